Background: an optimization exercise with open tools, aiming at small area, a short achievable clock period and few clock cycles per item. Do not read the settings as production practice. RTL that was checked went through simulation tests only; none was proved equivalent to the original. Runs are listed by start time; runs that overlapped did not see each other's results, and the first one shown may already differ from the original design. Some runs may be left out. An edit can pass the tests and still lose a function that they never use. Only the layout flow was run in runs 1 to 12, 14, 17 to 19 and 24; the RTL was not checked for function there.

--- flow/constraint.sdc ---
create_clock -name core_clock -period 12.0 [get_ports {clk}]
set_input_delay 2.4000 -clock core_clock [delete_from_list [all_inputs] [get_ports {clk}]]
set_output_delay 2.4000 -clock core_clock [all_outputs]
set_load 0.01 [all_outputs]
--- flow/config.mk ---
export PLATFORM = sky130hd
export DESIGN_NAME = div
export DESIGN_NICKNAME = div
export VERILOG_FILES = /design/flow/design.v
export SDC_FILE = /design/flow/constraint.sdc
export NUM_CORES = 4
export LEC_CHECK = 0
export CAP_MARGIN = 20
export CORE_MARGIN = 2
export CORE_UTILIZATION = 40
export SLEW_MARGIN = 20
--- flow/run.sh ---
#!/bin/bash
# synth_recipe.tcl (not shown) runs the flow's synth.tcl, then flattens the netlist and writes it again
# the make line also repeats each setting of config.mk as NAME=value (left out here)
make -C /OpenROAD-flow-scripts/flow DESIGN_CONFIG=/design/flow/config.mk WORK_HOME=/design/flow/orfs CLKGATE_MAP_FILE= SYNTH_SCRIPT=/design/flow/synth_recipe.tcl finish
--- flow/design.v ---
module div_find_ones (
    input wire [32-1 : 0]  data_in,
    output wire [4:0]               lz,
    output wire                     zero
);
wire [15:0] data_1;
wire [7:0]  data_2;
wire [3:0]  data_3;
wire [1:0]  data_4;
assign zero  = ~|data_in;
assign lz[4] = ~|data_in[31:16];
assign data_1 = (lz[4])? data_in[15:0] : data_in[31:16];
assign lz[3] = ~|data_1[15:8];
assign data_2 = (lz[3])? data_1[7:0] : data_1[15:8];
assign lz[2] = ~|data_2[7:4];
assign data_3 = (lz[2])? data_2[3:0] : data_2[7:4];
assign lz[1] = ~|data_3[3:2];
assign data_4 = (lz[1])? data_3[1:0] : data_3[3:2];
assign lz[0] = ~data_4[1];
endmodule
module div (
    input wire                      clk,
    input wire                      rst_n,
    input wire                      div_start,
    input wire [2:0]                div_opcode,
    input wire [32-1 : 0]  div_divident,
    input wire [32-1 : 0]  div_divisor,
    output wire [32-1 : 0] div_quotient,
    output wire [32-1 : 0] div_remainder,
    output wire                     div_finish
);
localparam S_IDLE  = 3'd0;
localparam S_ABS   = 3'd1;
localparam S_ALIGN = 3'd2;
localparam S_ITER  = 3'd3;
localparam S_FIX   = 3'd4;
localparam S_DONE  = 3'd5;
reg [2:0]  state;
reg [31:0] rem_r;     
reg [31:0] dsr_r;     
reg [31:0] quo_r;
reg [4:0]  cnt_r;
reg        sgn_r;     
reg        neg_q;     
reg        neg_r;     
wire sa = sgn_r & rem_r[31];
wire sb = sgn_r & dsr_r[31];
wire [4:0] lz_a, lz_b;
wire       zero_a, zero_b;
div_find_ones u_lz_a (.data_in(rem_r), .lz(lz_a), .zero(zero_a));
div_find_ones u_lz_b (.data_in(dsr_r), .lz(lz_b), .zero(zero_b));
wire [5:0]  k     = {1'b0, lz_b} - {1'b0, lz_a};
wire [32:0] diff  = {1'b0, rem_r} - {1'b0, dsr_r};
wire start_signed = (div_opcode == 3'd1);
wire start_neg    = start_signed & (div_divident[31] | div_divisor[31]);
always @(posedge clk or negedge rst_n) begin
    if (!rst_n) begin
        state <= S_IDLE;
    end else if (div_start) begin
        state <= start_neg ? S_ABS : S_ALIGN;
    end else begin
        case (state)
        S_ABS:   state <= S_ALIGN;
        S_ALIGN: state <= (zero_b | k[5]) ? ((neg_q | neg_r) ? S_FIX : S_DONE) : S_ITER;
        S_ITER:  state <= (cnt_r == 5'd0) ? ((neg_q | neg_r) ? S_FIX : S_DONE) : S_ITER;
        S_FIX:   state <= S_DONE;
        default: state <= S_IDLE;
        endcase
    end
end
always @(posedge clk) begin
    if (div_start) begin
        rem_r <= div_divident;
        dsr_r <= div_divisor;
        sgn_r <= start_signed;
        neg_q <= 1'b0;
        neg_r <= 1'b0;
    end else begin
        case (state)
        S_ABS: begin
            rem_r <= sa ? (~rem_r + 32'd1) : rem_r;
            dsr_r <= sb ? (~dsr_r + 32'd1) : dsr_r;
            neg_q <= sa ^ sb;
            neg_r <= sa;
        end
        S_ALIGN: begin
            cnt_r <= k[4:0];
            dsr_r <= dsr_r << k[4:0];
            quo_r <= zero_b ? 32'hFFFF_FFFF : 32'd0;
            if (zero_b) neg_q <= 1'b0;
        end
        S_ITER: begin
            if (!diff[32]) rem_r <= diff[31:0];
            quo_r <= {quo_r[30:0], ~diff[32]};
            dsr_r <= {1'b0, dsr_r[31:1]};
            cnt_r <= cnt_r - 5'd1;
        end
        S_FIX: begin
            rem_r <= neg_r ? (~rem_r + 32'd1) : rem_r;
            quo_r <= neg_q ? (~quo_r + 32'd1) : quo_r;
        end
        default: ;
        endcase
    end
end
assign div_quotient  = quo_r;
assign div_remainder = rem_r;
assign div_finish    = (state == S_DONE);
endmodule
==> key figures, run 1 <==
Outcome
  – Outcome: complete, no violations

Critical path
  – Max stage delay on crit path: 0.68 ns
  – WS Path Type: flip-flop to flip-flop
  – Max FO, Critical Path: 33
  – Cell Chain, Critical Path: or4_1 -> nor2_1 -> and3_1 -> inv_6 -> nor4_4 -> nor2_2 -> nor4b_2 -> a211o_1 -> a21oi_1 -> o21a_1 -> ha_2 -> fa_1 -> buf_4 -> inv_1 -> nand3_1 -> o21ai_0 -> mux2i_1 -> mux4_2 -> nor2_1 -> a211oi_1 -> a21oi_1 -> mux2_2
  – Startpoint types: flip-flop
  – CP Data Arrival Time: 6.55 ns
  – CP required: 12.13 ns
  – Slowest-stage cell, CP: or4_1
  – WP buf/inv: 3
  – CP top delay family: simple AND/OR/NAND/NOR gates
  – CP endpoint kind: flip-flop

Die
  – I/O pin count: 135
  – Initial Util: 40.8%
  – Row count: 60
  – Die area: 0.0289 mm^2
  – Die Ht: 170 um
  – Core ar.: 0.0270 mm^2
  – Die Wd: 170 um

Detailed routing
  – Post-Route M1 WL: 17.2 mm
  – Vias: 10.8k
  – WL/cell: 22.5 um
  – Met3 WL: 2.95 mm
  – Antenna-violating nets left: 0
  – 1st-pass router iterations: 7
  – DR top layer: met4
  – DRC Markers: 0
  – Met2 WL: 17.3 mm
  – DRT iter0 DRCs: 1356
  – Via/cell ratio: 6.30
  – WL final: 38.6 mm

STA
  – RSZ-0062 raised after global routing: false
  – Fin crit share: 53.5%
  – Worst-Margin Slew: 1.02 ns
  – Final slew viol count: 0
  – Endpoints failing setup: 0
  – Final Skew: 0.0196 ns
  – Achievable Freq: 156 MHz
  – Final Hold Fails: 0
  – Min Clock Period, post-route: 6.42 ns
  – Max_slew headroom: 31.6%
  – Setup ws final: 5.58 ns
  – Fin Setup TNS: 0 ns

Clock network
  – H-tree levels: 3
  – Cts bufs inserted: 9
  – Post-cts sizing count: 0
  – Worst skew pair latency: 0.37 ns
  – Postcts setup bufs: 0
  – Bufs on Longest Clock Path: 2
  – CTS clk-pin slew, worst paths: 0.09 ns
  – Post-CTS Hold Buffers: 0
  – CTS sink count: 107
  – CTS root buffer: clkbuf_16
  – CTS tree: yes

Finish
  – Number of diodes: 0
  – Layout cells sized above 1: 8.50%
  – Area Overhead vs Synth: 16.8%
  – Final nets: 1484
  – FILL cells: 2662

Global route
  – First-pass GRT wire length: 58.4 mm
  – Largest net degree at the start of global routing: 87
  – Total GRT Usage: 26.2%
  – Initial antenna violation count: 0
  – Vias in the first global route: 9832
  – Total grt overflow: 0

Synth
  – Number of synthesized register bits: 107
  – Top_reg_cell synth: edfxtp_1
  – Seq/Total Area, Yosys: 28.8%
  – Ys async rst share: 2.80%
  – Number of synthesized flops with an enable pin: 102
  – Syn Area/Cell: 8.51 um^2
  – Cells after Synth: 1297
  – Yosys warns: 1
  – Syn_nets: 1410
  – Synthesized area: 0.0110 mm^2
  – Yosys cell types: 81

Flow run
  – Max cap viols: 0

Hold path
  – Worst hold path class: flip-flop to flip-flop

Placement
  – Pre-CTS setup slack: 5.70 ns
  – Final Wtd Congestion: 0.952
  – DP HPWL: 28.5 mm
  – IO Port Bufs: 134
[layer usage]
layer	up-vias	GRT usage (%)
li1	5013	-
met3	77	3.74
met1	5178	36.8
met4	0	8.77
met2	542	41.3
met5	-	0
[cell usage in the layout (no fill, tap or decap), types with 14 or more instances in the layout]
cell	n
mux2_2	32
a221oi_1	15
nor2b_1	16
nand3_1	22
nand2b_1	14
clkdlybuf4s50_1	133
o21ai_0	94
mux2i_1	57
a211oi_1	14
mux4_2	18
o211ai_1	16
edfxtp_1	102
buf_4	15
xor2_1	36
nand2_1	120
nor2_1	95
nor4_1	18
nor3_1	29
ha_1	40
xnor2_1	60
inv_1	64
a21oi_1	107
[cell type report]
cell class                      count  area [um^2]  share of cell area, %
Clock buffer                        9          225                   1.75
Tap cell                          341          427                   3.31
Sequential cell                   107         3180                   24.6
Multi-Input combinational cell   1038         7280                   56.5
Clock inverter                      7         80.1                  0.621
Inverter                           67          256                   1.99
Timing Repair Buffer              148         1440                   11.2
[path summary, 6_finish.rpt]
| kind | slack, ns | end | startpoint | cells past startpoint |
|---|---|---|---|---|
| worst max-delay path | 5.58 | dsr_r[30]$_DFFE_PP_ | rem_r[16]$_DFFE_PP_ | 22 |
| worst min-delay path | 0.49 | neg_r$_SDFFE_PP0P_ | neg_r$_SDFFE_PP0P_ | 2 |
| worst max register to register | 5.58 | dsr_r[30]$_DFFE_PP_ | rem_r[16]$_DFFE_PP_ | 22 |
| worst min register to register | 0.49 | neg_r$_SDFFE_PP0P_ | neg_r$_SDFFE_PP0P_ | 2 |
| max in group asynchronous | 9.65 | state[1]$_DFF_PN0_ | rst_n | 1 |
| min in group asynchronous | 2.21 | state[2]$_DFF_PN0_ | rst_n | 1 |
[worst min-delay path, stage by stage, from the launching register on]
cell and delay (ns):
dfxtp_1 0.33, nand2_1 0.06, a21oi_1 0.05
[flip-flops by register name, summed over array words and instances (netlist names)]
| name | count |
|---|---|
| rem_r | 32 |
| cnt_r | 5 |
| neg_q | 1 |
| neg_r | 1 |
| dsr_r | 32 |
| state | 3 |
| quo_r | 32 |
| sgn_r | 1 |
[cells by family after synthesis]
group | share of synthesized area, %
AND/OR/NAND/NOR | 17.8
AO/OA/AOI/OAI | 23.1
buffers and inverters | 5.45
multiplexers | 12.1
flip-flops | 28.8
XOR/XNOR | 7.70
adder cells (fa/ha/maj) | 5.01
[cells in the mapped netlist (all sizes together), types with 31 or more instances]
master,count,area (um^2)
xnor2,60,526
nor2,98,373
xor2,37,324
o21ai,106,534
ha,41,513
mux2i,57,571
mux2,32,360
a21oi,108,541
nand2,121,454
inv,67,257
clkbuf,63,236
nor3,31,165
edfxtp,102,3060
[stage by stage]
stage / utilization, % / instances / area [um^2] / hold WS (ns)
detailed placement: 46.6 / 1701 / 12600 / 0.475
floorplan: - / 1297 / 11000 / 0.449
global placement: 46.6 / 1701 / 12600 / 0.477
finish: 47.7 / 1717 / 12900 / 0.489
CTS: 47.7 / 1717 / 12900 / 0.487
global route: 47.7 / 1717 / 12900 / 0.503
Power of run 1 is not shown: the default activity estimate is doubtful for this run.
==> run 2, diff against run 1 <==
--- a/flow/design.v
+++ b/flow/design.v
@@ -37,9 +37,9 @@
 localparam S_DONE  = 3'd5;
 reg [2:0]  state;
 reg [31:0] rem_r;     
-reg [31:0] dsr_r;     
+reg [32:0] dsr_r;     
 reg [31:0] quo_r;
-reg [4:0]  cnt_r;
+reg [3:0]  cnt_r;
 reg        sgn_r;     
 reg        neg_q;     
 reg        neg_r;     
@@ -48,9 +48,13 @@
 wire [4:0] lz_a, lz_b;
 wire       zero_a, zero_b;
 div_find_ones u_lz_a (.data_in(rem_r), .lz(lz_a), .zero(zero_a));
-div_find_ones u_lz_b (.data_in(dsr_r), .lz(lz_b), .zero(zero_b));
+div_find_ones u_lz_b (.data_in(dsr_r[31:0]), .lz(lz_b), .zero(zero_b));
 wire [5:0]  k     = {1'b0, lz_b} - {1'b0, lz_a};
-wire [32:0] diff  = {1'b0, rem_r} - {1'b0, dsr_r};
+wire [4:0]  sh    = k[4:0] | 5'd1;
+wire [33:0] diff1 = {2'b0, rem_r} - {1'b0, dsr_r};
+wire [31:0] rem1  = diff1[33] ? rem_r : diff1[31:0];
+wire [32:0] diff2 = {1'b0, rem1} - {1'b0, dsr_r[32:1]};
+wire [31:0] rem2  = diff2[32] ? rem1 : diff2[31:0];
 wire start_signed = (div_opcode == 3'd1);
 wire start_neg    = start_signed & (div_divident[31] | div_divisor[31]);
 always @(posedge clk or negedge rst_n) begin
@@ -62,7 +66,7 @@
         case (state)
         S_ABS:   state <= S_ALIGN;
         S_ALIGN: state <= (zero_b | k[5]) ? ((neg_q | neg_r) ? S_FIX : S_DONE) : S_ITER;
-        S_ITER:  state <= (cnt_r == 5'd0) ? ((neg_q | neg_r) ? S_FIX : S_DONE) : S_ITER;
+        S_ITER:  state <= (cnt_r == 4'd0) ? ((neg_q | neg_r) ? S_FIX : S_DONE) : S_ITER;
         S_FIX:   state <= S_DONE;
         default: state <= S_IDLE;
         endcase
@@ -71,7 +75,7 @@
 always @(posedge clk) begin
     if (div_start) begin
         rem_r <= div_divident;
-        dsr_r <= div_divisor;
+        dsr_r <= {1'b0, div_divisor};
         sgn_r <= start_signed;
         neg_q <= 1'b0;
         neg_r <= 1'b0;
@@ -79,21 +83,21 @@
         case (state)
         S_ABS: begin
             rem_r <= sa ? (~rem_r + 32'd1) : rem_r;
-            dsr_r <= sb ? (~dsr_r + 32'd1) : dsr_r;
+            dsr_r <= {1'b0, sb ? (~dsr_r[31:0] + 32'd1) : dsr_r[31:0]};
             neg_q <= sa ^ sb;
             neg_r <= sa;
         end
         S_ALIGN: begin
-            cnt_r <= k[4:0];
-            dsr_r <= dsr_r << k[4:0];
+            cnt_r <= sh[4:1];
+            dsr_r <= {1'b0, dsr_r[31:0]} << sh;
             quo_r <= zero_b ? 32'hFFFF_FFFF : 32'd0;
             if (zero_b) neg_q <= 1'b0;
         end
         S_ITER: begin
-            if (!diff[32]) rem_r <= diff[31:0];
-            quo_r <= {quo_r[30:0], ~diff[32]};
-            dsr_r <= {1'b0, dsr_r[31:1]};
-            cnt_r <= cnt_r - 5'd1;
+            rem_r <= rem2;
+            quo_r <= {quo_r[29:0], ~diff1[33], ~diff2[32]};
+            dsr_r <= {2'b0, dsr_r[32:2]};
+            cnt_r <= cnt_r - 4'd1;
         end
         S_FIX: begin
             rem_r <= neg_r ? (~rem_r + 32'd1) : rem_r;
==> run 2 against run 1 <==
Compared with the run above:
- worst setup slack lost 1.4 ns
- clock skew shrank 0.0016 ns
- non-clock buffer count grew 10
- worst hold slack gained 0.042 ns
- synthesized cell count grew 16%
- area after synthesis grew 13%
- routed wire length grew 17%
- cell area grew 13%
- via count grew 16%
- die area grew 13%
- sequential share of layout area shrank 2.8 points
- critical path type unchanged
- critical endpoint is now rem_r[31]$_DFFE_PP_
==> key figures, run 2 <==
Clock network
  – H-tree levels: 3 (unchanged)
  – Post-cts sizing count: 0 (unchanged)
  – CTS sink count: 107 (unchanged)
  – Cts bufs inserted: 9 (unchanged)
  – CTS root buffer: clkbuf_16 (unchanged)
  – Bufs on Longest Clock Path: 2 (unchanged)
  – Postcts setup bufs: 0 (unchanged)
  – CTS tree: yes (unchanged)
  – Post-CTS Hold Buffers: 0 (unchanged)
  – CTS clk-pin slew, worst paths: 0.09 ns (about the same)
  – Worst skew pair latency: 0.39 ns (was 0.37 ns)

Detailed routing
  – WL/cell: 22.6 um (was 22.5 um)
  – DRC Markers: 0 (unchanged)
  – Vias: 12.6k (was 10.8k)
  – 1st-pass router iterations: 5 (was 7)
  – WL final: 45.2 mm (was 38.6 mm)
  – Via/cell ratio: 6.28 (was 6.30)
  – Antenna-violating nets left: 0 (unchanged)
  – DRT iter0 DRCs: 1168 (was 1356)

Hold path
  – Worst hold path class: flip-flop to flip-flop (unchanged)

Placement
  – IO Port Bufs: 134 (unchanged)
  – DP HPWL: 33.9 mm (was 28.5 mm)
  – DP Cell Count: 1985 (was 1701)
  – Final Wtd Congestion: 0.990 (was 0.952)

Synth
  – Seq/Total Area, Yosys: 25.3% (was 28.8%)
  – Yosys cell types: 90 (was 81)
  – Yosys warns: 1 (unchanged)
  – Number of synthesized register bits: 107 (unchanged)
  – Syn_nets: 1656 (was 1410)
  – Synthesized area: 0.0125 mm^2 (was 0.0110 mm^2)
  – Top_reg_cell synth: edfxtp_1 (unchanged)
  – Top-area cell type share of the netlist area: 24.2% (was 27.8%)
  – Yosys top cell by area: edfxtp_1 (unchanged)
  – Top-count cell post-synth: nor2_1 (was nand2_1)
  – Number of synthesized flops with an enable pin: 101 (was 102)
  – Cells after Synth: 1511 (was 1297)
  – Syn Area/Cell: 8.28 um^2 (was 8.51 um^2)
  – Synth cell count leaders: nor2_1, a21oi_1, nand2_1, edfxtp_1, o21ai_0 (was nand2_1, a21oi_1, edfxtp_1, nor2_1, o21ai_0)
  – Synth top area cells: edfxtp_1, ha_1, xnor2_1, a21oi_1, nor2_1 (was edfxtp_1, mux2i_1, a21oi_1, xnor2_1, ha_1)
  – Ys async rst share: 2.80% (unchanged)

Global route
  – Total grt overflow: 0 (unchanged)
  – Initial antenna violation count: 0 (unchanged)
  – First-pass GRT wire length: 69.4 mm (was 58.4 mm)
  – Vias in the first global route: 12.0k (was 9832)
  – Largest net degree at the start of global routing: 52 (was 87)
  – Total GRT Usage: 27.0% (was 26.2%)

Critical path
  – Crit path depth: 27 (was 22)
  – Crit path top cell by count: a21o_1
  – CP Data Arrival Time: 8.04 ns (was 6.55 ns)
  – CP endpoint: rem_r[31]$_DFFE_PP_ (was dsr_r[30]$_DFFE_PP_)
  – Max FO, Critical Path: 33 (unchanged)
  – CP endpoint kind: flip-flop (unchanged)
  – WP buf/inv: 3 (unchanged)
  – R2R Path Start: dsr_r[1]$_DFFE_PP_ (was rem_r[16]$_DFFE_PP_)
  – Max stage delay on crit path: 0.81 ns (was 0.68 ns)
  – CP startpoint: dsr_r[1]$_DFFE_PP_ (was rem_r[16]$_DFFE_PP_)
  – WS Path Type: flip-flop to flip-flop (unchanged)
  – Slowest-stage cell, CP: nor2_2 (was or4_1)
  – RR Endpoint: rem_r[31]$_DFFE_PP_ (was dsr_r[30]$_DFFE_PP_)
  – R2R depth: 27 (was 22)
  – CP required: 12.23 ns (was 12.13 ns)
  – Startpoint types: flip-flop (unchanged)
  – CP top delay family: compound AO/OA/AOI/OAI gates (was simple AND/OR/NAND/NOR gates)
  – R2R setup slack: 4.19 ns (was 5.58 ns)

Die
  – I/O pin count: 135 (unchanged)
  – Die Wd: 181 um (was 170 um)
  – Initial Util: 40.8% (about the same)
  – Core ar.: 0.0307 mm^2 (was 0.0270 mm^2)
  – Die area: 0.0327 mm^2 (was 0.0289 mm^2)
  – Die Ht: 181 um (was 170 um)
  – Row count: 64 (was 60)

Finish
  – Commonest non-fill, non-tap cell in the layout: nor2_1 (was clkdlybuf4s50_1)
  – Number of diodes: 0 (unchanged)
  – Area Overhead vs Synth: 16.0% (was 16.8%)
  – Final nets: 1745 (was 1484)
  – Largest registers: dsr_r x33, quo_r x32, rem_r x32 (was dsr_r x32, quo_r x32, rem_r x32)
  – Largest register FFs: 33
  – Top reg by flops: dsr_r
  – Layout Cells excl Fill: 2001 (was 1717)
  – FILL cells: 3046 (was 2662)
  – Highest-count cells in the layout ignoring fill and taps: nor2_1, a21oi_1, clkdlybuf4s50_1 (was clkdlybuf4s50_1, nand2_1, a21oi_1)
  – Layout cells sized above 1: 7.98% (was 8.50%)

Outcome
  – Outcome: complete, no violations (unchanged)

STA
  – Fin Setup TNS: 0 ns (unchanged)
  – Achievable Freq: 128 MHz (was 156 MHz)
  – Min Clock Period, post-route: 7.81 ns (was 6.42 ns)
  – Final Skew: 0.0180 ns (was 0.0196 ns)
  – Final slew viol count: 0 (unchanged)
  – Final Hold Fails: 0 (unchanged)
  – Endpoints failing setup: 0 (unchanged)
  – Fin crit share: 65.1% (was 53.5%)
  – Max_slew headroom: 31.1% (was 31.6%)
  – Worst-Margin Slew: 1.03 ns (was 1.02 ns)
  – RSZ-0062 raised after global routing: false (unchanged)

Flow run
  – Max cap viols: 0 (unchanged)
-- run 2: metrics by stage --
stage / setup slack, ns / area (um^2) / utilization, % / hold WS, ns
after floorplan: 5.79 / 12500 / - / 0.462
after global placement: 4.56 / 14200 / 46.4 / 0.481
after detailed placement: 4.38 / 14200 / 46.4 / 0.504
after CTS: 4.33 / 14500 / 47.3 / 0.522
after global routing: 3.64 / 14500 / 47.3 / 0.589
final: 4.19 / 14500 / 47.3 / 0.531
-- run 2: cells by family after synthesis --
| logic type | count (synthesis) | synth area share [%] |
|---|---|---|
| AND/OR/NAND/NOR | 462 | 18.1 |
| AO/OA/AOI/OAI | 510 | 27.4 |
| buffers and inverters | 151 | 4.99 |
| flip-flops | 107 | 25.3 |
| multiplexers | 78 | 7.44 |
| XOR/XNOR | 128 | 9.11 |
| adder cells (fa/ha/maj) | 75 | 7.68 |
-- run 2: final cells by class --
type	count	area, um^2	area share, %
Clock inverter	7	63.8	0.440
Tap cell	396	495	3.41
Sequential cell	107	3170	21.8
Inverter	71	267	1.84
Multi-Input combinational cell	1253	8780	60.5
Timing Repair Buffer	158	1520	10.5
Clock buffer	9	225	1.55
-- run 2: per-layer routing --
layer  track usage, %  wire length [um]  vias up
met4             10.9              1670        0
met1             36.8             20000     6019
li1                 -                 -     5891
met2             42.0             20000      559
met3             5.14              3510       93
met5                0                 0        -
-- run 2: how the worst min path moves through the flow --
stage | startpoint | endpoint | slack, ns | cells after the start
4_1_cts | neg_r$_SDFFE_PP0P_ | neg_r$_SDFFE_PP0P_ | 0.52 | 2
6_report | neg_r$_SDFFE_PP0P_ | neg_r$_SDFFE_PP0P_ | 0.53 | 2
2_1_floorplan | neg_r$_SDFFE_PP0P_ | neg_r$_SDFFE_PP0P_ | 0.46 | 2
5_1_grt | neg_r$_SDFFE_PP0P_ | neg_r$_SDFFE_PP0P_ | 0.59 | 2
3_5_place_dp | neg_r$_SDFFE_PP0P_ | neg_r$_SDFFE_PP0P_ | 0.50 | 2
3_3_place_gp | neg_r$_SDFFE_PP0P_ | neg_r$_SDFFE_PP0P_ | 0.48 | 2
-- run 2: worst reg2reg max path, delay by kind of cell (launching register included) --
kind                     cells  cell delay [ns]
AO/OA/AOI/OAI               19             4.60
buffers and inverters        3             0.78
adder cells (fa/ha/maj)      2             0.64
flip-flops                   1             0.49
AND/OR/NAND/NOR              3             1.14
Power of run 2 is left out: the tool's default activity adds up to more than one toggle a clock period on the data nets, which glitch-free logic cannot reach.
==> run 3, diff against run 2 <==
==> flow/flow/run.sh (new file) <==
#!/bin/bash
set -euo pipefail
MARGIN=7.0
bash standard.sh synth > synth.log 2>&1
bash standard.sh SETUP_SLACK_MARGIN=$MARGIN finish > layout.log 2>&1
==> flow/standard.sh (new file) <==
#!/bin/bash
# synth_recipe.tcl (not shown) runs the flow's synth.tcl, then flattens the netlist and writes it again
# the make line also repeats each setting of config.mk as NAME=value (left out here)
make -C /OpenROAD-flow-scripts/flow DESIGN_CONFIG=/design/flow/config.mk WORK_HOME=/design/flow/orfs CLKGATE_MAP_FILE= SYNTH_SCRIPT=/design/flow/synth_recipe.tcl "${@:-finish}"
removed: flow/run.sh
==> run 3 against run 2 <==
Compared with the run above:
- still clean on timing, DRC and antenna
- first-iteration DRC count grew 12%
- sequential cell count unchanged
- worst setup slack improved by 2.2 ns
- core utilization increased by 7.7 points
- die area unchanged
- worst hold slack lost 0.035 ns
- via count is 10% higher
- clock skew grew 0.0016 ns
- non-clock buffer count is 157 higher
==> key figures, run 3 <==
Finish
  – Area Overhead vs Synth: 34.8% (was 16.0%)
  – Largest registers: dsr_r x33, quo_r x32, rem_r x32 (unchanged)
  – Commonest non-fill, non-tap cell in the layout: buf_4 (was nor2_1)
  – Layout cells sized above 1: 24.6% (was 7.98%)
  – Largest register FFs: 33 (unchanged)
  – Highest-count cells in the layout ignoring fill and taps: buf_4, clkdlybuf4s50_1, nor2_1 (was nor2_1, a21oi_1, clkdlybuf4s50_1)
  – Top reg by flops: dsr_r (unchanged)
  – Final nets: 1903 (was 1745)

Critical path
  – Startpoint types: flip-flop (unchanged)
  – R2R Path Start: dsr_r[10]$_DFFE_PP_ (was dsr_r[1]$_DFFE_PP_)
  – R2R setup slack: 6.37 ns (was 4.19 ns)
  – CP required: 12.12 ns (was 12.23 ns)
  – CP endpoint kind: flip-flop (unchanged)
  – Max FO, Critical Path: 7 (was 33)
  – WS Path Type: flip-flop to flip-flop (unchanged)
  – R2R depth: 27 (unchanged)
  – CP Data Arrival Time: 5.75 ns (was 8.04 ns)
  – RR Endpoint: rem_r[31]$_DFFE_PP_ (unchanged)

Clock network
  – H-tree levels: 3 (unchanged)
  – CTS root buffer: clkbuf_16 (unchanged)
  – Bufs on Longest Clock Path: 2 (unchanged)
  – Cts bufs inserted: 9 (unchanged)
  – CTS tree: yes (unchanged)
  – CTS sink count: 107 (unchanged)
  – CTS clk-pin slew, worst paths: 0.09 ns (about the same)
  – Post-CTS Hold Buffers: 0 (unchanged)
  – Worst skew pair latency: 0.39 ns (about the same)

Global route
  – Initial antenna violation count: 0 (unchanged)
  – Vias in the first global route: 12.7k (was 12.0k)
  – Total GRT Usage: 29.6% (was 27.0%)
  – First-pass GRT wire length: 75.6 mm (was 69.4 mm)
  – Total grt overflow: 0 (unchanged)
  – Largest net degree at the start of global routing: 51 (was 52)

Synth
  – Number of synthesized flops with an enable pin: 101 (unchanged)
  – Yosys cell types: 90 (unchanged)
  – Yosys warns: 1 (unchanged)
  – Yosys top cell by area: edfxtp_1 (unchanged)
  – Syn Area/Cell: 8.28 um^2 (unchanged)
  – Top-area cell type share of the netlist area: 24.2% (unchanged)
  – Top-count cell post-synth: nor2_1 (unchanged)
  – Seq/Total Area, Yosys: 25.3% (unchanged)
  – Cells after Synth: 1511 (unchanged)
  – Synth cell count leaders: nor2_1, a21oi_1, nand2_1, edfxtp_1, o21ai_0 (unchanged)
  – Syn_nets: 1656 (unchanged)
  – Ys async rst share: 2.80% (unchanged)
  – Number of synthesized register bits: 107 (unchanged)
  – Synth top area cells: edfxtp_1, ha_1, xnor2_1, a21oi_1, nor2_1 (unchanged)
  – Top_reg_cell synth: edfxtp_1 (unchanged)
  – Synthesized area: 0.0125 mm^2 (unchanged)

Detailed routing
  – Antenna-violating nets left: 0 (unchanged)
  – Via/cell ratio: 6.41 (was 6.28)
  – Vias: 13.8k (was 12.6k)
  – DRC Markers: 0 (unchanged)
  – 1st-pass router iterations: 6 (was 5)
  – WL final: 51.6 mm (was 45.2 mm)
  – WL/cell: 23.9 um (was 22.6 um)
  – DRT iter0 DRCs: 1311 (was 1168)

STA
  – Max_slew headroom: 29.5% (was 31.1%)
  – Worst-Margin Slew: 1.05 ns (was 1.03 ns)
  – Endpoints failing setup: 0 (unchanged)
  – Final Hold Fails: 0 (unchanged)
  – Min Clock Period, post-route: 5.63 ns (was 7.81 ns)
  – RSZ-0062 raised after global routing: true (was false)
  – Final slew viol count: 0 (unchanged)
  – Fin crit share: 46.9% (was 65.1%)
  – Final Skew: 0.0196 ns (was 0.0180 ns)
  – Achievable Freq: 178 MHz (was 128 MHz)
  – Fin Setup TNS: 0 ns (unchanged)

Die
  – Die area: 0.0327 mm^2 (unchanged)
  – Row count: 64 (unchanged)
  – Die Ht: 181 um (unchanged)
  – I/O pin count: 135 (unchanged)
  – Die Wd: 181 um (unchanged)
  – Initial Util: 40.8% (unchanged)
  – Core ar.: 0.0307 mm^2 (unchanged)

Flow run
  – Max cap viols: 0 (unchanged)

Placement
  – DP HPWL: 34.9 mm (was 33.9 mm)
  – IO Port Bufs: 134 (unchanged)
  – Final Wtd Congestion: 0.973 (was 0.990)

Hold path
  – Hold EP: neg_r$_SDFFE_PP0P_ (unchanged)
  – Worst hold start: neg_r$_SDFFE_PP0P_ (unchanged)
  – Worst hold path class: flip-flop to flip-flop (unchanged)
  – Hold Path Cell Cnt: 2 (unchanged)

Outcome
  – Outcome: complete, no violations (unchanged)
[run 3: changes by cell type in the layout (fill, tap and decap cells not counted), sizes merged]
cell	before	now
buf	25	178
clkbuf	9	13
clkinv	1	3
clkinvlp	0	4
diode	0	1
inv	77	71
nor2	140	141
[run 3: worst max-delay path by stage]
stage	slack [ns]	to	startpoint
after global placement	5.48	rem_r[31]$_DFFE_PP_	dsr_r[11]$_DFFE_PP_
after CTS	6.46	rem_r[31]$_DFFE_PP_	rem_r[5]$_DFFE_PP_
after floorplan	6.65	rem_r[19]$_DFFE_PP_	rem_r[1]$_DFFE_PP_
after detailed placement	5.35	rem_r[31]$_DFFE_PP_	dsr_r[11]$_DFFE_PP_
final	6.37	rem_r[31]$_DFFE_PP_	dsr_r[10]$_DFFE_PP_
after global routing	6.25	rem_r[21]$_DFFE_PP_	dsr_r[10]$_DFFE_PP_
[run 3: metal layers]
layer,share of wire (%),wire [um],GRT usage [%]
met1,42,21900,40.7
met2,45,23000,46.3
met3,8.8,4560,4.76
met4,4.1,2130,11.7
met5,0,0,0
[run 3: worst max-delay path, cell delays in order (launching register included)]
cell,delay [ns]
edfxtp_1,0.44
inv_4,0.13
ha_4,0.22
a21o_1,0.19
a21o_1,0.16
a221o_1,0.38
o31ai_4,0.31
a21boi_2,0.11
o21ai_2,0.22
a311oi_4,0.16
buf_6,0.17
mux2_4,0.32
ha_4,0.17
inv_2,0.06
fa_2,0.20
a21o_1,0.13
a21oi_2,0.06
o21ai_2,0.23
a21oi_4,0.10
o31ai_4,0.20
a32o_2,0.32
a21oi_4,0.10
a21oi_4,0.20
buf_12,0.17
nor2_4,0.05
buf_12,0.17
a221oi_2,0.24
a32oi_1,0.12
[run 3: cell type report]
class                           instances  area [um^2]
Fill cell                            2826        13800
Tap cell                              396          495
Multi-Input combinational cell       1254         9660
Antenna cell                            1         2.50
Sequential cell                       107         3170
Inverter                               71          288
Clock inverter                          7         60.1
Clock buffer                            9          225
Timing Repair Buffer                  315         2970
[run 3: logic make-up after synthesis]
logic type | synth area share (%)
AOI/OAI and AO/OA | 27.4
and+or+nand+nor | 18.1
buffers and inverters | 4.99
xor gates and xnor gates | 9.11
DFF | 25.3
muxes | 7.44
adders and majority gates | 7.68
[run 3: timing repair]
action,4_1_cts,5_1_grt
setup endpoints to repair,63,64
gates cloned,2,4
setup buffers,98,55
gates resized for setup,81,127
hold endpoints to repair,0,0
pin swaps,46,54
[run 3: metrics by stage]
stage	std cells	cell area (um^2)	hold slack (ns)	utilization [%]	setup WS (ns)
finish	2160	16900	0.496	55.0	6.37
global placement	1983	14400	0.483	46.9	5.48
CTS	2100	15800	0.493	51.6	6.46
floorplan	1511	12800	0.462	-	6.65
detailed placement	1984	14400	0.481	47.0	5.35
global route	2159	16900	0.532	55.0	6.25
Power of run 3 is left out for the same reason.
==> run 4, diff against run 3 <==
==> flow/design.v: back to that of run 1 <==
==> flow/flow/run.sh (replaced) <==
#!/bin/bash
set -euo pipefail
MARGIN=8.5
bash standard.sh synth > synth.log 2>&1
bash standard.sh SETUP_SLACK_MARGIN=$MARGIN finish > layout.log 2>&1
==> run 4 against run 3 <==
Compared with the run above:
- core utilization up 4.7 points
- sequential share of layout area up 0.95 points
- non-clock buffer count up 70
- maximum frequency up 4.2%
- cell area down 4.4%
- synthesized cell count down 14%
- cell count down 9.4%
==> key figures, run 4 <==
Outcome
  – Outcome: complete, no violations (unchanged)

Synth
  – Top-area cell type share of the netlist area: 27.8% (was 24.2%)
  – Top-count cell post-synth: nand2_1 (was nor2_1)
  – Yosys cell types: 81 (was 90)
  – Largest family of logic cells by synthesized area: compound AO/OA/AOI/OAI gates (unchanged)
  – Synth cell count leaders: nand2_1, a21oi_1, edfxtp_1, nor2_1, o21ai_0 (was nor2_1, a21oi_1, nand2_1, edfxtp_1, o21ai_0)
  – Yosys warns: 1 (unchanged)
  – Post-synthesis mux area share: 12.1% (was 7.44%)
  – Post-Synth XOR/XNOR Area: 7.70% (was 9.11%)
  – Yosys top cell by area: edfxtp_1 (unchanged)
  – Synth top area cells: edfxtp_1, mux2i_1, a21oi_1, xnor2_1, ha_1 (was edfxtp_1, ha_1, xnor2_1, a21oi_1, nor2_1)
  – Syn Area/Cell: 8.51 um^2 (was 8.28 um^2)
  – Syn_nets: 1410 (was 1656)
  – Simple-Gate Fraction of Synth Area: 17.8% (was 18.1%)
  – Cells after Synth: 1297 (was 1511)
  – Synthesized area: 0.0110 mm^2 (was 0.0125 mm^2)
  – Seq/Total Area, Yosys: 28.8% (was 25.3%)
  – Top_reg_cell synth: edfxtp_1 (unchanged)
  – Number of synthesized flops with an enable pin: 102 (was 101)
  – Number of synthesized register bits: 107 (unchanged)
  – Post-synthesis adder-cell area fraction: 5.01% (was 7.68%)
  – Post-synthesis compound-gate area fraction: 23.1% (was 27.4%)
  – Ys async rst share: 2.80% (unchanged)

STA
  – Max_slew headroom: 45.1% (was 29.5%)
  – Fin Setup TNS: 0 ns (unchanged)
  – Achievable Freq: 185 MHz (was 178 MHz)
  – Endpoints failing setup: 0 (unchanged)
  – RSZ-0062 raised after global routing: true (unchanged)
  – Worst-Margin Slew: 0.812 ns (was 1.05 ns)
  – Final Skew: 0.0148 ns (was 0.0196 ns)
  – Fin crit share: 45.0% (was 46.9%)
  – Final Hold Fails: 0 (unchanged)
  – Final slew viol count: 0 (unchanged)
  – Min Clock Period, post-route: 5.40 ns (was 5.63 ns)

Critical path
  – CP required: 12.13 ns (was 12.12 ns)
  – Startpoint types: flip-flop (unchanged)
  – CP Data Arrival Time: 5.53 ns (was 5.75 ns)
  – Max FO, Critical Path: 7 (unchanged)
  – R2R setup slack: 6.60 ns (was 6.37 ns)
  – CP endpoint kind: flip-flop (unchanged)
  – R2R depth: 21 (was 27)
  – WS Path Type: flip-flop to flip-flop (unchanged)
  – R2R Path Start: rem_r[18]$_DFFE_PP_ (was dsr_r[10]$_DFFE_PP_)
  – RR Endpoint: dsr_r[24]$_DFFE_PP_ (was rem_r[31]$_DFFE_PP_)

Global route
  – Largest net degree at the start of global routing: 52 (was 51)
  – Total grt overflow: 0 (unchanged)
  – Total GRT Usage: 30.3% (was 29.6%)
  – Initial antenna violation count: 0 (unchanged)
  – First-pass GRT wire length: 67.3 mm (was 75.6 mm)
  – Vias in the first global route: 11.6k (was 12.7k)

Detailed routing
  – 1st-pass router iterations: 6 (unchanged)
  – Met2 WL: 20.4 mm (was 23.0 mm)
  – Met3 WL: 4.07 mm (was 4.56 mm)
  – DR top layer: met4 (unchanged)
  – Via/cell ratio: 6.29 (was 6.41)
  – Vias: 12.3k (was 13.8k)
  – Post-Route M1 WL: 18.9 mm (was 21.9 mm)
  – Antenna-violating nets left: 0 (unchanged)
  – WL final: 45.7 mm (was 51.6 mm)
  – DRC Markers: 0 (unchanged)
  – WL/cell: 23.3 um (was 23.9 um)
  – DRT iter0 DRCs: 1385 (was 1311)

Hold path
  – Worst hold path class: flip-flop to flip-flop (unchanged)
  – Hold EP: neg_r$_SDFFE_PP0P_ (unchanged)
  – Worst hold start: neg_r$_SDFFE_PP0P_ (unchanged)
  – Hold Path Cell Cnt: 2 (unchanged)

Clock network
  – Post-CTS Hold Buffers: 0 (unchanged)
  – CTS clk-pin slew, worst paths: 0.09 ns (about the same)
  – Worst skew pair latency: 0.38 ns (was 0.39 ns)
  – CTS tree: yes (unchanged)
  – CTS sink count: 107 (unchanged)
  – Bufs on Longest Clock Path: 2 (unchanged)
  – Cts bufs inserted: 9 (unchanged)
  – CTS root buffer: clkbuf_16 (unchanged)
  – H-tree levels: 3 (unchanged)

Finish
  – Largest registers: dsr_r x32, quo_r x32, rem_r x32 (was dsr_r x33, quo_r x32, rem_r x32)
  – Area Overhead vs Synth: 46.1% (was 34.8%)
  – Layout Cells excl Fill: 1956 (was 2160)
  – Final nets: 1723 (was 1903)
  – Highest-count cells in the layout ignoring fill and taps: buf_4, nand2_1, edfxtp_1 (was buf_4, clkdlybuf4s50_1, nor2_1)
  – Post-layout util: 59.7% (was 55.0%)
  – FILL cells: 2385 (was 2826)
  – Number of diodes: 0 (was 1)
  – Layout cells sized above 1: 31.6% (was 24.6%)
  – Commonest non-fill, non-tap cell in the layout: buf_4 (unchanged)

Placement
  – Final Wtd Congestion: 0.957 (was 0.973)
  – IO Port Bufs: 134 (unchanged)
  – DP HPWL: 28.1 mm (was 34.9 mm)
  – DP Cell Count: 1697 (was 1984)

Die
  – I/O pin count: 135 (unchanged)
  – Initial Util: 40.8% (about the same)
  – Core ar.: 0.0270 mm^2 (was 0.0307 mm^2)
  – Die Ht: 170 um (was 181 um)
  – Row count: 60 (was 64)
  – Die area: 0.0289 mm^2 (was 0.0327 mm^2)
  – Die Wd: 170 um (was 181 um)

Flow run
  – Max cap viols: 0 (unchanged)
## run 4: cell families after synthesis
family,Yosys count
AO/OA/AOI/OAI,395
buffers and inverters,152
flip-flops,107
multiplexers,107
adder cells (fa/ha/maj),43
AND/OR/NAND/NOR,396
XOR/XNOR,97
## run 4: worst max-delay path by stage
stage	start	to	slack, ns	cells past startpoint
floorplan	rem_r[23]$_DFFE_PP_	dsr_r[24]$_DFFE_PP_	6.92	22
global placement	rem_r[23]$_DFFE_PP_	dsr_r[2]$_DFFE_PP_	5.67	20
detailed placement	rem_r[26]$_DFFE_PP_	dsr_r[3]$_DFFE_PP_	5.70	19
CTS	rem_r[20]$_DFFE_PP_	dsr_r[26]$_DFFE_PP_	6.73	19
global route	rem_r[18]$_DFFE_PP_	dsr_r[24]$_DFFE_PP_	6.47	21
finish	rem_r[18]$_DFFE_PP_	dsr_r[24]$_DFFE_PP_	6.60	21
## run 4: cell type report
cell class / count / area [um^2] / area share [%]
inverters: 67 / 272 / 1.68
clock inverters: 7 / 70.1 / 0.434
flip-flops and latches: 107 / 3180 / 19.7
clock buffers: 9 / 225 / 1.40
multi-input cells: 1040 / 8160 / 50.6
repair buffers: 385 / 3790 / 23.5
well taps: 341 / 427 / 2.65
## run 4: through the flow
stage	hold WS, ns	worst slack (ns)	cell area, um^2
after global routing	0.510	6.47	16100
after floorplan	0.448	6.92	11200
final	0.500	6.60	16100
after CTS	0.491	6.73	15000
after global placement	0.474	5.67	12600
after detailed placement	0.479	5.70	12600
## run 4: critical path, stage by stage, from the launching register on
cell,delay [ns]
edfxtp_1,0.44
or4_4,0.59
nor2_4,0.14
and3_4,0.25
inv_8,0.05
o211a_4,0.26
nand4b_1,0.09
o211ai_1,0.15
or3_1,0.37
o21a_1,0.24
ha_4,0.17
fa_2,0.56
buf_12,0.14
buf_4,0.12
buf_4,0.10
mux4_2,0.33
mux2i_1,0.26
mux2i_1,0.12
mux2_4,0.30
a22oi_2,0.11
o21ai_1,0.08
mux2_2,0.26
## run 4: repair_timing
item                                    CTS  global route
pin swaps                                25            37
gates resized for setup                 343           147
endpoints found under the setup margin  249           142
buffers inserted                        174            61
cloned                                    6             2
## run 4: layer usage
metal	vias up	track usage (%)
met5	-	0
met4	0	13.0
met3	171	5.77
met2	738	48.3
met1	5903	40.2
li1	5500	-
Power of run 4 is left out for the same reason.
==> run 5, diff against run 4 <==
==> flow/design.v (replaced) <==
module div_find_ones (
    input wire [32-1 : 0]  data_in,
    output wire [4:0]               lz,
    output wire                     zero
);
wire [15:0] data_1;
wire [7:0]  data_2;
wire [3:0]  data_3;
wire [1:0]  data_4;
assign zero  = ~|data_in;
assign lz[4] = ~|data_in[31:16];
assign data_1 = (lz[4])? data_in[15:0] : data_in[31:16];
assign lz[3] = ~|data_1[15:8];
assign data_2 = (lz[3])? data_1[7:0] : data_1[15:8];
assign lz[2] = ~|data_2[7:4];
assign data_3 = (lz[2])? data_2[3:0] : data_2[7:4];
assign lz[1] = ~|data_3[3:2];
assign data_4 = (lz[1])? data_3[1:0] : data_3[3:2];
assign lz[0] = ~data_4[1];
endmodule
module div (
    input wire                      clk,
    input wire                      rst_n,
    input wire                      div_start,
    input wire [2:0]                div_opcode,
    input wire [32-1 : 0]  div_divident,
    input wire [32-1 : 0]  div_divisor,
    output wire [32-1 : 0] div_quotient,
    output wire [32-1 : 0] div_remainder,
    output wire                     div_finish
);
reg st_idle, st_abs, st_lz, st_shift, st_iter, st_fix, st_done;
reg [31:0] rem_r;     
reg [33:0] dsr_r;     
reg [31:0] quo_r;
reg [4:0]  lza_r;     
reg [4:0]  lzb_r;     
reg [4:0]  k_r;       
reg        sa_r;      
reg        sb_r;      
reg        neg_q;     
reg        neg_r;     
wire load = st_idle | st_done;
wire start_signed = (div_opcode == 3'd1);
wire [31:0] rem_neg = ~rem_r + 32'd1;
wire [31:0] b_mag = dsr_r[31:0] ^ {32{sb_r}};
wire [4:0] lz_a, lz_b;
wire       zero_a, zero_b;
div_find_ones u_lz_a (.data_in(rem_r), .lz(lz_a), .zero(zero_a));
div_find_ones u_lz_b (.data_in(b_mag), .lz(lz_b), .zero(zero_b));
wire       b_is_0 = zero_b & ~sb_r;
wire       k_neg  = (lz_b < lz_a);
wire [4:0] k      = lzb_r - lza_r;
wire       fix_lz = sa_r | ((sa_r ^ sb_r) & ~b_is_0);
wire       lz_end = st_lz & (b_is_0 | k_neg);
wire       it_end = st_iter & (k_r == 5'd0);
wire        fill = ~sb_r;
wire [33:0] s0 = k[0] ? {dsr_r[32:0], fill}     : dsr_r;
wire [33:0] s1 = k[1] ? {s0[31:0], {2{fill}}}   : s0;
wire [33:0] s2 = k[2] ? {s1[29:0], {4{fill}}}   : s1;
wire [33:0] s3 = k[3] ? {s2[25:0], {8{fill}}}   : s2;
wire [33:0] s4 = k[4] ? {s3[17:0], {16{fill}}}  : s3;
wire [33:0] sum = {2'b00, rem_r} + dsr_r + {33'd0, ~sb_r};
wire        qbit = ~sum[33];
always @(posedge clk or negedge rst_n) begin
    if (!rst_n) begin
        st_idle  <= 1'b1;
        st_abs   <= 1'b0;
        st_lz    <= 1'b0;
        st_shift <= 1'b0;
        st_iter  <= 1'b0;
        st_fix   <= 1'b0;
        st_done  <= 1'b0;
    end else begin
        st_idle  <= (st_idle | st_done) & ~div_start;
        st_abs   <= div_start & start_signed & div_divident[31];
        st_lz    <= (div_start & ~(start_signed & div_divident[31])) | st_abs;
        st_shift <= st_lz & ~(b_is_0 | k_neg);
        st_iter  <= st_shift | (st_iter & (k_r != 5'd0));
        st_fix   <= (lz_end & fix_lz) | (it_end & (neg_r | neg_q));
        st_done  <= st_fix | (lz_end & ~fix_lz) | (it_end & ~(neg_r | neg_q));
    end
end
always @(posedge clk) begin
    if (load) begin
        rem_r <= div_divident;
        dsr_r <= {{2{start_signed & div_divisor[31]}}, div_divisor};
        sa_r  <= start_signed & div_divident[31];
        sb_r  <= start_signed & div_divisor[31];
    end
    if (st_abs) begin
        rem_r <= rem_neg;
    end
    if (st_lz) begin
        dsr_r <= sb_r ? dsr_r : ~dsr_r;
        lza_r <= lz_a;
        lzb_r <= lz_b;
        quo_r <= {32{b_is_0}};
        neg_q <= (sa_r ^ sb_r) & ~b_is_0;
        neg_r <= sa_r;
    end
    if (st_shift) begin
        dsr_r <= s4;
        k_r   <= k;
    end
    if (st_iter) begin
        if (qbit) rem_r <= sum[31:0];
        quo_r <= {quo_r[30:0], qbit};
        dsr_r <= {dsr_r[33], dsr_r[33:1]};
        k_r   <= k_r - 5'd1;
    end
    if (st_fix) begin
        if (neg_r) rem_r <= rem_neg;
        if (neg_q) quo_r <= ~quo_r + 32'd1;
    end
end
assign div_quotient  = quo_r;
assign div_remainder = rem_r;
assign div_finish    = st_done;
endmodule
==> flow/flow/run.sh (replaced) <==
#!/bin/bash
set -euo pipefail
MARGIN=7.5
bash standard.sh synth > synth.log 2>&1
bash standard.sh SETUP_SLACK_MARGIN=$MARGIN finish > layout.log 2>&1
==> run 5 against run 4 <==
Compared with the run above:
- non-clock buffer count shrank 217
- clock skew grew 0.0059 ns
- worst setup slack better by 1.2 ns
- still clean on timing, DRC and antenna
- core utilization fell by 11 points
- first-iteration DRC count grew 19%
- largest cell class unchanged
- cell count rose by 8.3%
- synthesized cell count up 27%
- critical path depth down 20
- routed wire length fell by 2.5%
- count of clock-buffer cells in the layout increased by 11
- sequential cell count is 17 higher
- global-route usage down 2.7 points
==> key figures, run 5 <==
Synth
  – Ys async rst share: 5.65% (was 2.80%)
  – Seq/Total Area, Yosys: 25.4% (was 28.8%)
  – Yosys top cell by area: edfxtp_1 (unchanged)
  – Top-area cell type share of the netlist area: 13.7% (was 27.8%)
  – Synth cell count leaders: nand2_1, a21oi_1, o21ai_0, nor2_1, clkbuf_1 (was nand2_1, a21oi_1, edfxtp_1, nor2_1, o21ai_0)
  – Top_reg_cell synth: dfxtp_1 (was edfxtp_1)
  – Number of synthesized flops with an enable pin: 55 (was 102)
  – Cells after Synth: 1650 (was 1297)
  – Syn Area/Cell: 7.33 um^2 (was 8.51 um^2)
  – Yosys warns: 1 (unchanged)
  – Synth top area cells: edfxtp_1, dfxtp_1, a21oi_1, nand2_1, o21ai_0 (was edfxtp_1, mux2i_1, a21oi_1, xnor2_1, ha_1)
  – Yosys cell types: 78 (was 81)
  – Number of synthesized register bits: 124 (was 107)
  – Synthesized area: 0.0121 mm^2 (was 0.0110 mm^2)
  – Syn_nets: 1767 (was 1410)
  – Top-count cell post-synth: nand2_1 (unchanged)

Clock network
  – CTS tree: yes (unchanged)
  – Post-CTS Hold Buffers: 0 (unchanged)
  – H-tree levels: 4 (was 3)
  – Worst skew pair latency: 0.44 ns (was 0.38 ns)
  – Cts bufs inserted: 17 (was 9)
  – CTS root buffer: clkbuf_16 (unchanged)
  – CTS clk-pin slew, worst paths: 0.07 ns (was 0.09 ns)
  – Bufs on Longest Clock Path: 2 (unchanged)
  – CTS sink count: 124 (was 107)

Detailed routing
  – Via/cell ratio: 6.17 (was 6.29)
  – Antenna-violating nets left: 0 (unchanged)
  – 1st-pass router iterations: 6 (unchanged)
  – Vias: 13.1k (was 12.3k)
  – WL/cell: 21.0 um (was 23.3 um)
  – DRT iter0 DRCs: 1649 (was 1385)
  – WL final: 44.5 mm (was 45.7 mm)
  – DRC Markers: 0 (unchanged)

Critical path
  – Slowest-stage cell, CP: dfxtp_1 (was or4_4)
  – CP endpoint kind: output port (was flip-flop)
  – Cell Chain, Critical Path: clkdlybuf4s50_1 (was or4_4 -> nor2_4 -> and3_4 -> inv_8 -> o211a_4 -> nand4b_1 -> o211ai_1 -> or3_1 -> o21a_1 -> ha_4 -> fa_2 -> buf_12 -> buf_4 -> buf_4 -> mux4_2 -> mux2i_1 -> mux2i_1 -> mux2_4 -> a22oi_2 -> o21ai_1 -> mux2_2)
  – WP buf/inv: 1 (was 4)
  – CP top delay family: flip-flops (was simple AND/OR/NAND/NOR gates)
  – Startpoint types: flip-flop (unchanged)
  – WS Path Type: flip-flop to output port (was flip-flop to flip-flop)
  – CP Data Arrival Time: 1.80 ns (was 5.53 ns)
  – Max FO, Critical Path: 10 (was 7)
  – Max stage delay on crit path: 0.70 ns (was 0.59 ns)
  – CP required: 9.60 ns (was 12.13 ns)
  – R2R setup slack: 7.83 ns (was 6.60 ns)

Die
  – Die Ht: 178 um (was 170 um)
  – Die area: 0.0316 mm^2 (was 0.0289 mm^2)
  – Die Wd: 178 um (was 170 um)
  – Row count: 63 (was 60)
  – Initial Util: 40.7% (was 40.8%)
  – Core ar.: 0.0297 mm^2 (was 0.0270 mm^2)
  – I/O pin count: 135 (unchanged)

Global route
  – First-pass GRT wire length: 67.9 mm (was 67.3 mm)
  – Initial antenna violation count: 0 (unchanged)
  – Largest net degree at the start of global routing: 71 (was 52)
  – Vias in the first global route: 11.8k (was 11.6k)
  – Total grt overflow: 0 (unchanged)
  – Total GRT Usage: 27.7% (was 30.3%)

Finish
  – Commonest non-fill, non-tap cell in the layout: nand2_1 (was buf_4)
  – Number of diodes: 0 (unchanged)
  – Layout cells sized above 1: 7.06% (was 31.6%)
  – Top reg by flops: dsr_r
  – Largest registers: dsr_r x34, quo_r x32, rem_r x32 (was dsr_r x32, quo_r x32, rem_r x32)
  – FILL cells: 2963 (was 2385)
  – Highest-count cells in the layout ignoring fill and taps: nand2_1, a21oi_1, o21ai_0 (was buf_4, nand2_1, edfxtp_1)
  – Register area: 0.00307 mm^2 (was 0.00318 mm^2)
  – Multi-input logic area: 0.00843 mm^2 (was 0.00816 mm^2)
  – Largest register FFs: 34
  – Final nets: 1832 (was 1723)
  – Area Overhead vs Synth: 18.7% (was 46.1%)

Placement
  – IO Port Bufs: 134 (unchanged)
  – Pre-CTS setup slack: 7.36 ns (was 5.70 ns)
  – Final Wtd Congestion: 0.956 (was 0.957)
  – DP HPWL: 31.5 mm (was 28.1 mm)

STA
  – Final Hold Fails: 0 (unchanged)
  – Max_slew headroom: 37.8% (was 45.1%)
  – Min Clock Period, post-route: 4.20 ns (was 5.40 ns)
  – Final slew viol count: 0 (unchanged)
  – Achievable Freq: 238 MHz (was 185 MHz)
  – Worst-Margin Slew: 0.920 ns (was 0.812 ns)
  – Endpoints failing setup: 0 (unchanged)
  – RSZ-0062 raised after global routing: false (was true)
  – Fin crit share: 35.0% (was 45.0%)
  – Setup ws final: 7.80 ns (was 6.60 ns)
  – Fin Setup TNS: 0 ns (unchanged)
  – Final Skew: 0.0207 ns (was 0.0148 ns)

Flow run
  – Max cap viols: 0 (unchanged)

Outcome
  – Outcome: complete, no violations (unchanged)

Hold path
  – Worst hold path class: flip-flop to flip-flop (unchanged)
run 5: layer usage:
| metal | track usage, % | part of all wire, % |
|---|---|---|
| met1 | 39.4 | 45 |
| met4 | 10.6 | 3.4 |
| met2 | 42.4 | 44 |
| met5 | 0 | 0 |
| met3 | 3.56 | 7.6 |
run 5: kinds of logic (layout without fill, tap and decap cells):
logic type,after synthesis,count (layout),synth area share [%]
AO/OA/AOI/OAI,565,565,28.2
XOR/XNOR,87,87,6.30
adder cells (fa/ha/maj),47,47,5.05
buffers and inverters,173,251,5.41
flip-flops,124,124,25.4
multiplexers,78,78,7.59
AND/OR/NAND/NOR,576,576,22.1
run 5: layout make-up:
type	count	area share (%)
Sequential cell	124	21.4
Timing Repair Buffer	168	11.1
Inverter	51	1.39
Clock buffer	20	3.26
Clock inverter	12	0.767
Tap cell	390	3.40
Multi-Input combinational cell	1353	58.7
run 5: path summary, 6_finish.rpt:
path | depth (start not counted) | from | endpoint
min reg2reg | 0 | sa_r$_DFFE_PN_ | neg_r$_DFFE_PP_
min in group asynchronous | 1 | rst_n | st_done$_DFF_PN0_
max in group asynchronous | 1 | rst_n | st_idle$_DFF_PN1_
min | 0 | sa_r$_DFFE_PN_ | neg_r$_DFFE_PP_
max | 1 | rem_r[21]$_DFF_P_ | div_remainder[21]
max reg2reg | 14 | sb_r$_DFFE_PN_ | rem_r[20]$_DFF_P_
run 5: per-stage QoR:
step                      utilization, %  instance area [um^2]  hold slack (ns)  std cells
after floorplan                        -                 12100            0.426       1650
after global placement              46.1                 13700            0.448       2079
after detailed placement            46.1                 13700            0.442       2079
after CTS                           48.1                 14300            0.457       2111
after global routing                48.3                 14400            0.467       2118
final                               48.3                 14400            0.457       2118
run 5: repair_timing:
item | in CTS | in global routing
pin swaps | 0 | 1
gates resized for setup | 1 | 5
hold endpoints to repair | 0 | 0
setup endpoints to repair | 7 | 27
buffers inserted | 0 | 7
cloned | 0 | 0
Power of run 5 is not shown: the default activity estimate is doubtful for this run.
==> run 6, diff against run 5 <==
==> flow/flow/run.sh (replaced) <==
#!/bin/bash
set -euo pipefail
MARGIN=8.8
bash standard.sh synth > synth.log 2>&1
bash standard.sh SETUP_SLACK_MARGIN=$MARGIN finish > layout.log 2>&1
==> run 6 against run 5 <==
Compared with the run above:
- first-iteration DRC count increased by 32%
- critical path depth increased by 12
- core utilization increased by 11 points
- area after synthesis unchanged
- cell count increased by 10%
- cell area increased by 22%
- maximum frequency increased by 19%
- routed wire length increased by 15%
- count of clock-buffer cells in the layout decreased by 3
- worst setup slack improved by 0.66 ns
- die area unchanged
==> key figures, run 6 <==
Outcome
  – Outcome: complete, no violations (unchanged)

STA
  – Max_slew headroom: 20.6% (was 37.8%)
  – Final Hold Fails: 0 (unchanged)
  – Fin Setup TNS: 0 ns (unchanged)
  – Fin crit share: 29.5% (was 35.0%)
  – Endpoints failing setup: 0 (unchanged)
  – Worst-Margin Slew: 1.19 ns (was 0.920 ns)
  – Min Clock Period, post-route: 3.53 ns (was 4.20 ns)
  – Achievable Freq: 283 MHz (was 238 MHz)
  – Final Skew: 0.0156 ns (was 0.0207 ns)
  – RSZ-0062 raised after global routing: true (was false)
  – Setup ws final: 8.47 ns (was 7.80 ns)
  – Final slew viol count: 0 (unchanged)

Synth
  – Yosys top cell by area: edfxtp_1 (unchanged)
  – Ys async rst share: 5.65% (unchanged)
  – Synth top area cells: edfxtp_1, dfxtp_1, a21oi_1, nand2_1, o21ai_0 (unchanged)
  – Syn Area/Cell: 7.33 um^2 (unchanged)
  – Synthesized area: 0.0121 mm^2 (unchanged)
  – Number of synthesized flops with an enable pin: 55 (unchanged)
  – Top-area cell type share of the netlist area: 13.7% (unchanged)
  – Yosys cell types: 78 (unchanged)
  – Top_reg_cell synth: dfxtp_1 (unchanged)
  – Number of synthesized register bits: 124 (unchanged)
  – Top-count cell post-synth: nand2_1 (unchanged)
  – Yosys warns: 1 (unchanged)
  – Syn_nets: 1767 (unchanged)
  – Cells after Synth: 1650 (unchanged)
  – Seq/Total Area, Yosys: 25.4% (unchanged)
  – Synth cell count leaders: nand2_1, a21oi_1, o21ai_0, nor2_1, clkbuf_1 (unchanged)

Global route
  – Total GRT Usage: 31.0% (was 27.7%)
  – Largest net degree at the start of global routing: 89 (was 71)
  – Vias in the first global route: 13.2k (was 11.8k)
  – Initial antenna violation count: 1 (was 0)
  – Total grt overflow: 0 (unchanged)
  – First-pass GRT wire length: 75.9 mm (was 67.9 mm)

Detailed routing
  – Vias: 14.5k (was 13.1k)
  – WL final: 51.1 mm (was 44.5 mm)
  – Via/cell ratio: 6.22 (was 6.17)
  – DRC Markers: 0 (unchanged)
  – 1st-pass router iterations: 8 (was 6)
  – DRT iter0 DRCs: 2177 (was 1649)
  – WL/cell: 21.8 um (was 21.0 um)
  – Antenna-violating nets left: 0 (unchanged)

Finish
  – Largest registers: dsr_r x34, quo_r x32, rem_r x32 (unchanged)
  – Highest-count cells in the layout ignoring fill and taps: nand2_1, buf_4, a21oi_1 (was nand2_1, a21oi_1, o21ai_0)
  – Commonest non-fill, non-tap cell in the layout: nand2_1 (unchanged)
  – Largest register FFs: 34 (unchanged)
  – Layout cells sized above 1: 31.6% (was 7.06%)
  – Top reg by flops: dsr_r (unchanged)
  – Area Overhead vs Synth: 45.0% (was 18.7%)
  – Layout Cells excl Fill: 2338 (was 2118)
  – FILL cells: 2667 (was 2963)
  – Final nets: 2051 (was 1832)

Critical path
  – WP buf/inv: 2 (was 1)
  – R2R Path Start: sb_r$_DFFE_PN_ (unchanged)
  – CP top delay family: compound AO/OA/AOI/OAI gates (was flip-flops)
  – Max FO, Critical Path: 8 (was 10)
  – Cell Chain, Critical Path: buf_6 -> buf_4 -> or3_1 -> o31ai_1 -> o22ai_4 -> o22ai_2 -> a211oi_2 -> o31a_1 -> ha_1 -> nand4_1 -> or2_4 -> o221ai_4 -> o211a_1 (was clkdlybuf4s50_1)
  – Max stage delay on crit path: 0.44 ns (was 0.70 ns)
  – Slowest-stage cell, CP: o31ai_1 (was dfxtp_1)
  – CP Data Arrival Time: 3.90 ns (was 1.80 ns)
  – R2R depth: 13 (was 14)
  – WS Path Type: flip-flop to flip-flop (was flip-flop to output port)
  – CP required: 12.37 ns (was 9.60 ns)
  – R2R setup slack: 8.47 ns (was 7.83 ns)
  – Startpoint types: flip-flop (unchanged)
  – RR Endpoint: st_shift$_DFF_PN0_ (was rem_r[20]$_DFF_P_)
  – CP endpoint kind: flip-flop (was output port)

Clock network
  – H-tree levels: 4 (unchanged)
  – Cts bufs inserted: 17 (unchanged)
  – Post-CTS Hold Buffers: 0 (unchanged)
  – CTS clk-pin slew, worst paths: 0.08 ns (was 0.07 ns)
  – Worst skew pair latency: 0.44 ns (about the same)
  – CTS sink count: 124 (unchanged)
  – Bufs on Longest Clock Path: 2 (unchanged)
  – CTS root buffer: clkbuf_16 (unchanged)
  – CTS tree: yes (unchanged)

Die
  – Initial Util: 40.7% (unchanged)
  – Die Ht: 178 um (unchanged)
  – I/O pin count: 135 (unchanged)
  – Die area: 0.0316 mm^2 (unchanged)
  – Row count: 63 (unchanged)
  – Die Wd: 178 um (unchanged)
  – Core ar.: 0.0297 mm^2 (unchanged)

Flow run
  – Max cap viols: 0 (unchanged)

Placement
  – DP Cell Count: 2072 (was 2079)
  – Final Wtd Congestion: 0.931 (was 0.956)
  – DP HPWL: 31.2 mm (was 31.5 mm)
  – IO Port Bufs: 134 (unchanged)
  – Pre-CTS setup slack: 7.41 ns (was 7.36 ns)

Hold path
  – Hold EP: neg_r$_DFFE_PP_ (unchanged)
  – Worst hold path class: flip-flop to flip-flop (unchanged)
  – Hold Path Cell Cnt: 0 (unchanged)
  – Worst hold start: sa_r$_DFFE_PN_ (unchanged)
[run 6: cell counts after synthesis]
No cell type changed its count.
[run 6: metrics by stage]
step | hold WS, ns | util, % | area (um^2)
2_1_floorplan | 0.426 | - | 12300
3_3_place_gp | 0.475 | 46.5 | 13800
5_1_grt | 0.539 | 59.0 | 17500
3_5_place_dp | 0.465 | 46.5 | 13800
6_report | 0.505 | 59.0 | 17500
4_1_cts | 0.519 | 55.7 | 16600
[run 6: worst max path at each step]
stage | start | to | slack (ns) | cells past startpoint
finish | sb_r$_DFFE_PN_ | st_shift$_DFF_PN0_ | 8.47 | 13
global route | sb_r$_DFFE_PN_ | st_shift$_DFF_PN0_ | 8.30 | 13
CTS | quo_r[0]$_DFFE_PP_ | div_quotient[0] | 8.51 | 1
detailed placement | sb_r$_DFFE_PN_ | st_fix$_DFF_PN0_ | 7.41 | 14
global placement | sb_r$_DFFE_PN_ | st_fix$_DFF_PN0_ | 7.58 | 15
floorplan | sb_r$_DFFE_PN_ | rem_r[20]$_DFF_P_ | 8.63 | 17
[run 6: routing by layer]
layer / wire [um] / GRT usage (%) / vias to the layer above
li1: - / - / 6640
met3: 5300 / 5.18 / 170
met2: 22200 / 47.7 / 858
met4: 2240 / 11.8 / 0
met5: 0 / 0 / -
met1: 21300 / 43.3 / 6866
[run 6: kinds of logic (layout without fill, tap and decap cells)]
group | Yosys count | in the layout | synth area share (%)
other cells | 0 | 1 | 0
mux | 78 | 78 | 7.59
simple gates | 576 | 578 | 22.1
compound gates | 565 | 565 | 28.2
buf+inv | 173 | 468 | 5.41
flops | 124 | 124 | 25.4
fa+ha+maj | 47 | 47 | 5.05
xor+xnor | 87 | 87 | 6.30
[run 6: final cells by class]
class,count,area [um^2],area share [%]
Inverter,51,214,1.22
Timing Repair inverter,2,12.5,0.0714
Multi-Input combinational cell,1355,9420,53.7
Timing Repair Buffer,383,3510,20.0
Clock buffer,17,425,2.43
Sequential cell,124,3300,18.8
Tap cell,390,488,2.78
Clock inverter,15,150,0.856
Antenna cell,1,2.50,0.0143
[run 6: repair_timing]
action / CTS / global route
pin swaps: 34 / 67
gates cloned: 3 / 3
buffers inserted: 181 / 46
gates resized for setup: 551 / 150
setup endpoints to repair: 175 / 167
Power of run 6 is not shown: the default activity estimate is doubtful for this run.
==> run 7, diff against run 6 <==
--- a/flow/design.v
+++ b/flow/design.v
@@ -17,6 +17,32 @@
 assign lz[1] = ~|data_3[3:2];
 assign data_4 = (lz[1])? data_3[1:0] : data_3[3:2];
 assign lz[0] = ~data_4[1];
+endmodule
+module div_add_ks #(parameter W = 34) (
+    input  wire [W-1:0] a,
+    input  wire [W-1:0] b,
+    input  wire         cin,
+    output wire [W-1:0] sum
+);
+wire [W:0] g [0:6];
+wire [W:0] p [0:6];
+assign g[0] = {a & b, cin};
+assign p[0] = {a ^ b, 1'b0};
+genvar l, i;
+generate
+    for (l = 0; l < 6; l = l + 1) begin : lvl
+        for (i = 0; i <= W; i = i + 1) begin : bitn
+            if (i >= (1 << l)) begin : comb
+                assign g[l+1][i] = g[l][i] | (p[l][i] & g[l][i-(1<<l)]);
+                assign p[l+1][i] = p[l][i] & p[l][i-(1<<l)];
+            end else begin : pass
+                assign g[l+1][i] = g[l][i];
+                assign p[l+1][i] = p[l][i];
+            end
+        end
+    end
+endgenerate
+assign sum = p[0][W:1] ^ g[6][W-1:0];
 endmodule
 module div (
     input wire                      clk,
@@ -60,7 +86,8 @@
 wire [33:0] s2 = k[2] ? {s1[29:0], {4{fill}}}   : s1;
 wire [33:0] s3 = k[3] ? {s2[25:0], {8{fill}}}   : s2;
 wire [33:0] s4 = k[4] ? {s3[17:0], {16{fill}}}  : s3;
-wire [33:0] sum = {2'b00, rem_r} + dsr_r + {33'd0, ~sb_r};
+wire [33:0] sum;
+div_add_ks #(.W(34)) u_add (.a({2'b00, rem_r}), .b(dsr_r), .cin(~sb_r), .sum(sum));
 wire        qbit = ~sum[33];
 always @(posedge clk or negedge rst_n) begin
     if (!rst_n) begin
==> flow/flow/run.sh (replaced) <==
#!/bin/bash
set -euo pipefail
MARGIN=8.1
bash standard.sh synth > synth.log 2>&1
bash standard.sh SETUP_SLACK_MARGIN=$MARGIN finish > layout.log 2>&1
==> run 7 against run 6 <==
Compared with the run above:
- area after synthesis up 1.2%
- synthesized cell count fell by 1.2%
- still clean
- sequential cell count stayed put
- routed wire length decreased by 11%
- die area rose by 1.2%
- non-clock buffer count is 193 lower
==> key figures, run 7 <==
Finish
  – Layout cells sized above 1: 12.9% (was 31.6%)
  – Area Overhead vs Synth: 21.1% (was 45.0%)
  – Number of diodes: 0 (was 1)
  – Final Cell Area: 0.0148 mm^2 (was 0.0175 mm^2)
  – Largest registers: dsr_r x34, quo_r x32, rem_r x32 (unchanged)
  – Top reg by flops: dsr_r (unchanged)
  – Commonest non-fill, non-tap cell in the layout: nand2_1 (unchanged)
  – Largest register FFs: 34 (unchanged)
  – Highest-count cells in the layout ignoring fill and taps: nand2_1, o21ai_0, a21oi_1 (was nand2_1, buf_4, a21oi_1)
  – Final nets: 1834 (was 2051)

Clock network
  – CTS tree: yes (unchanged)
  – CTS clk-pin slew, worst paths: 0.07 ns (was 0.08 ns)
  – Worst skew pair latency: 0.43 ns (was 0.44 ns)
  – Bufs on Longest Clock Path: 2 (unchanged)
  – H-tree levels: 4 (unchanged)
  – Cts bufs inserted: 17 (unchanged)
  – CTS sink count: 124 (unchanged)
  – CTS root buffer: clkbuf_16 (unchanged)
  – Post-CTS Hold Buffers: 0 (unchanged)

Critical path
  – Max stage delay on crit path: 0.57 ns (was 0.44 ns)
  – Max FO, Critical Path: 8 (unchanged)
  – CP required: 9.60 ns (was 12.37 ns)
  – CP Data Arrival Time: 1.46 ns (was 3.90 ns)
  – WS Path Type: flip-flop to output port (was flip-flop to flip-flop)
  – Slowest-stage cell, CP: clkdlybuf4s50_1 (was o31ai_1)
  – Startpoint types: flip-flop (unchanged)
  – R2R Path Start: dsr_r[23]$_DFFE_PP_ (was sb_r$_DFFE_PN_)
  – R2R setup slack: 8.21 ns (was 8.47 ns)
  – CP top delay family: buffers and inverters (was compound AO/OA/AOI/OAI gates)
  – WP buf/inv: 1 (was 2)
  – R2R depth: 14 (was 13)
  – RR Endpoint: st_fix$_DFF_PN0_ (was st_shift$_DFF_PN0_)
  – Cell Chain, Critical Path: clkdlybuf4s50_1 (was buf_6 -> buf_4 -> or3_1 -> o31ai_1 -> o22ai_4 -> o22ai_2 -> a211oi_2 -> o31a_1 -> ha_1 -> nand4_1 -> or2_4 -> o221ai_4 -> o211a_1)
  – CP endpoint kind: output port (was flip-flop)

STA
  – Endpoints failing setup: 0 (unchanged)
  – Final Skew: 0.0158 ns (was 0.0156 ns)
  – Min Clock Period, post-route: 3.86 ns (was 3.53 ns)
  – Final Hold Fails: 0 (unchanged)
  – Worst-Margin Slew: 1.08 ns (was 1.19 ns)
  – Achievable Freq: 259 MHz (was 283 MHz)
  – Final slew viol count: 0 (unchanged)
  – Fin Setup TNS: 0 ns (unchanged)
  – Max_slew headroom: 28.1% (was 20.6%)
  – RSZ-0062 raised after global routing: false (was true)
  – Fin crit share: 32.1% (was 29.5%)

Synth
  – Yosys top cell by area: edfxtp_1 (unchanged)
  – Number of synthesized register bits: 124 (unchanged)
  – Syn_nets: 1748 (was 1767)
  – Top_reg_cell synth: dfxtp_1 (unchanged)
  – Top-area cell type share of the netlist area: 13.5% (was 13.7%)
  – Yosys warns: 2 (was 1)
  – Syn Area/Cell: 7.50 um^2 (was 7.33 um^2)
  – Seq/Total Area, Yosys: 25.1% (was 25.4%)
  – Synth top area cells: edfxtp_1, dfxtp_1, o21ai_0, nand2_1, a21oi_1 (was edfxtp_1, dfxtp_1, a21oi_1, nand2_1, o21ai_0)
  – Ys async rst share: 5.65% (unchanged)
  – Cells after Synth: 1631 (was 1650)
  – Synth cell count leaders: nand2_1, o21ai_0, a21oi_1, nor2_1, clkbuf_1 (was nand2_1, a21oi_1, o21ai_0, nor2_1, clkbuf_1)
  – Number of synthesized flops with an enable pin: 55 (unchanged)
  – Top-count cell post-synth: nand2_1 (unchanged)
  – Synthesized area: 0.0122 mm^2 (was 0.0121 mm^2)
  – Yosys cell types: 96 (was 78)

Global route
  – Total GRT Usage: 27.7% (was 31.0%)
  – Vias in the first global route: 12.0k (was 13.2k)
  – Initial antenna violation count: 0 (was 1)
  – Largest net degree at the start of global routing: 92 (was 89)
  – Total grt overflow: 0 (unchanged)
  – First-pass GRT wire length: 68.7 mm (was 75.9 mm)

Flow run
  – Max cap viols: 0 (unchanged)

Detailed routing
  – 1st-pass router iterations: 6 (was 8)
  – Via/cell ratio: 6.15 (was 6.22)
  – DRT iter0 DRCs: 1656 (was 2177)
  – Antenna-violating nets left: 0 (unchanged)
  – WL/cell: 21.5 um (was 21.8 um)
  – WL final: 45.6 mm (was 51.1 mm)
  – Vias: 13.1k (was 14.5k)
  – DRC Markers: 0 (unchanged)

Die
  – Die Ht: 179 um (was 178 um)
  – I/O pin count: 135 (unchanged)
  – Core ar.: 0.0303 mm^2 (was 0.0297 mm^2)
  – Die Wd: 179 um (was 178 um)
  – Row count: 64 (was 63)
  – Die area: 0.0320 mm^2 (was 0.0316 mm^2)
  – Initial Util: 40.3% (was 40.7%)

Hold path
  – Hold Path Cell Cnt: 0 (unchanged)
  – Hold EP: neg_r$_DFFE_PP_ (unchanged)
  – Worst hold path class: flip-flop to flip-flop (unchanged)
  – Worst hold start: sa_r$_DFFE_PN_ (unchanged)

Placement
  – Post-Place Cell Area: 0.0137 mm^2 (was 0.0138 mm^2)
  – Final Wtd Congestion: 0.952 (was 0.931)
  – DP HPWL: 31.7 mm (was 31.2 mm)
  – IO Port Bufs: 134 (unchanged)

Outcome
  – Outcome: complete, no violations (unchanged)
-- run 7: how the worst max path moves through the flow --
stage | from | to | slack, ns | depth (start not counted)
final | rem_r[26]$_DFF_P_ | div_remainder[26] | 8.14 | 1
after global routing | dsr_r[23]$_DFFE_PP_ | st_fix$_DFF_PN0_ | 8.10 | 14
after floorplan | dsr_r[21]$_DFFE_PP_ | st_fix$_DFF_PN0_ | 8.36 | 16
after global placement | lzb_r[0]$_DFFE_PP_ | dsr_r[13]$_DFFE_PP_ | 7.52 | 14
after detailed placement | lzb_r[0]$_DFFE_PP_ | dsr_r[13]$_DFFE_PP_ | 7.60 | 14
after CTS | lzb_r[0]$_DFFE_PP_ | dsr_r[13]$_DFFE_PP_ | 8.07 | 14
-- run 7: kinds of logic after synthesis --
kind of cell / Yosys count / share of synthesized area (%)
AOI/OAI and AO/OA: 553 / 28.1
xor gates and xnor gates: 93 / 6.66
and+or+nand+nor: 562 / 21.4
adders and majority gates: 47 / 4.93
buffers and inverters: 170 / 6.07
muxes: 82 / 7.72
DFF: 124 / 25.1
-- run 7: final cells by class --
type	count	area (um^2)
Inverter	44	170
Multi-Input combinational cell	1340	8630
Clock buffer	18	429
Fill cell	3012	15500
Clock inverter	14	133
Sequential cell	124	3160
Timing Repair Buffer	190	1800
Tap cell	396	495
-- run 7: through the flow --
step                hold WS [ns]  setup slack, ns  cells  utilization [%]
floorplan                  0.426             8.36   1631                -
global placement           0.485             7.52   2059             45.2
detailed placement         0.485             7.60   2059             45.2
CTS                        0.513             8.07   2097             47.6
global route               0.517             8.10   2126             48.8
finish                     0.516             8.14   2126             48.8
-- run 7: layer usage --
metal  track usage (%)  part of all wire (%)
met3              3.99                   7.6
met1              38.5                    44
met5                 0                     0
met4              10.2                   3.1
met2              43.3                    45
-- run 7: timing repair --
action                                  4_1_cts  5_1_grt
buffers inserted                              4       27
cloned                                        2        2
endpoints found under the setup margin       69       47
resized for setup                            51       43
pin swaps                                     3        8
Power of run 7 is not shown: the default activity estimate is doubtful for this run.
==> run 8, diff against run 7 <==
==> flow/flow/run.sh (replaced) <==
#!/bin/bash
set -euo pipefail
MARGIN=8.6
bash standard.sh synth > synth.log 2>&1
bash standard.sh SETUP_SLACK_MARGIN=$MARGIN finish > layout.log 2>&1
==> run 8 against run 7 <==
Compared with the run above:
- sequential share of layout area is 0.93 points lower
- cell count rose by 4.8%
- routed wire length increased by 12%
- synthesized cell count unchanged
- worst setup slack improved by 0.11 ns
- first-iteration DRC count is 7.1% higher
- core utilization rose by 4.3 points
- sequential cell count unchanged
- worst hold slack worse by 0.012 ns
- cell area rose by 8.9%
- maximum frequency increased by 3.0%
- non-clock buffer count grew 97
- highest routed layer unchanged
==> key figures, run 8 <==
Outcome
  – Outcome: complete, no violations (unchanged)

Global route
  – Initial antenna violation count: 0 (unchanged)
  – Met2 Usage GRT: 48.1% (was 43.3%)
  – Vias in the first global route: 13.1k (was 12.0k)
  – Largest net degree at the start of global routing: 92 (unchanged)
  – M3 GR Usage: 5.79% (was 3.99%)
  – First-pass GRT wire length: 76.4 mm (was 68.7 mm)
  – Total GRT Usage: 31.1% (was 27.7%)
  – Total grt overflow: 0 (unchanged)
  – Met1 Usage GRT: 42.1% (was 38.5%)
  – GR peak layer: met2 (unchanged)

Clock network
  – Worst skew pair latency: 0.44 ns (was 0.43 ns)
  – CTS sink count: 124 (unchanged)
  – Cts bufs inserted: 17 (unchanged)
  – CTS root buffer: clkbuf_16 (unchanged)
  – Post-CTS Hold Buffers: 0 (unchanged)
  – CTS tree: yes (unchanged)
  – Bufs on Longest Clock Path: 2 (unchanged)
  – H-tree levels: 4 (unchanged)
  – CTS clk-pin slew, worst paths: 0.07 ns (about the same)

STA
  – RSZ-0062 raised after global routing: true (was false)
  – Endpoints failing setup: 0 (unchanged)
  – Final slew viol count: 0 (unchanged)
  – Fin crit share: 31.2% (was 32.1%)
  – Final Hold Fails: 0 (unchanged)
  – Max_slew headroom: 25.9% (was 28.1%)
  – Min Clock Period, post-route: 3.74 ns (was 3.86 ns)
  – Achievable Freq: 267 MHz (was 259 MHz)
  – Final Skew: 0.0131 ns (was 0.0158 ns)
  – Fin Setup TNS: 0 ns (unchanged)
  – Worst-Margin Slew: 1.11 ns (was 1.08 ns)

Critical path
  – CP Data Arrival Time: 4.03 ns (was 1.46 ns)
  – CP required: 12.29 ns (was 9.60 ns)
  – Crit path top cell by count: o21ai_4
  – Startpoint types: flip-flop (unchanged)
  – WS Path Type: flip-flop to flip-flop (was flip-flop to output port)
  – CP endpoint kind: flip-flop (was output port)
  – R2R setup slack: 8.26 ns (was 8.21 ns)
  – Cell Chain, Critical Path: buf_12 -> or4_4 -> o22ai_4 -> o2111ai_2 -> o211ai_1 -> o21ai_2 -> o21ai_4 -> nor2b_4 -> ha_1 -> nand3_1 -> or2_4 -> or3_4 -> o21ai_4 -> o32ai_2 (was clkdlybuf4s50_1)
  – Slowest-stage cell, CP: or4_4 (was clkdlybuf4s50_1)
  – Max FO, Critical Path: 5 (was 8)
  – R2R depth: 14 (unchanged)
  – Max stage delay on crit path: 0.52 ns (was 0.57 ns)

Synth
  – Synth top area cells: edfxtp_1, dfxtp_1, o21ai_0, nand2_1, a21oi_1 (unchanged)
  – Top-area cell type share of the netlist area: 13.5% (unchanged)
  – Yosys warns: 2 (unchanged)
  – Cells after Synth: 1631 (unchanged)
  – Seq/Total Area, Yosys: 25.1% (unchanged)
  – Top-count cell post-synth: nand2_1 (unchanged)
  – Synth cell count leaders: nand2_1, o21ai_0, a21oi_1, nor2_1, clkbuf_1 (unchanged)
  – Top_reg_cell synth: dfxtp_1 (unchanged)
  – Number of synthesized register bits: 124 (unchanged)
  – Number of synthesized flops with an enable pin: 55 (unchanged)
  – Yosys top cell by area: edfxtp_1 (unchanged)
  – Yosys cell types: 96 (unchanged)
  – Syn Area/Cell: 7.50 um^2 (unchanged)
  – Ys async rst share: 5.65% (unchanged)
  – Synthesized area: 0.0122 mm^2 (unchanged)
  – Syn_nets: 1748 (unchanged)

Die
  – Die Ht: 179 um (unchanged)
  – Row count: 64 (unchanged)
  – Die Wd: 179 um (unchanged)
  – Core ar.: 0.0303 mm^2 (unchanged)
  – Initial Util: 40.3% (unchanged)
  – Die area: 0.0320 mm^2 (unchanged)
  – I/O pin count: 135 (unchanged)

Finish
  – Number of diodes: 0 (unchanged)
  – Commonest non-fill, non-tap cell in the layout: nand2_1 (unchanged)
  – Largest register FFs: 34 (unchanged)
  – Highest-count cells in the layout ignoring fill and taps: nand2_1, o21ai_0, a21oi_1 (unchanged)
  – Layout cells sized above 1: 25.1% (was 12.9%)
  – Final nets: 1936 (was 1834)
  – Area Overhead vs Synth: 31.8% (was 21.1%)
  – Top reg by flops: dsr_r (unchanged)
  – Largest registers: dsr_r x34, quo_r x32, rem_r x32 (unchanged)

Detailed routing
  – Vias: 13.9k (was 13.1k)
  – DRC Markers: 0 (unchanged)
  – Via/cell ratio: 6.25 (was 6.15)
  – WL final: 50.9 mm (was 45.6 mm)
  – DRT iter0 DRCs: 1773 (was 1656)
  – Antenna-violating nets left: 0 (unchanged)
  – 1st-pass router iterations: 6 (unchanged)
  – WL/cell: 22.9 um (was 21.5 um)

Placement
  – DP HPWL: 31.7 mm (about the same)
  – Final Wtd Congestion: 0.960 (was 0.952)
  – IO Port Bufs: 134 (unchanged)

Hold path
  – Hold Path Cell Cnt: 0 (unchanged)
  – Worst hold path class: flip-flop to flip-flop (unchanged)

Flow run
  – Max cap viols: 0 (unchanged)
## run 8: path summary, 6_finish.rpt
path	end	start
setup / recovery	st_fix$_DFF_PN0_	sb_r$_DFFE_PN_
hold / removal	neg_r$_DFFE_PP_	sa_r$_DFFE_PN_
setup reg to reg	st_fix$_DFF_PN0_	sb_r$_DFFE_PN_
hold reg to reg	neg_r$_DFFE_PP_	sa_r$_DFFE_PN_
max in group asynchronous	st_idle$_DFF_PN1_	rst_n
min in group asynchronous	st_fix$_DFF_PN0_	rst_n
## run 8: per-stage QoR
step                util [%]  hold slack (ns)  std cells  worst slack [ns]  area [um^2]
detailed placement      45.2            0.468       2054              7.51        13700
global placement        45.2            0.466       2054              7.49        13700
CTS                     52.0            0.501       2214              8.36        15800
floorplan                  -            0.426       1631              8.50        12300
global route            53.2            0.518       2228              8.20        16100
finish                  53.2            0.504       2228              8.26        16100
## run 8: worst max-delay path, delay by kind of cell, from the launching register on
kind	cells	cell delay, ns
adders and majority gates	1	0.31
buffers and inverters	1	0.19
DFF	1	0.48
and+or+nand+nor	5	1.26
AOI/OAI and AO/OA	7	1.36
## run 8: cells by family (layout without fill, tap and decap cells)
family          Yosys count  after routing  synth area share (%)
buf+inv                 170            363                  6.07
xor+xnor                 93             93                  6.66
fa+ha+maj                47             47                  4.93
flops                   124            124                  25.1
mux                      82             88                  7.72
simple gates            562            562                  21.4
compound gates          553            555                  28.1
## run 8: final cells by class
class | count | area, um^2
clock buffers | 17 | 425
fillers | 2865 | 14200
flip-flops and latches | 124 | 3290
clock inverters | 15 | 201
inverters | 44 | 181
well taps | 396 | 495
repair buffers | 287 | 2400
multi-input cells | 1345 | 9130
## run 8: routing by layer
layer	wire length [um]	vias up
met2	22800	732
li1	-	6383
met5	0	-
met1	21400	6634
met3	4410	178
met4	2300	0
## run 8: what timing repair did
| item | 4_1_cts | 5_1_grt |
|---|---|---|
| hold endpoints to repair | 0 | 0 |
| setup endpoints to repair | 166 | 77 |
| buffers inserted | 116 | 14 |
| gates resized for setup | 468 | 57 |
| gates cloned | 12 | 0 |
| pin swaps | 32 | 25 |
Power of run 8 is not shown: the default activity estimate is doubtful for this run.
==> run 9, diff against run 8 <==
--- a/flow/design.v
+++ b/flow/design.v
@@ -64,6 +64,7 @@
 reg [4:0]  k_r;       
 reg        sa_r;      
 reg        sb_r;      
+reg        cin_r;     
 reg        neg_q;     
 reg        neg_r;     
 wire load = st_idle | st_done;
@@ -87,7 +88,7 @@
 wire [33:0] s3 = k[3] ? {s2[25:0], {8{fill}}}   : s2;
 wire [33:0] s4 = k[4] ? {s3[17:0], {16{fill}}}  : s3;
 wire [33:0] sum;
-div_add_ks #(.W(34)) u_add (.a({2'b00, rem_r}), .b(dsr_r), .cin(~sb_r), .sum(sum));
+div_add_ks #(.W(34)) u_add (.a({2'b00, rem_r}), .b(dsr_r), .cin(cin_r), .sum(sum));
 wire        qbit = ~sum[33];
 always @(posedge clk or negedge rst_n) begin
     if (!rst_n) begin
@@ -111,7 +112,7 @@
 always @(posedge clk) begin
     if (load) begin
         rem_r <= div_divident;
-        dsr_r <= {{2{start_signed & div_divisor[31]}}, div_divisor};
+        dsr_r <= {2'b00, div_divisor};
         sa_r  <= start_signed & div_divident[31];
         sb_r  <= start_signed & div_divisor[31];
     end
@@ -119,7 +120,8 @@
         rem_r <= rem_neg;
     end
     if (st_lz) begin
-        dsr_r <= sb_r ? dsr_r : ~dsr_r;
+        dsr_r <= {2'b11, sb_r ? dsr_r[31:0] : ~dsr_r[31:0]};
+        cin_r <= ~sb_r;
         lza_r <= lz_a;
         lzb_r <= lz_b;
         quo_r <= {32{b_is_0}};
==> flow/flow/run.sh (replaced) <==
#!/bin/bash
set -euo pipefail
MARGIN=8.1
bash standard.sh synth > synth.log 2>&1
bash standard.sh SETUP_SLACK_MARGIN=$MARGIN finish > layout.log 2>&1
==> run 9 against run 8 <==
Compared with the run above:
- still clean on timing, DRC and antenna
- clock skew increased by 0.0040 ns
- cell area decreased by 7.8%
- routed wire length decreased by 13%
- global-route usage decreased by 4.5 points
- synthesized cell count decreased by 0.74%
- worst setup slack got worse by 0.13 ns
- critical path depth decreased by 13
- cell count decreased by 5.8%
- non-clock buffer count decreased by 106
- count of clock-buffer cells in the layout increased by 2
- critical path type is now flip-flop to output port
- largest cell class unchanged
- highest routed layer unchanged
==> key figures, run 9 <==
Synth
  – Synth cell count leaders: nand2_1, o21ai_0, a21oi_1, nor2_1, clkbuf_1 (unchanged)
  – Top-count cell post-synth: nand2_1 (unchanged)
  – Yosys top cell by area: edfxtp_1 (unchanged)
  – Seq/Total Area, Yosys: 25.1% (about the same)
  – Synth top area cells: edfxtp_1, dfxtp_1, o21ai_0, nand2_1, a21oi_1 (unchanged)
  – Top_reg_cell synth: dfxtp_1 (unchanged)
  – Syn Area/Cell: 7.64 um^2 (was 7.50 um^2)
  – Yosys warns: 2 (unchanged)
  – Number of synthesized register bits: 125 (was 124)
  – Yosys cell types: 93 (was 96)
  – Syn_nets: 1736 (was 1748)
  – Number of synthesized flops with an enable pin: 56 (was 55)
  – Cells after Synth: 1619 (was 1631)
  – Top-area cell type share of the netlist area: 13.6% (was 13.5%)
  – Synthesized area: 0.0124 mm^2 (was 0.0122 mm^2)
  – Ys async rst share: 5.60% (was 5.65%)

Die
  – Die Wd: 180 um (was 179 um)
  – Die area: 0.0323 mm^2 (was 0.0320 mm^2)
  – Die Ht: 180 um (was 179 um)
  – I/O pin count: 135 (unchanged)
  – Row count: 64 (unchanged)
  – Initial Util: 40.5% (was 40.3%)
  – Core ar.: 0.0305 mm^2 (was 0.0303 mm^2)

Global route
  – First-pass GRT wire length: 68.7 mm (was 76.4 mm)
  – Largest net degree at the start of global routing: 77 (was 92)
  – Vias in the first global route: 11.9k (was 13.1k)
  – Total grt overflow: 0 (unchanged)
  – Total GRT Usage: 26.5% (was 31.1%)
  – Initial antenna violation count: 0 (unchanged)

Clock network
  – H-tree levels: 4 (unchanged)
  – CTS tree: yes (unchanged)
  – Post-CTS Hold Buffers: 0 (unchanged)
  – Bufs on Longest Clock Path: 2 (unchanged)
  – CTS sink count: 125 (was 124)
  – CTS root buffer: clkbuf_16 (unchanged)
  – CTS clk-pin slew, worst paths: 0.07 ns (about the same)
  – Worst skew pair latency: 0.44 ns (about the same)
  – Cts bufs inserted: 17 (unchanged)

Detailed routing
  – Via/cell ratio: 6.09 (was 6.25)
  – WL final: 44.4 mm (was 50.9 mm)
  – DRT iter0 DRCs: 1329 (was 1773)
  – DRC Markers: 0 (unchanged)
  – 1st-pass router iterations: 7 (was 6)
  – WL/cell: 21.2 um (was 22.9 um)
  – Vias: 12.8k (was 13.9k)
  – Antenna-violating nets left: 0 (unchanged)

STA
  – Final Hold Fails: 0 (unchanged)
  – Max_slew headroom: 26.3% (was 25.9%)
  – Final Skew: 0.0172 ns (was 0.0131 ns)
  – Endpoints failing setup: 0 (unchanged)
  – Worst-Margin Slew: 1.11 ns (about the same)
  – Fin Setup TNS: 0 ns (unchanged)
  – Min Clock Period, post-route: 3.87 ns (was 3.74 ns)
  – RSZ-0062 raised after global routing: true (unchanged)
  – Final slew viol count: 0 (unchanged)
  – Achievable Freq: 258 MHz (was 267 MHz)
  – Fin crit share: 32.3% (was 31.2%)

Placement
  – DP HPWL: 31.4 mm (was 31.7 mm)
  – Final Wtd Congestion: 0.917 (was 0.960)
  – DP Cell Count: 2042 (was 2054)
  – IO Port Bufs: 134 (unchanged)

Finish
  – Number of diodes: 0 (unchanged)
  – Commonest non-fill, non-tap cell in the layout: nand2_1 (unchanged)
  – Layout Cells excl Fill: 2098 (was 2228)
  – Final nets: 1806 (was 1936)
  – Highest-count cells in the layout ignoring fill and taps: nand2_1, o21ai_0, a21oi_1 (unchanged)
  – Largest registers: dsr_r x34, quo_r x32, rem_r x32 (unchanged)
  – Layout cells sized above 1: 13.2% (was 25.1%)
  – Largest register FFs: 34 (unchanged)
  – Top reg by flops: dsr_r (unchanged)
  – FILL cells: 3028 (was 2865)
  – Area Overhead vs Synth: 20.3% (was 31.8%)

Critical path
  – CP required: 9.60 ns (was 12.29 ns)
  – Max stage delay on crit path: 0.58 ns (was 0.52 ns)
  – Cell Chain, Critical Path: clkdlybuf4s50_1 (was buf_12 -> or4_4 -> o22ai_4 -> o2111ai_2 -> o211ai_1 -> o21ai_2 -> o21ai_4 -> nor2b_4 -> ha_1 -> nand3_1 -> or2_4 -> or3_4 -> o21ai_4 -> o32ai_2)
  – CP Data Arrival Time: 1.47 ns (was 4.03 ns)
  – WS Path Type: flip-flop to output port (was flip-flop to flip-flop)
  – Slowest-stage cell, CP: clkdlybuf4s50_1 (was or4_4)
  – CP endpoint kind: output port (was flip-flop)
  – WP buf/inv: 1 (unchanged)
  – Max FO, Critical Path: 8 (was 5)
  – CP top delay family: buffers and inverters (was compound AO/OA/AOI/OAI gates)
  – Startpoint types: flip-flop (unchanged)

Flow run
  – Max cap viols: 0 (unchanged)

Hold path
  – Worst hold path class: flip-flop to flip-flop (unchanged)

Outcome
  – Outcome: complete, no violations (unchanged)
==> run 9: worst paths after layout <==
kind                                startpoint            endpoint  slack, ns  cells after the start
setup / recovery             rem_r[17]$_DFF_P_   div_remainder[17]       8.13                      1
min in group asynchronous                rst_n    st_abs$_DFF_PN0_       2.25                      1
hold reg to reg                 sa_r$_DFFE_PN_     neg_r$_DFFE_PP_       0.46                      0
setup reg to reg           dsr_r[10]$_DFFE_PP_  rem_r[0]$_DFFE_PP_       8.27                     12
max in group asynchronous                rst_n   st_idle$_DFF_PN1_       9.44                      1
hold / removal                  sa_r$_DFFE_PN_     neg_r$_DFFE_PP_       0.46                      0
==> run 9: cell type report <==
type                            count  area, um^2  area share, %
Sequential cell                   125        3200           21.5
Clock inverter                     13         115          0.774
Inverter                           49         193           1.30
Tap cell                          396         495           3.33
Timing Repair inverter              1        5.00         0.0337
Timing Repair Buffer              181        1740           11.7
Clock buffer                       19         464           3.12
Multi-Input combinational cell   1314        8660           58.2
==> run 9: cells by family (layout without fill, tap and decap cells) <==
| group | count (synthesis) | after routing | synth area share (%) |
|---|---|---|---|
| AO/OA/AOI/OAI | 541 | 541 | 27.6 |
| XOR/XNOR | 102 | 102 | 7.23 |
| adder cells (fa/ha/maj) | 47 | 47 | 4.88 |
| buffers and inverters | 180 | 263 | 5.87 |
| flip-flops | 125 | 125 | 25.1 |
| multiplexers | 85 | 85 | 8.47 |
| AND/OR/NAND/NOR | 539 | 539 | 20.9 |
==> run 9: metal layers <==
metal / vias to the layer above / part of all wire, % / global-route usage (%) / routed length (um)
li1: 6086 / - / - / -
met4: 0 / 2.5 / 8.42 / 1120
met3: 75 / 5.6 / 3.95 / 2490
met5: - / 0 / 0 / 0
met1: 6114 / 46 / 36.0 / 20300
met2: 493 / 46 / 43.5 / 20500
==> run 9: repair_timing <==
action                                  CTS  global route
resized for setup                        50            50
pin swaps                                 1             4
gates cloned                              0             2
setup buffers                             5            17
endpoints found under the setup margin   61            68
==> run 9: metrics by stage <==
stage	setup WS (ns)	area [um^2]	utilization, %	hold WS, ns
final	8.13	14900	48.7	0.456
after global routing	8.06	14900	48.7	0.476
after CTS	8.10	14600	47.8	0.457
after detailed placement	7.86	13900	45.5	0.440
after global placement	7.89	13900	45.5	0.441
after floorplan	8.55	12400	-	0.426
Power of run 9 is not shown: the default activity estimate is doubtful for this run.
==> run 10, diff against run 9 <==
==> flow/flow/run.sh (replaced) <==
#!/bin/bash
set -euo pipefail
MARGIN=8.4
bash standard.sh synth > synth.log 2>&1
bash standard.sh SETUP_SLACK_MARGIN=$MARGIN finish > layout.log 2>&1
==> run 10 against run 9 <==
Compared with the run above:
- first-iteration DRC count grew 25%
- still clean on timing, DRC and antenna
- synthesized cell count stayed put
- area after synthesis did not move
- critical endpoint is now st_fix$_DFF_PN0_
- core utilization rose by 2.4 points
- count of clock-buffer cells in the layout stayed put
==> key figures, run 10 <==
Outcome
  – Outcome: complete, no violations (unchanged)

Clock network
  – Post-CTS Hold Buffers: 0 (unchanged)
  – CTS root buffer: clkbuf_16 (unchanged)
  – Cts bufs inserted: 17 (unchanged)
  – Worst skew pair latency: 0.44 ns (about the same)
  – CTS clk-pin slew, worst paths: 0.07 ns (about the same)
  – CTS tree: yes (unchanged)
  – H-tree levels: 4 (unchanged)
  – CTS sink count: 125 (unchanged)
  – Bufs on Longest Clock Path: 2 (unchanged)

Global route
  – Total GRT Usage: 27.4% (was 26.5%)
  – First-pass GRT wire length: 70.5 mm (was 68.7 mm)
  – Initial antenna violation count: 1 (was 0)
  – Largest net degree at the start of global routing: 77 (unchanged)
  – Vias in the first global route: 12.1k (was 11.9k)
  – Total grt overflow: 0 (unchanged)

Hold path
  – Worst hold start: sa_r$_DFFE_PN_ (unchanged)
  – Worst hold path class: flip-flop to flip-flop (unchanged)
  – Hold Path Cell Cnt: 0 (unchanged)

Die
  – Core ar.: 0.0305 mm^2 (unchanged)
  – I/O pin count: 135 (unchanged)
  – Row count: 64 (unchanged)
  – Die Ht: 180 um (unchanged)
  – Initial Util: 40.5% (unchanged)
  – Die Wd: 180 um (unchanged)
  – Die area: 0.0323 mm^2 (unchanged)

STA
  – Endpoints failing setup: 0 (unchanged)
  – Achievable Freq: 278 MHz (was 258 MHz)
  – Max_slew headroom: 20.9% (was 26.3%)
  – Final Skew: 0.0169 ns (was 0.0172 ns)
  – Fin Setup TNS: 0 ns (unchanged)
  – Worst-Margin Slew: 1.17 ns (was 1.11 ns)
  – Final slew viol count: 0 (unchanged)
  – Min Hold Slack: 0.458 ns (was 0.456 ns)
  – Min Clock Period, post-route: 3.60 ns (was 3.87 ns)
  – RSZ-0062 raised after global routing: true (unchanged)
  – Fin crit share: 30.0% (was 32.3%)
  – Final Hold Fails: 0 (unchanged)

Critical path
  – Cell Chain, Critical Path: buf_4 -> or4_1 -> mux2i_4 -> and2_4 -> o211a_4 -> a22oi_1 -> o31ai_4 -> inv_2 -> ha_4 -> a21o_1 -> a21o_1 -> a21oi_2 -> o21ai_2 -> a21oi_2 -> nor2_2 -> o32ai_2 (was clkdlybuf4s50_1)
  – CP Data Arrival Time: 3.94 ns (was 1.47 ns)
  – Slowest-stage cell, CP: edfxtp_1 (was clkdlybuf4s50_1)
  – R2R Path Start: dsr_r[8]$_DFFE_PP_ (was dsr_r[10]$_DFFE_PP_)
  – Max stage delay on crit path: 0.55 ns (was 0.58 ns)
  – WP buf/inv: 2 (was 1)
  – WS Path Type: flip-flop to flip-flop (was flip-flop to output port)
  – Crit path depth: 16 (was 1)
  – Startpoint types: flip-flop (unchanged)
  – Max FO, Critical Path: 5 (was 8)
  – CP startpoint: dsr_r[8]$_DFFE_PP_ (was rem_r[17]$_DFF_P_)
  – R2R depth: 16 (was 12)
  – CP endpoint kind: flip-flop (was output port)
  – CP required: 12.34 ns (was 9.60 ns)
  – CP top delay family: compound AO/OA/AOI/OAI gates (was buffers and inverters)

Finish
  – Commonest non-fill, non-tap cell in the layout: nand2_1 (unchanged)
  – Area Overhead vs Synth: 26.3% (was 20.3%)
  – Largest registers: dsr_r x34, quo_r x32, rem_r x32 (unchanged)
  – FILL cells: 2981 (was 3028)
  – Highest-count cells in the layout ignoring fill and taps: nand2_1, o21ai_0, a21oi_1 (unchanged)
  – Top reg by flops: dsr_r (unchanged)
  – Final nets: 1866 (was 1806)
  – Layout cells sized above 1: 18.1% (was 13.2%)
  – Largest register FFs: 34 (unchanged)

Synth
  – Yosys warns: 2 (unchanged)
  – Yosys cell types: 93 (unchanged)
  – Ys async rst share: 5.60% (unchanged)
  – Top-area cell type share of the netlist area: 13.6% (unchanged)
  – Synth cell count leaders: nand2_1, o21ai_0, a21oi_1, nor2_1, clkbuf_1 (unchanged)
  – Yosys top cell by area: edfxtp_1 (unchanged)
  – Syn Area/Cell: 7.64 um^2 (unchanged)
  – Seq/Total Area, Yosys: 25.1% (unchanged)
  – Syn_nets: 1736 (unchanged)
  – Number of synthesized flops with an enable pin: 56 (unchanged)
  – Synthesized area: 0.0124 mm^2 (unchanged)
  – Number of synthesized register bits: 125 (unchanged)
  – Cells after Synth: 1619 (unchanged)
  – Top_reg_cell synth: dfxtp_1 (unchanged)
  – Synth top area cells: edfxtp_1, dfxtp_1, o21ai_0, nand2_1, a21oi_1 (unchanged)
  – Top-count cell post-synth: nand2_1 (unchanged)

Detailed routing
  – DRT iter0 DRCs: 1655 (was 1329)
  – DRC Markers: 0 (unchanged)
  – Via/cell ratio: 6.11 (was 6.09)
  – Antenna-violating nets left: 0 (unchanged)
  – Vias: 13.2k (was 12.8k)
  – WL/cell: 21.8 um (was 21.2 um)
  – 1st-pass router iterations: 6 (was 7)
  – WL final: 47.0 mm (was 44.4 mm)

Placement
  – Final Wtd Congestion: 0.917 (unchanged)
  – DP HPWL: 31.4 mm (unchanged)
  – IO Port Bufs: 134 (unchanged)

Flow run
  – Max cap viols: 0 (unchanged)
==> run 10: area by class of cell <==
| cell class | instances | area (um^2) | share of cell area (%) |
|---|---|---|---|
| Timing Repair Buffer | 241 | 2240 | 14.4 |
| Antenna cell | 1 | 2.50 | 0.0160 |
| Sequential cell | 125 | 3240 | 20.8 |
| Inverter | 49 | 200 | 1.28 |
| Clock buffer | 19 | 464 | 2.97 |
| Multi-Input combinational cell | 1314 | 8850 | 56.7 |
| Clock inverter | 13 | 115 | 0.737 |
| Timing Repair inverter | 1 | 7.51 | 0.0481 |
| Tap cell | 396 | 495 | 3.17 |
==> run 10: cells by family (layout without fill, tap and decap cells) <==
group / after synthesis / count (layout) / synth area share, %
xor gates and xnor gates: 102 / 102 / 7.23
other: 0 / 1 / 0
muxes: 85 / 85 / 8.47
AOI/OAI and AO/OA: 541 / 541 / 27.6
adders and majority gates: 47 / 47 / 4.88
buffers and inverters: 180 / 323 / 5.87
DFF: 125 / 125 / 25.1
and+or+nand+nor: 539 / 539 / 20.9
==> run 10: final timing paths <==
| check | end | slack (ns) |
|---|---|---|
| worst max-delay path | st_fix$_DFF_PN0_ | 8.40 |
| worst min-delay path | neg_r$_DFFE_PP_ | 0.46 |
| worst max register to register | st_fix$_DFF_PN0_ | 8.40 |
| min in group asynchronous | st_abs$_DFF_PN0_ | 2.25 |
| max in group asynchronous | st_idle$_DFF_PN1_ | 9.44 |
| worst min register to register | neg_r$_DFFE_PP_ | 0.46 |
==> run 10: metal layers <==
| layer | global-route usage [%] | wire length [um] | vias up |
|---|---|---|---|
| met5 | 0 | 0 | - |
| met3 | 4.44 | 3250 | 104 |
| li1 | - | - | 6214 |
| met4 | 8.59 | 1450 | 0 |
| met2 | 44.5 | 21600 | 616 |
| met1 | 37.3 | 20700 | 6267 |
==> run 10: repair_timing <==
item,4_1_cts,5_1_grt
setup endpoints to repair,112,79
gates resized for setup,175,55
pin swaps,1,23
gates cloned,1,6
setup buffers,32,45
==> run 10: through the flow <==
| stage | cells | utilization (%) | worst slack [ns] | area, um^2 |
|---|---|---|---|---|
| global route | 2158 | 51.2 | 8.26 | 15600 |
| CTS | 2107 | 48.7 | 8.26 | 14900 |
| global placement | 2042 | 45.5 | 7.89 | 13900 |
| finish | 2159 | 51.2 | 8.40 | 15600 |
| detailed placement | 2042 | 45.5 | 7.86 | 13900 |
| floorplan | 1619 | - | 8.55 | 12400 |
Power of run 10 is not shown: the default activity estimate is doubtful for this run.
==> run 11, diff against run 10 <==
--- a/flow/design.v
+++ b/flow/design.v
@@ -32,9 +32,9 @@
 generate
     for (l = 0; l < 6; l = l + 1) begin : lvl
         for (i = 0; i <= W; i = i + 1) begin : bitn
-            if (i >= (1 << l)) begin : comb
-                assign g[l+1][i] = g[l][i] | (p[l][i] & g[l][i-(1<<l)]);
-                assign p[l+1][i] = p[l][i] & p[l][i-(1<<l)];
+            if ((i >> l) % 2 == 1) begin : comb
+                assign g[l+1][i] = g[l][i] | (p[l][i] & g[l][((i >> l) << l) - 1]);
+                assign p[l+1][i] = p[l][i] & p[l][((i >> l) << l) - 1];
             end else begin : pass
                 assign g[l+1][i] = g[l][i];
                 assign p[l+1][i] = p[l][i];
==> flow/flow/run.sh (replaced) <==
#!/bin/bash
set -euo pipefail
MARGIN=8.3
bash standard.sh synth > synth.log 2>&1
bash standard.sh SETUP_SLACK_MARGIN=$MARGIN finish > layout.log 2>&1
==> run 11 against run 10 <==
Compared with the run above:
- count of clock-buffer cells in the layout up 1
- routed wire length shrank 6.4%
- via count fell by 4.8%
- critical path depth down 3
- cell area shrank 3.8%
- area after synthesis is 3.5% lower
- clock skew decreased by 0.00073 ns
- first-iteration DRC count decreased by 11%
- die area is 3.4% lower
- cell count is 4.7% lower
- global-route usage is 0.25 points higher
- core utilization decreased by 0.21 points
- critical endpoint unchanged
- highest routed layer unchanged
==> key figures, run 11 <==
Placement
  – DP HPWL: 29.6 mm (was 31.4 mm)
  – Final Wtd Congestion: 0.912 (was 0.917)
  – IO Port Bufs: 134 (unchanged)

Global route
  – Total grt overflow: 0 (unchanged)
  – Largest net degree at the start of global routing: 90 (was 77)
  – Met1 Usage GRT: 39.4% (was 37.3%)
  – First-pass GRT wire length: 67.6 mm (was 70.5 mm)
  – M3 GR Usage: 3.87% (was 4.44%)
  – Met2 Usage GRT: 41.8% (was 44.5%)
  – Initial antenna violation count: 0 (was 1)
  – Vias in the first global route: 11.5k (was 12.1k)
  – Total GRT Usage: 27.7% (was 27.4%)
  – GR peak layer: met2 (unchanged)

Die
  – I/O pin count: 135 (unchanged)
  – Die Wd: 177 um (was 180 um)
  – Die Ht: 177 um (was 180 um)
  – Row count: 63 (was 64)
  – Core ar.: 0.0295 mm^2 (was 0.0305 mm^2)
  – Initial Util: 40.5% (about the same)
  – Die area: 0.0312 mm^2 (was 0.0323 mm^2)

Clock network
  – Worst skew pair latency: 0.43 ns (was 0.44 ns)
  – Post-CTS Hold Buffers: 0 (unchanged)
  – H-tree levels: 4 (unchanged)
  – CTS root buffer: clkbuf_16 (unchanged)
  – CTS clk-pin slew, worst paths: 0.07 ns (about the same)
  – Bufs on Longest Clock Path: 2 (unchanged)
  – CTS sink count: 125 (unchanged)
  – Cts bufs inserted: 17 (unchanged)
  – CTS tree: yes (unchanged)

Flow run
  – Max cap viols: 0 (unchanged)

Synth
  – Cells after Synth: 1528 (was 1619)
  – Syn Area/Cell: 7.81 um^2 (was 7.64 um^2)
  – Post-synthesis mux area share: 8.22% (was 8.47%)
  – Number of synthesized register bits: 125 (unchanged)
  – Post-synthesis compound-gate area fraction: 28.2% (was 27.6%)
  – Synthesized area: 0.0119 mm^2 (was 0.0124 mm^2)
  – Synth top area cells: edfxtp_1, dfxtp_1, o21ai_0, nand2_1, a21oi_1 (unchanged)
  – Post-Synth XOR/XNOR Area: 6.46% (was 7.23%)
  – Yosys cell types: 89 (was 93)
  – Syn_nets: 1648 (was 1736)
  – Synth cell count leaders: nand2_1, o21ai_0, a21oi_1, nor2_1, clkbuf_1 (unchanged)
  – Seq/Total Area, Yosys: 26.0% (was 25.1%)
  – Top-area cell type share of the netlist area: 14.1% (was 13.6%)
  – Largest family of logic cells by synthesized area: compound AO/OA/AOI/OAI gates (unchanged)
  – Yosys top cell by area: edfxtp_1 (unchanged)
  – Simple-Gate Fraction of Synth Area: 19.7% (was 20.9%)
  – Ys async rst share: 5.60% (unchanged)
  – Yosys warns: 2 (unchanged)
  – Number of synthesized flops with an enable pin: 56 (unchanged)
  – Post-synthesis adder-cell area fraction: 5.62% (was 4.88%)
  – Top_reg_cell synth: dfxtp_1 (unchanged)
  – Top-count cell post-synth: nand2_1 (unchanged)

Critical path
  – Cell Chain, Critical Path: or4_4 -> o311ai_1 -> o2111a_2 -> o21a_1 -> a211o_1 -> nor2_1 -> o21ai_1 -> ha_4 -> nand4_1 -> or2_4 -> a311o_1 -> nand2_2 -> o32ai_2 (was buf_4 -> or4_1 -> mux2i_4 -> and2_4 -> o211a_4 -> a22oi_1 -> o31ai_4 -> inv_2 -> ha_4 -> a21o_1 -> a21o_1 -> a21oi_2 -> o21ai_2 -> a21oi_2 -> nor2_2 -> o32ai_2)
  – CP Data Arrival Time: 4.02 ns (was 3.94 ns)
  – Max FO, Critical Path: 10 (was 5)
  – Slowest-stage cell, CP: or4_4 (was edfxtp_1)
  – Max stage delay on crit path: 0.58 ns (was 0.55 ns)
  – Startpoint types: flip-flop (unchanged)
  – CP top delay family: compound AO/OA/AOI/OAI gates (unchanged)
  – CP endpoint kind: flip-flop (unchanged)
  – WS Path Type: flip-flop to flip-flop (unchanged)
  – CP required: 12.29 ns (was 12.34 ns)
  – WP buf/inv: 0 (was 2)

Outcome
  – Outcome: complete, no violations (unchanged)

Detailed routing
  – DRC Markers: 0 (unchanged)
  – WL/cell: 21.4 um (was 21.8 um)
  – WL final: 43.9 mm (was 47.0 mm)
  – 1st-pass router iterations: 5 (was 6)
  – Vias: 12.6k (was 13.2k)
  – DRT iter0 DRCs: 1481 (was 1655)
  – Via/cell ratio: 6.11 (about the same)
  – Antenna-violating nets left: 0 (unchanged)

STA
  – Final Skew: 0.0161 ns (was 0.0169 ns)
  – Endpoints failing setup: 0 (unchanged)
  – Final slew viol count: 0 (unchanged)
  – Final Hold Fails: 0 (unchanged)
  – Max_slew headroom: 39.4% (was 20.9%)
  – Fin Setup TNS: 0 ns (unchanged)
  – Min Clock Period, post-route: 3.73 ns (was 3.60 ns)
  – RSZ-0062 raised after global routing: true (unchanged)
  – Fin crit share: 31.1% (was 30.0%)
  – Worst-Margin Slew: 0.896 ns (was 1.17 ns)
  – Achievable Freq: 268 MHz (was 278 MHz)

Finish
  – Highest-count cells in the layout ignoring fill and taps: nand2_1, o21ai_0, a21oi_1 (unchanged)
  – Number of diodes: 0 (was 1)
  – FILL cells: 2873 (was 2981)
  – Commonest non-fill, non-tap cell in the layout: nand2_1 (unchanged)
  – Largest registers: dsr_r x34, quo_r x32, rem_r x32 (unchanged)
  – Top reg by flops: dsr_r (unchanged)
  – Area Overhead vs Synth: 25.9% (was 26.3%)
  – Largest register FFs: 34 (unchanged)
  – Layout cells sized above 1: 17.9% (was 18.1%)
  – Final nets: 1774 (was 1866)

Hold path
  – Worst hold path class: flip-flop to flip-flop (unchanged)
-- run 11: final cells by class --
cell class              instances  area [um^2]  area share [%]
multi-input cells            1229         8390            55.9
flip-flops and latches        125         3250            21.6
inverters                      45          175            1.17
clock buffers                  20          479            3.19
clock inverters                12          144           0.958
well taps                     390          488            3.25
repair buffers                235         2090            13.9
repair inverters                1         7.51          0.0500
-- run 11: kinds of logic (layout without fill, tap and decap cells) --
group / count (synthesis) / count (layout)
fa+ha+maj: 50 / 50
buf+inv: 176 / 313
flops: 125 / 125
mux: 81 / 81
compound gates: 527 / 528
simple gates: 481 / 482
xor+xnor: 88 / 88
-- run 11: worst paths after layout --
| path | startpoint | to | slack (ns) | cells after the start |
|---|---|---|---|---|
| worst min-delay path | sa_r$_DFFE_PN_ | neg_r$_DFFE_PP_ | 0.46 | 0 |
| worst min register to register | sa_r$_DFFE_PN_ | neg_r$_DFFE_PP_ | 0.46 | 0 |
| worst max-delay path | rem_r[12]$_DFF_P_ | st_fix$_DFF_PN0_ | 8.27 | 13 |
| worst max register to register | rem_r[12]$_DFF_P_ | st_fix$_DFF_PN0_ | 8.27 | 13 |
| min in group asynchronous | rst_n | st_abs$_DFF_PN0_ | 2.25 | 1 |
| max in group asynchronous | rst_n | st_idle$_DFF_PN1_ | 9.44 | 1 |
-- run 11: worst reg2reg max path: stages (launching register included) --
cell and delay, ns:
dfxtp_4 0.40, or4_4 0.58, o311ai_1 0.45, o2111a_2 0.44, o21a_1 0.19, a211o_1 0.10, nor2_1 0.04, o21ai_1 0.37
ha_4 0.20, nand4_1 0.07, or2_4 0.24, a311o_1 0.35, nand2_2 0.10, o32ai_2 0.08
-- run 11: stage by stage --
stage / area (um^2) / setup slack (ns) / util [%] / hold slack, ns / instances
floorplan: 11900 / 8.51 / - / 0.426 / 1528
global route: 15000 / 8.15 / 51.0 / 0.468 / 2057
finish: 15000 / 8.27 / 51.0 / 0.462 / 2057
CTS: 14600 / 8.28 / 49.6 / 0.452 / 2020
detailed placement: 13400 / 7.75 / 45.6 / 0.455 / 1946
global placement: 13400 / 7.93 / 45.6 / 0.463 / 1946
-- run 11: layer usage --
| layer | wire, um | up-vias | part of all wire, % |
|---|---|---|---|
| met5 | 0 | - | 0 |
| met4 | 1610 | 0 | 3.7 |
| met3 | 3460 | 102 | 7.9 |
| met2 | 19300 | 640 | 44 |
| met1 | 19600 | 5910 | 45 |
| li1 | - | 5915 | - |
-- run 11: repair_timing --
action,CTS,global route
hold endpoints to repair,0,0
buffers inserted,37,36
resized for setup,181,27
setup endpoints to repair,110,52
gates cloned,5,1
pin swaps,11,12
Power of run 11 is not shown: the default activity estimate is doubtful for this run.
==> run 12, diff against run 11 <==
==> flow/flow/run.sh (replaced) <==
#!/bin/bash
set -euo pipefail
MARGIN=8.3
bash standard.sh synth > synth.log 2>&1
bash standard.sh SETUP_SLACK_MARGIN=$MARGIN "BUFFER_PORTS_ARGS=-buffer_cell sky130_fd_sc_hd__buf_1" finish > layout.log 2>&1
==> run 12 against run 11 <==
Compared with the run above:
- still clean
- clock skew fell by 0.00065 ns
- global-route usage fell by 0.62 points
- cell area fell by 6.9%
- sequential share of layout area rose by 0.70 points
- non-clock buffer count fell by 5
- critical path depth rose by 1
- largest cell class unchanged
==> key figures, run 12 <==
Outcome
  – Outcome: complete, no violations (unchanged)

Clock network
  – CTS clk-pin slew, worst paths: 0.07 ns (about the same)
  – Post-CTS Hold Buffers: 0 (unchanged)
  – CTS sink count: 125 (unchanged)
  – H-tree levels: 4 (unchanged)
  – CTS root buffer: clkbuf_16 (unchanged)
  – Cts bufs inserted: 17 (unchanged)
  – CTS tree: yes (unchanged)
  – Bufs on Longest Clock Path: 2 (unchanged)
  – Worst skew pair latency: 0.44 ns (was 0.43 ns)

Critical path
  – Slowest-stage cell, CP: or4_4 (unchanged)
  – R2R setup slack: 8.28 ns (was 8.27 ns)
  – Max FO, Critical Path: 8 (was 10)
  – CP Data Arrival Time: 4.01 ns (was 4.02 ns)
  – WS Path Type: flip-flop to flip-flop (unchanged)
  – Startpoint types: flip-flop (unchanged)
  – RR Endpoint: st_fix$_DFF_PN0_ (unchanged)
  – CP required: 12.29 ns (about the same)
  – CP endpoint kind: flip-flop (unchanged)
  – Cell Chain, Critical Path: buf_12 -> or4_4 -> mux2i_4 -> nand4_4 -> or3_4 -> a221oi_2 -> a31oi_1 -> o221a_2 -> ha_4 -> nand4_1 -> or2_4 -> a311o_1 -> nand2_2 -> o32ai_2 (was or4_4 -> o311ai_1 -> o2111a_2 -> o21a_1 -> a211o_1 -> nor2_1 -> o21ai_1 -> ha_4 -> nand4_1 -> or2_4 -> a311o_1 -> nand2_2 -> o32ai_2)
  – R2R Path Start: sb_r$_DFFE_PN_ (was rem_r[12]$_DFF_P_)
  – Max stage delay on crit path: 0.52 ns (was 0.58 ns)
  – R2R depth: 14 (was 13)

Die
  – Core ar.: 0.0295 mm^2 (unchanged)
  – Die Ht: 177 um (unchanged)
  – I/O pin count: 135 (unchanged)
  – Die area: 0.0312 mm^2 (unchanged)
  – Initial Util: 40.5% (unchanged)
  – Die Wd: 177 um (unchanged)
  – Row count: 63 (unchanged)

Hold path
  – Worst hold path class: flip-flop to flip-flop (unchanged)
  – Hold Path Cell Cnt: 0 (unchanged)
  – Worst hold start: sa_r$_DFFE_PN_ (unchanged)
  – Hold EP: neg_r$_DFFE_PP_ (unchanged)

Global route
  – Vias in the first global route: 11.2k (was 11.5k)
  – Total grt overflow: 0 (unchanged)
  – Initial antenna violation count: 0 (unchanged)
  – First-pass GRT wire length: 65.8 mm (was 67.6 mm)
  – Largest net degree at the start of global routing: 87 (was 90)
  – Total GRT Usage: 27.0% (was 27.7%)

Placement
  – Pre-CTS setup slack: 7.86 ns (was 7.75 ns)
  – IO Port Bufs: 134 (unchanged)
  – DP HPWL: 29.4 mm (was 29.6 mm)
  – DP Cell Count: 1943 (was 1946)
  – Final Wtd Congestion: 0.910 (was 0.912)

STA
  – Setup ws final: 8.28 ns (was 8.27 ns)
  – Final Hold Fails: 0 (unchanged)
  – Max_slew headroom: 27.2% (was 39.4%)
  – Achievable Freq: 269 MHz (was 268 MHz)
  – Worst-Margin Slew: 1.08 ns (was 0.896 ns)
  – Fin Setup TNS: 0 ns (unchanged)
  – Final slew viol count: 0 (unchanged)
  – Min Clock Period, post-route: 3.72 ns (was 3.73 ns)
  – Endpoints failing setup: 0 (unchanged)
  – Fin crit share: 31.0% (was 31.1%)
  – RSZ-0062 raised after global routing: true (unchanged)
  – Final Skew: 0.0155 ns (was 0.0161 ns)

Detailed routing
  – DRT iter0 DRCs: 1354 (was 1481)
  – Antenna-violating nets left: 0 (unchanged)
  – DRC Markers: 0 (unchanged)
  – 1st-pass router iterations: 6 (was 5)
  – Vias: 12.5k (was 12.6k)
  – WL/cell: 21.1 um (was 21.4 um)
  – Via/cell ratio: 6.09 (was 6.11)
  – WL final: 43.2 mm (was 43.9 mm)

Synth
  – Ys async rst share: 5.60% (unchanged)
  – Synth cell count leaders: nand2_1, o21ai_0, a21oi_1, nor2_1, clkbuf_1 (unchanged)
  – Top-area cell type share of the netlist area: 14.1% (unchanged)
  – Number of synthesized register bits: 125 (unchanged)
  – Yosys top cell by area: edfxtp_1 (unchanged)
  – Cells after Synth: 1528 (unchanged)
  – Synthesized area: 0.0119 mm^2 (unchanged)
  – Syn_nets: 1648 (unchanged)
  – Synth top area cells: edfxtp_1, dfxtp_1, o21ai_0, nand2_1, a21oi_1 (unchanged)
  – Top_reg_cell synth: dfxtp_1 (unchanged)
  – Syn Area/Cell: 7.81 um^2 (unchanged)
  – Yosys cell types: 89 (unchanged)
  – Seq/Total Area, Yosys: 26.0% (unchanged)
  – Top-count cell post-synth: nand2_1 (unchanged)
  – Yosys warns: 2 (unchanged)
  – Number of synthesized flops with an enable pin: 56 (unchanged)

Finish
  – Commonest non-fill, non-tap cell in the layout: nand2_1 (unchanged)
  – Number of diodes: 0 (unchanged)
  – Layout Cells excl Fill: 2051 (was 2057)
  – Highest-count cells in the layout ignoring fill and taps: nand2_1, o21ai_0, buf_1 (was nand2_1, o21ai_0, a21oi_1)
  – Area Overhead vs Synth: 17.2% (was 25.9%)
  – Largest register FFs: 34 (unchanged)
  – Largest registers: dsr_r x34, quo_r x32, rem_r x32 (unchanged)
  – Layout cells sized above 1: 14.6% (was 17.9%)
  – Final nets: 1768 (was 1774)
  – Top reg by flops: dsr_r (unchanged)

Flow run
  – Max cap viols: 0 (unchanged)
run 12: cell types whose count changed in the layout (fill, tap and decap cells not counted), sizes merged:
cell / change
a21oi: -1
clkinvlp: +1
inv: -2
clkbuf: +2
clkinv: +1
dlygate4sd2: -65
buf: +129
bufinv: -2
clkdlybuf4s50: -69
run 12: routing by layer:
layer | wire [um] | up-vias | global-route usage [%] | part of all wire (%)
met5 | 0 | - | 0 | 0
met4 | 1320 | 0 | 10.7 | 3.0
met3 | 3600 | 81 | 4.53 | 8.3
met2 | 19000 | 588 | 40.8 | 44
met1 | 19300 | 5939 | 38.4 | 45
li1 | - | 5881 | - | -
run 12: worst max path at each step:
stage	start	depth (start not counted)	endpoint	slack [ns]
after floorplan	dsr_r[21]$_DFFE_PP_	14	st_fix$_DFF_PN0_	8.51
after global placement	dsr_r[0]$_DFFE_PP_	11	rem_r[30]$_DFF_P_	7.90
after detailed placement	dsr_r[0]$_DFFE_PP_	12	rem_r[24]$_DFF_P_	7.86
after CTS	dsr_r[28]$_DFFE_PP_	13	st_fix$_DFF_PN0_	8.31
after global routing	rem_r[26]$_DFF_P_	14	st_fix$_DFF_PN0_	8.18
final	sb_r$_DFFE_PN_	14	st_fix$_DFF_PN0_	8.28
run 12: kinds of logic after synthesis:
kind of cell | synth area share, %
flops | 26.0
simple gates | 19.7
xor+xnor | 6.46
fa+ha+maj | 5.62
mux | 8.22
compound gates | 28.2
buf+inv | 5.91
run 12: cell type report:
class                   instances  area (um^2)
fillers                      2972        15500
multi-input cells            1228         8330
flip-flops and latches        125         3120
repair buffers                230         1310
well taps                     390          488
clock buffers                  22          485
inverters                      45          173
clock inverters                10         77.6
repair inverters                1         5.00
run 12: repair_timing:
item,in CTS,in global routing
hold endpoints to repair,0,0
pin swaps,7,12
gates resized for setup,31,25
gates cloned,4,0
setup endpoints to repair,52,46
setup buffers,20,52
run 12: critical path: cells and delay by family (launching register included):
family | cells | cell delay (ns)
DFF | 1 | 0.44
and+or+nand+nor | 6 | 1.50
adders and majority gates | 1 | 0.27
AOI/OAI and AO/OA | 5 | 1.02
muxes | 1 | 0.20
buffers and inverters | 1 | 0.17
run 12: stage by stage:
stage	utilization, %	hold slack (ns)	area, um^2
floorplan	-	0.426	11900
global route	47.4	0.486	14000
global placement	42.7	0.442	12600
CTS	45.8	0.474	13500
finish	47.4	0.470	14000
detailed placement	42.7	0.446	12600
Power of run 12 is not shown: the default activity estimate is doubtful for this run.
==> run 13, diff against run 12 <==
--- a/flow/design.v
+++ b/flow/design.v
@@ -24,25 +24,81 @@
     input  wire         cin,
     output wire [W-1:0] sum
 );
-wire [W:0] g [0:6];
-wire [W:0] p [0:6];
-assign g[0] = {a & b, cin};
-assign p[0] = {a ^ b, 1'b0};
-genvar l, i;
-generate
-    for (l = 0; l < 6; l = l + 1) begin : lvl
-        for (i = 0; i <= W; i = i + 1) begin : bitn
-            if ((i >> l) % 2 == 1) begin : comb
-                assign g[l+1][i] = g[l][i] | (p[l][i] & g[l][((i >> l) << l) - 1]);
-                assign p[l+1][i] = p[l][i] & p[l][((i >> l) << l) - 1];
-            end else begin : pass
-                assign g[l+1][i] = g[l][i];
-                assign p[l+1][i] = p[l][i];
-            end
-        end
-    end
-endgenerate
-assign sum = p[0][W:1] ^ g[6][W-1:0];
+localparam [63:0] BM0 = 64'h5555555555555555;
+localparam [63:0] UP0 = 64'haaaaaaaaaaaaaaaa;
+localparam [63:0] BM1 = 64'h2222222222222222;
+localparam [63:0] UP1 = 64'hcccccccccccccccc;
+localparam [63:0] BM2 = 64'h0808080808080808;
+localparam [63:0] UP2 = 64'hf0f0f0f0f0f0f0f0;
+localparam [63:0] BM3 = 64'h0080008000800080;
+localparam [63:0] UP3 = 64'hff00ff00ff00ff00;
+localparam [63:0] BM4 = 64'h0000800000008000;
+localparam [63:0] UP4 = 64'hffff0000ffff0000;
+localparam [63:0] BM5 = 64'h0000000080000000;
+localparam [63:0] UP5 = 64'hffffffff00000000;
+function [W-1:0] add_sk(input [W-1:0] x, input [W-1:0] y, input c);
+    reg [W:0] g, p, gs, ps;
+    begin
+        g = {x & y, c};
+        p = {x ^ y, 1'b0};
+        gs = (g & BM0[W:0]) << 1;
+        ps = (p & BM0[W:0]) << 1;
+        g = g | (p & gs);
+        p = p & (ps | ~UP0[W:0]);
+        gs = (g & BM1[W:0]) << 1;
+        ps = (p & BM1[W:0]) << 1;
+        gs = gs | (gs << 1);
+        ps = ps | (ps << 1);
+        g = g | (p & gs);
+        p = p & (ps | ~UP1[W:0]);
+        gs = (g & BM2[W:0]) << 1;
+        ps = (p & BM2[W:0]) << 1;
+        gs = gs | (gs << 1);
+        ps = ps | (ps << 1);
+        gs = gs | (gs << 2);
+        ps = ps | (ps << 2);
+        g = g | (p & gs);
+        p = p & (ps | ~UP2[W:0]);
+        gs = (g & BM3[W:0]) << 1;
+        ps = (p & BM3[W:0]) << 1;
+        gs = gs | (gs << 1);
+        ps = ps | (ps << 1);
+        gs = gs | (gs << 2);
+        ps = ps | (ps << 2);
+        gs = gs | (gs << 4);
+        ps = ps | (ps << 4);
+        g = g | (p & gs);
+        p = p & (ps | ~UP3[W:0]);
+        gs = (g & BM4[W:0]) << 1;
+        ps = (p & BM4[W:0]) << 1;
+        gs = gs | (gs << 1);
+        ps = ps | (ps << 1);
+        gs = gs | (gs << 2);
+        ps = ps | (ps << 2);
+        gs = gs | (gs << 4);
+        ps = ps | (ps << 4);
+        gs = gs | (gs << 8);
+        ps = ps | (ps << 8);
+        g = g | (p & gs);
+        p = p & (ps | ~UP4[W:0]);
+        gs = (g & BM5[W:0]) << 1;
+        ps = (p & BM5[W:0]) << 1;
+        gs = gs | (gs << 1);
+        ps = ps | (ps << 1);
+        gs = gs | (gs << 2);
+        ps = ps | (ps << 2);
+        gs = gs | (gs << 4);
+        ps = ps | (ps << 4);
+        gs = gs | (gs << 8);
+        ps = ps | (ps << 8);
+        gs = gs | (gs << 16);
+        ps = ps | (ps << 16);
+        g = g | (p & gs);
+        p = p & (ps | ~UP5[W:0]);
+        add_sk = (x ^ y) ^ g[W-1:0];
+    end
+endfunction
+assign sum = add_sk(a, b, cin);
 endmodule
 module div (
     input wire                      clk,
==> run 13 against run 12 <==
Compared with the run above:
- worst setup slack got worse by 0.0081 ns
- register-to-register slack improved by 0.04 ns
- critical endpoint is now div_remainder[27]
- synthesized cell count increased by 2.0%
- cell count increased by 2.5%
- via count increased by 4.6%
- area after synthesis increased by 0.13%
- clock skew increased by 0.0050 ns
==> key figures, run 13 <==
Outcome
  – Outcome: complete, no violations (unchanged)

STA
  – Achievable Freq: 268 MHz (was 269 MHz)
  – RSZ-0062 raised after global routing: true (unchanged)
  – Fin crit share: 31.0% (about the same)
  – Final Hold Fails: 0 (unchanged)
  – Fin Setup TNS: 0 ns (unchanged)
  – Worst-Margin Slew: 1.03 ns (was 1.08 ns)
  – Endpoints failing setup: 0 (unchanged)
  – Min Clock Period, post-route: 3.73 ns (was 3.72 ns)
  – Max_slew headroom: 30.2% (was 27.2%)
  – Final Skew: 0.0205 ns (was 0.0155 ns)
  – Final slew viol count: 0 (unchanged)

Detailed routing
  – 1st-pass router iterations: 7 (was 6)
  – Via/cell ratio: 6.21 (was 6.09)
  – DRC Markers: 0 (unchanged)
  – DRT iter0 DRCs: 1361 (was 1354)
  – WL/cell: 22.1 um (was 21.1 um)
  – Antenna-violating nets left: 0 (unchanged)
  – Vias: 13.1k (was 12.5k)
  – WL final: 46.4 mm (was 43.2 mm)

Synth
  – Syn Area/Cell: 7.67 um^2 (was 7.81 um^2)
  – Top_reg_cell synth: dfxtp_1 (unchanged)
  – Syn_nets: 1678 (was 1648)
  – Synth top area cells: edfxtp_1, dfxtp_1, nand2_1, o21ai_0, a21oi_1 (was edfxtp_1, dfxtp_1, o21ai_0, nand2_1, a21oi_1)
  – Top-count cell post-synth: nand2_1 (unchanged)
  – Post-synthesis adder-cell area fraction: 5.61% (was 5.62%)
  – Largest family of logic cells by synthesized area: compound AO/OA/AOI/OAI gates (unchanged)
  – Ys async rst share: 5.60% (unchanged)
  – Yosys cell types: 94 (was 89)
  – Number of synthesized flops with an enable pin: 56 (unchanged)
  – Post-synthesis mux area share: 8.40% (was 8.22%)
  – Number of synthesized register bits: 125 (unchanged)
  – Cells after Synth: 1558 (was 1528)
  – Synth cell count leaders: nand2_1, o21ai_0, a21oi_1, nor2_1, clkbuf_1 (unchanged)
  – Seq/Total Area, Yosys: 25.9% (was 26.0%)
  – Synthesized area: 0.0119 mm^2 (about the same)
  – Post-synthesis compound-gate area fraction: 26.5% (was 28.2%)
  – Simple-Gate Fraction of Synth Area: 21.5% (was 19.7%)
  – Post-Synth XOR/XNOR Area: 6.16% (was 6.46%)
  – Yosys top cell by area: edfxtp_1 (unchanged)
  – Yosys warns: 2 (unchanged)
  – Top-area cell type share of the netlist area: 14.1% (about the same)

Critical path
  – CP endpoint kind: output port (was flip-flop)
  – WS Path Type: flip-flop to output port (was flip-flop to flip-flop)
  – CP top delay family: flip-flops (was simple AND/OR/NAND/NOR gates)
  – R2R Path Start: sb_r$_DFFE_PN_ (unchanged)
  – CP required: 9.60 ns (was 12.29 ns)
  – WP buf/inv: 1 (unchanged)
  – Max FO, Critical Path: 8 (unchanged)
  – Max stage delay on crit path: 0.67 ns (was 0.52 ns)
  – Startpoint types: flip-flop (unchanged)
  – Slowest-stage cell, CP: dfxtp_1 (was or4_4)
  – CP startpoint: rem_r[27]$_DFF_P_ (was sb_r$_DFFE_PN_)
  – CP Data Arrival Time: 1.33 ns (was 4.01 ns)
  – Cell Chain, Critical Path: buf_1 (was buf_12 -> or4_4 -> mux2i_4 -> nand4_4 -> or3_4 -> a221oi_2 -> a31oi_1 -> o221a_2 -> ha_4 -> nand4_1 -> or2_4 -> a311o_1 -> nand2_2 -> o32ai_2)

Finish
  – Largest registers: dsr_r x34, quo_r x32, rem_r x32 (unchanged)
  – Final nets: 1819 (was 1768)
  – Largest register FFs: 34 (unchanged)
  – Top reg by flops: dsr_r (unchanged)
  – Layout cells sized above 1: 17.2% (was 14.6%)
  – Commonest non-fill, non-tap cell in the layout: nand2_1 (unchanged)
  – Highest-count cells in the layout ignoring fill and taps: nand2_1, o21ai_0, buf_1 (unchanged)
  – Area Overhead vs Synth: 21.2% (was 17.2%)

Clock network
  – Cts bufs inserted: 17 (unchanged)
  – CTS root buffer: clkbuf_16 (unchanged)
  – CTS sink count: 125 (unchanged)
  – CTS tree: yes (unchanged)
  – Post-CTS Hold Buffers: 0 (unchanged)
  – Worst skew pair latency: 0.45 ns (was 0.44 ns)
  – Bufs on Longest Clock Path: 2 (unchanged)
  – H-tree levels: 4 (unchanged)
  – CTS clk-pin slew, worst paths: 0.07 ns (about the same)

Die
  – Die Wd: 177 um (about the same)
  – Die area: 0.0313 mm^2 (was 0.0312 mm^2)
  – Core ar.: 0.0296 mm^2 (was 0.0295 mm^2)
  – Die Ht: 177 um (about the same)
  – Initial Util: 40.4% (was 40.5%)
  – Row count: 63 (unchanged)
  – I/O pin count: 135 (unchanged)

Global route
  – Initial antenna violation count: 1 (was 0)
  – Largest net degree at the start of global routing: 89 (was 87)
  – Vias in the first global route: 11.8k (was 11.2k)
  – Total GRT Usage: 28.5% (was 27.0%)
  – Total grt overflow: 0 (unchanged)
  – First-pass GRT wire length: 69.2 mm (was 65.8 mm)

Hold path
  – Worst hold path class: flip-flop to flip-flop (unchanged)
  – Worst hold start: sa_r$_DFFE_PN_ (unchanged)

Placement
  – IO Port Bufs: 134 (unchanged)
  – Final Wtd Congestion: 0.921 (was 0.910)
  – DP HPWL: 30.6 mm (was 29.4 mm)

Flow run
  – Max cap viols: 0 (unchanged)
==> run 13: changes by cell type in the layout (fill, tap and decap cells not counted), sizes merged, moves of 11 or more <==
| cell | change |
|---|---|
| nand2 | +20 |
| buf | +15 |
| o21ai | +13 |
| or3 | -13 |
| nand3 | +11 |
==> run 13: area by class of cell <==
type	count	area, um^2
diodes	1	2.50
fillers	2961	15100
repair buffers	247	1460
clock inverters	13	130
clock buffers	19	454
flip-flops and latches	125	3130
repair inverters	1	5.00
multi-input cells	1257	8600
well taps	390	488
inverters	50	203
==> run 13: final timing paths <==
path | to | slack, ns | cells after the start
max | div_remainder[27] | 8.27 | 1
min | neg_r$_DFFE_PP_ | 0.50 | 0
max reg2reg | st_fix$_DFF_PN0_ | 8.32 | 16
min reg2reg | neg_r$_DFFE_PP_ | 0.50 | 0
max in group asynchronous | st_idle$_DFF_PN1_ | 9.86 | 1
min in group asynchronous | st_abs$_DFF_PN0_ | 1.84 | 1
==> run 13: per-stage QoR <==
step	worst slack [ns]	utilization, %	area [um^2]	hold slack [ns]	cells
2_1_floorplan	8.30	-	12000	0.426	1558
3_3_place_gp	7.70	42.9	12700	0.472	1980
3_5_place_dp	7.67	42.9	12700	0.460	1980
4_1_cts	8.24	46.4	13700	0.497	2049
5_1_grt	8.13	49.0	14500	0.512	2102
6_report	8.27	49.0	14500	0.496	2103
==> run 13: timing repair <==
| item | CTS | global route |
|---|---|---|
| pin swaps | 4 | 22 |
| gates resized for setup | 39 | 71 |
| cloned | 4 | 4 |
| setup endpoints to repair | 54 | 53 |
| buffers inserted | 33 | 49 |
==> run 13: kinds of logic after synthesis <==
| group | after synthesis |
|---|---|
| flip-flops | 125 |
| adder cells (fa/ha/maj) | 50 |
| buffers and inverters | 179 |
| AO/OA/AOI/OAI | 515 |
| multiplexers | 82 |
| XOR/XNOR | 84 |
| AND/OR/NAND/NOR | 523 |
==> run 13: routing by layer <==
metal | track usage (%) | vias up | routed length (um)
met3 | 5.05 | 127 | 3790
met2 | 44.2 | 691 | 20500
li1 | - | 6019 | -
met4 | 11.7 | 0 | 2010
met5 | 0 | - | 0
met1 | 39.1 | 6222 | 20100
Testbench counts for the RTL of run 13, summed over its fixed seeds: cycles 187,953, ops 12,000.
Power of run 13 is not shown: the default activity estimate is doubtful for this run.
==> run 14, diff against run 13 <==
--- a/flow/design.v
+++ b/flow/design.v
@@ -111,95 +111,70 @@
     output wire [32-1 : 0] div_remainder,
     output wire                     div_finish
 );
-reg st_idle, st_abs, st_lz, st_shift, st_iter, st_fix, st_done;
+localparam S_IDLE  = 2'd0;
+localparam S_ALIGN = 2'd1;
+localparam S_ITER  = 2'd2;
+localparam S_DONE  = 2'd3;
+reg [1:0]  state;
 reg [31:0] rem_r;     
-reg [33:0] dsr_r;     
+reg [32:0] dsr_r;     
 reg [31:0] quo_r;
-reg [4:0]  lza_r;     
-reg [4:0]  lzb_r;     
-reg [4:0]  k_r;       
-reg        sa_r;      
-reg        sb_r;      
-reg        cin_r;     
+reg [3:0]  cnt_r;
 reg        neg_q;     
 reg        neg_r;     
-wire load = st_idle | st_done;
 wire start_signed = (div_opcode == 3'd1);
-wire [31:0] rem_neg = ~rem_r + 32'd1;
-wire [31:0] b_mag = dsr_r[31:0] ^ {32{sb_r}};
+wire sa = start_signed & div_divident[31];
+wire sb = start_signed & div_divisor[31];
 wire [4:0] lz_a, lz_b;
 wire       zero_a, zero_b;
 div_find_ones u_lz_a (.data_in(rem_r), .lz(lz_a), .zero(zero_a));
-div_find_ones u_lz_b (.data_in(b_mag), .lz(lz_b), .zero(zero_b));
-wire       b_is_0 = zero_b & ~sb_r;
-wire       k_neg  = (lz_b < lz_a);
-wire [4:0] k      = lzb_r - lza_r;
-wire       fix_lz = sa_r | ((sa_r ^ sb_r) & ~b_is_0);
-wire       lz_end = st_lz & (b_is_0 | k_neg);
-wire       it_end = st_iter & (k_r == 5'd0);
-wire        fill = ~sb_r;
-wire [33:0] s0 = k[0] ? {dsr_r[32:0], fill}     : dsr_r;
-wire [33:0] s1 = k[1] ? {s0[31:0], {2{fill}}}   : s0;
-wire [33:0] s2 = k[2] ? {s1[29:0], {4{fill}}}   : s1;
-wire [33:0] s3 = k[3] ? {s2[25:0], {8{fill}}}   : s2;
-wire [33:0] s4 = k[4] ? {s3[17:0], {16{fill}}}  : s3;
-wire [33:0] sum;
-div_add_ks #(.W(34)) u_add (.a({2'b00, rem_r}), .b(dsr_r), .cin(cin_r), .sum(sum));
-wire        qbit = ~sum[33];
+div_find_ones u_lz_b (.data_in(dsr_r[31:0]), .lz(lz_b), .zero(zero_b));
+wire [5:0]  k     = {1'b0, lz_b} - {1'b0, lz_a};
+wire [4:0]  sh    = k[4:0] | 5'd1;
+wire [33:0] diff1;
+div_add_ks #(.W(34)) u_add1 (.a({2'b0, rem_r}), .b(~{1'b0, dsr_r}), .cin(1'b1), .sum(diff1));
+wire [31:0] rem1  = diff1[33] ? rem_r : diff1[31:0];
+wire [32:0] diff2;
+div_add_ks #(.W(33)) u_add2 (.a({1'b0, rem1}), .b(~{1'b0, dsr_r[32:1]}), .cin(1'b1), .sum(diff2));
+wire [31:0] rem2  = diff2[32] ? rem1 : diff2[31:0];
 always @(posedge clk or negedge rst_n) begin
     if (!rst_n) begin
-        st_idle  <= 1'b1;
-        st_abs   <= 1'b0;
-        st_lz    <= 1'b0;
-        st_shift <= 1'b0;
-        st_iter  <= 1'b0;
-        st_fix   <= 1'b0;
-        st_done  <= 1'b0;
+        state <= S_IDLE;
+    end else if (div_start) begin
+        state <= S_ALIGN;
     end else begin
-        st_idle  <= (st_idle | st_done) & ~div_start;
-        st_abs   <= div_start & start_signed & div_divident[31];
-        st_lz    <= (div_start & ~(start_signed & div_divident[31])) | st_abs;
-        st_shift <= st_lz & ~(b_is_0 | k_neg);
-        st_iter  <= st_shift | (st_iter & (k_r != 5'd0));
-        st_fix   <= (lz_end & fix_lz) | (it_end & (neg_r | neg_q));
-        st_done  <= st_fix | (lz_end & ~fix_lz) | (it_end & ~(neg_r | neg_q));
+        case (state)
+        S_ALIGN: state <= (zero_b | k[5]) ? S_DONE : S_ITER;
+        S_ITER:  state <= (cnt_r == 4'd0) ? S_DONE : S_ITER;
+        default: state <= S_IDLE;
+        endcase
     end
 end
 always @(posedge clk) begin
-    if (load) begin
-        rem_r <= div_divident;
-        dsr_r <= {2'b00, div_divisor};
-        sa_r  <= start_signed & div_divident[31];
-        sb_r  <= start_signed & div_divisor[31];
-    end
-    if (st_abs) begin
-        rem_r <= rem_neg;
-    end
-    if (st_lz) begin
-        dsr_r <= {2'b11, sb_r ? dsr_r[31:0] : ~dsr_r[31:0]};
-        cin_r <= ~sb_r;
-        lza_r <= lz_a;
-        lzb_r <= lz_b;
-        quo_r <= {32{b_is_0}};
-        neg_q <= (sa_r ^ sb_r) & ~b_is_0;
-        neg_r <= sa_r;
-    end
-    if (st_shift) begin
-        dsr_r <= s4;
-        k_r   <= k;
-    end
-    if (st_iter) begin
-        if (qbit) rem_r <= sum[31:0];
-        quo_r <= {quo_r[30:0], qbit};
-        dsr_r <= {dsr_r[33], dsr_r[33:1]};
-        k_r   <= k_r - 5'd1;
-    end
-    if (st_fix) begin
-        if (neg_r) rem_r <= rem_neg;
-        if (neg_q) quo_r <= ~quo_r + 32'd1;
+    if (div_start) begin
+        rem_r <= sa ? (~div_divident + 32'd1) : div_divident;
+        dsr_r <= {1'b0, sb ? (~div_divisor + 32'd1) : div_divisor};
+        neg_q <= sa ^ sb;
+        neg_r <= sa;
+    end else begin
+        case (state)
+        S_ALIGN: begin
+            cnt_r <= sh[4:1];
+            dsr_r <= {1'b0, dsr_r[31:0]} << sh;
+            quo_r <= zero_b ? 32'hFFFF_FFFF : 32'd0;
+            if (zero_b) neg_q <= 1'b0;
+        end
+        S_ITER: begin
+            rem_r <= rem2;
+            quo_r <= {quo_r[29:0], ~diff1[33], ~diff2[32]};
+            dsr_r <= {2'b0, dsr_r[32:2]};
+            cnt_r <= cnt_r - 4'd1;
+        end
+        default: ;
+        endcase
     end
 end
-assign div_quotient  = quo_r;
-assign div_remainder = rem_r;
-assign div_finish    = st_done;
+assign div_quotient  = neg_q ? (~quo_r + 32'd1) : quo_r;
+assign div_remainder = neg_r ? (~rem_r + 32'd1) : rem_r;
+assign div_finish    = (state == S_DONE);
 endmodule
==> flow/flow/run.sh (replaced) <==
#!/bin/bash
set -euo pipefail
MARGIN=6.8
bash standard.sh synth > synth.log 2>&1
bash standard.sh SETUP_SLACK_MARGIN=$MARGIN "BUFFER_PORTS_ARGS=-buffer_cell sky130_fd_sc_hd__buf_1" finish > layout.log 2>&1
==> run 14 against run 13 <==
Compared with the run above:
- still clean on timing, DRC and antenna
- cell area is 14% higher
- synthesized cell count is 3.9% lower
- sequential cell count is 20 lower
- worst hold slack better by 0.11 ns
- sequential share of layout area is 2.6 points lower
- maximum frequency is 39% lower
- area after synthesis is 4.5% higher
- first-iteration DRC count is 24% higher
- largest cell class unchanged
==> key figures, run 14 <==
Synth
  – Yosys warns: 3 (was 2)
  – Synth top area cells: edfxtp_1, xnor2_1, ha_1, o21ai_0, a21oi_1 (was edfxtp_1, dfxtp_1, nand2_1, o21ai_0, a21oi_1)
  – Yosys cell types: 77 (was 94)
  – Top_reg_cell synth: edfxtp_1 (was dfxtp_1)
  – Synth cell count leaders: xnor2_1, o21ai_0, nand2_1, edfxtp_1, nor2_1 (was nand2_1, o21ai_0, a21oi_1, nor2_1, clkbuf_1)
  – Seq/Total Area, Yosys: 25.1% (was 25.9%)
  – Number of synthesized register bits: 105 (was 125)
  – Synthesized area: 0.0125 mm^2 (was 0.0119 mm^2)
  – Ys async rst share: 1.90% (was 5.60%)
  – Syn_nets: 1654 (was 1678)
  – Syn Area/Cell: 8.34 um^2 (was 7.67 um^2)
  – Cells after Synth: 1498 (was 1558)
  – Top-area cell type share of the netlist area: 24.5% (was 14.1%)
  – Number of synthesized flops with an enable pin: 102 (was 56)
  – Top-count cell post-synth: xnor2_1 (was nand2_1)
  – Yosys top cell by area: edfxtp_1 (unchanged)

Finish
  – Largest registers: dsr_r x33, quo_r x32, rem_r x32 (was dsr_r x34, quo_r x32, rem_r x32)
  – Number of diodes: 0 (was 1)
  – Area Overhead vs Synth: 31.6% (was 21.2%)
  – Commonest non-fill, non-tap cell in the layout: xnor2_1 (was nand2_1)
  – Largest register FFs: 33 (was 34)
  – Layout cells sized above 1: 26.0% (was 17.2%)
  – Highest-count cells in the layout ignoring fill and taps: xnor2_1, buf_4, buf_1 (was nand2_1, o21ai_0, buf_1)
  – FILL cells: 2833 (was 2961)
  – Layout Cells excl Fill: 2135 (was 2103)
  – Final Cell Area: 0.0164 mm^2 (was 0.0145 mm^2)
  – Top reg by flops: dsr_r (unchanged)
  – Post-layout util: 53.6% (was 49.0%)
  – Final nets: 1890 (was 1819)

Critical path
  – Slowest-stage cell, CP: fa_4 (was dfxtp_1)
  – R2R setup slack: 5.89 ns (was 8.32 ns)
  – CP Data Arrival Time: 6.31 ns (was 1.33 ns)
  – Startpoint types: flip-flop (unchanged)
  – WP buf/inv: 5 (was 1)
  – CP required: 12.20 ns (was 9.60 ns)
  – Max stage delay on crit path: 0.53 ns (was 0.67 ns)
  – CP endpoint kind: flip-flop (was output port)
  – WS Path Type: flip-flop to flip-flop (was flip-flop to output port)
  – CP top delay family: compound AO/OA/AOI/OAI gates (was flip-flops)
  – Max FO, Critical Path: 6 (was 8)

Placement
  – Final Wtd Congestion: 0.966 (was 0.921)
  – IO Port Bufs: 134 (unchanged)
  – Post-Place Cell Area: 0.0136 mm^2 (was 0.0127 mm^2)
  – DP HPWL: 33.2 mm (was 30.6 mm)
  – DP Cell Count: 1967 (was 1980)

Detailed routing
  – Antenna-violating nets left: 0 (unchanged)
  – DRT iter0 DRCs: 1684 (was 1361)
  – WL/cell: 23.1 um (was 22.1 um)
  – Vias: 13.4k (was 13.1k)
  – Via/cell ratio: 6.27 (was 6.21)
  – 1st-pass router iterations: 6 (was 7)
  – WL final: 49.3 mm (was 46.4 mm)
  – DRC Markers: 0 (unchanged)

STA
  – Achievable Freq: 164 MHz (was 268 MHz)
  – Fin Setup TNS: 0 ns (unchanged)
  – Final Hold Fails: 0 (unchanged)
  – Worst-Margin Slew: 0.985 ns (was 1.03 ns)
  – Max_slew headroom: 34.2% (was 30.2%)
  – Final Skew: 0.0212 ns (was 0.0205 ns)
  – Endpoints failing setup: 0 (unchanged)
  – Fin crit share: 50.9% (was 31.0%)
  – RSZ-0062 raised after global routing: true (unchanged)
  – Min Clock Period, post-route: 6.11 ns (was 3.73 ns)
  – Final slew viol count: 0 (unchanged)

Clock network
  – CTS tree: yes (unchanged)
  – CTS root buffer: clkbuf_16 (unchanged)
  – Cts bufs inserted: 9 (was 17)
  – H-tree levels: 3 (was 4)
  – CTS sink count: 105 (was 125)
  – CTS clk-pin slew, worst paths: 0.08 ns (was 0.07 ns)
  – Bufs on Longest Clock Path: 2 (unchanged)
  – Worst skew pair latency: 0.38 ns (was 0.45 ns)

Die
  – Core ar.: 0.0307 mm^2 (was 0.0296 mm^2)
  – Die Ht: 181 um (was 177 um)
  – Die Wd: 181 um (was 177 um)
  – Initial Util: 40.7% (was 40.4%)
  – Die area: 0.0327 mm^2 (was 0.0313 mm^2)
  – Row count: 64 (was 63)
  – I/O pin count: 135 (unchanged)

Global route
  – Largest net degree at the start of global routing: 56 (was 89)
  – Vias in the first global route: 12.5k (was 11.8k)
  – Total grt overflow: 0 (unchanged)
  – Total GRT Usage: 28.8% (was 28.5%)
  – Initial antenna violation count: 0 (was 1)
  – First-pass GRT wire length: 73.7 mm (was 69.2 mm)

Hold path
  – Worst hold path class: flip-flop to flip-flop (unchanged)

Flow run
  – Max cap viols: 0 (unchanged)

Outcome
  – Outcome: complete, no violations (unchanged)
==> run 14: cell types whose count changed after synthesis, sizes merged, moves of 26 or more <==
cell	previous run	this run
ha	44	76
nand2	211	111
a21o	22	51
xnor2	45	136
edfxtp	56	102
o211ai	39	13
clkbuf	100	60
dfxtp	62	1
o21ai	173	118
a21oi	136	99
o31ai	3	38
inv	46	80
==> run 14: cell type report <==
class	instances	area, um^2	share of cell area (%)
Sequential cell	105	3130	19.1
Timing Repair inverter	1	16.3	0.0989
Multi-Input combinational cell	1236	10000	60.9
Timing Repair Buffer	299	2140	13.0
Inverter	82	334	2.03
Tap cell	396	495	3.01
Clock buffer	9	225	1.37
Clock inverter	7	86.3	0.525
==> run 14: cells by family after synthesis <==
logic type               after synthesis  synth area share (%)
adder cells (fa/ha/maj)               86                  9.22
multiplexers                          62                  5.73
AO/OA/AOI/OAI                        498                  26.4
flip-flops                           105                  25.1
AND/OR/NAND/NOR                      423                  17.0
buffers and inverters                159                  5.00
XOR/XNOR                             165                  11.6
==> run 14: what timing repair did <==
action	4_1_cts	5_1_grt
endpoints found under the setup margin	91	90
pin swaps	77	44
gates cloned	6	2
hold buffers	0	0
resized for setup	205	82
buffers inserted	102	40
==> run 14: metal layers <==
layer / vias up / GRT usage (%) / routed length, um
met4: 0 / 11.1 / 2070
met5: - / 0 / 0
met1: 6424 / 39.0 / 20400
li1: 6097 / - / -
met2: 741 / 45.5 / 22400
met3: 128 / 5.32 / 4410
==> run 14: stage by stage <==
stage	setup slack [ns]	hold slack (ns)
CTS	5.93	0.603
detailed placement	4.43	0.583
global placement	4.63	0.581
global route	5.65	0.625
finish	5.89	0.609
floorplan	6.13	0.560
==> run 14: worst paths after layout <==
check | end | cells past startpoint | start
setup / recovery | rem_r[18]$_DFFE_PP_ | 28 | dsr_r[1]$_DFFE_PP_
hold / removal | quo_r[7]$_DFFE_PP_ | 1 | quo_r[5]$_DFFE_PP_
setup reg to reg | rem_r[18]$_DFFE_PP_ | 28 | dsr_r[1]$_DFFE_PP_
hold reg to reg | quo_r[7]$_DFFE_PP_ | 1 | quo_r[5]$_DFFE_PP_
max in group asynchronous | state[0]$_DFF_PN0_ | 1 | rst_n
min in group asynchronous | state[0]$_DFF_PN0_ | 1 | rst_n
==> run 14: worst register-to-register path, delay by kind of cell, from the launching register on <==
kind,cells,cell delay (ns)
flip-flops,1,0.42
buffers and inverters,5,0.66
AO/OA/AOI/OAI,13,2.90
AND/OR/NAND/NOR,7,0.91
adder cells (fa/ha/maj),3,1.04
Power of run 14 is left out: the tool's default activity adds up to more than one toggle a clock period on the data nets, which glitch-free logic cannot reach.
==> run 15, diff against run 14 <==
--- a/flow/design.v
+++ b/flow/design.v
@@ -3,20 +3,24 @@
     output wire [4:0]               lz,
     output wire                     zero
 );
-wire [15:0] data_1;
-wire [7:0]  data_2;
-wire [3:0]  data_3;
-wire [1:0]  data_4;
-assign zero  = ~|data_in;
-assign lz[4] = ~|data_in[31:16];
-assign data_1 = (lz[4])? data_in[15:0] : data_in[31:16];
-assign lz[3] = ~|data_1[15:8];
-assign data_2 = (lz[3])? data_1[7:0] : data_1[15:8];
-assign lz[2] = ~|data_2[7:4];
-assign data_3 = (lz[2])? data_2[3:0] : data_2[7:4];
-assign lz[1] = ~|data_3[3:2];
-assign data_4 = (lz[1])? data_3[1:0] : data_3[3:2];
-assign lz[0] = ~data_4[1];
+wire [3:0] v;         
+wire [2:0] z [0:3];   
+genvar j;
+generate
+    for (j = 0; j < 4; j = j + 1) begin : byte_lz
+        wire [7:0] b  = data_in[8*j+7 : 8*j];
+        wire       z2 = ~|b[7:4];
+        wire [3:0] n  = z2 ? b[3:0] : b[7:4];
+        wire       z1 = ~|n[3:2];
+        wire [1:0] t  = z1 ? n[1:0] : n[3:2];
+        assign v[j] = |b;
+        assign z[j] = {z2, z1, ~t[1]};
+    end
+endgenerate
+assign zero   = ~|v;
+assign lz[4]  = ~v[3] & ~v[2];
+assign lz[3]  = ~v[3] & (v[2] | ~v[1]);
+assign lz[2:0] = v[3] ? z[3] : v[2] ? z[2] : v[1] ? z[1] : z[0];
 endmodule
 module div_add_ks #(parameter W = 34) (
     input  wire [W-1:0] a,
@@ -111,70 +115,99 @@
     output wire [32-1 : 0] div_remainder,
     output wire                     div_finish
 );
-localparam S_IDLE  = 2'd0;
-localparam S_ALIGN = 2'd1;
-localparam S_ITER  = 2'd2;
-localparam S_DONE  = 2'd3;
-reg [1:0]  state;
+reg st_idle, st_abs, st_shift, st_iter, st_fix, st_done;
 reg [31:0] rem_r;     
-reg [32:0] dsr_r;     
+reg [33:0] dsr_r;     
 reg [31:0] quo_r;
-reg [3:0]  cnt_r;
+reg [4:0]  lza_r;     
+reg [4:0]  lzb_r;     
+reg [4:0]  k_r;       
+reg        sa_r;      
+reg        sb_r;      
+reg        cin_r;     
 reg        neg_q;     
 reg        neg_r;     
+wire load = st_idle | st_done;
 wire start_signed = (div_opcode == 3'd1);
-wire sa = start_signed & div_divident[31];
-wire sb = start_signed & div_divisor[31];
-wire [4:0] lz_a, lz_b;
-wire       zero_a, zero_b;
-div_find_ones u_lz_a (.data_in(rem_r), .lz(lz_a), .zero(zero_a));
-div_find_ones u_lz_b (.data_in(dsr_r[31:0]), .lz(lz_b), .zero(zero_b));
-wire [5:0]  k     = {1'b0, lz_b} - {1'b0, lz_a};
-wire [4:0]  sh    = k[4:0] | 5'd1;
-wire [33:0] diff1;
-div_add_ks #(.W(34)) u_add1 (.a({2'b0, rem_r}), .b(~{1'b0, dsr_r}), .cin(1'b1), .sum(diff1));
-wire [31:0] rem1  = diff1[33] ? rem_r : diff1[31:0];
-wire [32:0] diff2;
-div_add_ks #(.W(33)) u_add2 (.a({1'b0, rem1}), .b(~{1'b0, dsr_r[32:1]}), .cin(1'b1), .sum(diff2));
-wire [31:0] rem2  = diff2[32] ? rem1 : diff2[31:0];
+wire start_sa     = start_signed & div_divident[31];
+wire start_sb     = start_signed & div_divisor[31];
+wire [31:0] rem_neg = ~rem_r + 32'd1;
+wire [4:0] lz_in_a, lz_in_b, lz_neg_a, lz_neg_b;
+wire       z_in_a, z_in_b, z_neg_a, z_neg_b;
+div_find_ones u_lz_in_a  (.data_in(div_divident),  .lz(lz_in_a),  .zero(z_in_a));
+div_find_ones u_lz_in_b  (.data_in(div_divisor),   .lz(lz_in_b),  .zero(z_in_b));
+div_find_ones u_lz_neg_a (.data_in(rem_neg),       .lz(lz_neg_a), .zero(z_neg_a));
+div_find_ones u_lz_neg_b (.data_in(~dsr_r[31:0]),  .lz(lz_neg_b), .zero(z_neg_b));
+wire [5:0] k6     = {1'b0, lzb_r} - {1'b0, lza_r};
+wire [4:0] k      = k6[4:0];
+wire       fix    = neg_r | (neg_q & ~(st_shift & zb));
+wire       zb     = ~|dsr_r[31:0];    
+wire       sh_end = st_shift & (zb | k6[5]);
+wire       it_end = st_iter & (k_r == 5'd0);
+wire        fill = ~sb_r;
+wire [33:0] s_in = {2'b11, dsr_r[31:0] ^ {32{~sb_r}}};
+wire [33:0] s0 = k[0] ? {s_in[32:0], fill}    : s_in;
+wire [33:0] s1 = k[1] ? {s0[31:0], {2{fill}}}   : s0;
+wire [33:0] s2 = k[2] ? {s1[29:0], {4{fill}}}   : s1;
+wire [33:0] s3 = k[3] ? {s2[25:0], {8{fill}}}   : s2;
+wire [33:0] s4 = k[4] ? {s3[17:0], {16{fill}}}  : s3;
+wire [33:0] sum;
+div_add_ks #(.W(34)) u_add (.a({2'b00, rem_r}), .b(dsr_r), .cin(cin_r), .sum(sum));
+wire        qbit = ~sum[33];
 always @(posedge clk or negedge rst_n) begin
     if (!rst_n) begin
-        state <= S_IDLE;
-    end else if (div_start) begin
-        state <= S_ALIGN;
+        st_idle  <= 1'b1;
+        st_abs   <= 1'b0;
+        st_shift <= 1'b0;
+        st_iter  <= 1'b0;
+        st_fix   <= 1'b0;
+        st_done  <= 1'b0;
     end else begin
-        case (state)
-        S_ALIGN: state <= (zero_b | k[5]) ? S_DONE : S_ITER;
-        S_ITER:  state <= (cnt_r == 4'd0) ? S_DONE : S_ITER;
-        default: state <= S_IDLE;
-        endcase
+        st_idle  <= (st_idle | st_done) & ~div_start;
+        st_abs   <= div_start & (start_sa | start_sb);
+        st_shift <= (div_start & ~(start_sa | start_sb)) | st_abs;
+        st_iter  <= (st_shift & ~(zb | k6[5])) | (st_iter & (k_r != 5'd0));
+        st_fix   <= (sh_end | it_end) & fix;
+        st_done  <= st_fix | ((sh_end | it_end) & ~fix);
     end
 end
 always @(posedge clk) begin
-    if (div_start) begin
-        rem_r <= sa ? (~div_divident + 32'd1) : div_divident;
-        dsr_r <= {1'b0, sb ? (~div_divisor + 32'd1) : div_divisor};
-        neg_q <= sa ^ sb;
-        neg_r <= sa;
-    end else begin
-        case (state)
-        S_ALIGN: begin
-            cnt_r <= sh[4:1];
-            dsr_r <= {1'b0, dsr_r[31:0]} << sh;
-            quo_r <= zero_b ? 32'hFFFF_FFFF : 32'd0;
-            if (zero_b) neg_q <= 1'b0;
+    if (load) begin
+        rem_r <= div_divident;
+        dsr_r <= {2'b00, div_divisor};
+        lza_r <= lz_in_a;
+        lzb_r <= lz_in_b;
+        sa_r  <= start_sa;
+        sb_r  <= start_sb;
+        cin_r <= ~start_sb;
+        neg_q <= start_sa ^ start_sb;
+        neg_r <= start_sa;
+    end
+    if (st_abs) begin
+        if (sa_r) begin
+            rem_r <= rem_neg;
+            lza_r <= lz_neg_a;
         end
-        S_ITER: begin
-            rem_r <= rem2;
-            quo_r <= {quo_r[29:0], ~diff1[33], ~diff2[32]};
-            dsr_r <= {2'b0, dsr_r[32:2]};
-            cnt_r <= cnt_r - 4'd1;
-        end
-        default: ;
-        endcase
+        if (sb_r) lzb_r <= lz_neg_b;
+    end
+    if (st_shift) begin
+        dsr_r <= s4;
+        k_r   <= k;
+        quo_r <= {32{zb}};
+        if (zb) neg_q <= 1'b0;
+    end
+    if (st_iter) begin
+        if (qbit) rem_r <= sum[31:0];
+        quo_r <= {quo_r[30:0], qbit};
+        dsr_r <= {dsr_r[33], dsr_r[33:1]};
+        k_r   <= k_r - 5'd1;
+    end
+    if (st_fix) begin
+        if (neg_r) rem_r <= rem_neg;
+        if (neg_q) quo_r <= ~quo_r + 32'd1;
     end
 end
-assign div_quotient  = neg_q ? (~quo_r + 32'd1) : quo_r;
-assign div_remainder = neg_r ? (~rem_r + 32'd1) : rem_r;
-assign div_finish    = (state == S_DONE);
+assign div_quotient  = quo_r;
+assign div_remainder = rem_r;
+assign div_finish    = st_done;
 endmodule
==> flow/flow/run.sh (replaced) <==
#!/bin/bash
set -euo pipefail
MARGIN=8.0
bash standard.sh synth > synth.log 2>&1
bash standard.sh SETUP_SLACK_MARGIN=$MARGIN "BUFFER_PORTS_ARGS=-buffer_cell sky130_fd_sc_hd__buf_1" finish > layout.log 2>&1
==> run 15 against run 14 <==
Compared with the run above:
- clock skew is 0.0094 ns lower
- non-clock buffer count is 136 lower
- critical path type unchanged
- worst hold slack worse by 0.088 ns
- sequential cell count is 18 higher
- still clean
- via count is 1.9% lower
- global-route usage is 1.9 points lower
- routed wire length is 8.9% lower
==> key figures, run 15 <==
Finish
  – Number of diodes: 0 (unchanged)
  – Commonest non-fill, non-tap cell in the layout: nand2_1 (was xnor2_1)
  – Largest registers: dsr_r x34, quo_r x32, rem_r x32 (was dsr_r x33, quo_r x32, rem_r x32)
  – Final Cell Area: 0.0138 mm^2 (was 0.0164 mm^2)
  – Layout cells sized above 1: 8.08% (was 26.0%)
  – Highest-count cells in the layout ignoring fill and taps: nand2_1, a21oi_1, buf_1 (was xnor2_1, buf_4, buf_1)
  – Largest register FFs: 34 (was 33)
  – FILL cells: 3053 (was 2833)
  – Top reg by flops: dsr_r (unchanged)
  – Area Overhead vs Synth: 11.7% (was 31.6%)
  – Final nets: 1775 (was 1890)

Synth
  – Synthesized area: 0.0124 mm^2 (was 0.0125 mm^2)
  – Yosys top cell by area: dfxtp_1 (was edfxtp_1)
  – Top_reg_cell synth: dfxtp_1 (was edfxtp_1)
  – Cells after Synth: 1591 (was 1498)
  – Number of synthesized flops with an enable pin: 44 (was 102)
  – Yosys cell types: 89 (was 77)
  – Top-area cell type share of the netlist area: 11.8% (was 24.5%)
  – Synth top area cells: dfxtp_1, edfxtp_1, nand2_1, a21oi_1, mux2i_1 (was edfxtp_1, xnor2_1, ha_1, o21ai_0, a21oi_1)
  – Number of synthesized register bits: 123 (was 105)
  – Top-count cell post-synth: nand2_1 (was xnor2_1)
  – Syn Area/Cell: 7.76 um^2 (was 8.34 um^2)
  – Ys async rst share: 4.88% (was 1.90%)
  – Syn_nets: 1708 (was 1654)
  – Synth cell count leaders: nand2_1, a21oi_1, nor2_1, clkbuf_1, o21ai_0 (was xnor2_1, o21ai_0, nand2_1, edfxtp_1, nor2_1)
  – Seq/Total Area, Yosys: 23.8% (was 25.1%)
  – Yosys warns: 3 (unchanged)

Clock network
  – Bufs on Longest Clock Path: 2 (unchanged)
  – CTS sink count: 123 (was 105)
  – CTS clk-pin slew, worst paths: 0.06 ns (was 0.08 ns)
  – H-tree levels: 4 (was 3)
  – Worst skew pair latency: 0.43 ns (was 0.38 ns)
  – CTS root buffer: clkbuf_16 (unchanged)
  – Cts bufs inserted: 17 (was 9)
  – CTS tree: yes (unchanged)

Critical path
  – R2R Path Start: lza_r[0]$_DFF_P_ (was dsr_r[1]$_DFFE_PP_)
  – R2R setup slack: 8.09 ns (was 5.89 ns)
  – RR Endpoint: dsr_r[30]$_DFFE_PP_ (was rem_r[18]$_DFFE_PP_)
  – R2R depth: 12 (was 28)
  – Startpoint types: flip-flop (unchanged)
  – CP endpoint kind: flip-flop (unchanged)
  – CP endpoint: dsr_r[30]$_DFFE_PP_ (was rem_r[18]$_DFFE_PP_)
  – Cell Chain, Critical Path: ha_2 -> inv_1 -> fa_1 -> buf_4 -> clkinvlp_4 -> mux2i_1 -> xnor2_1 -> mux2i_1 -> mux4_2 -> nand2_1 -> o21ai_0 -> o21ai_0
  – Max FO, Critical Path: 31 (was 6)
  – CP startpoint: lza_r[0]$_DFF_P_ (was dsr_r[1]$_DFFE_PP_)
  – Max stage delay on crit path: 0.52 ns (was 0.53 ns)
  – CP required: 12.28 ns (was 12.20 ns)
  – Slowest-stage cell, CP: mux4_2 (was fa_4)
  – CP Data Arrival Time: 4.19 ns (was 6.31 ns)
  – WS Path Type: flip-flop to flip-flop (unchanged)

STA
  – Min Clock Period, post-route: 3.91 ns (was 6.11 ns)
  – RSZ-0062 raised after global routing: true (unchanged)
  – Final Skew: 0.0119 ns (was 0.0212 ns)
  – Fin Setup TNS: 0 ns (unchanged)
  – Worst-Margin Slew: 1.04 ns (was 0.985 ns)
  – Max_slew headroom: 30.2% (was 34.2%)
  – Min Hold Slack: 0.521 ns (was 0.609 ns)
  – Endpoints failing setup: 0 (unchanged)
  – Achievable Freq: 255 MHz (was 164 MHz)
  – Final Hold Fails: 0 (unchanged)
  – Final slew viol count: 0 (unchanged)
  – Fin crit share: 32.6% (was 50.9%)

Placement
  – Post-Place Cell Area: 0.0131 mm^2 (was 0.0136 mm^2)
  – Final Wtd Congestion: 0.939 (was 0.966)
  – IO Port Bufs: 134 (unchanged)
  – DP HPWL: 32.8 mm (was 33.2 mm)

Global route
  – First-pass GRT wire length: 69.6 mm (was 73.7 mm)
  – Total GRT Usage: 26.9% (was 28.8%)
  – Vias in the first global route: 12.3k (was 12.5k)
  – Total grt overflow: 0 (unchanged)
  – Largest net degree at the start of global routing: 72 (was 56)
  – Initial antenna violation count: 0 (unchanged)

Die
  – Core ar.: 0.0305 mm^2 (was 0.0307 mm^2)
  – Initial Util: 40.5% (was 40.7%)
  – Die area: 0.0323 mm^2 (was 0.0327 mm^2)
  – I/O pin count: 135 (unchanged)
  – Die Ht: 180 um (was 181 um)
  – Die Wd: 180 um (was 181 um)
  – Row count: 64 (unchanged)

Detailed routing
  – WL/cell: 21.7 um (was 23.1 um)
  – DRT iter0 DRCs: 1615 (was 1684)
  – Antenna-violating nets left: 0 (unchanged)
  – WL final: 44.9 mm (was 49.3 mm)
  – 1st-pass router iterations: 6 (unchanged)
  – DRC Markers: 0 (unchanged)
  – Vias: 13.1k (was 13.4k)
  – Via/cell ratio: 6.36 (was 6.27)

Hold path
  – Worst hold path class: flip-flop to flip-flop (unchanged)

Outcome
  – Outcome: complete, no violations (unchanged)

Flow run
  – Max cap viols: 0 (unchanged)
==> run 15: how the worst min path moves through the flow <==
| stage | from | endpoint | slack (ns) | cells past startpoint |
|---|---|---|---|---|
| global placement | st_fix$_DFF_PN0_ | st_done$_DFF_PN0_ | 0.48 | 1 |
| CTS | st_fix$_DFF_PN0_ | st_done$_DFF_PN0_ | 0.51 | 1 |
| floorplan | st_fix$_DFF_PN0_ | st_done$_DFF_PN0_ | 0.45 | 1 |
| detailed placement | st_fix$_DFF_PN0_ | st_done$_DFF_PN0_ | 0.49 | 1 |
| global route | lzb_r[2]$_DFF_P_ | lzb_r[2]$_DFF_P_ | 0.53 | 2 |
| finish | st_fix$_DFF_PN0_ | st_done$_DFF_PN0_ | 0.52 | 1 |
==> run 15: layout make-up <==
cell class | instances | area, um^2 | share of cell area [%]
Timing Repair Buffer | 163 | 721 | 5.22
Clock buffer | 23 | 489 | 3.54
Sequential cell | 123 | 2940 | 21.3
Clock inverter | 9 | 86.3 | 0.626
Multi-Input combinational cell | 1298 | 8860 | 64.2
Tap cell | 396 | 495 | 3.59
Inverter | 55 | 210 | 1.52
==> run 15: logic make-up (layout without fill, tap and decap cells) <==
logic type                 Yosys count  after routing  share of synthesized area (%)
muxes                               88             88                           9.62
buffers and inverters              170            250                           5.25
xor gates and xnor gates           103            103                           7.30
and+or+nand+nor                    580            580                           23.2
AOI/OAI and AO/OA                  480            480                           25.7
DFF                                123            123                           23.8
adders and majority gates           47             47                           5.13
==> run 15: metrics by stage <==
stage                     setup slack [ns]  util (%)  std cells
after floorplan                       8.03         -       1591
after global placement                7.49      43.1       2031
after detailed placement              7.41      43.1       2031
after CTS                             8.05      45.1       2064
after global routing                  7.99      45.2       2067
final                                 8.09      45.2       2067
==> run 15: critical path, delay by kind of cell (launching register included) <==
family / cells / cell delay [ns]
mux: 3 / 1.00
compound gates: 2 / 0.27
buf+inv: 3 / 0.78
xor+xnor: 1 / 0.43
fa+ha+maj: 2 / 0.70
simple gates: 1 / 0.11
flops: 1 / 0.46
==> run 15: layer usage <==
metal	part of all wire, %	vias to the layer above	GRT usage [%]
li1	-	6139	-
met5	0	-	0
met2	45	624	42.4
met1	44	6301	37.8
met4	2.3	0	8.39
met3	8.7	72	4.27
==> run 15: repair_timing <==
action	4_1_cts	5_1_grt
hold buffers	0	0
resized for setup	5	5
gates cloned	0	0
setup buffers	1	3
setup endpoints to repair	23	22
pin swaps	0	1
Testbench counts for the RTL of run 15, summed over its fixed seeds: cycles 179,195, ops 12,000.
Power of run 15 is not shown: the default activity estimate is doubtful for this run.
==> run 16, diff against run 15 <==
==> flow/flow/run.sh (replaced) <==
#!/bin/bash
set -euo pipefail
MARGIN=8.3
bash standard.sh synth > synth.log 2>&1
bash standard.sh SETUP_SLACK_MARGIN=$MARGIN "BUFFER_PORTS_ARGS=-buffer_cell sky130_fd_sc_hd__buf_1" finish > layout.log 2>&1
==> run 16 against run 15 <==
Compared with the run above:
- still clean
- global-route usage grew 0.11 points
- worst hold slack lost 0.0064 ns
- cell area grew 0.93%
- sequential share of layout area shrank 0.14 points
- synthesized cell count is the same
- core utilization grew 0.42 points
- clock skew is essentially flat
- worst setup slack gained 0.27 ns
- maximum frequency grew 7.3%
- via count shrank 0.99%
==> key figures, run 16 <==
Die
  – I/O pin count: 135 (unchanged)
  – Die Wd: 180 um (unchanged)
  – Die Ht: 180 um (unchanged)
  – Initial Util: 40.5% (unchanged)
  – Die area: 0.0323 mm^2 (unchanged)
  – Row count: 64 (unchanged)
  – Core ar.: 0.0305 mm^2 (unchanged)

Detailed routing
  – Vias: 13.0k (was 13.1k)
  – Antenna-violating nets left: 0 (unchanged)
  – Via/cell ratio: 6.27 (was 6.36)
  – 1st-pass router iterations: 6 (unchanged)
  – DRC Markers: 0 (unchanged)
  – WL/cell: 21.6 um (was 21.7 um)
  – DRT iter0 DRCs: 1453 (was 1615)
  – WL final: 44.7 mm (was 44.9 mm)

Hold path
  – Worst hold path class: flip-flop to flip-flop (unchanged)
  – Hold EP: st_done$_DFF_PN0_ (unchanged)
  – Hold Path Cell Cnt: 1 (unchanged)
  – Worst hold start: st_fix$_DFF_PN0_ (unchanged)

Synth
  – Post-synthesis adder-cell area fraction: 5.13% (unchanged)
  – Yosys warns: 3 (unchanged)
  – Post-Synth XOR/XNOR Area: 7.30% (unchanged)
  – Yosys top cell by area: dfxtp_1 (unchanged)
  – Largest family of logic cells by synthesized area: compound AO/OA/AOI/OAI gates (unchanged)
  – Post-synthesis compound-gate area fraction: 25.7% (unchanged)
  – Ys async rst share: 4.88% (unchanged)
  – Yosys cell types: 89 (unchanged)
  – Synth cell count leaders: nand2_1, a21oi_1, nor2_1, clkbuf_1, o21ai_0 (unchanged)
  – Syn_nets: 1708 (unchanged)
  – Synthesized area: 0.0124 mm^2 (unchanged)
  – Seq/Total Area, Yosys: 23.8% (unchanged)
  – Cells after Synth: 1591 (unchanged)
  – Top-area cell type share of the netlist area: 11.8% (unchanged)
  – Top_reg_cell synth: dfxtp_1 (unchanged)
  – Number of synthesized register bits: 123 (unchanged)
  – Number of synthesized flops with an enable pin: 44 (unchanged)
  – Synth top area cells: dfxtp_1, edfxtp_1, nand2_1, a21oi_1, mux2i_1 (unchanged)
  – Top-count cell post-synth: nand2_1 (unchanged)
  – Post-synthesis mux area share: 9.62% (unchanged)
  – Simple-Gate Fraction of Synth Area: 23.2% (unchanged)
  – Syn Area/Cell: 7.76 um^2 (unchanged)

Critical path
  – WP buf/inv: 1 (was 3)
  – CP endpoint kind: output port (was flip-flop)
  – RR Endpoint: lza_r[0]$_DFF_P_ (was dsr_r[30]$_DFFE_PP_)
  – Max stage delay on crit path: 0.62 ns (was 0.52 ns)
  – CP startpoint: rem_r[5]$_DFF_P_ (was lza_r[0]$_DFF_P_)
  – Slowest-stage cell, CP: dfxtp_1 (was mux4_2)
  – R2R setup slack: 8.41 ns (was 8.09 ns)
  – Startpoint types: flip-flop (unchanged)
  – Cell Chain, Critical Path: buf_1 (was ha_2 -> inv_1 -> fa_1 -> buf_4 -> clkinvlp_4 -> mux2i_1 -> xnor2_1 -> mux2i_1 -> mux4_2 -> nand2_1 -> o21ai_0 -> o21ai_0)
  – WS Path Type: flip-flop to output port (was flip-flop to flip-flop)
  – R2R Path Start: rem_r[1]$_DFF_P_ (was lza_r[0]$_DFF_P_)
  – CP required: 9.60 ns (was 12.28 ns)
  – R2R depth: 10 (was 12)
  – Max FO, Critical Path: 11 (was 31)
  – CP Data Arrival Time: 1.25 ns (was 4.19 ns)
  – CP top delay family: flip-flops (was multiplexers)

Global route
  – Vias in the first global route: 12.2k (was 12.3k)
  – Largest net degree at the start of global routing: 65 (was 72)
  – Total GRT Usage: 27.0% (was 26.9%)
  – Initial antenna violation count: 0 (unchanged)
  – Total grt overflow: 0 (unchanged)
  – First-pass GRT wire length: 69.9 mm (was 69.6 mm)

Finish
  – Number of diodes: 0 (unchanged)
  – Largest registers: dsr_r x34, quo_r x32, rem_r x32 (unchanged)
  – FILL cells: 3056 (was 3053)
  – Layout cells sized above 1: 9.54% (was 8.08%)
  – Area Overhead vs Synth: 12.8% (was 11.7%)
  – Commonest non-fill, non-tap cell in the layout: nand2_1 (unchanged)
  – Final nets: 1781 (was 1775)
  – Highest-count cells in the layout ignoring fill and taps: nand2_1, a21oi_1, buf_1 (unchanged)
  – Top reg by flops: dsr_r (unchanged)
  – Largest register FFs: 34 (unchanged)

STA
  – Final Skew: 0.0123 ns (was 0.0119 ns)
  – Worst-Margin Slew: 1.03 ns (was 1.04 ns)
  – Endpoints failing setup: 0 (unchanged)
  – Fin Setup TNS: 0 ns (unchanged)
  – Fin crit share: 30.4% (was 32.6%)
  – Final Hold Fails: 0 (unchanged)
  – RSZ-0062 raised after global routing: true (unchanged)
  – Max_slew headroom: 31.2% (was 30.2%)
  – Achievable Freq: 274 MHz (was 255 MHz)
  – Final slew viol count: 0 (unchanged)
  – Min Clock Period, post-route: 3.65 ns (was 3.91 ns)

Clock network
  – CTS tree: yes (unchanged)
  – Cts bufs inserted: 17 (unchanged)
  – Worst skew pair latency: 0.43 ns (about the same)
  – CTS clk-pin slew, worst paths: 0.06 ns (about the same)
  – CTS sink count: 123 (unchanged)
  – CTS root buffer: clkbuf_16 (unchanged)
  – Bufs on Longest Clock Path: 2 (unchanged)
  – H-tree levels: 4 (unchanged)

Outcome
  – Outcome: complete, no violations (unchanged)

Placement
  – DP HPWL: 32.8 mm (about the same)
  – Final Wtd Congestion: 0.932 (was 0.939)
  – IO Port Bufs: 134 (unchanged)

Flow run
  – Max cap viols: 0 (unchanged)
==> run 16: changes by cell type in the layout (fill, tap and decap cells not counted), moves of 3 or more <==
cell / delta
buf_1: -3
nor4_1: -5
dfxtp_2: +6
nor4_2: +4
buf_4: +4
dfxtp_1: -6
clkinv_2: +3
==> run 16: per-stage QoR <==
| stage | std cells | hold WS (ns) | area (um^2) | util [%] | setup slack, ns |
|---|---|---|---|---|---|
| 2_1_floorplan | 1591 | 0.449 | 12400 | - | 8.15 |
| 3_3_place_gp | 2029 | 0.483 | 13200 | 43.2 | 7.67 |
| 3_5_place_dp | 2029 | 0.514 | 13200 | 43.2 | 7.65 |
| 4_1_cts | 2065 | 0.520 | 13700 | 45.0 | 8.31 |
| 5_1_grt | 2073 | 0.531 | 13900 | 45.7 | 8.24 |
| 6_report | 2073 | 0.514 | 13900 | 45.7 | 8.35 |
==> run 16: timing repair <==
item                                    4_1_cts  5_1_grt
pin swaps                                     1        2
endpoints found under the setup margin       45       34
buffers inserted                              4        8
gates resized for setup                      13       33
hold buffers                                  0        0
==> run 16: how the worst max path moves through the flow <==
stage          cells past startpoint               end
2_1_floorplan                      8  lzb_r[0]$_DFF_P_
3_3_place_gp                       9  lzb_r[0]$_DFF_P_
3_5_place_dp                       9  lzb_r[0]$_DFF_P_
4_1_cts                            7  lzb_r[1]$_DFF_P_
5_1_grt                            9  lzb_r[0]$_DFF_P_
6_report                           1  div_remainder[5]
==> run 16: layout make-up <==
class	count	area, um^2	area share, %
clock buffers	19	433	3.11
inverters	55	210	1.51
repair buffers	169	807	5.79
clock inverters	13	77.6	0.557
well taps	396	495	3.56
flip-flops and latches	123	2940	21.1
multi-input cells	1298	8960	64.3
==> run 16: kinds of logic (layout without fill, tap and decap cells) <==
logic type,after synthesis,count (layout)
fa+ha+maj,47,47
buf+inv,170,256
mux,88,88
compound gates,480,480
flops,123,123
xor+xnor,103,103
simple gates,580,580
==> run 16: per-layer routing <==
metal / track usage (%) / routed length (um) / up-vias
met1: 38.4 / 20200 / 6210
met3: 4.44 / 3410 / 63
li1: - / - / 6132
met5: 0 / 0 / -
met2: 41.7 / 20000 / 601
met4: 8.88 / 1100 / 0
Power of run 16 is not shown: the default activity estimate is doubtful for this run.
==> run 17, diff against run 16 <==
--- a/flow/design.v
+++ b/flow/design.v
@@ -121,7 +121,6 @@
 reg [31:0] quo_r;
 reg [4:0]  lza_r;     
 reg [4:0]  lzb_r;     
-reg [4:0]  k_r;       
 reg        sa_r;      
 reg        sb_r;      
 reg        cin_r;     
@@ -143,7 +142,7 @@
 wire       fix    = neg_r | (neg_q & ~(st_shift & zb));
 wire       zb     = ~|dsr_r[31:0];    
 wire       sh_end = st_shift & (zb | k6[5]);
-wire       it_end = st_iter & (k_r == 5'd0);
+wire       it_end = st_iter & (lzb_r == 5'd0);
 wire        fill = ~sb_r;
 wire [33:0] s_in = {2'b11, dsr_r[31:0] ^ {32{~sb_r}}};
 wire [33:0] s0 = k[0] ? {s_in[32:0], fill}    : s_in;
@@ -166,7 +165,7 @@
         st_idle  <= (st_idle | st_done) & ~div_start;
         st_abs   <= div_start & (start_sa | start_sb);
         st_shift <= (div_start & ~(start_sa | start_sb)) | st_abs;
-        st_iter  <= (st_shift & ~(zb | k6[5])) | (st_iter & (k_r != 5'd0));
+        st_iter  <= (st_shift & ~(zb | k6[5])) | (st_iter & (lzb_r != 5'd0));
         st_fix   <= (sh_end | it_end) & fix;
         st_done  <= st_fix | ((sh_end | it_end) & ~fix);
     end
@@ -192,7 +191,7 @@
     end
     if (st_shift) begin
         dsr_r <= s4;
-        k_r   <= k;
+        lzb_r <= k;
         quo_r <= {32{zb}};
         if (zb) neg_q <= 1'b0;
     end
@@ -200,7 +199,7 @@
         if (qbit) rem_r <= sum[31:0];
         quo_r <= {quo_r[30:0], qbit};
         dsr_r <= {dsr_r[33], dsr_r[33:1]};
-        k_r   <= k_r - 5'd1;
+        lzb_r <= lzb_r - 5'd1;
     end
     if (st_fix) begin
         if (neg_r) rem_r <= rem_neg;
==> flow/flow/run.sh (replaced) <==
#!/bin/bash
set -euo pipefail
MARGIN=8.6
bash standard.sh synth > synth.log 2>&1
bash standard.sh SETUP_SLACK_MARGIN=$MARGIN "BUFFER_PORTS_ARGS=-buffer_cell sky130_fd_sc_hd__buf_1" finish > layout.log 2>&1
==> run 17 against run 16 <==
Compared with the run above:
- synthesized cell count is 4.3% lower
- cell area is 8.2% higher
- via count is 2.0% higher
- critical endpoint is now lzb_r[0]$_DFF_P_
==> key figures, run 17 <==
Detailed routing
  – 1st-pass router iterations: 6 (unchanged)
  – Vias: 13.3k (was 13.0k)
  – DRT iter0 DRCs: 1786 (was 1453)
  – Via/cell ratio: 6.32 (was 6.27)
  – DRC Markers: 0 (unchanged)
  – WL final: 45.5 mm (was 44.7 mm)
  – Antenna-violating nets left: 0 (unchanged)
  – WL/cell: 21.7 um (was 21.6 um)

Finish
  – Multi-input logic area: 0.00899 mm^2 (was 0.00896 mm^2)
  – Layout cells sized above 1: 25.3% (was 9.54%)
  – Highest-count cells in the layout ignoring fill and taps: nand2_1, a21oi_1, nor2_1 (was nand2_1, a21oi_1, buf_1)
  – Register area: 0.00301 mm^2 (was 0.00294 mm^2)
  – Largest register FFs: 34 (unchanged)
  – Area Overhead vs Synth: 28.1% (was 12.8%)
  – Post-layout util: 52.2% (was 45.7%)
  – FILL cells: 2823 (was 3056)
  – Number of diodes: 0 (unchanged)
  – Final nets: 1820 (was 1781)
  – Commonest non-fill, non-tap cell in the layout: nand2_1 (unchanged)
  – Largest registers: dsr_r x34, quo_r x32, rem_r x32 (unchanged)
  – Top reg by flops: dsr_r (unchanged)

Clock network
  – Post-CTS Hold Buffers: 0 (unchanged)
  – Worst skew pair latency: 0.43 ns (about the same)
  – CTS root buffer: clkbuf_16 (unchanged)
  – CTS sink count: 118 (was 123)
  – Bufs on Longest Clock Path: 2 (unchanged)
  – CTS clk-pin slew, worst paths: 0.07 ns (was 0.06 ns)
  – H-tree levels: 4 (unchanged)
  – CTS tree: yes (unchanged)
  – Cts bufs inserted: 17 (unchanged)

Critical path
  – Max stage delay on crit path: 0.40 ns (was 0.62 ns)
  – Crit path depth: 9 (was 1)
  – CP endpoint kind: flip-flop (was output port)
  – Max FO, Critical Path: 4 (was 11)
  – CP required: 12.32 ns (was 9.60 ns)
  – Cell Chain, Critical Path: buf_1 -> nor4_4 -> o21a_1 -> nor2_1 -> o21ai_0 -> a21oi_2 -> a2111oi_2 -> a211oi_2 -> o31a_1 (was buf_1)
  – WS Path Type: input port to flip-flop (was flip-flop to output port)
  – R2R depth: 11 (was 10)
  – WP buf/inv: 1 (unchanged)
  – CP Data Arrival Time: 4.15 ns (was 1.25 ns)
  – Slowest-stage cell, CP: nor4_4 (was dfxtp_1)
  – Startpoint types: input port (was flip-flop)
  – CP top delay family: compound AO/OA/AOI/OAI gates (was flip-flops)

Synth
  – Top_reg_cell synth: dfxtp_1 (unchanged)
  – Top-count cell post-synth: nand2_1 (unchanged)
  – Syn_nets: 1640 (was 1708)
  – Synth cell count leaders: nand2_1, a21oi_1, nor2_1, clkbuf_1, dfxtp_1 (was nand2_1, a21oi_1, nor2_1, clkbuf_1, o21ai_0)
  – Cells after Synth: 1523 (was 1591)
  – Ys async rst share: 5.08% (was 4.88%)
  – Seq/Total Area, Yosys: 23.7% (was 23.8%)
  – Yosys warns: 3 (unchanged)
  – Synth top area cells: dfxtp_1, edfxtp_1, a21oi_1, xnor2_1, nand2_1 (was dfxtp_1, edfxtp_1, nand2_1, a21oi_1, mux2i_1)
  – Number of synthesized register bits: 118 (was 123)
  – Synthesized area: 0.0118 mm^2 (was 0.0124 mm^2)
  – Yosys top cell by area: dfxtp_1 (unchanged)
  – Number of synthesized flops with an enable pin: 39 (was 44)
  – Syn Area/Cell: 7.72 um^2 (was 7.76 um^2)
  – Yosys cell types: 83 (was 89)
  – Top-area cell type share of the netlist area: 12.4% (was 11.8%)

STA
  – Endpoints failing setup: 0 (unchanged)
  – Min Hold Slack: 0.472 ns (was 0.514 ns)
  – Max_slew headroom: 32.7% (was 31.2%)
  – Worst-Margin Slew: 1.00 ns (was 1.03 ns)
  – Final slew viol count: 0 (unchanged)
  – Fin crit share: 31.9% (was 30.4%)
  – Final Hold Fails: 0 (unchanged)
  – Setup ws final: 8.17 ns (was 8.35 ns)
  – Achievable Freq: 261 MHz (was 274 MHz)
  – Min Clock Period, post-route: 3.83 ns (was 3.65 ns)
  – Fin Setup TNS: 0 ns (unchanged)
  – Final Skew: 0.0158 ns (was 0.0123 ns)
  – RSZ-0062 raised after global routing: true (unchanged)

Die
  – Core ar.: 0.0289 mm^2 (was 0.0305 mm^2)
  – Die Ht: 175 um (was 180 um)
  – Die area: 0.0308 mm^2 (was 0.0323 mm^2)
  – I/O pin count: 135 (unchanged)
  – Die Wd: 175 um (was 180 um)
  – Initial Util: 40.8% (was 40.5%)
  – Row count: 62 (was 64)

Flow run
  – Max cap viols: 0 (unchanged)

Hold path
  – Worst hold path class: flip-flop to flip-flop (unchanged)
  – Hold Path Cell Cnt: 2 (was 1)

Global route
  – First-pass GRT wire length: 67.8 mm (was 69.9 mm)
  – Vias in the first global route: 11.8k (was 12.2k)
  – Total grt overflow: 0 (unchanged)
  – Initial antenna violation count: 0 (unchanged)
  – Largest net degree at the start of global routing: 70 (was 65)
  – Total GRT Usage: 27.9% (was 27.0%)

Placement
  – DP HPWL: 31.1 mm (was 32.8 mm)
  – Pre-CTS setup slack: 7.32 ns (was 7.65 ns)
  – IO Port Bufs: 134 (unchanged)
  – Final Wtd Congestion: 0.924 (was 0.932)

Outcome
  – Outcome: complete, no violations (unchanged)
## run 17: cell families after synthesis
family,count (synthesis),share of synthesized area (%)
buf+inv,158,5.19
flops,118,23.7
xor+xnor,115,8.63
mux,75,8.01
fa+ha+maj,47,5.38
compound gates,465,26.3
simple gates,545,22.9
## run 17: path summary, 6_finish.rpt
path | startpoint | endpoint | slack, ns
setup / recovery | div_divisor[15] | lzb_r[0]$_DFF_P_ | 8.17
hold / removal | neg_q$_DFF_P_ | neg_q$_DFF_P_ | 0.47
setup reg to reg | rem_r[0]$_DFFE_PP_ | lza_r[0]$_DFF_P_ | 8.46
hold reg to reg | neg_q$_DFF_P_ | neg_q$_DFF_P_ | 0.47
max in group asynchronous | rst_n | st_idle$_DFF_PN1_ | 9.85
min in group asynchronous | rst_n | st_shift$_DFF_PN0_ | 1.85
## run 17: tightest hold or removal path, delay by kind of cell, from the launching register on
| kind | cells | cell delay [ns] |
|---|---|---|
| compound gates | 1 | 0.05 |
| simple gates | 1 | 0.06 |
| flops | 1 | 0.32 |
## run 17: layout make-up
type	instances	area share, %
multi-input cells	1248	59.7
clock inverters	13	0.880
clock buffers	19	3.08
well taps	384	3.19
inverters	56	1.46
repair buffers	262	11.7
flip-flops and latches	118	20.0
## run 17: routing by layer
metal  vias to the layer above  GRT usage, %  share of wire [%]
li1                       6116             -                  -
met4                         0          8.71                3.1
met1                      6329          39.9                 43
met2                       721          43.0                 45
met3                       101          4.74                9.3
met5                         -             0                  0
## run 17: through the flow
step           instance area, um^2  instances
3_5_place_dp                 12700       1962
6_report                     15100       2100
5_1_grt                      15100       2100
2_1_floorplan                11900       1523
3_3_place_gp                 12700       1962
4_1_cts                      14100       2035
## run 17: timing repair
action,4_1_cts,5_1_grt
setup buffers,40,61
hold endpoints to repair,0,0
endpoints found under the setup margin,143,126
pin swaps,19,31
gates cloned,1,4
gates resized for setup,214,120
Power of run 17 is not shown: the default activity estimate is doubtful for this run.
==> run 18, diff against run 17 <==
==> flow/flow/run.sh (replaced) <==
#!/bin/bash
set -euo pipefail
MARGIN=8.3
bash standard.sh synth > synth.log 2>&1
bash standard.sh SETUP_SLACK_MARGIN=$MARGIN "BUFFER_PORTS_ARGS=-buffer_cell sky130_fd_sc_hd__buf_1" finish > layout.log 2>&1
==> run 18 against run 17 <==
Compared with the run above:
- first-iteration DRC count decreased by 13%
- area after synthesis unchanged
- worst hold slack improved by 0.017 ns
- via count decreased by 4.6%
- global-route usage decreased by 0.52 points
- core utilization decreased by 3.9 points
- count of clock-buffer cells in the layout increased by 7
- die area unchanged
- routed wire length decreased by 5.0%
- sequential share of layout area about the same
==> key figures, run 18 <==
Outcome
  – Outcome: complete, no violations (unchanged)

Clock network
  – CTS tree: yes (unchanged)
  – CTS clk-pin slew, worst paths: 0.06 ns (was 0.07 ns)
  – Cts bufs inserted: 17 (unchanged)
  – CTS sink count: 118 (unchanged)
  – H-tree levels: 4 (unchanged)
  – Bufs on Longest Clock Path: 2 (unchanged)
  – Worst skew pair latency: 0.43 ns (about the same)
  – CTS root buffer: clkbuf_16 (unchanged)

Synth
  – Synth cell count leaders: nand2_1, a21oi_1, nor2_1, clkbuf_1, dfxtp_1 (unchanged)
  – Synth top area cells: dfxtp_1, edfxtp_1, a21oi_1, xnor2_1, nand2_1 (unchanged)
  – Yosys cell types: 83 (unchanged)
  – Number of synthesized flops with an enable pin: 39 (unchanged)
  – Cells after Synth: 1523 (unchanged)
  – Syn Area/Cell: 7.72 um^2 (unchanged)
  – Seq/Total Area, Yosys: 23.7% (unchanged)
  – Synthesized area: 0.0118 mm^2 (unchanged)
  – Top-count cell post-synth: nand2_1 (unchanged)
  – Syn_nets: 1640 (unchanged)
  – Ys async rst share: 5.08% (unchanged)
  – Top-area cell type share of the netlist area: 12.4% (unchanged)
  – Number of synthesized register bits: 118 (unchanged)
  – Yosys warns: 3 (unchanged)
  – Yosys top cell by area: dfxtp_1 (unchanged)
  – Top_reg_cell synth: dfxtp_1 (unchanged)

Finish
  – Post-layout util: 48.3% (was 52.2%)
  – FILL cells: 2899 (was 2823)
  – Number of diodes: 0 (unchanged)
  – Top reg by flops: dsr_r (unchanged)
  – Multi-input logic area: 0.00881 mm^2 (was 0.00899 mm^2)
  – Register area: 0.00279 mm^2 (was 0.00301 mm^2)
  – Commonest non-fill, non-tap cell in the layout: nand2_1 (unchanged)
  – Largest registers: dsr_r x34, quo_r x32, rem_r x32 (unchanged)
  – Layout Cells excl Fill: 2029 (was 2100)
  – Highest-count cells in the layout ignoring fill and taps: nand2_1, a21oi_1, nor2_1 (unchanged)
  – Layout cells sized above 1: 12.4% (was 25.3%)
  – Area Overhead vs Synth: 18.6% (was 28.1%)
  – Final nets: 1750 (was 1820)
  – Largest register FFs: 34 (unchanged)

Placement
  – IO Port Bufs: 134 (unchanged)
  – DP HPWL: 31.1 mm (about the same)
  – Final Wtd Congestion: 0.922 (was 0.924)
  – DP Cell Count: 1959 (was 1962)

Die
  – I/O pin count: 135 (unchanged)
  – Die area: 0.0308 mm^2 (unchanged)
  – Row count: 62 (unchanged)
  – Die Wd: 175 um (unchanged)
  – Initial Util: 40.8% (unchanged)
  – Die Ht: 175 um (unchanged)
  – Core ar.: 0.0289 mm^2 (unchanged)

Flow run
  – Max cap viols: 0 (unchanged)

Detailed routing
  – Antenna-violating nets left: 0 (unchanged)
  – WL final: 43.3 mm (was 45.5 mm)
  – Via/cell ratio: 6.24 (was 6.32)
  – DRT iter0 DRCs: 1545 (was 1786)
  – 1st-pass router iterations: 6 (unchanged)
  – WL/cell: 21.3 um (was 21.7 um)
  – Vias: 12.7k (was 13.3k)
  – DRC Markers: 0 (unchanged)

Global route
  – Total grt overflow: 0 (unchanged)
  – Largest net degree at the start of global routing: 76 (was 70)
  – Total GRT Usage: 27.4% (was 27.9%)
  – Initial antenna violation count: 0 (unchanged)
  – Vias in the first global route: 11.7k (was 11.8k)
  – First-pass GRT wire length: 66.8 mm (was 67.8 mm)

Hold path
  – Worst hold path class: flip-flop to flip-flop (unchanged)
  – Hold Path Cell Cnt: 2 (unchanged)

STA
  – Final slew viol count: 0 (unchanged)
  – Min Clock Period, post-route: 3.84 ns (was 3.83 ns)
  – Achievable Freq: 260 MHz (was 261 MHz)
  – Endpoints failing setup: 0 (unchanged)
  – Fin crit share: 32.0% (was 31.9%)
  – Fin Setup TNS: 0 ns (unchanged)
  – RSZ-0062 raised after global routing: true (unchanged)
  – Max_slew headroom: 24.7% (was 32.7%)
  – Final Skew: 0.0178 ns (was 0.0158 ns)
  – Final Hold Fails: 0 (unchanged)
  – Worst-Margin Slew: 1.13 ns (was 1.00 ns)

Critical path
  – CP endpoint kind: flip-flop (unchanged)
  – Max FO, Critical Path: 3 (was 4)
  – Startpoint types: input port (unchanged)
  – CP required: 12.37 ns (was 12.32 ns)
  – R2R depth: 13 (was 11)
  – WS Path Type: input port to flip-flop (unchanged)
  – CP Data Arrival Time: 4.21 ns (was 4.15 ns)
==> run 18: cell type report <==
class / count / share of cell area, %
multi-input combinational: 1247 / 63.2
sequential: 118 / 20.0
timing repair buffer: 193 / 7.42
clock buffer: 26 / 4.04
tap: 384 / 3.44
inverter: 56 / 1.53
clock inverter: 5 / 0.413
==> run 18: routing by layer <==
layer	track usage (%)	vias up	wire length, um
met1	39.5	6030	19500
met5	0	-	0
met2	41.6	583	19000
li1	-	5976	-
met3	4.48	68	3610
met4	9.16	0	1110
==> run 18: cell families (layout without fill, tap and decap cells) <==
logic type               after synthesis  count (layout)  share of synthesized area, %
AO/OA/AOI/OAI                        465             465                          26.3
XOR/XNOR                             115             115                          8.63
adder cells (fa/ha/maj)               47              47                          5.38
flip-flops                           118             118                          23.7
AND/OR/NAND/NOR                      545             545                          22.9
buffers and inverters                158             280                          5.19
multiplexers                          75              75                          8.01
==> run 18: worst paths after layout <==
kind                                   from                   to  slack (ns)
max reg2reg                lzb_r[0]$_DFF_P_  dsr_r[26]$_DFFE_PP_        8.38
min in group asynchronous             rst_n    st_done$_DFF_PN0_        1.85
min                           neg_q$_DFF_P_        neg_q$_DFF_P_        0.49
min reg2reg                   neg_q$_DFF_P_        neg_q$_DFF_P_        0.49
max                         div_divisor[30]     lzb_r[0]$_DFF_P_        8.16
max in group asynchronous             rst_n    st_idle$_DFF_PN1_        9.86
==> run 18: through the flow <==
stage                     instance area [um^2]  hold slack [ns]  setup WS [ns]
after floorplan                          11800            0.441           7.84
after global placement                   12600            0.461           7.44
after detailed placement                 12600            0.468           7.32
after CTS                                13500            0.476           8.07
after global routing                     14000            0.517           7.99
final                                    14000            0.489           8.16
==> run 18: timing repair <==
item | CTS | global route
buffers inserted | 13 | 26
cloned | 0 | 0
resized for setup | 40 | 55
hold buffers | 0 | 0
pin swaps | 18 | 18
setup endpoints to repair | 43 | 63
==> run 18: critical path, cell delays in order <==
cell	delay, ns
buf_8	0.10
nor4_4	0.28
nor2b_4	0.19
nor4b_4	0.21
buf_4	0.16
buf_4	0.11
nand4_1	0.15
o21ai_2	0.24
a2111oi_4	0.05
a211oi_2	0.18
o31a_1	0.13
Power of run 18 is not shown: the default activity estimate is doubtful for this run.
==> run 19, diff against run 18 <==
--- a/flow/config.mk
+++ b/flow/config.mk
@@ -7,5 +7,5 @@
 export LEC_CHECK = 0
 export CAP_MARGIN = 20
 export CORE_MARGIN = 2
-export CORE_UTILIZATION = 40
+export CORE_UTILIZATION = 55
 export SLEW_MARGIN = 20
==> run 19 against run 18 <==
Compared with the run above:
- global-route usage is 8.6 points higher
- synthesized cell count stayed put
- sequential share of layout area is 0.60 points higher
- non-clock buffer count is 9 lower
- count of clock-buffer cells in the layout is 7 lower
- area after synthesis stayed put
- core utilization is 16 points higher
- cell area is 2.9% lower
- register-to-register slack worse by 0.05 ns
==> key figures, run 19 <==
Finish
  – Area Overhead vs Synth: 15.1% (was 18.6%)
  – Top reg by flops: dsr_r (unchanged)
  – Commonest non-fill, non-tap cell in the layout: nand2_1 (unchanged)
  – Highest-count cells in the layout ignoring fill and taps: nand2_1, a21oi_1, nor2_1 (unchanged)
  – FILL cells: 1887 (was 2899)
  – Largest register FFs: 34 (unchanged)
  – Layout cells sized above 1: 10.8% (was 12.4%)
  – Final nets: 1741 (was 1750)
  – Largest registers: dsr_r x34, quo_r x32, rem_r x32 (unchanged)
  – Number of diodes: 0 (unchanged)

Critical path
  – R2R setup slack: 8.33 ns (was 8.38 ns)
  – CP endpoint kind: flip-flop (unchanged)
  – WS Path Type: input port to flip-flop (unchanged)
  – Startpoint types: input port (unchanged)
  – Max FO, Critical Path: 4 (was 3)
  – CP Data Arrival Time: 4.26 ns (was 4.21 ns)
  – CP required: 12.37 ns (about the same)

Synth
  – Yosys top cell by area: dfxtp_1 (unchanged)
  – Synthesized area: 0.0118 mm^2 (unchanged)
  – Cells after Synth: 1523 (unchanged)
  – Top-count cell post-synth: nand2_1 (unchanged)
  – Number of synthesized register bits: 118 (unchanged)
  – Syn_nets: 1640 (unchanged)
  – Syn Area/Cell: 7.72 um^2 (unchanged)
  – Number of synthesized flops with an enable pin: 39 (unchanged)
  – Synth cell count leaders: nand2_1, a21oi_1, nor2_1, clkbuf_1, dfxtp_1 (unchanged)
  – Synth top area cells: dfxtp_1, edfxtp_1, a21oi_1, xnor2_1, nand2_1 (unchanged)
  – Top-area cell type share of the netlist area: 12.4% (unchanged)
  – Yosys warns: 3 (unchanged)
  – Yosys cell types: 83 (unchanged)
  – Top_reg_cell synth: dfxtp_1 (unchanged)
  – Ys async rst share: 5.08% (unchanged)
  – Seq/Total Area, Yosys: 23.7% (unchanged)

Clock network
  – CTS root buffer: clkbuf_16 (unchanged)
  – Bufs on Longest Clock Path: 2 (unchanged)
  – CTS tree: yes (unchanged)
  – CTS clk-pin slew, worst paths: 0.06 ns (about the same)
  – Cts bufs inserted: 17 (unchanged)
  – Worst skew pair latency: 0.43 ns (about the same)
  – H-tree levels: 4 (unchanged)
  – CTS sink count: 118 (unchanged)

STA
  – Max_slew headroom: 28.0% (was 24.7%)
  – Fin Setup TNS: 0 ns (unchanged)
  – Final Hold Fails: 0 (unchanged)
  – RSZ-0062 raised after global routing: true (unchanged)
  – Fin crit share: 32.4% (was 32.0%)
  – Min Clock Period, post-route: 3.88 ns (was 3.84 ns)
  – Final slew viol count: 0 (unchanged)
  – Worst-Margin Slew: 1.08 ns (was 1.13 ns)
  – Min Hold Slack: 0.480 ns (was 0.489 ns)
  – Endpoints failing setup: 0 (unchanged)
  – Final Skew: 0.0161 ns (was 0.0178 ns)
  – Achievable Freq: 258 MHz (was 260 MHz)

Die
  – Die Ht: 150 um (was 175 um)
  – I/O pin count: 135 (unchanged)
  – Initial Util: 55.9% (was 40.8%)
  – Die area: 0.0226 mm^2 (was 0.0308 mm^2)
  – Die Wd: 150 um (was 175 um)
  – Core ar.: 0.0210 mm^2 (was 0.0289 mm^2)
  – Row count: 53 (was 62)

Detailed routing
  – Via/cell ratio: 6.71 (was 6.24)
  – 1st-pass router iterations: 7 (was 6)
  – WL final: 41.7 mm (was 43.3 mm)
  – DR top layer: met4 (unchanged)
  – WL/cell: 21.8 um (was 21.3 um)
  – Post-Route M1 WL: 17.8 mm (was 19.5 mm)
  – Met2 WL: 18.7 mm (was 19.0 mm)
  – DRC Markers: 0 (unchanged)
  – DRT iter0 DRCs: 1459 (was 1545)
  – Met3 WL: 3.73 mm (was 3.61 mm)
  – Antenna-violating nets left: 0 (unchanged)
  – Vias: 12.8k (was 12.7k)

Global route
  – Vias in the first global route: 11.3k (was 11.7k)
  – Total grt overflow: 0 (unchanged)
  – Initial antenna violation count: 0 (unchanged)
  – Total GRT Usage: 36.0% (was 27.4%)
  – Largest net degree at the start of global routing: 102 (was 76)
  – First-pass GRT wire length: 63.4 mm (was 66.8 mm)

Placement
  – Final Wtd Congestion: 0.949 (was 0.922)
  – DP HPWL: 30.0 mm (was 31.1 mm)
  – IO Port Bufs: 134 (unchanged)

Outcome
  – Outcome: complete, no violations (unchanged)

Hold path
  – Worst hold path class: flip-flop to flip-flop (unchanged)

Flow run
  – Max cap viols: 0 (unchanged)
==> run 19: timing repair <==
item,4_1_cts,5_1_grt
setup buffers,11,18
setup endpoints to repair,49,61
pin swaps,13,9
hold buffers,0,0
resized for setup,29,29
==> run 19: logic make-up after synthesis <==
logic type      Yosys count  synth area share, %
compound gates          465                 26.3
xor+xnor                115                 8.63
fa+ha+maj                47                 5.38
buf+inv                 158                 5.19
flops                   118                 23.7
mux                      75                 8.01
simple gates            545                 22.9
==> run 19: per-layer routing <==
layer  up-vias  GRT usage (%)
met5         -              0
met4         0           13.6
met3        91           5.09
met2       697           56.1
met1      6105           50.8
li1       5935              -
==> run 19: final cells by class <==
cell class                 count  area, um^2  share of cell area [%]
clock buffer                  19         454                    3.35
multi-input combinational   1247        8690                    64.2
sequential                   118        2790                    20.6
inverter                      56         214                    1.58
tap                          275         344                    2.54
timing repair buffer         184         920                    6.79
clock inverter                13         134                   0.989
==> run 19: worst paths after layout <==
path / start / endpoint / depth (start not counted)
worst max register to register: dsr_r[9]$_DFFE_PP_ / rem_r[0]$_DFFE_PP_ / 11
max in group asynchronous: rst_n / st_idle$_DFF_PN1_ / 1
min in group asynchronous: rst_n / st_done$_DFF_PN0_ / 1
worst min register to register: neg_q$_DFF_P_ / neg_q$_DFF_P_ / 2
worst max-delay path: div_divisor[30] / lzb_r[0]$_DFF_P_ / 10
worst min-delay path: neg_q$_DFF_P_ / neg_q$_DFF_P_ / 2
==> run 19: through the flow <==
stage / worst slack (ns) / instances / area (um^2) / util (%)
6_report: 8.12 / 1912 / 13500 / 64.4
2_1_floorplan: 7.84 / 1523 / 11800 / -
3_5_place_dp: 7.32 / 1851 / 12500 / 59.4
3_3_place_gp: 7.52 / 1851 / 12500 / 59.4
4_1_cts: 8.18 / 1894 / 13300 / 63.1
5_1_grt: 8.05 / 1912 / 13500 / 64.4
==> run 19: critical path: stages <==
cell       delay (ns)
buf_8            0.10
nor4_4           0.30
nor2b_4          0.19
nor4b_4          0.25
buf_4            0.18
nand4_1          0.16
a21oi_1          0.23
a2111oi_1        0.08
a211oi_1         0.22
o31a_1           0.14
Power of run 19 is not shown: the default activity estimate is doubtful for this run.
==> run 20, diff against run 19 <==
--- a/flow/design.v
+++ b/flow/design.v
@@ -121,6 +121,7 @@
 reg [31:0] quo_r;
 reg [4:0]  lza_r;     
 reg [4:0]  lzb_r;     
+reg [4:0]  k_r;       
 reg        sa_r;      
 reg        sb_r;      
 reg        cin_r;     
@@ -142,7 +143,7 @@
 wire       fix    = neg_r | (neg_q & ~(st_shift & zb));
 wire       zb     = ~|dsr_r[31:0];    
 wire       sh_end = st_shift & (zb | k6[5]);
-wire       it_end = st_iter & (lzb_r == 5'd0);
+wire       it_end = st_iter & (k_r == 5'd0);
 wire        fill = ~sb_r;
 wire [33:0] s_in = {2'b11, dsr_r[31:0] ^ {32{~sb_r}}};
 wire [33:0] s0 = k[0] ? {s_in[32:0], fill}    : s_in;
@@ -165,7 +166,7 @@
         st_idle  <= (st_idle | st_done) & ~div_start;
         st_abs   <= div_start & (start_sa | start_sb);
         st_shift <= (div_start & ~(start_sa | start_sb)) | st_abs;
-        st_iter  <= (st_shift & ~(zb | k6[5])) | (st_iter & (lzb_r != 5'd0));
+        st_iter  <= (st_shift & ~(zb | k6[5])) | (st_iter & (k_r != 5'd0));
         st_fix   <= (sh_end | it_end) & fix;
         st_done  <= st_fix | ((sh_end | it_end) & ~fix);
     end
@@ -191,7 +192,7 @@
     end
     if (st_shift) begin
         dsr_r <= s4;
-        lzb_r <= k;
+        k_r   <= k;
         quo_r <= {32{zb}};
         if (zb) neg_q <= 1'b0;
     end
@@ -199,7 +200,7 @@
         if (qbit) rem_r <= sum[31:0];
         quo_r <= {quo_r[30:0], qbit};
         dsr_r <= {dsr_r[33], dsr_r[33:1]};
-        lzb_r <= lzb_r - 5'd1;
+        k_r   <= k_r - 5'd1;
     end
     if (st_fix) begin
         if (neg_r) rem_r <= rem_neg;
==> flow/flow/run.sh (replaced) <==
#!/bin/bash
set -euo pipefail
MARGIN=8.45
bash standard.sh synth > synth.log 2>&1
bash standard.sh SETUP_SLACK_MARGIN=$MARGIN "BUFFER_PORTS_ARGS=-buffer_cell sky130_fd_sc_hd__buf_1" finish > layout.log 2>&1
--- a/flow/config.mk
+++ b/flow/config.mk
@@ -7,5 +7,5 @@
 export LEC_CHECK = 0
 export CAP_MARGIN = 20
 export CORE_MARGIN = 2
-export CORE_UTILIZATION = 55
+export CORE_UTILIZATION = 40
 export SLEW_MARGIN = 20
==> run 20 against run 19 <==
Compared with the run above:
- sequential share of layout area grew 0.068 points
- first-iteration DRC count up 12%
- register-to-register slack gained 0.20 ns
- clock skew is 0.0064 ns lower
- sequential cell count grew 5
- count of clock-buffer cells in the layout is 5 higher
- maximum frequency rose by 7.4%
- critical endpoint is now lzb_r[1]$_DFF_P_
- highest routed layer unchanged
==> key figures, run 20 <==
Finish
  – Commonest non-fill, non-tap cell in the layout: nand2_1 (unchanged)
  – Number of diodes: 0 (unchanged)
  – Multi-input logic area: 0.00912 mm^2 (was 0.00869 mm^2)
  – Layout cells sized above 1: 14.1% (was 10.8%)
  – Top reg by flops: dsr_r (unchanged)
  – Register area: 0.00299 mm^2 (was 0.00279 mm^2)
  – Final nets: 1800 (was 1741)
  – FILL cells: 3002 (was 1887)
  – Largest registers: dsr_r x34, quo_r x32, rem_r x32 (unchanged)
  – Highest-count cells in the layout ignoring fill and taps: nand2_1, a21oi_1, buf_1 (was nand2_1, a21oi_1, nor2_1)
  – Area Overhead vs Synth: 17.1% (was 15.1%)
  – Largest register FFs: 34 (unchanged)
  – Final Cell Area: 0.0145 mm^2 (was 0.0135 mm^2)

Synth
  – Yosys warns: 3 (unchanged)
  – Ys async rst share: 4.88% (was 5.08%)
  – Number of synthesized register bits: 123 (was 118)
  – Syn_nets: 1708 (was 1640)
  – Top_reg_cell synth: dfxtp_1 (unchanged)
  – Synthesized area: 0.0124 mm^2 (was 0.0118 mm^2)
  – Synth cell count leaders: nand2_1, a21oi_1, nor2_1, clkbuf_1, o21ai_0 (was nand2_1, a21oi_1, nor2_1, clkbuf_1, dfxtp_1)
  – Top-area cell type share of the netlist area: 11.8% (was 12.4%)
  – Top-count cell post-synth: nand2_1 (unchanged)
  – Number of synthesized flops with an enable pin: 44 (was 39)
  – Yosys top cell by area: dfxtp_1 (unchanged)
  – Synth top area cells: dfxtp_1, edfxtp_1, nand2_1, a21oi_1, mux2i_1 (was dfxtp_1, edfxtp_1, a21oi_1, xnor2_1, nand2_1)
  – Seq/Total Area, Yosys: 23.8% (was 23.7%)
  – Syn Area/Cell: 7.76 um^2 (was 7.72 um^2)
  – Yosys cell types: 89 (was 83)
  – Cells after Synth: 1591 (was 1523)

STA
  – Final slew viol count: 0 (unchanged)
  – Fin crit share: 30.1% (was 32.4%)
  – Endpoints failing setup: 0 (unchanged)
  – Min Hold Slack: 0.517 ns (was 0.480 ns)
  – Worst-Margin Slew: 0.894 ns (was 1.08 ns)
  – Achievable Freq: 276 MHz (was 258 MHz)
  – RSZ-0062 raised after global routing: true (unchanged)
  – Final Skew: 0.00974 ns (was 0.0161 ns)
  – Max_slew headroom: 40.4% (was 28.0%)
  – Min Clock Period, post-route: 3.62 ns (was 3.88 ns)
  – Fin Setup TNS: 0 ns (unchanged)
  – Setup ws final: 8.38 ns (was 8.12 ns)
  – Final Hold Fails: 0 (unchanged)

Placement
  – Pre-CTS setup slack: 7.52 ns (was 7.32 ns)
  – DP HPWL: 32.7 mm (was 30.0 mm)
  – Final Wtd Congestion: 0.980 (was 0.949)
  – Post-Place Cell Area: 0.0132 mm^2 (was 0.0125 mm^2)
  – IO Port Bufs: 134 (unchanged)

Hold path
  – Worst hold path class: flip-flop to flip-flop (unchanged)
  – Hold Path Cell Cnt: 1 (was 2)
  – Hold EP: st_done$_DFF_PN0_ (was neg_q$_DFF_P_)
  – Worst hold start: st_fix$_DFF_PN0_ (was neg_q$_DFF_P_)

Critical path
  – CP Data Arrival Time: 3.98 ns (was 4.26 ns)
  – CP required: 12.36 ns (was 12.37 ns)
  – Cell Chain, Critical Path: buf_6 -> nor4_4 -> nor2b_4 -> nor4b_4 -> buf_4 -> nand4_1 -> o221a_2 -> a31oi_1 (was buf_8 -> nor4_4 -> nor2b_4 -> nor4b_4 -> buf_4 -> nand4_1 -> a21oi_1 -> a2111oi_1 -> a211oi_1 -> o31a_1)
  – Max FO, Critical Path: 3 (was 4)
  – CP endpoint kind: flip-flop (unchanged)
  – Slowest-stage cell, CP: o221a_2 (was nor4_4)
  – Startpoint types: input port (unchanged)
  – WP buf/inv: 2 (unchanged)
  – CP top delay family: simple AND/OR/NAND/NOR gates (unchanged)
  – R2R depth: 10 (was 11)
  – R2R Path Start: rem_r[0]$_DFFE_PP_ (was dsr_r[9]$_DFFE_PP_)
  – WS Path Type: input port to flip-flop (unchanged)
  – R2R setup slack: 8.53 ns (was 8.33 ns)
  – RR Endpoint: lza_r[0]$_DFF_P_ (was rem_r[0]$_DFFE_PP_)
  – Max stage delay on crit path: 0.33 ns (was 0.30 ns)

Global route
  – Vias in the first global route: 12.2k (was 11.3k)
  – Largest net degree at the start of global routing: 78 (was 102)
  – Total grt overflow: 0 (unchanged)
  – Initial antenna violation count: 1 (was 0)
  – First-pass GRT wire length: 70.0 mm (was 63.4 mm)
  – Total GRT Usage: 26.9% (was 36.0%)

Detailed routing
  – WL/cell: 21.6 um (was 21.8 um)
  – Met2 WL: 20.2 mm (was 18.7 mm)
  – Antenna-violating nets left: 0 (unchanged)
  – WL final: 45.3 mm (was 41.7 mm)
  – Post-Route M1 WL: 19.9 mm (was 17.8 mm)
  – DR top layer: met4 (unchanged)
  – 1st-pass router iterations: 6 (was 7)
  – Vias: 13.3k (was 12.8k)
  – Via/cell ratio: 6.37 (was 6.71)
  – DRT iter0 DRCs: 1639 (was 1459)
  – Met3 WL: 4.01 mm (was 3.73 mm)
  – DRC Markers: 0 (unchanged)

Die
  – Die Wd: 180 um (was 150 um)
  – I/O pin count: 135 (unchanged)
  – Core ar.: 0.0305 mm^2 (was 0.0210 mm^2)
  – Die Ht: 180 um (was 150 um)
  – Row count: 64 (was 53)
  – Initial Util: 40.5% (was 55.9%)
  – Die area: 0.0323 mm^2 (was 0.0226 mm^2)

Clock network
  – CTS tree: yes (unchanged)
  – CTS sink count: 123 (was 118)
  – Cts bufs inserted: 17 (unchanged)
  – CTS clk-pin slew, worst paths: 0.06 ns (about the same)
  – Worst skew pair latency: 0.43 ns (about the same)
  – Bufs on Longest Clock Path: 2 (unchanged)
  – H-tree levels: 4 (unchanged)
  – CTS root buffer: clkbuf_16 (unchanged)

Outcome
  – Outcome: complete, no violations (unchanged)

Flow run
  – Max cap viols: 0 (unchanged)
-- run 20: cell count changes in the layout (fill, tap and decap cells not counted), moves of 9 or more --
| cell | before | now |
|---|---|---|
| dfxtp_1 | 73 | 38 |
| xnor2_1 | 69 | 57 |
| dfxtp_2 | 0 | 32 |
| nor3_1 | 46 | 58 |
| nand2_1 | 157 | 192 |
| mux4_2 | 15 | 24 |
| o21ai_0 | 64 | 89 |
| a21oi_1 | 152 | 134 |
| a211oi_1 | 34 | 17 |
| nor2_1 | 142 | 122 |
| a221oi_1 | 43 | 16 |
-- run 20: area by class of cell --
class | count | share of cell area [%]
Clock buffer | 24 | 3.92
Clock inverter | 8 | 0.415
Inverter | 55 | 1.45
Multi-Input combinational cell | 1298 | 63.1
Sequential cell | 123 | 20.7
Tap cell | 396 | 3.43
Timing Repair Buffer | 188 | 7.04
-- run 20: how the worst max path moves through the flow --
stage	to	from	cells after the start	slack, ns
6_report	lzb_r[1]$_DFF_P_	div_divisor[28]	8	8.38
3_3_place_gp	lzb_r[0]$_DFF_P_	div_divisor[31]	9	7.64
5_1_grt	lzb_r[1]$_DFF_P_	div_divisor[28]	8	8.26
4_1_cts	lzb_r[1]$_DFF_P_	div_divisor[28]	8	8.43
2_1_floorplan	lzb_r[0]$_DFF_P_	div_divisor[31]	8	8.15
3_5_place_dp	rem_r[1]$_DFF_P_	rem_r[12]$_DFF_P_	9	7.52
-- run 20: stage by stage --
| step | util, % | cells |
|---|---|---|
| global placement | 43.2 | 2030 |
| CTS | 46.1 | 2072 |
| global route | 47.4 | 2092 |
| floorplan | - | 1591 |
| detailed placement | 43.2 | 2030 |
| finish | 47.4 | 2092 |
-- run 20: layer usage --
metal	up-vias	global-route usage [%]
li1	6172	-
met1	6341	38.3
met2	718	42.0
met3	89	4.34
met4	0	7.77
met5	-	0
-- run 20: repair_timing --
item | CTS | global route
setup endpoints to repair | 87 | 73
hold buffers | 0 | 0
buffers inserted | 10 | 19
pin swaps | 4 | 8
gates resized for setup | 65 | 53
cloned | 0 | 1
-- run 20: cell families (layout without fill, tap and decap cells) --
family | count (synthesis) | after routing | synth area share [%]
flip-flops | 123 | 123 | 23.8
multiplexers | 88 | 88 | 9.62
adder cells (fa/ha/maj) | 47 | 47 | 5.13
AND/OR/NAND/NOR | 580 | 580 | 23.2
AO/OA/AOI/OAI | 480 | 480 | 25.7
XOR/XNOR | 103 | 103 | 7.30
buffers and inverters | 170 | 275 | 5.25
Testbench counts for the RTL of run 20, summed over its fixed seeds: cycles 179,195, ops 12,000.
Power of run 20 is not shown: the default activity estimate is doubtful for this run.
==> run 21, diff against run 20 <==
==> flow/flow/run.sh (replaced) <==
#!/bin/bash
set -euo pipefail
MARGIN=8.3
bash standard.sh synth > synth.log 2>&1
bash standard.sh SETUP_SLACK_MARGIN=$MARGIN "BUFFER_PORTS_ARGS=-buffer_cell sky130_fd_sc_hd__buf_1" finish > layout.log 2>&1
--- a/flow/config.mk
+++ b/flow/config.mk
@@ -5,6 +5,7 @@
 export SDC_FILE = /design/flow/constraint.sdc
 export NUM_CORES = 4
 export LEC_CHECK = 0
+export ABC_AREA = 1
 export CAP_MARGIN = 20
 export CORE_MARGIN = 2
 export CORE_UTILIZATION = 40
==> run 21 against run 20 <==
Compared with the run above:
- die area grew 5.9%
- first-iteration DRC count shrank 6.1%
- global-route usage grew 1.2 points
- worst setup slack lost 0.034 ns
- critical path depth shrank 7
- worst hold slack lost 0.0012 ns
- sequential cell count is the same
- cell area grew 0.96%
- synthesized cell count grew 36%
- still clean
==> key figures, run 21 <==
Global route
  – Total grt overflow: 0 (unchanged)
  – First-pass GRT wire length: 74.2 mm (was 70.0 mm)
  – Vias in the first global route: 13.7k (was 12.2k)
  – Initial antenna violation count: 0 (was 1)
  – Largest net degree at the start of global routing: 73 (was 78)
  – Total GRT Usage: 28.1% (was 26.9%)

Finish
  – Final nets: 2365 (was 1800)
  – Highest-count cells in the layout ignoring fill and taps: nand2_1, inv_1, o21ai_0 (was nand2_1, a21oi_1, buf_1)
  – Top reg by flops: dsr_r (unchanged)
  – Largest register FFs: 34 (unchanged)
  – Final Cell Area: 0.0146 mm^2 (was 0.0145 mm^2)
  – Layout cells sized above 1: 6.10% (was 14.1%)
  – Layout Cells excl Fill: 2703 (was 2092)
  – Largest registers: dsr_r x34, quo_r x32, rem_r x32 (unchanged)
  – FILL cells: 3588 (was 3002)
  – Commonest non-fill, non-tap cell in the layout: nand2_1 (unchanged)
  – Register area: 0.00294 mm^2 (was 0.00299 mm^2)
  – Multi-input logic area: 0.00877 mm^2 (was 0.00912 mm^2)
  – Area Overhead vs Synth: 11.5% (was 17.1%)
  – Number of diodes: 0 (unchanged)

Flow run
  – Max cap viols: 0 (unchanged)

Detailed routing
  – WL/cell: 17.8 um (was 21.6 um)
  – Vias: 14.9k (was 13.3k)
  – Antenna-violating nets left: 0 (unchanged)
  – Via/cell ratio: 5.52 (was 6.37)
  – DRC Markers: 0 (unchanged)
  – WL final: 48.2 mm (was 45.3 mm)
  – 1st-pass router iterations: 6 (unchanged)
  – DRT iter0 DRCs: 1539 (was 1639)

Critical path
  – CP startpoint: rem_r[3]$_DFF_P_ (was div_divisor[28])
  – WP buf/inv: 1 (was 2)
  – RR Endpoint: dsr_r[27]$_DFFE_PP_ (was lza_r[0]$_DFF_P_)
  – Max FO, Critical Path: 8 (was 3)
  – CP Data Arrival Time: 1.25 ns (was 3.98 ns)
  – Slowest-stage cell, CP: dfxtp_1 (was o221a_2)
  – Crit path depth: 1 (was 8)
  – R2R Path Start: lza_r[0]$_DFF_P_ (was rem_r[0]$_DFFE_PP_)
  – R2R depth: 12 (was 10)
  – R2R setup slack: 8.53 ns (about the same)
  – CP required: 9.60 ns (was 12.36 ns)
  – CP endpoint: div_remainder[3] (was lzb_r[1]$_DFF_P_)
  – Cell Chain, Critical Path: buf_1 (was buf_6 -> nor4_4 -> nor2b_4 -> nor4b_4 -> buf_4 -> nand4_1 -> o221a_2 -> a31oi_1)
  – Max stage delay on crit path: 0.59 ns (was 0.33 ns)
  – CP top delay family: flip-flops (was simple AND/OR/NAND/NOR gates)
  – WS Path Type: flip-flop to output port (was input port to flip-flop)
  – Startpoint types: flip-flop (was input port)
  – CP endpoint kind: output port (was flip-flop)

Synth
  – Top-area cell type share of the netlist area: 16.8% (was 11.8%)
  – Number of synthesized flops with an enable pin: 44 (unchanged)
  – Ys async rst share: 4.88% (unchanged)
  – Yosys cell types: 64 (was 89)
  – Cells after Synth: 2165 (was 1591)
  – Syn Area/Cell: 6.05 um^2 (was 7.76 um^2)
  – Yosys top cell by area: nand2_1 (was dfxtp_1)
  – Number of synthesized register bits: 123 (unchanged)
  – Synth top area cells: nand2_1, dfxtp_1, edfxtp_1, o21ai_0, inv_1 (was dfxtp_1, edfxtp_1, nand2_1, a21oi_1, mux2i_1)
  – Seq/Total Area, Yosys: 22.4% (was 23.8%)
  – Yosys warns: 3 (unchanged)
  – Top_reg_cell synth: dfxtp_1 (unchanged)
  – Top-count cell post-synth: nand2_1 (unchanged)
  – Synth cell count leaders: nand2_1, inv_1, o21ai_0, nor2_1, nand3_1 (was nand2_1, a21oi_1, nor2_1, clkbuf_1, o21ai_0)
  – Syn_nets: 2282 (was 1708)
  – Synthesized area: 0.0131 mm^2 (was 0.0124 mm^2)

STA
  – Min Hold Slack: 0.516 ns (was 0.517 ns)
  – Achievable Freq: 274 MHz (was 276 MHz)
  – Final Hold Fails: 0 (unchanged)
  – Final Skew: 0.0158 ns (was 0.00974 ns)
  – Fin Setup TNS: 0 ns (unchanged)
  – Final slew viol count: 0 (unchanged)
  – RSZ-0062 raised after global routing: true (unchanged)
  – Min Clock Period, post-route: 3.65 ns (was 3.62 ns)
  – Worst-Margin Slew: 1.01 ns (was 0.894 ns)
  – Fin crit share: 30.4% (was 30.1%)
  – Endpoints failing setup: 0 (unchanged)
  – Max_slew headroom: 32.9% (was 40.4%)

Placement
  – Post-Place Cell Area: 0.0139 mm^2 (was 0.0132 mm^2)
  – DP Cell Count: 2665 (was 2030)
  – Final Wtd Congestion: 0.961 (was 0.980)
  – DP HPWL: 36.3 mm (was 32.7 mm)
  – IO Port Bufs: 134 (unchanged)

Clock network
  – CTS sink count: 123 (unchanged)
  – CTS root buffer: clkbuf_16 (unchanged)
  – CTS tree: yes (unchanged)
  – CTS clk-pin slew, worst paths: 0.07 ns (was 0.06 ns)
  – H-tree levels: 4 (unchanged)
  – Worst skew pair latency: 0.45 ns (was 0.43 ns)
  – Bufs on Longest Clock Path: 2 (unchanged)
  – Cts bufs inserted: 17 (unchanged)

Die
  – Core ar.: 0.0324 mm^2 (was 0.0305 mm^2)
  – I/O pin count: 135 (unchanged)
  – Die area: 0.0342 mm^2 (was 0.0323 mm^2)
  – Die Ht: 185 um (was 180 um)
  – Row count: 66 (was 64)
  – Die Wd: 185 um (was 180 um)
  – Initial Util: 40.5% (about the same)

Outcome
  – Outcome: complete, no violations (unchanged)

Hold path
  – Worst hold path class: flip-flop to flip-flop (unchanged)
## run 21: cell types whose count changed after synthesis, moves of 19 or more
cell and delta:
a21oi_1 -35, mux2i_1 -50, nor2_1 +55, nand4_1 +23, nand2_2 +19, xnor2_1 -41
nor3_1 -37, o22ai_1 +27, nand2_1 +391, mux4_2 -24, inv_1 +220, nand3_1 +98
clkbuf_1 -41, o21ai_0 +148
## run 21: routing by layer
layer	wire length [um]	part of all wire (%)	GRT usage, %	vias to the layer above
met5	0	0	0	-
met4	1480	3.1	10.6	0
met3	3390	7.0	3.52	90
met2	21600	45	44.6	581
met1	21800	45	38.8	6858
li1	-	-	-	7382
## run 21: final cells by class
class / count / share of cell area [%]
Timing Repair inverter: 1 / 0.0514
Sequential cell: 123 / 20.1
Tap cell: 442 / 3.79
Clock inverter: 11 / 0.908
Timing Repair Buffer: 152 / 4.37
Clock buffer: 21 / 3.31
Multi-Input combinational cell: 1666 / 60.0
Inverter: 287 / 7.42
## run 21: metrics by stage
step                worst slack (ns)  utilization, %
global route                    8.27            45.1
global placement                7.62            42.9
floorplan                       8.36               -
detailed placement              7.61            42.9
finish                          8.35            45.1
CTS                             8.33            44.9
## run 21: worst min-delay path by stage
stage / start / to / slack (ns) / cells after the start
finish: st_fix$_DFF_PN0_ / st_done$_DFF_PN0_ / 0.52 / 1
global route: st_fix$_DFF_PN0_ / st_done$_DFF_PN0_ / 0.56 / 1
CTS: st_fix$_DFF_PN0_ / st_done$_DFF_PN0_ / 0.51 / 1
detailed placement: st_fix$_DFF_PN0_ / st_done$_DFF_PN0_ / 0.49 / 1
global placement: st_fix$_DFF_PN0_ / st_done$_DFF_PN0_ / 0.48 / 1
floorplan: st_fix$_DFF_PN0_ / st_done$_DFF_PN0_ / 0.45 / 1
## run 21: what timing repair did
| action | 4_1_cts | 5_1_grt |
|---|---|---|
| gates cloned | 0 | 2 |
| hold buffers | 0 | 0 |
| pin swaps | 0 | 3 |
| resized for setup | 2 | 9 |
| setup endpoints to repair | 13 | 25 |
| endpoints found under the hold margin | 0 | 0 |
| buffers inserted | 0 | 4 |
## run 21: kinds of logic (layout without fill, tap and decap cells)
logic type,after synthesis,count (layout),share of synthesized area [%]
buffers and inverters,377,472,11.3
AND/OR/NAND/NOR,1054,1055,35.5
AO/OA/AOI/OAI,493,493,21.1
adder cells (fa/ha/maj),47,47,4.83
flip-flops,123,123,22.4
multiplexers,8,8,0.611
XOR/XNOR,63,63,4.21
Power of run 21 is not shown: the default activity estimate is doubtful for this run.
==> run 22, diff against run 21 <==
--- a/flow/config.mk
+++ b/flow/config.mk
@@ -5,8 +5,8 @@
 export SDC_FILE = /design/flow/constraint.sdc
 export NUM_CORES = 4
 export LEC_CHECK = 0
-export ABC_AREA = 1
 export CAP_MARGIN = 20
 export CORE_MARGIN = 2
 export CORE_UTILIZATION = 40
+export CTS_BUF_LIST = sky130_fd_sc_hd__clkbuf_4 sky130_fd_sc_hd__clkbuf_8
 export SLEW_MARGIN = 20
==> run 22 against run 21 <==
Compared with the run above:
- still clean on timing, DRC and antenna
- worst setup slack worse by 0.0026 ns
- clock skew rose by 0.0045 ns
- non-clock buffer count is 18 higher
- routed wire length fell by 7.0%
- worst hold slack got worse by 0.016 ns
- count of clock-buffer cells in the layout fell by 2
- via count shrank 13%
- largest cell class unchanged
==> key figures, run 22 <==
Outcome
  – Outcome: complete, no violations (unchanged)

Clock network
  – Bufs on Longest Clock Path: 2 (unchanged)
  – CTS root buffer: clkbuf_8 (was clkbuf_16)
  – CTS sink count: 123 (unchanged)
  – H-tree levels: 4 (unchanged)
  – CTS clk-pin slew, worst paths: 0.09 ns (was 0.07 ns)
  – Worst skew pair latency: 0.47 ns (was 0.45 ns)
  – Post-CTS Hold Buffers: 0 (unchanged)
  – Cts bufs inserted: 17 (unchanged)
  – CTS tree: yes (unchanged)

Critical path
  – Startpoint types: flip-flop (unchanged)
  – R2R depth: 10 (was 12)
  – CP endpoint kind: output port (unchanged)
  – Max stage delay on crit path: 0.58 ns (was 0.59 ns)
  – WS Path Type: flip-flop to output port (unchanged)
  – R2R Path Start: rem_r[1]$_DFF_P_ (was lza_r[0]$_DFF_P_)
  – RR Endpoint: lza_r[0]$_DFF_P_ (was dsr_r[27]$_DFFE_PP_)
  – Cell Chain, Critical Path: buf_1 (unchanged)
  – R2R setup slack: 8.41 ns (was 8.53 ns)
  – CP Data Arrival Time: 1.25 ns (about the same)
  – Max FO, Critical Path: 8 (unchanged)
  – CP required: 9.60 ns (about the same)
  – CP top delay family: flip-flops (unchanged)
  – Slowest-stage cell, CP: dfxtp_1 (unchanged)
  – WP buf/inv: 1 (unchanged)

Finish
  – FILL cells: 3085 (was 3588)
  – Largest register FFs: 34 (unchanged)
  – Commonest non-fill, non-tap cell in the layout: nand2_1 (unchanged)
  – Multi-input logic area: 0.00896 mm^2 (was 0.00877 mm^2)
  – Area Overhead vs Synth: 11.5% (about the same)
  – Layout cells sized above 1: 10.3% (was 6.10%)
  – Number of diodes: 0 (unchanged)
  – Final nets: 1782 (was 2365)
  – Largest registers: dsr_r x34, quo_r x32, rem_r x32 (unchanged)
  – Register area: 0.00296 mm^2 (was 0.00294 mm^2)
  – Layout Cells excl Fill: 2074 (was 2703)
  – Highest-count cells in the layout ignoring fill and taps: nand2_1, a21oi_1, buf_1 (was nand2_1, inv_1, o21ai_0)
  – Top reg by flops: dsr_r (unchanged)

Placement
  – Final Wtd Congestion: 0.932 (was 0.961)
  – DP HPWL: 32.8 mm (was 36.3 mm)
  – DP Cell Count: 2029 (was 2665)
  – IO Port Bufs: 134 (unchanged)

Detailed routing
  – WL/cell: 21.6 um (was 17.8 um)
  – 1st-pass router iterations: 6 (unchanged)
  – Met3 WL: 3.20 mm (was 3.39 mm)
  – Antenna-violating nets left: 0 (unchanged)
  – DRT iter0 DRCs: 1396 (was 1539)
  – Met2 WL: 20.2 mm (was 21.6 mm)
  – WL final: 44.9 mm (was 48.2 mm)
  – Post-Route M1 WL: 20.5 mm (was 21.8 mm)
  – DRC Markers: 0 (unchanged)
  – Via/cell ratio: 6.28 (was 5.52)
  – DR top layer: met4 (unchanged)
  – Vias: 13.0k (was 14.9k)

Synth
  – Synth cell count leaders: nand2_1, a21oi_1, nor2_1, clkbuf_1, o21ai_0 (was nand2_1, inv_1, o21ai_0, nor2_1, nand3_1)
  – Top-count cell post-synth: nand2_1 (unchanged)
  – Yosys warns: 3 (unchanged)
  – Synthesized area: 0.0124 mm^2 (was 0.0131 mm^2)
  – Cells after Synth: 1591 (was 2165)
  – Syn Area/Cell: 7.76 um^2 (was 6.05 um^2)
  – Yosys top cell by area: dfxtp_1 (was nand2_1)
  – Seq/Total Area, Yosys: 23.8% (was 22.4%)
  – Top_reg_cell synth: dfxtp_1 (unchanged)
  – Yosys cell types: 89 (was 64)
  – Number of synthesized register bits: 123 (unchanged)
  – Top-area cell type share of the netlist area: 11.8% (was 16.8%)
  – Syn_nets: 1708 (was 2282)
  – Synth top area cells: dfxtp_1, edfxtp_1, nand2_1, a21oi_1, mux2i_1 (was nand2_1, dfxtp_1, edfxtp_1, o21ai_0, inv_1)
  – Number of synthesized flops with an enable pin: 44 (unchanged)
  – Ys async rst share: 4.88% (unchanged)

STA
  – Final slew viol count: 0 (unchanged)
  – RSZ-0062 raised after global routing: true (unchanged)
  – Final Hold Fails: 0 (unchanged)
  – Final Skew: 0.0203 ns (was 0.0158 ns)
  – Min Clock Period, post-route: 3.65 ns (about the same)
  – Max_slew headroom: 30.4% (was 32.9%)
  – Worst-Margin Slew: 1.04 ns (was 1.01 ns)
  – Achievable Freq: 274 MHz (about the same)
  – Fin Setup TNS: 0 ns (unchanged)
  – Min Hold Slack: 0.500 ns (was 0.516 ns)
  – Endpoints failing setup: 0 (unchanged)
  – Fin crit share: 30.5% (was 30.4%)

Hold path
  – Hold EP: st_done$_DFF_PN0_ (unchanged)
  – Worst hold path class: flip-flop to flip-flop (unchanged)
  – Worst hold start: st_fix$_DFF_PN0_ (unchanged)
  – Hold Path Cell Cnt: 1 (unchanged)

Flow run
  – Max cap viols: 0 (unchanged)

Die
  – Die Ht: 180 um (was 185 um)
  – Row count: 64 (was 66)
  – Die Wd: 180 um (was 185 um)
  – Die area: 0.0323 mm^2 (was 0.0342 mm^2)
  – Core ar.: 0.0305 mm^2 (was 0.0324 mm^2)
  – I/O pin count: 135 (unchanged)
  – Initial Util: 40.5% (about the same)

Global route
  – Total grt overflow: 0 (unchanged)
  – Largest net degree at the start of global routing: 65 (was 73)
  – First-pass GRT wire length: 70.0 mm (was 74.2 mm)
  – Initial antenna violation count: 0 (unchanged)
  – Vias in the first global route: 12.1k (was 13.7k)
  – Total GRT Usage: 27.1% (was 28.1%)
## run 22: final cells by class
type / instances / area share [%]
Clock inverter: 13 / 0.563
Multi-Input combinational cell: 1298 / 65.1
Timing Repair Buffer: 170 / 5.93
Clock buffer: 19 / 1.81
Inverter: 55 / 1.53
Tap cell: 396 / 3.60
Sequential cell: 123 / 21.5
## run 22: metrics by stage
| step | util, % | worst slack, ns | instance area [um^2] |
|---|---|---|---|
| final | 45.1 | 8.35 | 13800 |
| after global routing | 45.1 | 8.25 | 13800 |
| after CTS | 44.4 | 8.30 | 13600 |
| after detailed placement | 43.2 | 7.65 | 13200 |
| after global placement | 43.2 | 7.67 | 13200 |
| after floorplan | - | 8.15 | 12400 |
## run 22: kinds of logic (layout without fill, tap and decap cells)
kind of cell / after synthesis / in the layout / synth area share (%)
mux: 88 / 88 / 9.62
xor+xnor: 103 / 103 / 7.30
flops: 123 / 123 / 23.8
simple gates: 580 / 580 / 23.2
compound gates: 480 / 480 / 25.7
buf+inv: 170 / 257 / 5.25
fa+ha+maj: 47 / 47 / 5.13
## run 22: worst max-delay path by stage
stage	startpoint	to	slack (ns)	cells past startpoint
2_1_floorplan	div_divisor[31]	lzb_r[0]$_DFF_P_	8.15	8
3_3_place_gp	div_divisor[31]	lzb_r[0]$_DFF_P_	7.67	9
6_report	rem_r[25]$_DFF_P_	div_remainder[25]	8.35	1
4_1_cts	div_divisor[31]	lzb_r[0]$_DFF_P_	8.30	9
5_1_grt	div_divisor[28]	lzb_r[0]$_DFF_P_	8.25	9
3_5_place_dp	div_divisor[31]	lzb_r[0]$_DFF_P_	7.65	9
## run 22: repair_timing
item | CTS | global route
buffers inserted | 3 | 10
resized for setup | 15 | 44
setup endpoints to repair | 48 | 43
pin swaps | 1 | 2
endpoints found under the hold margin | 0 | 0
## run 22: per-layer routing
layer,up-vias,GRT usage (%)
li1,6134,-
met1,6249,38.8
met2,565,42.0
met3,72,4.13
met4,0,8.23
met5,-,0
Power of run 22 is not shown: the default activity estimate is doubtful for this run.
==> run 23, diff against run 22 <==
--- a/flow/config.mk
+++ b/flow/config.mk
@@ -8,5 +8,6 @@
 export CAP_MARGIN = 20
 export CORE_MARGIN = 2
 export CORE_UTILIZATION = 40
-export CTS_BUF_LIST = sky130_fd_sc_hd__clkbuf_4 sky130_fd_sc_hd__clkbuf_8
+export CTS_BUF_LIST = sky130_fd_sc_hd__clkbuf_8
+export CTS_CLUSTER_SIZE = 30
 export SLEW_MARGIN = 20
==> run 23 against run 22 <==
Compared with the run above:
- clock skew is essentially flat
- worst hold slack gained 0.0020 ns
- count of clock-buffer cells in the layout shrank 2
- sequential cell count is the same
- non-clock buffer count is the same
- via count grew 0.46%
- area after synthesis is the same
- synthesized cell count is the same
- maximum frequency is essentially flat
- critical path type unchanged
==> key figures, run 23 <==
Outcome
  – Outcome: complete, no violations (unchanged)

Critical path
  – CP top delay family: flip-flops (unchanged)
  – Startpoint types: flip-flop (unchanged)
  – WP buf/inv: 1 (unchanged)
  – WS Path Type: flip-flop to output port (unchanged)
  – Cell Chain, Critical Path: buf_1 (unchanged)
  – CP required: 9.60 ns (about the same)
  – Max FO, Critical Path: 8 (unchanged)
  – R2R depth: 10 (unchanged)
  – R2R setup slack: 8.41 ns (about the same)
  – R2R Path Start: rem_r[1]$_DFF_P_ (unchanged)
  – CP Data Arrival Time: 1.25 ns (about the same)
  – Max stage delay on crit path: 0.57 ns (was 0.58 ns)
  – Slowest-stage cell, CP: dfxtp_1 (unchanged)
  – RR Endpoint: lza_r[0]$_DFF_P_ (unchanged)
  – CP endpoint kind: output port (unchanged)

Synth
  – Post-synthesis adder-cell area fraction: 5.13% (unchanged)
  – Seq/Total Area, Yosys: 23.8% (unchanged)
  – Top-area cell type share of the netlist area: 11.8% (unchanged)
  – Yosys warns: 3 (unchanged)
  – Post-synthesis compound-gate area fraction: 25.7% (unchanged)
  – Yosys cell types: 89 (unchanged)
  – Synthesized area: 0.0124 mm^2 (unchanged)
  – Cells after Synth: 1591 (unchanged)
  – Synth top area cells: dfxtp_1, edfxtp_1, nand2_1, a21oi_1, mux2i_1 (unchanged)
  – Simple-Gate Fraction of Synth Area: 23.2% (unchanged)
  – Largest family of logic cells by synthesized area: compound AO/OA/AOI/OAI gates (unchanged)
  – Top-count cell post-synth: nand2_1 (unchanged)
  – Syn Area/Cell: 7.76 um^2 (unchanged)
  – Number of synthesized register bits: 123 (unchanged)
  – Yosys top cell by area: dfxtp_1 (unchanged)
  – Post-Synth XOR/XNOR Area: 7.30% (unchanged)
  – Syn_nets: 1708 (unchanged)
  – Synth cell count leaders: nand2_1, a21oi_1, nor2_1, clkbuf_1, o21ai_0 (unchanged)
  – Number of synthesized flops with an enable pin: 44 (unchanged)
  – Ys async rst share: 4.88% (unchanged)
  – Top_reg_cell synth: dfxtp_1 (unchanged)
  – Post-synthesis mux area share: 9.62% (unchanged)

Die
  – Row count: 64 (unchanged)
  – Initial Util: 40.5% (unchanged)
  – Core ar.: 0.0305 mm^2 (unchanged)
  – Die area: 0.0323 mm^2 (unchanged)
  – I/O pin count: 135 (unchanged)
  – Die Ht: 180 um (unchanged)
  – Die Wd: 180 um (unchanged)

STA
  – Setup ws final: 8.35 ns (about the same)
  – Achievable Freq: 274 MHz (about the same)
  – Fin Setup TNS: 0 ns (unchanged)
  – Final slew viol count: 0 (unchanged)
  – RSZ-0062 raised after global routing: true (unchanged)
  – Endpoints failing setup: 0 (unchanged)
  – Final Hold Fails: 0 (unchanged)
  – Worst-Margin Slew: 1.05 ns (was 1.04 ns)
  – Fin crit share: 30.5% (about the same)
  – Final Skew: 0.0204 ns (was 0.0203 ns)
  – Min Clock Period, post-route: 3.65 ns (about the same)
  – Max_slew headroom: 29.6% (was 30.4%)

Clock network
  – H-tree levels: 4 (unchanged)
  – CTS root buffer: clkbuf_8 (unchanged)
  – Post-CTS Hold Buffers: 0 (unchanged)
  – CTS sink count: 123 (unchanged)
  – Worst skew pair latency: 0.47 ns (about the same)
  – Bufs on Longest Clock Path: 2 (unchanged)
  – CTS tree: yes (unchanged)
  – CTS clk-pin slew, worst paths: 0.09 ns (about the same)
  – Cts bufs inserted: 17 (unchanged)

Global route
  – Met1 Usage GRT: 38.8% (unchanged)
  – M3 GR Usage: 4.13% (unchanged)
  – Largest net degree at the start of global routing: 65 (unchanged)
  – First-pass GRT wire length: 70.0 mm (about the same)
  – Total GRT Usage: 27.1% (about the same)
  – Total grt overflow: 0 (unchanged)
  – Met2 Usage GRT: 42.0% (about the same)
  – Vias in the first global route: 12.1k (unchanged)
  – Initial antenna violation count: 0 (unchanged)
  – GR peak layer: met2 (unchanged)

Detailed routing
  – Via/cell ratio: 6.31 (was 6.28)
  – 1st-pass router iterations: 6 (unchanged)
  – Antenna-violating nets left: 0 (unchanged)
  – Vias: 13.1k (was 13.0k)
  – DRC Markers: 0 (unchanged)
  – DRT iter0 DRCs: 1376 (was 1396)
  – WL final: 45.0 mm (was 44.9 mm)
  – WL/cell: 21.7 um (was 21.6 um)

Hold path
  – Hold EP: st_done$_DFF_PN0_ (unchanged)
  – Worst hold start: st_fix$_DFF_PN0_ (unchanged)
  – Worst hold path class: flip-flop to flip-flop (unchanged)
  – Hold Path Cell Cnt: 1 (unchanged)

Finish
  – Layout Cells excl Fill: 2074 (unchanged)
  – Layout cells sized above 1: 10.2% (was 10.3%)
  – Commonest non-fill, non-tap cell in the layout: nand2_1 (unchanged)
  – Multi-input logic area: 0.00896 mm^2 (unchanged)
  – Area Overhead vs Synth: 11.4% (was 11.5%)
  – Highest-count cells in the layout ignoring fill and taps: nand2_1, a21oi_1, buf_1 (unchanged)
  – Final nets: 1782 (unchanged)
  – Largest register FFs: 34 (unchanged)
  – Number of diodes: 0 (unchanged)
  – Largest registers: dsr_r x34, quo_r x32, rem_r x32 (unchanged)
  – Top reg by flops: dsr_r (unchanged)
  – FILL cells: 3084 (was 3085)
  – Register area: 0.00296 mm^2 (unchanged)

Placement
  – DP Cell Count: 2029 (unchanged)
  – DP HPWL: 32.8 mm (unchanged)
  – IO Port Bufs: 134 (unchanged)
  – Final Wtd Congestion: 0.932 (unchanged)
  – Pre-CTS setup slack: 7.65 ns (unchanged)

Flow run
  – Max cap viols: 0 (unchanged)
run 23: how the worst max path moves through the flow:
stage,startpoint,end,cells past startpoint
floorplan,div_divisor[31],lzb_r[0]$_DFF_P_,8
global placement,div_divisor[31],lzb_r[0]$_DFF_P_,9
detailed placement,div_divisor[31],lzb_r[0]$_DFF_P_,9
CTS,div_divisor[31],lzb_r[0]$_DFF_P_,9
global route,div_divisor[28],lzb_r[0]$_DFF_P_,9
finish,rem_r[17]$_DFF_P_,div_remainder[17],1
run 23: cells by family (layout without fill, tap and decap cells):
| group | Yosys count | in the layout |
|---|---|---|
| adder cells (fa/ha/maj) | 47 | 47 |
| buffers and inverters | 170 | 257 |
| AND/OR/NAND/NOR | 580 | 580 |
| AO/OA/AOI/OAI | 480 | 480 |
| multiplexers | 88 | 88 |
| flip-flops | 123 | 123 |
| XOR/XNOR | 103 | 103 |
run 23: metal layers:
layer	wire, um	vias to the layer above
met5	0	-
met4	933	0
met3	3360	61
met2	20200	611
met1	20400	6281
li1	-	6127
run 23: per-stage QoR:
step / hold slack [ns] / instance area, um^2 / utilization [%]
finish: 0.502 / 13800 / 45.1
global route: 0.527 / 13800 / 45.1
CTS: 0.516 / 13500 / 44.4
detailed placement: 0.514 / 13200 / 43.2
global placement: 0.483 / 13200 / 43.2
floorplan: 0.449 / 12400 / -
run 23: final cells by class:
cell class	count	share of cell area, %
Multi-Input combinational cell	1298	65.1
Sequential cell	123	21.5
Timing Repair Buffer	170	5.93
Tap cell	396	3.60
Clock buffer	17	1.70
Inverter	55	1.53
Clock inverter	15	0.618
run 23: repair_timing:
item                                    4_1_cts  5_1_grt
endpoints found under the setup margin       48       43
gates resized for setup                      15       44
pin swaps                                     1        2
setup buffers                                 3       10
Power of run 23 is not shown: the default activity estimate is doubtful for this run.
==> run 24, diff against run 23 <==
--- a/flow/design.v
+++ b/flow/design.v
@@ -121,7 +121,6 @@
 reg [31:0] quo_r;
 reg [4:0]  lza_r;     
 reg [4:0]  lzb_r;     
-reg [4:0]  k_r;       
 reg        sa_r;      
 reg        sb_r;      
 reg        cin_r;     
@@ -143,7 +142,7 @@
 wire       fix    = neg_r | (neg_q & ~(st_shift & zb));
 wire       zb     = ~|dsr_r[31:0];    
 wire       sh_end = st_shift & (zb | k6[5]);
-wire       it_end = st_iter & (k_r == 5'd0);
+wire       it_end = st_iter & (lzb_r == 5'd0);
 wire        fill = ~sb_r;
 wire [33:0] s_in = {2'b11, dsr_r[31:0] ^ {32{~sb_r}}};
 wire [33:0] s0 = k[0] ? {s_in[32:0], fill}    : s_in;
@@ -166,7 +165,7 @@
         st_idle  <= (st_idle | st_done) & ~div_start;
         st_abs   <= div_start & (start_sa | start_sb);
         st_shift <= (div_start & ~(start_sa | start_sb)) | st_abs;
-        st_iter  <= (st_shift & ~(zb | k6[5])) | (st_iter & (k_r != 5'd0));
+        st_iter  <= (st_shift & ~(zb | k6[5])) | (st_iter & (lzb_r != 5'd0));
         st_fix   <= (sh_end | it_end) & fix;
         st_done  <= st_fix | ((sh_end | it_end) & ~fix);
     end
@@ -192,7 +191,7 @@
     end
     if (st_shift) begin
         dsr_r <= s4;
-        k_r   <= k;
+        lzb_r <= k;
         quo_r <= {32{zb}};
         if (zb) neg_q <= 1'b0;
     end
@@ -200,7 +199,7 @@
         if (qbit) rem_r <= sum[31:0];
         quo_r <= {quo_r[30:0], qbit};
         dsr_r <= {dsr_r[33], dsr_r[33:1]};
-        k_r   <= k_r - 5'd1;
+        lzb_r <= lzb_r - 5'd1;
     end
     if (st_fix) begin
         if (neg_r) rem_r <= rem_neg;
==> run 24 against run 23 <==
Compared with the run above:
- global-route usage up 0.31 points
- critical path depth rose by 10
- non-clock buffer count rose by 31
- cell area grew 0.40%
- core utilization rose by 2.8 points
- register-to-register slack about the same
- area after synthesis decreased by 4.8%
- worst setup slack got worse by 0.18 ns
- routed wire length shrank 4.1%
- die area decreased by 4.7%
- sequential share of layout area is 1.3 points lower
- critical path type is now input port to flip-flop
- largest cell class unchanged
- highest routed layer unchanged
==> key figures, run 24 <==
Detailed routing
  – 1st-pass router iterations: 8 (was 6)
  – Via/cell ratio: 6.21 (was 6.31)
  – WL final: 43.1 mm (was 45.0 mm)
  – DRT iter0 DRCs: 1402 (was 1376)
  – Vias: 12.6k (was 13.1k)
  – WL/cell: 21.2 um (was 21.7 um)
  – DRC Markers: 0 (unchanged)
  – Antenna-violating nets left: 0 (unchanged)

Die
  – Core ar.: 0.0289 mm^2 (was 0.0305 mm^2)
  – I/O pin count: 135 (unchanged)
  – Die area: 0.0308 mm^2 (was 0.0323 mm^2)
  – Initial Util: 40.8% (was 40.5%)
  – Die Wd: 175 um (was 180 um)
  – Die Ht: 175 um (was 180 um)
  – Row count: 62 (was 64)

Global route
  – Total grt overflow: 0 (unchanged)
  – Largest net degree at the start of global routing: 76 (was 65)
  – Initial antenna violation count: 0 (unchanged)
  – Total GRT Usage: 27.4% (was 27.1%)
  – First-pass GRT wire length: 66.6 mm (was 70.0 mm)
  – Vias in the first global route: 11.6k (was 12.1k)

Clock network
  – CTS root buffer: clkbuf_8 (unchanged)
  – Worst skew pair latency: 0.45 ns (was 0.47 ns)
  – Bufs on Longest Clock Path: 2 (unchanged)
  – CTS clk-pin slew, worst paths: 0.08 ns (was 0.09 ns)
  – CTS tree: yes (unchanged)
  – CTS sink count: 118 (was 123)
  – H-tree levels: 4 (unchanged)
  – Cts bufs inserted: 17 (unchanged)

Synth
  – Synth cell count leaders: nand2_1, a21oi_1, nor2_1, clkbuf_1, dfxtp_1 (was nand2_1, a21oi_1, nor2_1, clkbuf_1, o21ai_0)
  – Ys async rst share: 5.08% (was 4.88%)
  – Top-count cell post-synth: nand2_1 (unchanged)
  – Cells after Synth: 1523 (was 1591)
  – Yosys warns: 3 (unchanged)
  – Syn_nets: 1640 (was 1708)
  – Yosys cell types: 83 (was 89)
  – Synth top area cells: dfxtp_1, edfxtp_1, a21oi_1, xnor2_1, nand2_1 (was dfxtp_1, edfxtp_1, nand2_1, a21oi_1, mux2i_1)
  – Synthesized area: 0.0118 mm^2 (was 0.0124 mm^2)
  – Syn Area/Cell: 7.72 um^2 (was 7.76 um^2)
  – Seq/Total Area, Yosys: 23.7% (was 23.8%)
  – Top_reg_cell synth: dfxtp_1 (unchanged)
  – Yosys top cell by area: dfxtp_1 (unchanged)
  – Number of synthesized register bits: 118 (was 123)
  – Number of synthesized flops with an enable pin: 39 (was 44)
  – Top-area cell type share of the netlist area: 12.4% (was 11.8%)

Finish
  – Largest register FFs: 34 (unchanged)
  – Commonest non-fill, non-tap cell in the layout: nand2_1 (unchanged)
  – Largest registers: dsr_r x34, quo_r x32, rem_r x32 (unchanged)
  – Number of diodes: 0 (unchanged)
  – Area Overhead vs Synth: 17.5% (was 11.4%)
  – FILL cells: 2931 (was 3084)
  – Layout Cells excl Fill: 2037 (was 2074)
  – Top reg by flops: dsr_r (unchanged)
  – Final Cell Area: 0.0138 mm^2 (about the same)
  – Highest-count cells in the layout ignoring fill and taps: nand2_1, a21oi_1, nor2_1 (was nand2_1, a21oi_1, buf_1)
  – Post-layout util: 47.9% (was 45.1%)
  – Final nets: 1758 (was 1782)
  – Layout cells sized above 1: 12.9% (was 10.2%)

Placement
  – DP HPWL: 31.1 mm (was 32.8 mm)
  – DP Cell Count: 1959 (was 2029)
  – IO Port Bufs: 134 (unchanged)
  – Final Wtd Congestion: 0.922 (was 0.932)
  – Post-Place Cell Area: 0.0126 mm^2 (was 0.0132 mm^2)

STA
  – Worst-Margin Slew: 0.920 ns (was 1.05 ns)
  – Min Clock Period, post-route: 3.83 ns (was 3.65 ns)
  – Endpoints failing setup: 0 (unchanged)
  – Fin Setup TNS: 0 ns (unchanged)
  – Fin crit share: 32.0% (was 30.5%)
  – Max_slew headroom: 38.1% (was 29.6%)
  – RSZ-0062 raised after global routing: true (unchanged)
  – Achievable Freq: 261 MHz (was 274 MHz)
  – Final Skew: 0.0218 ns (was 0.0204 ns)
  – Final slew viol count: 0 (unchanged)
  – Final Hold Fails: 0 (unchanged)

Flow run
  – Max cap viols: 0 (unchanged)

Hold path
  – Worst hold start: neg_q$_DFF_P_ (was st_fix$_DFF_PN0_)
  – Hold Path Cell Cnt: 2 (was 1)
  – Worst hold path class: flip-flop to flip-flop (unchanged)
  – Hold EP: neg_q$_DFF_P_ (was st_done$_DFF_PN0_)

Critical path
  – WS Path Type: input port to flip-flop (was flip-flop to output port)
  – Startpoint types: input port (was flip-flop)
  – CP Data Arrival Time: 4.18 ns (was 1.25 ns)
  – R2R setup slack: 8.40 ns (was 8.41 ns)
  – CP required: 12.34 ns (was 9.60 ns)
  – R2R Path Start: lzb_r[0]$_DFF_P_ (was rem_r[1]$_DFF_P_)
  – Max FO, Critical Path: 3 (was 8)
  – CP endpoint kind: flip-flop (was output port)
  – RR Endpoint: dsr_r[26]$_DFFE_PP_ (was lza_r[0]$_DFF_P_)
  – R2R depth: 13 (was 10)

Outcome
  – Outcome: complete, no violations (unchanged)
-- run 24: cell count changes after synthesis, moves of 9 or more --
cell      delta
a211oi_1    +15
nor2_1      +19
nor3_1      -11
clkbuf_1    -10
mux4_2       -9
nand2_1     -35
a221oi_1    +26
o21ai_0     -26
a21oi_1     +20
-- run 24: final cells by class --
class	instances	area, um^2	share of cell area (%)
Inverter	56	214	1.55
Timing Repair Buffer	201	1060	7.71
Clock inverter	10	155	1.12
Clock buffer	21	289	2.09
Multi-Input combinational cell	1247	8820	63.8
Tap cell	384	480	3.48
Sequential cell	118	2790	20.2
-- run 24: stage by stage --
stage          worst slack, ns  hold slack (ns)
3_5_place_dp              7.32            0.468
4_1_cts                   8.11            0.478
6_report                  8.17            0.493
3_3_place_gp              7.44            0.461
2_1_floorplan             7.84            0.441
5_1_grt                   8.05            0.520
-- run 24: worst max-delay path: stages --
cell and delay, ns:
buf_8 0.10, nor4_4 0.28, nor2b_4 0.19, nor4b_4 0.21, buf_4 0.17, a2111oi_4 0.04
o21ai_1 0.14, o21ai_2 0.10, a2111oi_4 0.22, a211oi_2 0.07, o31a_1 0.25
-- run 24: logic make-up after synthesis --
logic type | after synthesis | share of synthesized area, %
AND/OR/NAND/NOR | 545 | 22.9
AO/OA/AOI/OAI | 465 | 26.3
buffers and inverters | 158 | 5.19
flip-flops | 118 | 23.7
XOR/XNOR | 115 | 8.63
multiplexers | 75 | 8.01
adder cells (fa/ha/maj) | 47 | 5.38
-- run 24: worst max-delay path by stage --
stage | from | end | slack (ns) | cells after the start
6_report | div_divisor[30] | lzb_r[0]$_DFF_P_ | 8.17 | 11
5_1_grt | div_divisor[30] | lzb_r[0]$_DFF_P_ | 8.05 | 11
4_1_cts | div_divisor[28] | lzb_r[0]$_DFF_P_ | 8.11 | 10
3_5_place_dp | div_divisor[31] | lzb_r[0]$_DFF_P_ | 7.32 | 10
3_3_place_gp | div_divisor[31] | lzb_r[0]$_DFF_P_ | 7.44 | 9
2_1_floorplan | div_divisor[31] | lzb_r[0]$_DFF_P_ | 7.84 | 9
-- run 24: timing repair --
item / in CTS / in global routing
hold buffers: 0 / 0
setup endpoints to repair: 43 / 74
pin swaps: 18 / 17
gates resized for setup: 35 / 54
buffers inserted: 12 / 35
-- run 24: metal layers --
metal / global-route usage (%) / part of all wire, % / wire [um]
met5: 0 / 0 / 0
met4: 9.57 / 2.8 / 1210
met3: 5.24 / 8.9 / 3840
met2: 41.1 / 44 / 18800
met1: 39.1 / 45 / 19300
Power of run 24 is not shown: the default activity estimate is doubtful for this run.

[separate check: timing with driven ports]
In the flow no input, the clock included, has a driving cell. The finished layouts below were timed again as built, in two steps. Step 1 assumes that a clkbuf_16 drives the clock port and a buf_2 every other input. Step 2 adds t to the input delays and takes it off the output delays; t is the mean of the earliest and latest rising clock arrival at the registers after step 1. Input paths then give back, and output paths get back, about the clock's delay inside the block. Slacks: no drivers / after step 1 / after step 2; pairs: no drivers / after step 1.
| run | shift t [ns] | setup WS [ns] | worst data-port slew with drivers (ns) |
|---|---|---|---|
| run 1 | 0.412 | 5.583 / 5.583 / 5.583 | 0.07 |
| run 2 | 0.431 | 4.193 / 4.193 / 4.193 | 0.07 |
| run 3 | 0.435 | 6.372 / 6.373 / 6.373 | 0.06 |
| run 4 | 0.426 | 6.601 / 6.601 / 6.601 | 0.08 |
| run 5 | 0.483 | 7.804 / 7.754 / 7.665 | 0.06 |
| run 6 | 0.487 | 8.466 / 8.446 / 8.317 | 0.07 |
| run 7 | 0.475 | 8.144 / 8.093 / 7.898 | 0.05 |
| run 8 | 0.489 | 8.255 / 8.255 / 7.970 | 0.07 |
| run 9 | 0.480 | 8.127 / 8.075 / 8.077 | 0.06 |
| run 10 | 0.483 | 8.399 / 8.370 / 8.095 | 0.06 |
| run 11 | 0.475 | 8.268 / 8.268 / 8.145 | 0.05 |
| run 12 | 0.481 | 8.283 / 8.260 / 8.283 | 0.06 |
| run 13 | 0.493 | 8.274 / 8.221 / 8.318 | 0.06 |
| run 14 | 0.417 | 5.889 / 5.889 / 5.889 | 0.05 |
| run 15 | 0.482 | 8.086 / 8.086 / 7.698 | 0.05 |
| run 16 | 0.478 | 8.353 / 8.299 / 7.919 | 0.06 |
| run 17 | 0.474 | 8.171 / 8.186 / 7.712 | 0.06 |
| run 18 | 0.470 | 8.157 / 8.167 / 7.697 | 0.05 |
| run 19 | 0.472 | 8.117 / 8.126 / 7.655 | 0.05 |
| run 20 | 0.476 | 8.383 / 8.356 / 7.925 | 0.04 |
| run 21 | 0.499 | 8.348 / 8.296 / 7.946 | 0.05 |
| run 22 | 0.510 | 8.346 / 8.298 / 7.887 | 0.05 |
| run 23 | 0.514 | 8.346 / 8.296 / 7.898 | 0.05 |
| run 24 | 0.485 | 8.165 / 8.170 / 7.685 | 0.05 |
After both steps every run listed still meets setup and hold. The setup slack of run 24, which loses most, moves by +0.005 ns with the drivers and by -0.480 ns with both steps.
